Context: an optimization exercise on an open-source flow, tuned for small area. The choices shown serve that exercise and are no tape-out recipe. Where RTL was checked, it was by simulation tests only, not by an equivalence proof against the original. Runs are listed by start time; runs that overlapped did not see each other's results, and the first one shown may already differ from the original design. Some runs may be left out. An edit can pass the tests and still lose a function that they never use. Only the layout flow was run in run 10; the RTL was not checked for function there. No driver is modelled on the clock port, so clocking that relies on it looks cheaper here than on a real chip.

<file path="flow/config.mk">
export PLATFORM = sky130hd
export DESIGN_NAME = chip8
export DESIGN_NICKNAME = chip8
export VERILOG_FILES = /design/flow/design.v
export SDC_FILE = /design/flow/constraint.sdc
export NUM_CORES = 4
export LEC_CHECK = 0
export CAP_MARGIN = 20
export CORE_MARGIN = 2
export CORE_UTILIZATION = 30
export SLEW_MARGIN = 20
</file>
<file path="flow/constraint.sdc">
create_clock -name core_clock -period 10.0 [get_ports {clk}]
set_input_delay 2.0000 -clock core_clock [delete_from_list [all_inputs] [get_ports {clk}]]
set_output_delay 2.0000 -clock core_clock [all_outputs]
set_load 0.01 [all_outputs]
</file>
<file path="flow/design.v">
module Display (
    input clk,
    input rst,
    output uart_tx,
    input [63:0] screen_row,  
    output [4:0] row_sel,
    input set,
    output busy
);
    localparam DELAY_FRAMES = 15;
    localparam TX_STATE_IDLE = 0;
    localparam TX_STATE_START_BIT = 1;
    localparam TX_STATE_WRITE = 2;
    localparam TX_STATE_STOP_BIT = 3;
    localparam START_BYTE = 8'hAA;
    localparam END_BYTE = 8'h55;
    localparam ESCAPE_BYTE = 8'hEC;
    localparam PH_START = 0;
    localparam PH_DATA = 1;
    localparam PH_END = 2;
    reg [3:0] txState;
    reg txPinRegister;
    reg [24:0] txCounter;
    reg [7:0] data_out;
    reg [8:0] byteCounter;
    reg [2:0] txBitNumber;
    reg escaped;
    reg [1:0] phase;
    assign row_sel = byteCounter[7:3];
    wire [7:0] tempData = screen_row[byteCounter[2:0] * 8 +: 8];
    assign uart_tx = txPinRegister;
    assign busy = set | (txState != TX_STATE_IDLE);
    always @(posedge clk) begin
        if (rst) begin
            txState <= TX_STATE_IDLE;
            txPinRegister <= 1;
            txCounter <= 0;
            data_out <= 0;
            byteCounter <= 0;
            txBitNumber <= 0;
            escaped <= 0;
            phase <= PH_START;
        end else begin
        case (txState)
            TX_STATE_IDLE: begin
                txPinRegister <= 1;
                if (set) begin
                    txState <= TX_STATE_START_BIT;
                    byteCounter <= 0;
                    escaped <= 0;
                    phase <= PH_START;
                    data_out <= START_BYTE;
                    txCounter <= 0;
                end
            end
            TX_STATE_START_BIT: begin
                txPinRegister <= 0;
                if (txCounter >= DELAY_FRAMES) begin
                    txState <= TX_STATE_WRITE;
                    txBitNumber <= 0;
                    txCounter <= 0;
                end else begin
                    txCounter <= txCounter + 1;
                end
            end
            TX_STATE_WRITE: begin
                txPinRegister <= data_out[txBitNumber];
                if (txCounter >= DELAY_FRAMES) begin
                    if (txBitNumber == 3'b111) begin
                        txState <= TX_STATE_STOP_BIT;
                    end else begin
                        txBitNumber <= txBitNumber + 1;
                    end
                    txCounter <= 0;
                end else begin
                    txCounter <= txCounter + 1;
                end
            end
            TX_STATE_STOP_BIT: begin
                txPinRegister <= 1;
                if (txCounter >= DELAY_FRAMES) begin
                    txCounter <= 0;
                    if (phase == PH_END) begin
                        txState <= TX_STATE_IDLE;
                    end else if (byteCounter == 256) begin
                        data_out <= END_BYTE;
                        phase <= PH_END;
                        txState <= TX_STATE_START_BIT;
                    end else begin
                        phase <= PH_DATA;
                        if (escaped) begin
                            data_out <= tempData;
                            escaped <= 0;
                            byteCounter <= byteCounter + 1;
                        end else begin
                            case (tempData)
                                START_BYTE, END_BYTE, ESCAPE_BYTE: begin
                                    escaped <= 1;
                                    data_out <= ESCAPE_BYTE;
                                end
                                default: begin
                                    data_out <= tempData;
                                    byteCounter <= byteCounter + 1;
                                end
                            endcase
                        end
                        txState <= TX_STATE_START_BIT;
                    end
                end else begin
                    txCounter <= txCounter + 1;
                end
            end
            default: txState <= TX_STATE_IDLE;
        endcase
        end
    end
endmodule
module chip8 (
    input clk,
    input rst,
    output [11:0] mem_addr,
    input [7:0] mem_rdata,
    output uart_tx
);
    reg [2047:0] screen;   
    reg display_set;
    wire display_busy;
    wire [4:0] display_row;
    Display display (
        .clk(clk),
        .rst(rst),
        .uart_tx(uart_tx),
        .screen_row(cur),
        .row_sel(display_row),
        .set(display_set),
        .busy(display_busy)
    );
    localparam S_FETCH0 = 0;
    localparam S_FETCH1 = 1;
    localparam S_FETCH2 = 2;
    localparam S_EXEC = 3;
    localparam S_DRAW0 = 4;
    localparam S_DRAW1 = 5;
    localparam S_SHOW = 6;
    localparam S_WAIT = 7;
    reg [2:0] state;
    reg [11:0] PC;
    reg [7:0] V [0:15];
    reg [11:0] I;
    reg [11:0] addr;
    reg [7:0] hi;
    reg [3:0] N;
    reg [3:0] r;
    reg [5:0] x;
    reg [4:0] y;
    assign mem_addr = addr;
    wire [3:0] instr = hi[7:4];
    wire [3:0] X = hi[3:0];
    wire [3:0] Y = mem_rdata[7:4];
    wire [7:0] NN = mem_rdata;
    wire [11:0] NNN = {hi[3:0], mem_rdata};
    wire [7:0] b = mem_rdata;
    wire [7:0] b_rev = {b[0], b[1], b[2], b[3], b[4], b[5], b[6], b[7]};
    wire [63:0] mask = {56'd0, b_rev} << x;
    wire [5:0] row = y + r;
    wire [4:0] rsel = (state == S_WAIT) ? display_row : row[4:0];
    wire [63:0] cur = screen[rsel * 64 +: 64];
    wire collide = (row < 32) && ((cur & mask) != 0);
    integer k;
    always @(posedge clk) begin
        if (rst) begin
            state <= S_FETCH0;
            PC <= 12'h200;
            I <= 0;
            addr <= 0;
            hi <= 0;
            N <= 0;
            r <= 0;
            x <= 0;
            y <= 0;
            screen <= 0;
            display_set <= 0;
            for (k = 0; k < 16; k = k + 1) V[k] <= 0;
        end else begin
            display_set <= 0;
            case (state)
                S_FETCH0: begin
                    addr <= PC;
                    state <= S_FETCH1;
                end
                S_FETCH1: begin
                    addr <= PC + 1;
                    state <= S_FETCH2;
                end
                S_FETCH2: begin
                    hi <= mem_rdata;
                    state <= S_EXEC;
                end
                S_EXEC: begin
                    PC <= PC + 2;
                    state <= S_FETCH0;
                    case (instr)
                        'h0: begin
                            if (NN[3:0] == 0) screen <= 0;
                            state <= S_SHOW;
                        end
                        'h1: PC <= NNN;
                        'h6: V[X] <= NN;
                        'h7: V[X] <= V[X] + NN;
                        'hA: I <= NNN;
                        'hD: begin
                            x <= V[X][5:0];
                            y <= V[Y][4:0];
                            V[15] <= 0;
                            N <= NN[3:0];
                            r <= 0;
                            addr <= I;
                            state <= (NN[3:0] == 0) ? S_SHOW : S_DRAW0;
                        end
                        default: ;
                    endcase
                end
                S_DRAW0: begin
                    state <= S_DRAW1;
                end
                S_DRAW1: begin
                    if (row < 32) screen[row[4:0] * 64 +: 64] <= cur ^ mask;
                    if (collide) V[15] <= 1;
                    addr <= addr + 1;
                    r <= r + 1;
                    state <= (r + 1 == N) ? S_SHOW : S_DRAW0;
                end
                S_SHOW: begin
                    display_set <= 1;
                    state <= S_WAIT;
                end
                S_WAIT: begin
                    if (!display_busy) state <= S_FETCH0;
                end
            endcase
        end
    end
endmodule
</file>
<file path="flow/run.sh">
#!/bin/bash
# synth_recipe.tcl (not shown) runs the flow's synth.tcl, then flattens the netlist and writes it again
# the make line also repeats each setting of config.mk as NAME=value (left out here)
make -C /OpenROAD-flow-scripts/flow DESIGN_CONFIG=/design/flow/config.mk WORK_HOME=/design/flow/orfs CLKGATE_MAP_FILE= SYNTH_SCRIPT=/design/flow/synth_recipe.tcl finish
</file>
==> run summary, run 1 <==
Logic synthesis:
- The flip-flop cell with the highest count after synthesis is sky130_fd_sc_hd__dfxtp_1.
- The count of flip-flops with a built-in enable after synthesis is 96.
- For this run, the number of Yosys warnings is 2.
- A synthesized cell averages 8.418 um^2.
- The post-synth design cell area is 103500 um^2.
- The number of unique standard cell types used by synthesis is 110.
- In the synthesized netlist, the number of instances is 12300.
- When the netlist entered floorplanning its net count stood at 12400.
- The fraction of the yosys area taken by sequential cells is 44.74%.
- In this run, synthesis produced a sequential element count of 2266.
- The share of synthesized registers carrying an async set or reset is 0%.

Clock network:
- In this run the deepest clock path goes through 3 buffers.
- Counting every sink on the clock net gives 2266.
- The CTS root buffer is sky130_fd_sc_hd__clkbuf_16.
- The number of clock buffers added by TritonCTS is 239.
- The clock latency on the worst-skew pair is 970 ps.
- The hold-fix buffer count after cts is 0.
- The number of gates resized after CTS is 0.
- The CTS tree is built.
- The H-tree was split into 4 levels.
- Clock-pin slew was measured on the worst setup and hold paths at 60 ps.
- The total setup buffers inserted after CTS is 0.

Worst hold path:
- The classification of the worst-slack hold path is flop to flop.
- The number of cells traversed by the worst hold path is 2.

Global routing:
- The pin count of the biggest net entering global routing is 236.
- The number of antenna violations at the first check in global routing is 16.
- The number of global-route vias before repair was 90740.
- For this run, the total global-route usage over all layers was measured as 26.14%.
- The final global-route overflow total is 0.
- The global-route wire length before repair is 677900 um.

Placement:
- The placed instances occupy a cell area of 106600 um^2.
- Routability-driven placement finished with a final weighted congestion of 0.9940.
- The placed wire-length estimate is 258800 um.
- The quantity of I/O buffers inserted on ports is 22.

Setup path:
- The required time at the endpoint of the critical path is 10640 ps.
- The critical setup path kind is flop to flop.
- The depth of the most critical reg-to-reg path is 15.
- The critical path contains buffers and inverters numbering 3 combined.
- Walking the worst path, the cells encountered are and3_4 > buf_4 > o21ai_4 > buf_12 > buf_12 > nor2_1 > a32oi_1 > a311oi_1 > o21ai_0 > ha_1 > nor4_1 > nand4_1 > nor4_1 > nor3_1 > nand3b_1.
- STA puts the critical path data arrival time at 8790 ps.
- The endpoint type of the worst setup path is a flop.
- The register-to-register setup slack is 1840 ps.
- The cell family contributing the most delay on the critical path is simple AND/OR/NAND/NOR gates.
- The largest individual stage delay along the critical path comes from the cell sky130_fd_sc_hd__buf_4.
- The total stage count of the critical path is 15.
- In this run the worst path has a maximum fanout of 66.
- The kind of launch point of the worst setup path is a flop.
- The largest incremental delay on the critical path is 840 ps.

Detailed routing:
- Wire segments on met3 add up to 63070 um in the final route.
- The number of design-rule violations left by the first detailed-router iteration is 16720.
- After detailed routing, the wire length on met1 is 182000 um.
- The mean routed wirelength per cell is 29.59 um.
- The final layout contains routed wiring with a total length of 479000 um.
- The detailed-route via count is 100400.
- Once detail routing completed, the nets flagged for antenna violations numbered 0.
- For this run, the detailed router's first-pass iteration total came to 10.
- Using the TritonRoute via totals, the vias-per-cell ratio works out to 6.203.
- The top layer reached by signal wires is met5.
- The amount of wire on met2 after detailed routing is 199100 um.
- After detailed routing, the number of remaining DRC violations is 0.

Floorplan:
- The boundary pin count is 23.
- Once the floorplan was initialized, standard cells occupied 30.16% of the core.
- The floorplan step defined a die boundary enclosing 349800 um^2.
- The row count is 215.
- The core area is 343300 um^2.
- The floorplan die height is 591.5 um.
- The die is 591.5 um wide.

Timing:
- The worst hold margin is 443.6 ps.
- The total negative slack for setup checks is 0 ps.
- The worst path needs 8157 ps of the cycle, external delays included.
- Setup repair after global routing left no endpoint under its margin.
- After layout, the worst path uses 81.57% of the clock period.
- The number of hold-slack violations in the final timing report was 0.
- The worst pin sits at a relative slew slack of 9.036%.
- The number of pins with negative max-slew slack in the final report was 0.
- Derived from the worst setup path, the maximum achievable clock frequency is 0.1226 GHz.
- The final setup violation count is 0.
- Across the routed clock network, the largest skew measured is 102.5 ps.
- For the pin with the worst max-slew slack, the measured transition is 1364 ps.

Flow run:
- The max-cap check violation count is 0.

Cells and area:
- After routing the design area is 114800 um^2.
- The post-route netlist has 7.900% of its cells at a drive strength greater than 1.
- Measured on the finished design, the core utilization comes to 33.45%.
- Compared with the post-synthesis result, the final layout area differs by 10.90%.
- The final layout contains 11530 nets.

Status:
- The flow ran to the end and the layout has no timing, DRC or antenna violations.
## path summary, 6_finish.rpt
kind | endpoint | from
max | V[15][4] | state[2]
min | display.txCounter[18] | display.txCounter[18]
max reg2reg | V[15][4] | state[2]
min reg2reg | display.txCounter[18] | display.txCounter[18]
## routing by layer
| metal | vias up | global-route usage [%] |
|---|---|---|
| met2 | 7417 | 38.17 |
| met4 | 18 | 16.48 |
| met3 | 1741 | 7.330 |
| met5 | - | 0 |
| li1 | 42350 | - |
| met1 | 48900 | 33.86 |
## cell families (layout without fill, tap and decap cells)
logic type               Yosys count  after routing  synth area share (%)
buffers and inverters           1443            763                 5.930
multiplexers                     484            484                 5.895
XOR/XNOR                          30             30                0.2683
flip-flops                      2266           2266                 44.74
other                              0             11                     0
AND/OR/NAND/NOR                 4817           4817                 19.48
adder cells (fa/ha/maj)           91             91                 1.114
AO/OA/AOI/OAI                   3169           3169                 22.58
## layout by cell type (no fill, tap or decap), drive strengths merged, types with 153 or more instances in the layout
| master | instances |
|---|---|
| nor2 | 2401 |
| nand3 | 514 |
| clkbuf | 361 |
| nand2 | 1366 |
| a211oi | 153 |
| mux2i | 354 |
| a21oi | 256 |
| a22oi | 2123 |
| buf | 261 |
| dfxtp | 2170 |
## cell type report
class | instances | area (um^2)
multi-input cells | 8591 | 51870
repair buffers | 281 | 2641
clock buffers | 361 | 7043
clock inverters | 71 | 1030
flip-flops and latches | 2266 | 46330
fillers | 35680 | 228400
well taps | 4557 | 5702
diodes | 11 | 27.53
inverters | 50 | 187.7
## synthesized netlist by cell type (113+ instances only)
cell type / number / area (um^2)
sky130_fd_sc_hd__a22oi_1: 2121 / 15920
sky130_fd_sc_hd__buf_2: 236 / 1181
sky130_fd_sc_hd__a21oi_1: 252 / 1261
sky130_fd_sc_hd__clkbuf_1: 1032 / 3874
sky130_fd_sc_hd__nor2_1: 2399 / 9005
sky130_fd_sc_hd__and2_1: 113 / 706.9
sky130_fd_sc_hd__mux2i_1: 353 / 3533
sky130_fd_sc_hd__and3_1: 135 / 844.6
sky130_fd_sc_hd__a31oi_1: 123 / 769.5
sky130_fd_sc_hd__dfxtp_1: 2170 / 43440
sky130_fd_sc_hd__nand3_1: 510 / 2552
sky130_fd_sc_hd__a211oi_1: 151 / 1134
sky130_fd_sc_hd__nand2_1: 1366 / 5127
## registers in the layout (all words and copies together) (netlist names), 2 cells and up, named ones only
register,count
state,3
display.byteCounter,9
N,4
V,96
display.phase,2
display.txState,2
x,6
PC,12
y,5
display.data_out,8
screen,2048
r,4
hi,8
I,12
display.txBitNumber,3
display.txCounter,25
addr,12
## worst min-delay path: stages, from the launching register on
cell	delay, ps
sky130_fd_sc_hd__dfxtp_1	320
sky130_fd_sc_hd__inv_1	50
sky130_fd_sc_hd__nor2_1	30
## through the flow
| stage | cells | setup slack (ps) |
|---|---|---|
| 2_1_floorplan | 12300 | 5099 |
| 4_1_cts | 16180 | 2435 |
| 6_report | 16190 | 1843 |
| 5_1_grt | 16180 | 2118 |
| 3_5_place_dp | 15740 | 2461 |
| 3_3_place_gp | 15740 | 2477 |
Power of run 1 is not shown: the default activity estimate is doubtful for this run.
==> inputs of run 2 (changes only) <==
==> flow/design.v (replaced) <==
module Display (
    input clk,
    input rst,
    output uart_tx,
    input head,           
    input [3:0] t16,      
    input [7:0] knext,    
    input set,
    output busy
);
    localparam F_IDLE = 3'd0;
    localparam F_AA = 3'd1;     
    localparam F_BW = 3'd2;     
    localparam F_CAP = 3'd3;    
    localparam F_RDY = 3'd4;    
    localparam F_55 = 3'd5;     
    localparam F_END = 3'd6;    
    localparam C_D = 2'd0;      
    localparam C_AA = 2'd1;
    localparam C_55 = 2'd2;
    localparam C_EC = 2'd3;
    reg [2:0] fs;
    reg [7:0] d;
    reg [7:0] sendk;
    reg escd;
    reg [3:0] bc;     
    reg [1:0] csrc;
    reg tx;
    assign uart_tx = tx;
    assign busy = (fs != F_IDLE);
    wire edge16 = (t16 == 4'd15);
    wire slot_end = (t16[2:0] == 3'd7);
    wire ready = edge16 && ((bc == 4'd0) || (bc == 4'd10));
    wire [2:0] bi = bc[2:0] - 3'd1;    
    wire [7:0] ec = 8'hEC;
    wire cbit = (csrc == C_D) ? d[0] :
                (csrc == C_AA) ? bi[0] :
                (csrc == C_55) ? !bi[0] : ec[bi];
    wire special = (d == 8'hAA) || (d == 8'h55) || (d == 8'hEC);
    wire cap = (fs == F_CAP);
    wire shift = cap || (edge16 && (csrc == C_D) && (bc >= 4'd1) && (bc <= 4'd8));
    wire go = ready && ((fs == F_AA) || (fs == F_RDY) || (fs == F_55));
    always @(posedge clk) begin
        if (shift) d <= {head, d[7:1]};
    end
    always @(posedge clk) begin
        if (rst) begin
            fs <= F_IDLE;
            sendk <= 0;
            escd <= 0;
            bc <= 0;
            csrc <= C_D;
            tx <= 1;
        end else begin
            if (go) begin
                tx <= 0;
                bc <= 1;
            end else if (edge16 && bc != 0) begin
                if (bc == 4'd10) begin
                    bc <= 0;
                end else begin
                    tx <= (bc == 4'd9) ? 1'b1 : cbit;
                    bc <= bc + 1;
                end
            end
            case (fs)
                F_IDLE: if (set) fs <= F_AA;
                F_AA: if (go) begin
                    csrc <= C_AA;
                    fs <= F_BW;
                end
                F_BW: if (slot_end && knext == sendk) fs <= F_CAP;
                F_CAP: if (slot_end) fs <= F_RDY;
                F_RDY: if (go) begin
                    if (special && !escd) begin
                        csrc <= C_EC;
                        escd <= 1;
                    end else begin
                        csrc <= C_D;
                        escd <= 0;
                        sendk <= sendk + 1;
                        fs <= (sendk == 8'd255) ? F_55 : F_BW;
                    end
                end
                F_55: if (go) begin
                    csrc <= C_55;
                    fs <= F_END;
                end
                F_END: if (edge16 && bc == 4'd10) fs <= F_IDLE;
                default: fs <= F_IDLE;
            endcase
        end
    end
endmodule
module chip8 (
    input clk,
    input rst,
    output [11:0] mem_addr,
    input [7:0] mem_rdata,
    output uart_tx
);
    localparam S_F0 = 4'd0;      
    localparam S_F1 = 4'd1;      
    localparam S_EX = 4'd2;      
    localparam S_VW = 4'd3;      
    localparam S_VOP = 4'd4;     
    localparam S_DXW = 4'd5;     
    localparam S_DXL = 4'd6;     
    localparam S_DYW = 4'd7;     
    localparam S_DYL = 4'd8;     
    localparam S_RW = 4'd9;      
    localparam S_ROT = 4'd10;    
    localparam S_VFW = 4'd11;    
    localparam S_VFL = 4'd12;    
    localparam S_SHOW = 4'd13;   
    localparam S_WAIT = 4'd14;   
    reg [3:0] state;
    reg [11:0] PC;
    reg [11:0] I;
    reg [7:0] hi;
    reg [3:0] N;
    reg [5:0] x;
    reg [4:0] y;
    reg coll;
    reg carry;
    reg vclr;
    reg [3:0] t16;
    reg [7:0] kreg;
    wire [2:0] j = t16[2:0];
    wire [7:0] knext = kreg + 8'd61;
    wire slot_end = (j == 3'd7);
    reg [2047:0] scr;
    reg [127:0] vr;
    wire shead = scr[0];
    wire vhead = vr[0];
    wire [3:0] op = hi[7:4];
    wire [3:0] X = hi[3:0];
    wire [3:0] Y = mem_rdata[7:4];
    wire [5:0] dr = {1'b0, kreg[7:3]} - {1'b0, y};
    wire [6:0] dc = {1'b0, kreg[2:0], j} - {1'b0, x};
    wire inrow = !dr[5] && (dr[4:0] < {1'b0, N});
    wire incol = !dc[6] && (dc[5:3] == 3'd0);
    wire [7:0] kn1 = slot_end ? knext : kreg;
    wire [3:0] ra = kn1[6:3] - y[3:0];
    wire rot = (state == S_RW) || (state == S_ROT);
    assign mem_addr = rot ? (I + {8'd0, ra}) : PC;
    wire [2:0] bsel = (state == S_ROT) ? ~dc[2:0] : j;
    wire rbit = mem_rdata[bsel];
    wire draw = (state == S_ROT) && op[3];
    wire sbit = draw && inrow && incol && rbit;
    wire clear = (state == S_ROT) && !op[3];
    wire snew = !clear && (shead ^ sbit);
    wire vop = (state == S_VOP);
    wire cin = carry && (j != 3'd0);
    wire vsum = op[0] ? (vhead ^ rbit ^ cin) : rbit;   
    wire vnew = vclr ? 1'b0 :
                vop ? vsum :
                (state == S_VFL) ? (coll && (j == 3'd0)) :
                vhead;
    wire [3:0] want = (state == S_DYW) ? Y : (state == S_VFW) ? 4'hF : X;
    wire hit = slot_end && (knext[3:0] == want);
    wire hit0 = slot_end && (knext == 8'd0);
    wire display_busy;
    Display display (
        .clk(clk),
        .rst(rst),
        .uart_tx(uart_tx),
        .head(shead),
        .t16(t16),
        .knext(knext),
        .set(state == S_SHOW),
        .busy(display_busy)
    );
    always @(posedge clk) begin
        scr <= {snew, scr[2047:1]};
        vr <= {vnew, vr[127:1]};
    end
    always @(posedge clk) begin
        if (rst) begin
            t16 <= 0;
            kreg <= 0;
            state <= S_ROT;
            vclr <= 1;
            hi <= 0;
            PC <= 12'h200;
            I <= 0;
            N <= 0;
            x <= 0;
            y <= 0;
            coll <= 0;
            carry <= 0;
        end else begin
            t16 <= t16 + 1;
            if (slot_end) kreg <= knext;
            if (draw && inrow && incol && rbit && shead) coll <= 1;
            carry <= (vhead & rbit) | (vhead & cin) | (rbit & cin);
            case (state)
                S_F0: begin
                    PC <= PC + 1;
                    state <= S_F1;
                end
                S_F1: begin
                    hi <= mem_rdata;
                    state <= S_EX;
                end
                S_EX: begin
                    state <= S_F0;
                    case (op)
                        4'h0: begin
                            PC <= PC + 1;
                            state <= (mem_rdata[3:0] == 0) ? S_RW : S_SHOW;
                        end
                        4'h1: PC <= {X, mem_rdata};
                        4'h6, 4'h7: state <= S_VW;
                        4'hA: begin
                            I <= {X, mem_rdata};
                            PC <= PC + 1;
                        end
                        4'hD: begin
                            N <= mem_rdata[3:0];
                            coll <= 0;
                            state <= S_DXW;
                        end
                        default: PC <= PC + 1;
                    endcase
                end
                S_VW: if (hit) state <= S_VOP;
                S_VOP: if (slot_end) begin
                    PC <= PC + 1;
                    state <= S_F0;
                end
                S_DXW: if (hit) state <= S_DXL;
                S_DXL: begin
                    if (j < 6) x <= {vhead, x[5:1]};
                    if (slot_end) state <= S_DYW;
                end
                S_DYW: if (hit) state <= S_DYL;
                S_DYL: begin
                    if (j < 5) y <= {vhead, y[4:1]};
                    if (slot_end) begin
                        PC <= PC + 1;
                        state <= S_RW;
                    end
                end
                S_RW: if (hit0) state <= S_ROT;
                S_ROT: if (hit0) begin
                    vclr <= 0;
                    state <= vclr ? S_F0 : op[3] ? S_VFW : S_SHOW;
                end
                S_VFW: if (hit) state <= S_VFL;
                S_VFL: if (slot_end) state <= S_SHOW;
                S_SHOW: state <= S_WAIT;
                S_WAIT: if (!display_busy) state <= S_F0;
                default: state <= S_F0;
            endcase
        end
    end
endmodule
--- a/flow/config.mk
+++ b/flow/config.mk
@@ -7,5 +7,5 @@
 export LEC_CHECK = 0
 export CAP_MARGIN = 20
 export CORE_MARGIN = 2
-export CORE_UTILIZATION = 30
+export CORE_UTILIZATION = 65
 export SLEW_MARGIN = 20
==> run 2 against run 1 <==
  * Worst setup slack better by 750 ps
  * Critical endpoint is now mem_addr[11]
  * Worst hold slack worse by 150 ps
  * Global-route usage down 5.5 points
  * Count of clock-buffer cells in the layout down 93
  * Largest cell class is now flip-flops and latches
  * Cell count down 74%
  * Critical path depth up 2
  * Die area down 78%
  * Core utilization up 42 points
  * Final area down 50%
  * Still clean
==> run summary, run 2 <==
Status:
- The run finished with no timing, DRC or antenna violations.

Logic synthesis:
- The leading area contributor after synthesis is sky130_fd_sc_hd__dfxtp_1.
- After synthesis, the cell types taking the most area are sky130_fd_sc_hd__dfxtp_1 91%, sky130_fd_sc_hd__ha_1 0.83%, sky130_fd_sc_hd__a21oi_1 0.79%.
- The number of unique standard cell types used by synthesis is 66 (-40%).
- The commonest cells after synthesis are 2261 x sky130_fd_sc_hd__dfxtp_1, 100 x sky130_fd_sc_hd__nor2_1, 78 x sky130_fd_sc_hd__a21oi_1, 78 x sky130_fd_sc_hd__nand2_1, 38 x sky130_fd_sc_hd__inv_1.
- The flop and latch count out of synthesis is 2269 (+0.13%).
- The flip-flop cell with the highest count after synthesis is sky130_fd_sc_hd__dfxtp_1.
- The post-synth design cell area is 49560 um^2 (-52%).
- The fraction of the yosys area taken by sequential cells was 91.82% (+47 points).
- The area share of the largest cell type after synthesis is 91.34% (+49 points).
- The share of synthesized registers carrying an async set or reset is 0% (unchanged).
- The most numerous cell in the Yosys netlist is sky130_fd_sc_hd__dfxtp_1.
- The post-synthesis cell count is 2929 (-76%).
- The mean area per synthesized cell is 16.92 um^2 (+100%).
- The number of warnings reported in the yosys synthesis log is 2 (unchanged).
- The count of flip-flops with a built-in enable after synthesis is 8 (-92%).
- The synthesized netlist net count is 2977 (-76%).

Floorplan:
- The row count is 101 (-53%).
- The floorplan die height is 280.1 um (-53%).
- The initial standard-cell utilization of the core is 65.47% (+35 points).
- The overall die width came to 280.1 um (-53%).
- The core area is 75700 um^2 (-78%).
- The boundary pin count is 23 (unchanged).
- The floorplan die area is 78470 um^2 (-78%).

Timing:
- The top achievable clock speed is 0.1349 GHz (+10%).
- The clock skew after layout is 48.42 ps (-54.07 ps).
- The number of hold-slack violations in the final timing report was 0 (unchanged).
- Setup repair after global routing left no endpoint under its margin.
- The actual slew at the worst max-slew pin was 1039 ps (-325.9 ps).
- The clock period minus final worst setup slack is 7411 ps (-746.0 ps).
- The total negative slack for setup checks is 0 ps (unchanged).
- The portion of the clock cycle consumed by the worst path in the final layout is 74.11% (-7.5 points).
- The number of pins with negative max-slew slack in the final report is 0 (unchanged).
- The worst max-slew margin expressed relative to the limit is 30.77% (+22 points).
- The final setup violation count is 0 (unchanged).

Worst hold path:
- The worst hold path terminates at vr[108].
- The worst hold path belongs to the class flop to flop.
- The number of cells traversed by the worst hold path is 0 (-2).
- The worst min-delay path startpoint is vr[109].

Global routing:
- The pin count of the biggest net entering global routing is 88 (-63%).
- The number of antenna violations at the first check in global routing is 3 (-13).
- The global-route usage over all layers is 20.69% (-5.5 points).
- The number of global-route vias before repair is 21640 (-76%).
- The final global-route overflow total is 0 (unchanged).
- The global-route wire length before repair is 125000 um (-82%).

Cells and area:
- The number of flip-flops in the largest register is 2048 (unchanged).
- The most common cell after layout, fill and taps aside is sky130_fd_sc_hd__dfxtp_1.
- In the layout the commonest cells are 2261 x sky130_fd_sc_hd__dfxtp_1, 188 x sky130_fd_sc_hd__clkbuf_16, 100 x sky130_fd_sc_hd__nor2_1.
- The layout overhead on the synthesized area is 15.99%.
- The largest registers in the layout are scr (2048), vr (128).
- The summed area of non-filler cells in the final layout came to 57480 um^2 (-50%).
- The register containing the most flip-flops in the final layout is scr.
- The net count of the finished layout came to 3147 (-73%).
- The share of cells above drive strength 1 is 10.11% (+2.2 points).
- The number of antenna repair diodes came to 0 (-11).

Setup path:
- The beginning of the worst register-to-register path is state[1].
- The depth of the most critical reg-to-reg path is 11 (-4).
- The endpoint type of the worst setup path is an output port.
- The critical path arrival was 5410 ps (-3380 ps).
- The largest driver fanout on the critical path came to 14 (-79%).
- The required time at the endpoint of the critical path is 8000 ps (-2640 ps).
- The critical setup path kind is flop to output port.
- The kind of launch point of the worst setup path is a flop.
- The register-to-register setup slack came to 6010 ps (+4170 ps).
- The worst register-to-register path ends at vr[127].

Clock network:
- The sink count of the clock tree came to 2269 (+0.13%).
- TritonCTS built the clock tree.
- The number of gates resized after CTS came to 0 (unchanged).
- The clock latency on the worst-skew pair is 750 ps (-220 ps).
- The H-tree level count came to 4 (unchanged).
- The hold-fix buffer count after cts is 0 (unchanged).
- The clock edge transition at the registers on the reported setup and hold paths came to 60 ps (about the same).
- The number of buffers inserted during clock tree synthesis is 187 (-22%).
- The worst-case clock buffer depth is 3 (unchanged).
- The CTS root buffer is sky130_fd_sc_hd__clkbuf_16.
- The total setup buffers inserted after CTS is 0 (unchanged).

Detailed routing:
- The total DRC errors in the routed layout is 0 (unchanged).
- The number of detailed-route iterations in the first pass is 5 (-5).
- The via count normalized by instance count is 4.639 (-25%).
- The detailed-route via count is 19640 (-80%).
- The mean routed wirelength per cell is 18.33 um (-38%).
- The final wirelength was 77600 um (-84%).
- The number of nets with antenna violations after routing is 0 (unchanged).
- The number of design-rule violations left by the first detailed-router iteration is 1103 (-93%).

Placement:
- The quantity of I/O buffers inserted on ports is 22 (unchanged).
- The placed wire-length estimate came to 31250 um (-88%).
- The instance area after placement is 50830 um^2 (-52%).
- The final weighted congestion in routability-driven placement came to 0.7954 (-20%).

Flow run:
- The max-cap check violation count is 0 (unchanged).
[run 2: cell count changes after synthesis, sizes merged, moves of 347 or more]
cell    previous run  this run
nor2            2401       100
nand3            514        20
nand2           1366        78
a22oi           2123         1
clkbuf          1032        28
buf              361        14
[run 2: final cells by class]
cell class	instances	area, um^2
sequential	2269	45500
tap	978	1224
multi-input combinational	580	3755
timing repair buffer	23	222.7
fill	3857	18210
clock inverter	77	1191
clock buffer	268	5445
inverter	38	142.6
[run 2: critical path, cell delays in order (launching register included)]
cell and delay (ps):
sky130_fd_sc_hd__dfxtp_1 430, sky130_fd_sc_hd__ha_1 250, sky130_fd_sc_hd__ha_1 600, sky130_fd_sc_hd__nand2_1 130, sky130_fd_sc_hd__xor2_1 300, sky130_fd_sc_hd__inv_1 80
sky130_fd_sc_hd__ha_1 280, sky130_fd_sc_hd__a21o_1 150, sky130_fd_sc_hd__a21oi_1 160, sky130_fd_sc_hd__xnor2_1 100, sky130_fd_sc_hd__xnor2_1 300, sky130_fd_sc_hd__ha_1 330
sky130_fd_sc_hd__nor2b_1 140, sky130_fd_sc_hd__o21ai_0 440, sky130_fd_sc_hd__nor2_1 130, sky130_fd_sc_hd__xnor2_1 150, sky130_fd_sc_hd__a21oi_1 140, sky130_fd_sc_hd__clkdlybuf4s50_1 550
[run 2: layer usage]
metal  share of wire [%]  track usage [%]
met1                  46            28.01
met2                  48            33.88
met3                 3.5            3.897
met4                 2.0            6.883
met5                   0                0
[run 2: through the flow]
step	setup slack, ps	utilization [%]	instances	hold WS (ps)
after global routing	2129	75.94	4233	298.9
after floorplan	4461	-	2929	309.6
after detailed placement	3266	67.15	3888	312.1
final	2589	75.94	4233	289.4
after global placement	3327	67.15	3888	310.1
after CTS	2420	75.92	4233	290.6
[run 2: kinds of logic after synthesis]
family                   count (synthesis)  synth area share [%]
XOR/XNOR                                54                0.9973
buffers and inverters                   80                0.6413
AO/OA/AOI/OAI                          174                 2.171
AND/OR/NAND/NOR                        284                 2.671
adder cells (fa/ha/maj)                 38                 1.035
flip-flops                            2269                 91.82
multiplexers                            30                0.6640
[run 2: how the worst max path moves through the flow]
stage	start	to	slack, ps	cells past startpoint
final	t16[1]	mem_addr[11]	2590	17
after floorplan	t16[1]	mem_addr[11]	4460	17
after global placement	kreg[0]	mem_addr[11]	3330	17
after detailed placement	t16[0]	mem_addr[11]	3270	17
after CTS	t16[1]	mem_addr[7]	2420	17
after global routing	kreg[0]	mem_addr[7]	2130	17
Power of run 2 is not shown: the default activity estimate is doubtful for this run.
==> inputs of run 3 (changes only) <==
--- a/flow/config.mk
+++ b/flow/config.mk
@@ -8,4 +8,5 @@
 export CAP_MARGIN = 20
 export CORE_MARGIN = 2
 export CORE_UTILIZATION = 65
+export CTS_BUF_LIST = sky130_fd_sc_hd__clkbuf_4
 export SLEW_MARGIN = 20
==> run 3 against run 2 <==
  * Synthesized area is the same
  * Clock skew up 62 ps
  * Count of clock-buffer cells in the layout grew 465
  * Maximum frequency decreased by 4.6%
  * Routed wire length fell by 18%
  * Highest routed layer unchanged
  * Core utilization is 0.82 points lower
  * Worst setup slack got worse by 360 ps
  * Register-to-register slack improved by 30 ps
  * Final area decreased by 1.1%
  * Worst hold slack worse by 67 ps
  * Synthesized cell count unchanged
==> run summary, run 3 <==
Detailed routing:
- The final wirelength is 63260 um (-18%).
- The routed length on met1 is 32400 um (-9.3%).
- After detailed routing, no signal wire sits above met4.
- The detailed-routed wire length on met3 is 2366 um (-13%).
- The number of nets with antenna violations after routing came to 0 (unchanged).
- The number of design-rule violations left by the first detailed-router iteration is 858 (-22%).
- The total DRC errors in the routed layout is 0 (unchanged).
- The amount of wire on met2 after detailed routing came to 27000 um (-28%).
- The detailed-route via count is 20770 (+5.8%).
- The via count normalized by instance count is 4.399 (-5.2%).
- The number of detailed-route iterations in the first pass is 5 (unchanged).
- The mean routed wirelength per cell is 13.40 um (-27%).

Logic synthesis:
- The area share of xor/xnor cells in the synthesized design is 0.9973% (unchanged).
- In the synthesized netlist the dominant register cell turns out to be sky130_fd_sc_hd__dfxtp_1.
- The number of warnings reported in the yosys synthesis log was 2 (unchanged).
- The arithmetic-cell share of the synthesized area counting full adders, half adders and majority gates came to 1.035% (unchanged).
- The most common cell in the synthesized netlist is sky130_fd_sc_hd__dfxtp_1.
- The post-synthesis cell count is 2929 (unchanged).
- The count of flip-flops with a built-in enable after synthesis is 8 (unchanged).
- The simple-gate area share of the yosys netlist was 2.671% (unchanged).
- The leading area contributor after synthesis is sky130_fd_sc_hd__dfxtp_1.
- The mean area per synthesized cell is 16.92 um^2 (unchanged).
- The area share of the largest cell type after synthesis is 91.34% (unchanged).
- The synthesized-area fraction occupied by ao, oa, aoi and oai cells is 2.171% (unchanged).
- The share of synthesized registers carrying an async set or reset is 0% (unchanged).
- The synthesized netlist net count is 2977 (unchanged).
- Sorting the synthesized cells by how often they occur yields 2261 x sky130_fd_sc_hd__dfxtp_1, 100 x sky130_fd_sc_hd__nor2_1, 78 x sky130_fd_sc_hd__a21oi_1, 78 x sky130_fd_sc_hd__nand2_1, 38 x sky130_fd_sc_hd__inv_1.
- The flop and latch count out of synthesis is 2269 (unchanged).
- Yosys attributes the largest share of cell area to sky130_fd_sc_hd__dfxtp_1 91%, sky130_fd_sc_hd__ha_1 0.83%, sky130_fd_sc_hd__a21oi_1 0.79%.
- The main combinational cell family by area after synthesis is simple AND/OR/NAND/NOR gates.
- The number of unique standard cell types used by synthesis was 66 (unchanged).
- The fraction of synthesized area in multiplexers is 0.6640% (unchanged).
- The post-synth design cell area came to 49560 um^2 (unchanged).
- The fraction of the yosys area taken by sequential cells came to 91.82% (unchanged).

Setup path:
- The critical path in this run is classified as flop to output port.
- The critical path arrival is 5770 ps (+360 ps).
- The endpoint type of the worst setup path is an output port.
- The depth of the most critical reg-to-reg path is 11 (unchanged).
- In this run the critical register-to-register path is launched from state[1].
- The startpoint of the worst setup timing path is t16[1].
- In this run the critical register-to-register path is captured at vr[127].
- The register-to-register setup slack was 6040 ps (+30 ps).
- The required time at the endpoint of the critical path is 8000 ps (about the same).
- The kind of launch point of the worst setup path is a flop.
- The largest driver fanout on the critical path is 14 (unchanged).

Cells and area:
- The total area of multi-input combinational cells was 3755 um^2 (unchanged).
- The layout overhead on the synthesized area is 14.74%.
- The largest registers in the layout are scr (2048), vr (128).
- The share of cells above drive strength 1 is 20.59% (+10 points).
- The fill cell total of the finished layout was 4459 (+16%).
- The number of flip-flops in the largest register was 2048 (unchanged).
- The number of standard cells in the layout, taps in and fillers out is 4721 (+12%).
- The net count of the finished layout is 3450 (+9.6%).
- In the layout the commonest cells are 2261 x sky130_fd_sc_hd__dfxtp_1, 733 x sky130_fd_sc_hd__clkbuf_4, 100 x sky130_fd_sc_hd__nor2_1.
- The library cell used most frequently in the layout, excluding fill and tap cells, is sky130_fd_sc_hd__dfxtp_1.
- The summed area of non-filler cells in the final layout is 56860 um^2 (-1.1%).
- The area taken by flip-flops and latches is 45500 um^2 (unchanged).
- More flip-flops sit in one register than any other, and that register is scr.

Floorplan:
- The initial standard-cell utilization of the core is 65.47% (unchanged).
- The floorplan die area is 78470 um^2 (unchanged).
- The overall die width is 280.1 um (unchanged).
- The core area came to 75700 um^2 (unchanged).
- The row count is 101 (unchanged).
- The floorplan die height was 280.1 um (unchanged).
- The boundary pin count came to 23 (unchanged).

Clock network:
- The clock edge transition at the registers on the reported setup and hold paths was 70 ps (about the same).
- The clock latency on the worst-skew pair is 1170 ps (+420 ps).
- The tree is rooted in a sky130_fd_sc_hd__clkbuf_4.
- The H-tree level count came to 5 (+1).
- The number of gates resized after CTS is 0 (unchanged).
- The worst-case clock buffer depth is 4 (+1).
- The total setup buffers inserted after CTS is 0 (unchanged).
- The hold-fix buffer count after cts is 0 (unchanged).
- The number of buffers inserted during clock tree synthesis is 490 (+160%).
- The CTS tree is built.
- The sink count of the clock tree is 2269 (unchanged).

Timing:
- The clock skew after layout was 110.3 ps (+61.92 ps).
- The top achievable clock speed came to 0.1288 GHz (-4.6%).
- The number of hold-slack violations in the final timing report is 0 (unchanged).
- The final setup violation count is 0 (unchanged).
- The portion of the clock cycle consumed by the worst path in the final layout is 77.66% (+3.6 points).
- The worst max-slew margin expressed relative to the limit was 26.02% (-4.7 points).
- The clock period minus final worst setup slack came to 7766 ps (+355.5 ps).
- The actual slew at the worst max-slew pin is 1098 ps (+59.61 ps).
- The number of pins with negative max-slew slack in the final report came to 0 (unchanged).
- The total negative slack for setup checks is 0 ps (unchanged).
- Setup repair after global routing left no endpoint under its margin.
- The slack of the critical path is 2234 ps (-355.5 ps).

Worst hold path:
- In this run the most critical hold path is launched from scr[1455].
- The tightest min-delay check is of the flop to flop type.
- The number of cells traversed by the worst hold path is 0 (unchanged).
- The path with the worst hold slack has its endpoint at scr[1454].

Global routing:
- The global-route wire length before repair was 107500 um (-14%).
- The number of global-route vias before repair is 22550 (+4.2%).
- The number of antenna violations at the first check in global routing came to 2 (-1).
- The final global-route overflow total is 0 (unchanged).
- The pin count of the biggest net entering global routing is 88 (unchanged).
- The global-route usage over all layers came to 16.86% (-3.8 points).

Placement:
- The worst slack at placement is 3266 ps (unchanged).
- The cell total after placement was 3888 (unchanged).
- The instance area after placement came to 50830 um^2 (unchanged).
- The final weighted congestion in routability-driven placement is 0.7954 (unchanged).
- The placed wire-length estimate was 31250 um (unchanged).
- The quantity of I/O buffers inserted on ports is 22 (unchanged).

Flow run:
- The max-cap check violation count was 0 (unchanged).

Status:
- The run finished with no timing, DRC or antenna violations.
[run 3: how the worst max path moves through the flow]
stage / to / slack [ps] / cells past startpoint
finish: mem_addr[11] / 2230 / 17
floorplan: mem_addr[11] / 4460 / 17
global placement: mem_addr[11] / 3330 / 17
CTS: mem_addr[7] / 2000 / 17
detailed placement: mem_addr[11] / 3270 / 17
global route: mem_addr[7] / 1690 / 17
[run 3: layer usage]
layer	track usage (%)	vias up
li1	-	10570
met2	23.20	369
met5	0	-
met3	4.930	124
met1	23.79	9703
met4	9.941	0
[run 3: area by class of cell]
class,instances,area share (%)
flip-flops and latches,2269,80.02
well taps,978,2.152
repair buffers,23,0.3917
diodes,3,0.01320
multi-input cells,580,6.603
clock inverters,97,0.8868
inverters,38,0.2508
clock buffers,733,9.677
[run 3: logic make-up (layout without fill, tap and decap cells)]
logic type / after synthesis / in the layout
and+or+nand+nor: 284 / 284
other: 0 / 3
muxes: 30 / 30
xor gates and xnor gates: 54 / 54
DFF: 2269 / 2269
buffers and inverters: 80 / 891
adders and majority gates: 38 / 38
AOI/OAI and AO/OA: 174 / 174
[run 3: critical path, stage by stage, from the launching register on]
cell and delay (ps):
sky130_fd_sc_hd__dfxtp_1 440, sky130_fd_sc_hd__ha_1 240, sky130_fd_sc_hd__ha_1 630, sky130_fd_sc_hd__nand2_1 130
sky130_fd_sc_hd__xor2_1 300, sky130_fd_sc_hd__inv_1 80, sky130_fd_sc_hd__ha_1 280, sky130_fd_sc_hd__a21o_1 150
sky130_fd_sc_hd__a21oi_1 170, sky130_fd_sc_hd__xnor2_1 100, sky130_fd_sc_hd__xnor2_1 280, sky130_fd_sc_hd__ha_1 330
sky130_fd_sc_hd__nor2b_1 140, sky130_fd_sc_hd__o21ai_0 440, sky130_fd_sc_hd__nor2_1 130, sky130_fd_sc_hd__xnor2_1 150
sky130_fd_sc_hd__a21oi_1 140, sky130_fd_sc_hd__clkdlybuf4s50_1 550
[run 3: metrics by stage]
| step | utilization (%) | hold WS [ps] |
|---|---|---|
| 5_1_grt | 75.12 | 216.1 |
| 6_report | 75.12 | 222.1 |
| 3_3_place_gp | 67.15 | 310.1 |
| 3_5_place_dp | 67.15 | 312.1 |
| 4_1_cts | 75.09 | 208.4 |
| 2_1_floorplan | - | 309.6 |
Power of run 3 is not shown: the default activity estimate is doubtful for this run.
==> inputs of run 4 (changes only) <==
--- a/flow/config.mk
+++ b/flow/config.mk
@@ -8,5 +8,5 @@
 export CAP_MARGIN = 20
 export CORE_MARGIN = 2
 export CORE_UTILIZATION = 65
-export CTS_BUF_LIST = sky130_fd_sc_hd__clkbuf_4
+export CTS_BUF_LIST = sky130_fd_sc_hd__clkbuf_8
 export SLEW_MARGIN = 20
==> run 4 against run 3 <==
  * Still clean
  * Count of clock-buffer cells in the layout fell by 326
  * First-iteration DRC count rose by 9.7%
  * Critical path depth did not move
  * Core utilization rose by 0.29 points
  * Worst setup slack improved by 210 ps
  * Flip-flop and latch count did not move
  * Final area rose by 0.38%
  * Routed wire length rose by 2.6%
  * Synthesized area did not move
  * Maximum frequency rose by 2.8%
  * Critical path type unchanged
  * Largest cell class unchanged
==> run summary, run 4 <==
Logic synthesis:
- sky130_fd_sc_hd__dfxtp_1 is the most common cell in the netlist.
- The leading area contributor after synthesis is sky130_fd_sc_hd__dfxtp_1.
- The number of unique standard cell types used by synthesis is 66 (unchanged).
- The area share of the largest cell type after synthesis is 91.34% (unchanged).
- Counting instances in the post-synthesis netlist gives the leading cell types as 2261 x sky130_fd_sc_hd__dfxtp_1, 100 x sky130_fd_sc_hd__nor2_1, 78 x sky130_fd_sc_hd__a21oi_1, 78 x sky130_fd_sc_hd__nand2_1, 38 x sky130_fd_sc_hd__inv_1.
- The flop and latch count out of synthesis is 2269 (unchanged).
- The fraction of the yosys area taken by sequential cells is 91.82% (unchanged).
- The number of warnings reported in the yosys synthesis log is 2 (unchanged).
- The post-synthesis cell count was 2929 (unchanged).
- The post-synth design cell area is 49560 um^2 (unchanged).
- Ranked by total cell area, the synthesized netlist is headed by sky130_fd_sc_hd__dfxtp_1 91%, sky130_fd_sc_hd__ha_1 0.83%, sky130_fd_sc_hd__a21oi_1 0.79%.
- The share of synthesized registers carrying an async set or reset is 0% (unchanged).
- The mean area per synthesized cell is 16.92 um^2 (unchanged).
- Among all flip-flop cells after synthesis, the most frequent one is sky130_fd_sc_hd__dfxtp_1.
- The count of flip-flops with a built-in enable after synthesis was 8 (unchanged).
- The synthesized netlist net count is 2977 (unchanged).

Status:
- The run finished with no timing, DRC or antenna violations.

Global routing:
- The global-route wire length before repair came to 108700 um (+1.1%).
- The final global-route overflow total is 0 (unchanged).
- The global-route usage over all layers is 17.23% (+0.37 points).
- The number of antenna violations at the first check in global routing is 1 (-1).
- The number of global-route vias before repair is 21410 (-5.0%).
- The pin count of the biggest net entering global routing is 88 (unchanged).

Floorplan:
- The row count was 101 (unchanged).
- The core area is 75700 um^2 (unchanged).
- The initial standard-cell utilization of the core is 65.47% (unchanged).
- The overall die width was 280.1 um (unchanged).
- The floorplan die area was 78470 um^2 (unchanged).
- The floorplan die height is 280.1 um (unchanged).
- The boundary pin count is 23 (unchanged).

Cells and area:
- The net count of the finished layout is 3281 (-4.9%).
- The register containing the most flip-flops in the final layout is scr.
- The most common cell after layout, fill and taps aside is sky130_fd_sc_hd__dfxtp_1.
- The layout overhead on the synthesized area is 15.18%.
- The fill cell total of the finished layout was 4133 (-7.3%).
- The area taken by flip-flops and latches came to 45500 um^2 (unchanged).
- In the final layout, the registers with the most flip-flops are scr (2048), vr (128).
- The total area of multi-input combinational cells is 3755 um^2 (unchanged).
- The number of flip-flops in the largest register is 2048 (unchanged).
- The share of cells above drive strength 1 is 13.66% (-6.9 points).
- In the layout the commonest cells are 2261 x sky130_fd_sc_hd__dfxtp_1, 407 x sky130_fd_sc_hd__clkbuf_8, 119 x sky130_fd_sc_hd__inv_1.
- The post-layout utilization of the core is 75.40% (+0.29 points).

Setup path:
- The kind of launch point of the worst setup path is a flop.
- The depth of the most critical reg-to-reg path is 11 (unchanged).
- The register-to-register setup slack is 6040 ps (about the same).
- The critical path goes through ha_1 > ha_1 > nand2_1 > xor2_1 > inv_1 > ha_1 > a21o_1 > a21oi_1 > xnor2_1 > xnor2_1 > ha_1 > nor2b_1 > o21ai_0 > nor2_1 > xnor2_1 > a21oi_1 > clkdlybuf4s50_1.
- The reg-to-reg endpoint is vr[127].
- The critical path arrival is 5550 ps (-220 ps).
- The startpoint identified for the worst register-to-register timing path is state[1].
- The largest incremental delay on the critical path is 630 ps (about the same).
- The required time at the endpoint of the critical path is 8000 ps (about the same).
- The slowest stage of the critical path belongs to the cell sky130_fd_sc_hd__ha_1.
- The endpoint type of the worst setup path is an output port.
- Among the stages of the critical path, the cell type that occurs most often is sky130_fd_sc_hd__ha_1.
- The largest driver fanout on the critical path is 14 (unchanged).
- The critical setup path kind is flop to output port.

Timing:
- The worst max-slew margin expressed relative to the limit is 29.83% (+3.8 points).
- The actual slew at the worst max-slew pin was 1051 ps (-46.64 ps).
- The clock skew after layout is 72.53 ps (-37.80 ps).
- Setup repair after global routing left no endpoint under its margin.
- The total negative slack for setup checks came to 0 ps (unchanged).
- The number of pins with negative max-slew slack in the final report came to 0 (unchanged).
- The final setup violation count is 0 (unchanged).
- The number of hold-slack violations in the final timing report came to 0 (unchanged).
- The top achievable clock speed came to 0.1324 GHz (+2.8%).
- The clock period minus final worst setup slack is 7555 ps (-211.4 ps).
- The portion of the clock cycle consumed by the worst path in the final layout is 75.55% (-2.1 points).

Clock network:
- The clock latency on the worst-skew pair was 930 ps (-240 ps).
- The hold-fix buffer count after cts is 0 (unchanged).
- The total setup buffers inserted after CTS is 0 (unchanged).
- The H-tree level count is 5 (unchanged).
- The number of buffers inserted during clock tree synthesis was 321 (-34%).
- CTS placed an instance of sky130_fd_sc_hd__clkbuf_8 at the clock tree root.
- The number of gates resized after CTS is 0 (unchanged).
- The sink count of the clock tree is 2269 (unchanged).
- The clock edge transition at the registers on the reported setup and hold paths is 60 ps (about the same).
- The CTS tree is built.
- The worst-case clock buffer depth is 4 (unchanged).

Flow run:
- The max-cap check violation count is 0 (unchanged).

Detailed routing:
- The number of nets with antenna violations after routing is 0 (unchanged).
- The mean routed wirelength per cell came to 14.68 um (+9.6%).
- The number of detailed-route iterations in the first pass came to 5 (unchanged).
- The final wirelength is 64910 um (+2.6%).
- The detailed-route via count is 19870 (-4.3%).
- The total DRC errors in the routed layout is 0 (unchanged).
- The number of design-rule violations left by the first detailed-router iteration came to 941 (+9.7%).
- The via count normalized by instance count is 4.494 (+2.1%).

Worst hold path:
- In this run the most critical hold path is launched from scr[1048].
- The number of cells traversed by the worst hold path was 0 (unchanged).
- The classification of the worst-slack hold path is flop to flop.
- The end of the worst hold path is scr[1047].

Placement:
- The quantity of I/O buffers inserted on ports is 22 (unchanged).
- The final weighted congestion in routability-driven placement came to 0.7954 (unchanged).
- The placed wire-length estimate is 31250 um (unchanged).
==> run 4: metal layers <==
layer	vias up	wire length [um]	global-route usage, %	part of all wire (%)
li1	9980	-	-	-
met1	9327	32630	24.50	50
met2	383	27720	24.56	43
met3	176	2480	4.263	3.8
met4	0	2082	9.159	3.2
met5	-	0	0	0
==> run 4: through the flow <==
step           area, um^2  hold slack, ps  instances  setup slack (ps)
3_3_place_gp        50830           310.1       3888              3327
4_1_cts             57060           266.5       4419              2282
2_1_floorplan       49560           309.6       2929              4461
6_report            57080           273.6       4421              2445
3_5_place_dp        50830           312.1       3888              3266
5_1_grt             57080           276.7       4421              1975
==> run 4: worst max path at each step <==
| stage | startpoint | end | depth (start not counted) |
|---|---|---|---|
| floorplan | t16[1] | mem_addr[11] | 17 |
| detailed placement | t16[0] | mem_addr[11] | 17 |
| CTS | t16[1] | mem_addr[7] | 17 |
| global placement | kreg[0] | mem_addr[11] | 17 |
| finish | t16[1] | mem_addr[7] | 17 |
| global route | kreg[0] | mem_addr[7] | 17 |
==> run 4: cells by family after synthesis <==
| group | Yosys count | synth area share, % |
|---|---|---|
| buffers and inverters | 80 | 0.6413 |
| muxes | 30 | 0.6640 |
| and+or+nand+nor | 284 | 2.671 |
| xor gates and xnor gates | 54 | 0.9973 |
| AOI/OAI and AO/OA | 174 | 2.171 |
| DFF | 2269 | 91.82 |
| adders and majority gates | 38 | 1.035 |
==> run 4: critical path, delay by kind of cell (launching register included) <==
family	cells	cell delay, ps
flip-flops	1	440
AND/OR/NAND/NOR	3	370
AO/OA/AOI/OAI	4	910
buffers and inverters	2	640
XOR/XNOR	4	840
adder cells (fa/ha/maj)	4	1480
==> run 4: final cells by class <==
type	count	share of cell area (%)
flip-flops and latches	2269	79.72
clock buffers	407	9.814
multi-input cells	580	6.578
well taps	978	2.144
clock inverters	124	1.094
repair buffers	23	0.3902
inverters	38	0.2499
diodes	2	0.008768
Power of run 4 is not shown: the default activity estimate is doubtful for this run.
==> inputs of run 5 (changes only) <==
--- a/flow/config.mk
+++ b/flow/config.mk
@@ -8,5 +8,7 @@
 export CAP_MARGIN = 20
 export CORE_MARGIN = 2
 export CORE_UTILIZATION = 65
-export CTS_BUF_LIST = sky130_fd_sc_hd__clkbuf_8
+export CTS_BUF_LIST = sky130_fd_sc_hd__clkbuf_16
+export CTS_CLUSTER_DIAMETER = 100
+export CTS_CLUSTER_SIZE = 32
 export SLEW_MARGIN = 20
==> run 5 against run 4 <==
  * Still clean on timing, DRC and antenna
  * Worst setup slack better by 150 ps
  * Clock skew down 54 ps
  * Core utilization shrank 5.3 points
  * Global-route usage decreased by 1.9 points
  * Count of clock-buffer cells in the layout is 325 lower
  * Critical path depth is the same
  * Non-clock buffer count stayed put
  * Via count down 8.9%
  * Critical path type unchanged
==> run summary, run 5 <==
Status:
- The run finished with no timing, DRC or antenna violations.

Setup path:
- The critical path arrival was 5400 ps (-150 ps).
- The required time at the endpoint of the critical path is 8000 ps (about the same).
- The reg-to-reg endpoint is vr[127].
- By startpoint and endpoint, the worst setup path is classified as flop to output port.
- The register-to-register setup slack is 6020 ps (-20 ps).
- The worst setup path is captured at an output port.
- The kind of launch point of the worst setup path is a flop.
- The depth of the most critical reg-to-reg path was 11 (unchanged).
- The beginning of the worst register-to-register path is state[1].
- The largest driver fanout on the critical path is 14 (unchanged).

Timing:
- The number of pins with negative max-slew slack in the final report is 0 (unchanged).
- The number of hold-slack violations in the final timing report is 0 (unchanged).
- The clock skew after layout was 18.56 ps (-53.97 ps).
- The final setup violation count is 0 (unchanged).
- The actual slew at the worst max-slew pin came to 1036 ps (-15.22 ps).
- The worst hold margin is 319.7 ps (+46.12 ps).
- The total negative slack for setup checks is 0 ps (unchanged).
- Setup repair after global routing left no endpoint under its margin.
- The portion of the clock cycle consumed by the worst path in the final layout was 74.03% (-1.5 points).
- The worst max-slew margin expressed relative to the limit is 30.91% (+1.1 points).
- The top achievable clock speed is 0.1351 GHz (+2.1%).
- The clock period minus final worst setup slack is 7403 ps (-152.0 ps).

Cells and area:
- The largest registers in the layout are scr (2048), vr (128).
- The number of antenna repair diodes is 0 (-2).
- The layout overhead on the synthesized area is 7.145%.
- Leaving out fill and tap cells, the most frequent cell in the layout is sky130_fd_sc_hd__dfxtp_1.
- The top cell types in the final layout, fill and taps aside, are 2261 x sky130_fd_sc_hd__dfxtp_1, 100 x sky130_fd_sc_hd__nor2_1, 82 x sky130_fd_sc_hd__clkbuf_16.
- The register containing the most flip-flops in the final layout is scr.
- The share of cells above drive strength 1 is 3.695% (-10 points).
- The number of flip-flops in the largest register is 2048 (unchanged).
- The post-layout utilization of the core is 70.15% (-5.3 points).
- The net count of the finished layout came to 3041 (-7.3%).

Clock network:
- The H-tree level count was 3 (-2).
- The root buffer cell chosen for the clock tree is sky130_fd_sc_hd__clkbuf_16.
- The sink count of the clock tree was 2269 (unchanged).
- The total setup buffers inserted after CTS is 0 (unchanged).
- TritonCTS built the clock tree.
- The clock latency on the worst-skew pair was 670 ps (-260 ps).
- The clock edge transition at the registers on the reported setup and hold paths is 120 ps (+60 ps).
- The hold-fix buffer count after cts came to 0 (unchanged).
- The worst-case clock buffer depth is 3 (-1).
- The number of gates resized after CTS is 0 (unchanged).
- The number of buffers inserted during clock tree synthesis is 81 (-75%).

Logic synthesis:
- The share of synthesized registers carrying an async set or reset is 0% (unchanged).
- The synthesized netlist net count is 2977 (unchanged).
- The mean area per synthesized cell was 16.92 um^2 (unchanged).
- The number of warnings reported in the yosys synthesis log came to 2 (unchanged).
- After synthesis, the cell types taking the most area are sky130_fd_sc_hd__dfxtp_1 91%, sky130_fd_sc_hd__ha_1 0.83%, sky130_fd_sc_hd__a21oi_1 0.79%.
- The biggest area contributor in the post-synthesis netlist is sky130_fd_sc_hd__dfxtp_1.
- The post-synthesis cell count is 2929 (unchanged).
- By instance count, the leading cell after synthesis is sky130_fd_sc_hd__dfxtp_1.
- The count of flip-flops with a built-in enable after synthesis is 8 (unchanged).
- Among all flip-flop cells after synthesis, the most frequent one is sky130_fd_sc_hd__dfxtp_1.
- The post-synth design cell area is 49560 um^2 (unchanged).
- Counting instances in the post-synthesis netlist gives the leading cell types as 2261 x sky130_fd_sc_hd__dfxtp_1, 100 x sky130_fd_sc_hd__nor2_1, 78 x sky130_fd_sc_hd__a21oi_1, 78 x sky130_fd_sc_hd__nand2_1, 38 x sky130_fd_sc_hd__inv_1.
- The area share of the largest cell type after synthesis was 91.34% (unchanged).
- The flop and latch count out of synthesis came to 2269 (unchanged).
- The number of unique standard cell types used by synthesis came to 66 (unchanged).
- The fraction of the yosys area taken by sequential cells was 91.82% (unchanged).

Floorplan:
- The core area was 75700 um^2 (unchanged).
- The floorplan die area is 78470 um^2 (unchanged).
- The floorplan die height is 280.1 um (unchanged).
- The boundary pin count is 23 (unchanged).
- The initial standard-cell utilization of the core came to 65.47% (unchanged).
- The overall die width is 280.1 um (unchanged).
- The row count is 101 (unchanged).

Global routing:
- The global-route usage over all layers is 15.36% (-1.9 points).
- The final global-route overflow total is 0 (unchanged).
- The global-route wire length before repair is 97460 um (-10%).
- The pin count of the biggest net entering global routing is 88 (unchanged).
- The number of antenna violations at the first check in global routing is 0 (-1).
- The number of global-route vias before repair is 18320 (-14%).

Worst hold path:
- The worst hold path begins at scr[1649].
- The worst hold path terminates at scr[1648].
- The number of cells traversed by the worst hold path is 0 (unchanged).
- The classification of the worst-slack hold path is flop to flop.

Placement:
- The final weighted congestion in routability-driven placement was 0.7954 (unchanged).
- The quantity of I/O buffers inserted on ports is 22 (unchanged).
- The placed wire-length estimate came to 31250 um (unchanged).

Detailed routing:
- The number of detailed-route iterations in the first pass was 5 (unchanged).
- The detailed-route via count was 18100 (-8.9%).
- The total DRC errors in the routed layout came to 0 (unchanged).
- The final wirelength is 59320 um (-8.6%).
- The via count normalized by instance count is 4.546 (+1.2%).
- The number of design-rule violations left by the first detailed-router iteration is 1053 (+12%).
- The number of nets with antenna violations after routing is 0 (unchanged).
- The mean routed wirelength per cell was 14.90 um (+1.5%).

Flow run:
- The max-cap check violation count is 0 (unchanged).
run 5: cell count changes in the layout (fill, tap and decap cells not counted), sizes merged:
cell / delta
inv: -82
clkinvlp: -5
clkinv: -25
clkbuf: -325
diode: -2
run 5: logic make-up (layout without fill, tap and decap cells):
kind of cell	Yosys count	in the layout	synth area share, %
flip-flops	2269	2269	91.82
AND/OR/NAND/NOR	284	284	2.671
XOR/XNOR	54	54	0.9973
AO/OA/AOI/OAI	174	174	2.171
adder cells (fa/ha/maj)	38	38	1.035
buffers and inverters	80	155	0.6413
multiplexers	30	30	0.6640
run 5: area by class of cell:
cell class | count | area, um^2
flip-flops and latches | 2269 | 45500
fillers | 4747 | 22600
multi-input cells | 580 | 3755
clock buffers | 82 | 2052
well taps | 978 | 1224
repair buffers | 23 | 222.7
clock inverters | 12 | 198.9
inverters | 38 | 142.6
run 5: layer usage:
| layer | track usage [%] | vias up | part of all wire (%) |
|---|---|---|---|
| met2 | 22.00 | 182 | 41 |
| li1 | - | 9313 | - |
| met1 | 23.91 | 8507 | 53 |
| met5 | 0 | - | 0 |
| met3 | 2.723 | 100 | 3.2 |
| met4 | 4.703 | 0 | 2.4 |
run 5: worst max path at each step:
stage / startpoint / end / slack, ps
2_1_floorplan: t16[1] / mem_addr[11] / 4460
3_3_place_gp: kreg[0] / mem_addr[11] / 3330
3_5_place_dp: t16[0] / mem_addr[11] / 3270
4_1_cts: t16[1] / mem_addr[7] / 2470
5_1_grt: kreg[0] / mem_addr[7] / 2160
6_report: t16[1] / mem_addr[7] / 2600
run 5: worst max-delay path, stage by stage, from the launching register on:
cell and delay [ps]:
sky130_fd_sc_hd__dfxtp_1 450, sky130_fd_sc_hd__ha_1 240, sky130_fd_sc_hd__ha_1 640, sky130_fd_sc_hd__nand2_1 130, sky130_fd_sc_hd__xor2_1 300, sky130_fd_sc_hd__inv_1 80
sky130_fd_sc_hd__ha_1 280, sky130_fd_sc_hd__a21o_1 150, sky130_fd_sc_hd__a21oi_1 160, sky130_fd_sc_hd__xnor2_1 100, sky130_fd_sc_hd__xnor2_1 300, sky130_fd_sc_hd__ha_1 330
sky130_fd_sc_hd__nor2b_1 140, sky130_fd_sc_hd__o21ai_0 440, sky130_fd_sc_hd__nor2_1 100, sky130_fd_sc_hd__xnor2_1 150, sky130_fd_sc_hd__a21oi_1 160, sky130_fd_sc_hd__clkdlybuf4s50_1 570
run 5: per-stage QoR:
| stage | setup WS, ps | std cells | area, um^2 |
|---|---|---|---|
| 2_1_floorplan | 4461 | 2929 | 49560 |
| 3_3_place_gp | 3327 | 3888 | 50830 |
| 3_5_place_dp | 3266 | 3888 | 50830 |
| 4_1_cts | 2470 | 3982 | 53080 |
| 5_1_grt | 2161 | 3982 | 53100 |
| 6_report | 2597 | 3982 | 53100 |
Power of run 5 is not shown: the default activity estimate is doubtful for this run.
==> inputs of run 6 (changes only) <==
--- a/flow/config.mk
+++ b/flow/config.mk
@@ -7,7 +7,7 @@
 export LEC_CHECK = 0
 export CAP_MARGIN = 20
 export CORE_MARGIN = 2
-export CORE_UTILIZATION = 65
+export CORE_UTILIZATION = 80
 export CTS_BUF_LIST = sky130_fd_sc_hd__clkbuf_16
 export CTS_CLUSTER_DIAMETER = 100
 export CTS_CLUSTER_SIZE = 32
==> run 6 against run 5 <==
  * The flow now stops in 4_1_cts
  * Synthesized area did not move
  * Synthesized cell count is the same
==> run summary, run 6 <==
Logic synthesis:
- By area the synthesized netlist is led by sky130_fd_sc_hd__dfxtp_1 91%, sky130_fd_sc_hd__ha_1 0.83%, sky130_fd_sc_hd__a21oi_1 0.79%.
- The commonest cells after synthesis are 2261 x sky130_fd_sc_hd__dfxtp_1, 100 x sky130_fd_sc_hd__nor2_1, 78 x sky130_fd_sc_hd__a21oi_1, 78 x sky130_fd_sc_hd__nand2_1, 38 x sky130_fd_sc_hd__inv_1.
- The synthesized netlist net count was 2977 (unchanged).
- In the synthesized netlist the dominant register cell turns out to be sky130_fd_sc_hd__dfxtp_1.
- The mean area per synthesized cell is 16.92 um^2 (unchanged).
- The area share of the largest cell type after synthesis came to 91.34% (unchanged).
- The number of warnings reported in the yosys synthesis log was 2 (unchanged).
- The count of flip-flops with a built-in enable after synthesis came to 8 (unchanged).
- The post-synth design cell area is 49560 um^2 (unchanged).
- By instance count, the leading cell after synthesis is sky130_fd_sc_hd__dfxtp_1.
- The fraction of the yosys area taken by sequential cells is 91.82% (unchanged).
- The flop and latch count out of synthesis was 2269 (unchanged).
- The biggest area contributor in the post-synthesis netlist is sky130_fd_sc_hd__dfxtp_1.
- The number of unique standard cell types used by synthesis came to 66 (unchanged).
- The share of synthesized registers carrying an async set or reset is 0% (unchanged).
- The post-synthesis cell count is 2929 (unchanged).

Clock network:
- The sink count of the clock tree came to 2269 (unchanged).
- The number of buffers inserted during clock tree synthesis came to 80 (-1.2%).
- The H-tree level count was 3 (unchanged).
- The number of gates resized after CTS is 0 (unchanged).
- The hold-fix buffer count after cts came to 0 (unchanged).
- The worst-case clock buffer depth is 3 (unchanged).
- The total setup buffers inserted after CTS is 0 (unchanged).
- The root buffer cell chosen for the clock tree is sky130_fd_sc_hd__clkbuf_16.

Status:
- The failing step is 4_1_cts.
- The flow did not finish.
- The tool reported: "[ERROR DPL-0033] detailed placement checks failed during check placement".

Floorplan:
- The initial standard-cell utilization of the core is 80.60% (+15 points).
- The overall die width came to 252.9 um (-9.7%).
- The boundary pin count was 23 (unchanged).
- The floorplan die height is 252.9 um (-9.7%).
- The row count is 91 (-9.9%).

Placement:
- The worst slack at placement is 2760 ps (-505.8 ps).
- The placed wire-length estimate is 53190 um (+70%).
- The quantity of I/O buffers inserted on ports was 22 (unchanged).
- The final weighted congestion in routability-driven placement is 0.8556 (+7.6%).
- The cell total after placement is 3700 (-4.8%).
==> run 6: cell counts after synthesis <==
Identical to the previous run, type by type.
==> run 6: worst max-delay path by stage <==
| stage | from | end | slack (ps) | cells after the start |
|---|---|---|---|---|
| global placement | t16[1] | mem_addr[11] | 3220 | 17 |
| detailed placement | t16[1] | mem_addr[9] | 2760 | 17 |
| floorplan | t16[1] | mem_addr[11] | 4460 | 17 |
==> run 6: per-stage QoR <==
step,area (um^2),hold slack [ps]
floorplan,49560,309.6
global placement,50600,311.3
detailed placement,50600,312.1
==> run 6: cell families after synthesis <==
kind of cell / after synthesis / synth area share, %
fa+ha+maj: 38 / 1.035
xor+xnor: 54 / 0.9973
flops: 2269 / 91.82
buf+inv: 80 / 0.6413
simple gates: 284 / 2.671
mux: 30 / 0.6640
compound gates: 174 / 2.171
==> inputs of run 7 (changes only) <==
--- a/flow/design.v
+++ b/flow/design.v
@@ -14,7 +14,6 @@
     localparam F_CAP = 3'd3;    
     localparam F_RDY = 3'd4;    
     localparam F_55 = 3'd5;     
-    localparam F_END = 3'd6;    
     localparam C_D = 2'd0;      
     localparam C_AA = 2'd1;
     localparam C_55 = 2'd2;
@@ -22,24 +21,20 @@
     reg [2:0] fs;
     reg [7:0] d;
     reg [7:0] sendk;
-    reg escd;
-    reg [3:0] bc;     
-    reg [1:0] csrc;
-    reg tx;
-    assign uart_tx = tx;
+    reg [3:0] bc;
+    reg [1:0] ch;     
+    wire [2:0] bi = bc[2:0];
+    wire [7:0] ec = 8'hEC;
+    wire cbit = (ch == C_D) ? d[0] :
+                (ch == C_AA) ? bi[0] :
+                (ch == C_55) ? !bi[0] : ec[bi];
+    assign uart_tx = bc[3] ? cbit : (bc != 4'd7);
     assign busy = (fs != F_IDLE);
     wire edge16 = (t16 == 4'd15);
     wire slot_end = (t16[2:0] == 3'd7);
-    wire ready = edge16 && ((bc == 4'd0) || (bc == 4'd10));
-    wire [2:0] bi = bc[2:0] - 3'd1;    
-    wire [7:0] ec = 8'hEC;
-    wire cbit = (csrc == C_D) ? d[0] :
-                (csrc == C_AA) ? bi[0] :
-                (csrc == C_55) ? !bi[0] : ec[bi];
     wire special = (d == 8'hAA) || (d == 8'h55) || (d == 8'hEC);
-    wire cap = (fs == F_CAP);
-    wire shift = cap || (edge16 && (csrc == C_D) && (bc >= 4'd1) && (bc <= 4'd8));
-    wire go = ready && ((fs == F_AA) || (fs == F_RDY) || (fs == F_55));
+    wire shift = (fs == F_CAP) || (edge16 && (ch == C_D) && bc[3]);
+    wire go = edge16 && (bc == 4'd0) && ((fs == F_AA) || (fs == F_RDY) || (fs == F_55));
     always @(posedge clk) begin
         if (shift) d <= {head, d[7:1]};
     end
@@ -47,46 +42,32 @@
         if (rst) begin
             fs <= F_IDLE;
             sendk <= 0;
-            escd <= 0;
             bc <= 0;
-            csrc <= C_D;
-            tx <= 1;
+            ch <= C_D;
         end else begin
-            if (go) begin
-                tx <= 0;
-                bc <= 1;
-            end else if (edge16 && bc != 0) begin
-                if (bc == 4'd10) begin
-                    bc <= 0;
-                end else begin
-                    tx <= (bc == 4'd9) ? 1'b1 : cbit;
-                    bc <= bc + 1;
-                end
-            end
+            if (go) bc <= 4'd7;
+            else if (edge16 && bc != 0) bc <= bc + 1;
             case (fs)
                 F_IDLE: if (set) fs <= F_AA;
                 F_AA: if (go) begin
-                    csrc <= C_AA;
+                    ch <= C_AA;
                     fs <= F_BW;
                 end
                 F_BW: if (slot_end && knext == sendk) fs <= F_CAP;
                 F_CAP: if (slot_end) fs <= F_RDY;
                 F_RDY: if (go) begin
-                    if (special && !escd) begin
-                        csrc <= C_EC;
-                        escd <= 1;
+                    if (special && ch != C_EC) begin
+                        ch <= C_EC;
                     end else begin
-                        csrc <= C_D;
-                        escd <= 0;
+                        ch <= C_D;
                         sendk <= sendk + 1;
                         fs <= (sendk == 8'd255) ? F_55 : F_BW;
                     end
                 end
                 F_55: if (go) begin
-                    csrc <= C_55;
-                    fs <= F_END;
-                end
-                F_END: if (edge16 && bc == 4'd10) fs <= F_IDLE;
+                    ch <= C_55;
+                    fs <= F_IDLE;
+                end
                 default: fs <= F_IDLE;
             endcase
         end
@@ -118,11 +99,9 @@
     reg [11:0] PC;
     reg [11:0] I;
     reg [7:0] hi;
-    reg [3:0] N;
     reg [5:0] x;
     reg [4:0] y;
-    reg coll;
-    reg carry;
+    reg cf;          
     reg vclr;
     reg [3:0] t16;
     reg [7:0] kreg;
@@ -138,7 +117,7 @@
     wire [3:0] Y = mem_rdata[7:4];
     wire [5:0] dr = {1'b0, kreg[7:3]} - {1'b0, y};
     wire [6:0] dc = {1'b0, kreg[2:0], j} - {1'b0, x};
-    wire inrow = !dr[5] && (dr[4:0] < {1'b0, N});
+    wire inrow = !dr[5] && (dr[4:0] < {1'b0, X});    
     wire incol = !dc[6] && (dc[5:3] == 3'd0);
     wire [7:0] kn1 = slot_end ? knext : kreg;
     wire [3:0] ra = kn1[6:3] - y[3:0];
@@ -146,16 +125,16 @@
     assign mem_addr = rot ? (I + {8'd0, ra}) : PC;
     wire [2:0] bsel = (state == S_ROT) ? ~dc[2:0] : j;
     wire rbit = mem_rdata[bsel];
-    wire draw = (state == S_ROT) && op[3];
+    wire draw = (state == S_ROT) && op[3] && !vclr;
     wire sbit = draw && inrow && incol && rbit;
-    wire clear = (state == S_ROT) && !op[3];
+    wire clear = (state == S_ROT) && (!op[3] || vclr);
     wire snew = !clear && (shead ^ sbit);
     wire vop = (state == S_VOP);
-    wire cin = carry && (j != 3'd0);
+    wire cin = cf && (j != 3'd0);
     wire vsum = op[0] ? (vhead ^ rbit ^ cin) : rbit;   
     wire vnew = vclr ? 1'b0 :
                 vop ? vsum :
-                (state == S_VFL) ? (coll && (j == 3'd0)) :
+                (state == S_VFL) ? (cf && (j == 3'd0)) :
                 vhead;
     wire [3:0] want = (state == S_DYW) ? Y : (state == S_VFW) ? 4'hF : X;
     wire hit = slot_end && (knext[3:0] == want);
@@ -176,24 +155,16 @@
         vr <= {vnew, vr[127:1]};
     end
     always @(posedge clk) begin
+        t16 <= t16 + 1;
+        if (slot_end) kreg <= knext;
         if (rst) begin
-            t16 <= 0;
-            kreg <= 0;
-            state <= S_ROT;
+            state <= S_RW;
             vclr <= 1;
-            hi <= 0;
             PC <= 12'h200;
             I <= 0;
-            N <= 0;
-            x <= 0;
-            y <= 0;
-            coll <= 0;
-            carry <= 0;
         end else begin
-            t16 <= t16 + 1;
-            if (slot_end) kreg <= knext;
-            if (draw && inrow && incol && rbit && shead) coll <= 1;
-            carry <= (vhead & rbit) | (vhead & cin) | (rbit & cin);
+            if (vop) cf <= (vhead & rbit) | (vhead & cin) | (rbit & cin);
+            if (sbit && shead) cf <= 1;
             case (state)
                 S_F0: begin
                     PC <= PC + 1;
@@ -216,11 +187,7 @@
                             I <= {X, mem_rdata};
                             PC <= PC + 1;
                         end
-                        4'hD: begin
-                            N <= mem_rdata[3:0];
-                            coll <= 0;
-                            state <= S_DXW;
-                        end
+                        4'hD: state <= S_DXW;
                         default: PC <= PC + 1;
                     endcase
                 end
@@ -239,6 +206,8 @@
                     if (j < 5) y <= {vhead, y[4:1]};
                     if (slot_end) begin
                         PC <= PC + 1;
+                        hi[3:0] <= mem_rdata[3:0];   
+                        cf <= 0;
                         state <= S_RW;
                     end
                 end
--- a/flow/config.mk
+++ b/flow/config.mk
@@ -7,7 +7,7 @@
 export LEC_CHECK = 0
 export CAP_MARGIN = 20
 export CORE_MARGIN = 2
-export CORE_UTILIZATION = 80
+export CORE_UTILIZATION = 65
 export CTS_BUF_LIST = sky130_fd_sc_hd__clkbuf_16
 export CTS_CLUSTER_DIAMETER = 100
 export CTS_CLUSTER_SIZE = 32
==> run 7 against run 6 <==
  * Now clean on timing, DRC and antenna
  * Synthesized cell count down 4.2%
  * Synthesized area shrank 0.75%
==> run summary, run 7 <==
Status:
- The flow ran to the end and the layout has no timing, DRC or antenna violations.

Logic synthesis:
- The post-synth design cell area was 49180 um^2 (-0.75%).
- The share of synthesized registers carrying an async set or reset is 0% (unchanged).
- The arithmetic-cell share of the synthesized area counting full adders, half adders and majority gates was 1.018% (-0.018 points).
- The post-synthesis cell count is 2807 (-4.2%).
- The simple-gate area share of the yosys netlist came to 2.221% (-0.45 points).
- The synthesized-area fraction occupied by ao, oa, aoi and oai cells is 1.987% (-0.18 points).
- The most numerous cell in the Yosys netlist is sky130_fd_sc_hd__dfxtp_1.
- The number of warnings reported in the yosys synthesis log is 2 (unchanged).
- The leading area contributor after synthesis is sky130_fd_sc_hd__dfxtp_1.
- The number of unique standard cell types used by synthesis is 72 (+9.1%).
- The flop and latch count out of synthesis is 2262 (-0.31%).
- The area share of xor/xnor cells in the synthesized design came to 0.8675% (-0.13 points).
- The fraction of synthesized area in multiplexers was 0.5291% (-0.13 points).
- The count of flip-flops with a built-in enable after synthesis came to 32 (+24).
- By area the synthesized netlist is led by sky130_fd_sc_hd__dfxtp_1 91%, sky130_fd_sc_hd__edfxtp_1 2.0%, sky130_fd_sc_hd__ha_1 0.81%.
- The area share of the largest cell type after synthesis came to 90.77% (-0.57 points).
- The mean area per synthesized cell is 17.52 um^2 (+3.6%).
- The synthesized netlist net count is 2854 (-4.1%).
- The fraction of the yosys area taken by sequential cells is 92.72% (+0.90 points).
- After synthesis, the largest family of logic cells by area is simple AND/OR/NAND/NOR gates.
- The commonest cells after synthesis are 2230 x sky130_fd_sc_hd__dfxtp_1, 70 x sky130_fd_sc_hd__nor2_1, 57 x sky130_fd_sc_hd__nand2_1.
- The flip-flop cell with the highest count after synthesis is sky130_fd_sc_hd__dfxtp_1.

Cells and area:
- The area taken by flip-flops and latches is 45600 um^2.
- The share of cells above drive strength 1 is 3.867%.
- In the final design database the tool counted 2932 nets.
- The largest registers in the layout are scr (2048), vr (128).
- The fill cell total of the finished layout is 4659.
- Summing all multi-input logic gate instances after layout gives 3257 um^2.
- The library cell used most frequently in the layout, excluding fill and tap cells, is sky130_fd_sc_hd__dfxtp_1.
- The number of flip-flops in the largest register is 2048.
- Relative to the synthesized area, the layout overhead comes to 7.044%.
- The register containing the most flip-flops in the final layout is scr.
- 0 antenna diodes ended up in the layout.
- The library cells used most frequently in the layout, excluding fill and tap cells, are 2230 x sky130_fd_sc_hd__dfxtp_1, 83 x sky130_fd_sc_hd__clkbuf_16, 70 x sky130_fd_sc_hd__nor2_1.

Timing:
- Setup repair after global routing left no endpoint under its margin.
- The final setup violation count is 0.
- Setup slack on the critical path of the routed design comes to 2194 ps.
- The clock skew after layout is 33.69 ps.
- The worst max-slew margin expressed relative to the limit is 31.09%.
- Dividing the final minimum period by the clock period gives 78.06%.
- Counting I/O delays and the setup requirement, the final critical path takes 7806 ps.
- On the final layout, the worst hold slack is 313.3 ps.
- The number of pins with negative max-slew slack in the final report is 0.
- The number of hold-slack violations in the final timing report is 0.
- At the pin with the least slew margin, the transition time is 1027 ps.
- Summed over all failing endpoints, the final setup total negative slack is 0 ps.
- The top achievable clock speed is 0.1281 GHz.

Clock network:
- The number of buffers inserted during clock tree synthesis is 80 (unchanged).
- The CTS tree is built.
- The total setup buffers inserted after CTS came to 0 (unchanged).
- The H-tree level count is 3 (unchanged).
- The worst-case clock buffer depth is 3 (unchanged).
- The hold-fix buffer count after cts is 0 (unchanged).
- CTS placed an instance of sky130_fd_sc_hd__clkbuf_16 at the clock tree root.
- The clock latency on the worst-skew pair is 680 ps.
- The number of gates resized after CTS is 0 (unchanged).
- The sink count of the clock tree came to 2262 (-0.31%).
- The clock edge transition at the registers on the reported setup and hold paths is 120 ps.

Detailed routing:
- The first routing iteration left 861 violations.
- The via count normalized by instance count is 4.535.
- The number of nets with antenna violations after routing is 0.
- The mean routed wirelength per cell is 14.65 um.
- For this run, design rule violations remaining after detail routing come to 0.
- After detailed routing, the total wire length is 56640 um.
- The detailed-route via count is 17530.
- The pre-antenna-repair detailed-routing pass consisted of 5 iterations.

Floorplan:
- The overall die width came to 279.1 um (+10%).
- The core region is 74700 um^2.
- The initial standard-cell utilization of the core is 65.84% (-15 points).
- The floorplan die height is 279.1 um (+10%).
- The boundary pin count is 23 (unchanged).
- The floorplan die area is 77880 um^2.
- The row count is 100 (+9.9%).

Setup path:
- The endpoint type of the worst setup path is an output port.
- At the worst endpoint, the required time is 8000 ps.
- Of all nets on the critical path, the largest fanout is 15.
- The setup path with the least slack is of type flop to output port.
- The critical path arrival is 5810 ps.
- The number of cells on the worst reg-to-reg path is 10.
- STA classifies the critical path startpoint as a flop.

Global routing:
- The global-route wire length before repair is 94030 um.
- The pin count of the biggest net entering global routing is 46.
- The number of antenna violations at the first check in global routing came to 1.
- The number of global-route vias before repair came to 17800.
- The global-route usage over all layers is 14.86%.
- After global routing the overflow that remains totals 0.

Worst hold path:
- The worst hold path passes through 0 cells.
- The worst hold path belongs to the class flop to flop.

Placement:
- The quantity of I/O buffers inserted on ports is 22 (unchanged).
- The worst slack at placement is 2915 ps (+155.3 ps).
- The final weighted congestion in routability-driven placement is 0.7908 (-7.6%).
- The placed wire-length estimate is 29470 um (-45%).

Flow run:
- The max-cap check violation count is 0.
==> run 7: cell count changes after synthesis, moves of 5 or more <==
cell                       delta
sky130_fd_sc_hd__buf_1        -5
sky130_fd_sc_hd__nand2_1     -21
sky130_fd_sc_hd__and3_1      +13
sky130_fd_sc_hd__a21oi_1     -41
sky130_fd_sc_hd__a22oi_1      +8
sky130_fd_sc_hd__nand3_1     -11
sky130_fd_sc_hd__clkbuf_1    -11
sky130_fd_sc_hd__nor3_1      -10
sky130_fd_sc_hd__mux2i_1      -8
sky130_fd_sc_hd__edfxtp_1    +24
sky130_fd_sc_hd__nor2_1      -30
sky130_fd_sc_hd__dfxtp_1     -31
==> run 7: area by class of cell <==
class	instances	share of cell area (%)
clock inverter	10	0.1996
clock buffer	83	3.945
timing repair buffer	24	0.4468
sequential	2262	86.62
inverter	42	0.2994
multi-input combinational	475	6.186
tap	969	2.303
==> run 7: worst paths after layout <==
check	from	endpoint	slack [ps]
worst max register to register	state[3]	cf	6460
worst min register to register	scr[50]	scr[49]	310
worst min-delay path	scr[50]	scr[49]	310
worst max-delay path	t16[1]	mem_addr[11]	2190
==> run 7: logic make-up (layout without fill, tap and decap cells) <==
kind of cell | after synthesis | after routing
muxes | 23 | 23
DFF | 2262 | 2262
and+or+nand+nor | 219 | 219
buffers and inverters | 70 | 159
AOI/OAI and AO/OA | 149 | 149
adders and majority gates | 37 | 37
xor gates and xnor gates | 47 | 47
==> run 7: layer usage <==
metal  track usage (%)  part of all wire (%)  vias up  wire (um)
met2             20.90                    40      207      22650
met4             4.177                   2.5        2       1390
met1             23.45                    54     8251      30580
met3             3.004                   3.5       96       2009
met5                 0                 0.014        -          8
li1                  -                     -     8970          -
==> run 7: critical path, cell delays in order (launching register included) <==
cell and delay, ps:
sky130_fd_sc_hd__dfxtp_1 440, sky130_fd_sc_hd__ha_1 210, sky130_fd_sc_hd__ha_1 610, sky130_fd_sc_hd__inv_1 300, sky130_fd_sc_hd__nor4_1 360, sky130_fd_sc_hd__xor2_1 280, sky130_fd_sc_hd__inv_1 100, sky130_fd_sc_hd__fa_1 510
sky130_fd_sc_hd__inv_1 70, sky130_fd_sc_hd__ha_1 260, sky130_fd_sc_hd__a21o_1 180, sky130_fd_sc_hd__a21oi_1 230, sky130_fd_sc_hd__nor2b_1 70, sky130_fd_sc_hd__o21ai_0 480, sky130_fd_sc_hd__nor2_1 160, sky130_fd_sc_hd__xnor2_1 170
sky130_fd_sc_hd__a21oi_1 160, sky130_fd_sc_hd__clkdlybuf4s50_1 550
==> run 7: per-stage QoR <==
| stage | area, um^2 | util [%] | cells |
|---|---|---|---|
| after detailed placement | 50470 | 67.56 | 3772 |
| after floorplan | 49180 | - | 2807 |
| after global routing | 52650 | 70.48 | 3865 |
| after global placement | 50470 | 67.56 | 3772 |
| after CTS | 52650 | 70.48 | 3865 |
| final | 52650 | 70.48 | 3865 |
Power of run 7 is not shown: the default activity estimate is doubtful for this run.
==> inputs of run 8 (changes only) <==
--- a/flow/config.mk
+++ b/flow/config.mk
@@ -9,6 +9,6 @@
 export CORE_MARGIN = 2
 export CORE_UTILIZATION = 65
 export CTS_BUF_LIST = sky130_fd_sc_hd__clkbuf_16
-export CTS_CLUSTER_DIAMETER = 100
-export CTS_CLUSTER_SIZE = 32
+export CTS_CLUSTER_DIAMETER = 70
+export CTS_CLUSTER_SIZE = 36
 export SLEW_MARGIN = 20
==> run 8 against run 7 <==
  * Still clean on timing, DRC and antenna
  * Register-to-register slack better by 30 ps
  * Via count down 0.83%
  * Sequential share of layout area down 0.13 points
  * Maximum frequency up 1.2%
  * Cell count unchanged
  * Synthesized area unchanged
  * Largest cell class unchanged
  * Highest routed layer unchanged
==> run summary, run 8 <==
Status:
- The run finished with no timing, DRC or antenna violations.

Detailed routing:
- The number of design-rule violations left by the first detailed-router iteration is 790 (-8.2%).
- The amount of wire on met2 after detailed routing is 22590 um (-0.24%).
- The via count normalized by instance count is 4.497 (-0.83%).
- The number of detailed-route iterations in the first pass came to 5 (unchanged).
- The routed length on met1 is 31110 um (+1.7%).
- The total DRC errors in the routed layout came to 0 (unchanged).
- The final wirelength is 57080 um (+0.78%).
- The number of nets with antenna violations after routing is 0 (unchanged).
- The mean routed wirelength per cell is 14.77 um (+0.78%).
- The detailed-route via count came to 17380 (-0.83%).
- The detailed-routed wire length on met3 came to 1853 um (-7.8%).
- In this run the top signal layer used is met5.

Logic synthesis:
- The share of synthesized registers carrying an async set or reset was 0% (unchanged).
- The flop and latch count out of synthesis came to 2262 (unchanged).
- The leading area contributor after synthesis is sky130_fd_sc_hd__dfxtp_1.
- In the post-synthesis netlist, the cell with the most instances is sky130_fd_sc_hd__dfxtp_1.
- The area share of the largest cell type after synthesis is 90.77% (unchanged).
- The synthesized netlist net count is 2854 (unchanged).
- After synthesis, the most frequently instantiated cells are 2230 x sky130_fd_sc_hd__dfxtp_1, 70 x sky130_fd_sc_hd__nor2_1, 57 x sky130_fd_sc_hd__nand2_1.
- For this run, the leading register cell type out of synthesis is sky130_fd_sc_hd__dfxtp_1.
- The mean area per synthesized cell is 17.52 um^2 (unchanged).
- The count of flip-flops with a built-in enable after synthesis is 32 (unchanged).
- The post-synth design cell area is 49180 um^2 (unchanged).
- The number of unique standard cell types used by synthesis is 72 (unchanged).
- The number of warnings reported in the yosys synthesis log is 2 (unchanged).
- The fraction of the yosys area taken by sequential cells is 92.72% (unchanged).
- Ranked by total cell area, the synthesized netlist is headed by sky130_fd_sc_hd__dfxtp_1 91%, sky130_fd_sc_hd__edfxtp_1 2.0%, sky130_fd_sc_hd__ha_1 0.81%.
- The post-synthesis cell count came to 2807 (unchanged).

Setup path:
- The total buffers and inverters traversed by the critical path was 4 (unchanged).
- Traced cell by cell, the critical path runs through ha_1 > ha_1 > inv_1 > nor4_1 > xor2_1 > inv_1 > fa_1 > inv_1 > ha_1 > a21o_1 > a21oi_1 > nor2b_1 > o21ai_0 > nor2_1 > xnor2_1 > a21oi_1 > clkdlybuf4s50_1.
- The cell with the largest stage delay on the worst path is sky130_fd_sc_hd__ha_1.
- STA classifies the critical path startpoint as a flop.
- In this run the critical register-to-register path is launched from state[3].
- The largest incremental delay on the critical path is 610 ps (about the same).
- The critical setup path kind is flop to output port.
- The reg-to-reg endpoint is cf.
- The register-to-register setup slack is 6490 ps (+30 ps).
- Broken down by cell family, the worst path's largest delay share belongs to adder cells.
- The depth of the most critical reg-to-reg path is 10 (unchanged).
- The largest driver fanout on the critical path came to 15 (unchanged).
- The critical path arrival is 5710 ps (-100 ps).
- The required time at the endpoint of the critical path is 8000 ps (about the same).
- STA classifies the critical path endpoint as an output port.

Clock network:
- The clock latency on the worst-skew pair is 660 ps (-20 ps).
- The number of buffers inserted during clock tree synthesis was 76 (-5.0%).
- The hold-fix buffer count after cts is 0 (unchanged).
- The number of gates resized after CTS was 0 (unchanged).
- The total setup buffers inserted after CTS is 0 (unchanged).
- The worst-case clock buffer depth came to 3 (unchanged).
- The CTS tree is built.
- The H-tree level count was 3 (unchanged).
- The sink count of the clock tree was 2262 (unchanged).
- The CTS root buffer is sky130_fd_sc_hd__clkbuf_16.
- The clock edge transition at the registers on the reported setup and hold paths was 120 ps (about the same).

Floorplan:
- The floorplan die height came to 279.1 um (unchanged).
- The overall die width is 279.1 um (unchanged).
- The floorplan die area came to 77880 um^2 (unchanged).
- The core area came to 74700 um^2 (unchanged).
- The row count is 100 (unchanged).
- The boundary pin count is 23 (unchanged).
- The initial standard-cell utilization of the core is 65.84% (unchanged).

Timing:
- The total negative slack for setup checks is 0 ps (unchanged).
- The clock skew after layout is 26.28 ps (-7.416 ps).
- The number of pins with negative max-slew slack in the final report is 0 (unchanged).
- The final setup violation count is 0 (unchanged).
- The clock period minus final worst setup slack came to 7713 ps (-93.79 ps).
- The top achievable clock speed is 0.1297 GHz (+1.2%).
- The number of hold-slack violations in the final timing report is 0 (unchanged).
- The worst max-slew margin expressed relative to the limit is 36.56% (+5.5 points).
- The portion of the clock cycle consumed by the worst path in the final layout is 77.13% (-0.94 points).
- The actual slew at the worst max-slew pin is 945.9 ps (-81.50 ps).
- Setup repair after global routing left no endpoint under its margin.

Cells and area:
- The net count of the finished layout was 2928 (-0.14%).
- The area taken by flip-flops and latches is 45600 um^2 (unchanged).
- In the final layout, the registers with the most flip-flops are scr (2048), vr (128).
- The fill cell total of the finished layout is 4672 (+0.28%).
- The layout overhead on the synthesized area is 7.202%.
- The number of flip-flops in the largest register is 2048 (unchanged).
- The total area of multi-input combinational cells came to 3257 um^2 (unchanged).
- The share of cells above drive strength 1 came to 4.040% (+0.17 points).
- Leaving out fill and tap cells, the most frequent cell in the layout is sky130_fd_sc_hd__dfxtp_1.
- The register with the most flip-flops in the final layout is scr.
- The number of antenna repair diodes is 0 (unchanged).
- Leaving out fill and tap cells, the most frequent cells in the layout are 2230 x sky130_fd_sc_hd__dfxtp_1, 80 x sky130_fd_sc_hd__clkbuf_16, 70 x sky130_fd_sc_hd__nor2_1.

Worst hold path:
- The worst hold path terminates at scr[2042].
- The classification of the worst-slack hold path is flop to flop.
- The worst hold path begins at scr[2043].
- The number of cells traversed by the worst hold path was 0 (unchanged).

Placement:
- The quantity of I/O buffers inserted on ports was 22 (unchanged).
- The final weighted congestion in routability-driven placement was 0.7908 (unchanged).
- The placed wire-length estimate came to 29470 um (unchanged).

Global routing:
- The final global-route overflow total was 0 (unchanged).
- The global-route usage over all layers is 14.94% (+0.079 points).
- The number of global-route vias before repair is 17740 (-0.38%).
- The pin count of the biggest net entering global routing came to 46 (unchanged).
- The number of antenna violations at the first check in global routing is 2 (+1).
- The global-route wire length before repair is 94270 um (+0.26%).

Flow run:
- The max-cap check violation count was 0 (unchanged).
run 8: cell families after synthesis:
| group | share of synthesized area (%) |
|---|---|
| flops | 92.72 |
| fa+ha+maj | 1.018 |
| mux | 0.5291 |
| buf+inv | 0.6563 |
| xor+xnor | 0.8675 |
| simple gates | 2.221 |
| compound gates | 1.987 |
run 8: layer usage:
metal | vias to the layer above | GRT usage [%]
met5 | - | 0
met4 | 2 | 4.467
met3 | 99 | 2.811
met2 | 198 | 20.89
met1 | 8112 | 23.73
li1 | 8969 | -
run 8: worst register-to-register path, stage by stage, from the launching register on:
cell and delay, ps:
sky130_fd_sc_hd__dfxtp_1 720, sky130_fd_sc_hd__inv_2 250, sky130_fd_sc_hd__nor3_2 480, sky130_fd_sc_hd__nor2_1 100, sky130_fd_sc_hd__a21oi_2 240, sky130_fd_sc_hd__mux4_2 530, sky130_fd_sc_hd__mux2i_1 360, sky130_fd_sc_hd__fa_1 250
sky130_fd_sc_hd__nor2_1 50, sky130_fd_sc_hd__a211oi_1 220, sky130_fd_sc_hd__a31oi_1 70
run 8: layout make-up:
cell class / instances / share of cell area (%)
clock buffers: 80 / 3.797
clock inverters: 13 / 0.4888
inverters: 42 / 0.2990
multi-input cells: 475 / 6.177
flip-flops and latches: 2262 / 86.49
well taps: 969 / 2.299
repair buffers: 24 / 0.4461
run 8: how the worst max path moves through the flow:
stage / start / cells past startpoint / slack (ps) / end
global placement: t16[1] / 17 / 2990 / mem_addr[11]
finish: t16[1] / 17 / 2290 / mem_addr[11]
floorplan: t16[1] / 17 / 4320 / mem_addr[11]
global route: t16[1] / 17 / 1870 / mem_addr[11]
CTS: t16[1] / 17 / 2190 / mem_addr[11]
detailed placement: t16[1] / 17 / 2920 / mem_addr[11]
run 8: through the flow:
stage | worst slack [ps] | utilization [%] | instance area, um^2 | std cells | hold WS (ps)
detailed placement | 2915 | 67.56 | 50470 | 3772 | 312.1
global placement | 2995 | 67.56 | 50470 | 3772 | 310.1
floorplan | 4319 | - | 49180 | 2807 | 309.6
global route | 1869 | 70.59 | 52730 | 3865 | 322.2
finish | 2287 | 70.59 | 52730 | 3865 | 311.8
CTS | 2192 | 70.59 | 52730 | 3865 | 314.8
Power of run 8 is not shown: the default activity estimate is doubtful for this run.
==> inputs of run 9 (changes only) <==
==> flow/flow/run.sh (new file) <==
#!/bin/bash
# Standard layout with two changes: port buffers use the smallest buffer cell,
# and clock tree synthesis builds larger leaf clusters of clkbuf_16 without
# dummy loads.
set -euo pipefail
export BUFFER_PORTS_ARGS="-buffer_cell sky130_fd_sc_hd__buf_1"
export CTS_ARGS="-sink_clustering_enable -repair_clock_nets -buf_list sky130_fd_sc_hd__clkbuf_16 -sink_clustering_size 32 -sink_clustering_max_diameter 100 -dont_use_dummy_load"
bash standard.sh > standard.log 2>&1
==> flow/standard.sh (new file) <==
#!/bin/bash
# synth_recipe.tcl (not shown) runs the flow's synth.tcl, then flattens the netlist and writes it again
# the make line also repeats each setting of config.mk as NAME=value (left out here)
make -C /OpenROAD-flow-scripts/flow DESIGN_CONFIG=/design/flow/config.mk WORK_HOME=/design/flow/orfs CLKGATE_MAP_FILE= SYNTH_SCRIPT=/design/flow/synth_recipe.tcl "${@:-finish}"
--- a/flow/config.mk
+++ b/flow/config.mk
@@ -8,7 +8,4 @@
 export CAP_MARGIN = 20
 export CORE_MARGIN = 2
 export CORE_UTILIZATION = 65
-export CTS_BUF_LIST = sky130_fd_sc_hd__clkbuf_16
-export CTS_CLUSTER_DIAMETER = 70
-export CTS_CLUSTER_SIZE = 36
 export SLEW_MARGIN = 20
removed: flow/run.sh
==> run 9 against run 8 <==
  * Worst hold slack got worse by 15 ps
  * Synthesized area unchanged
  * Routed wire length decreased by 1.2%
  * First-iteration DRC count increased by 18%
  * Count of clock-buffer cells in the layout unchanged
  * Cell count decreased by 0.34%
==> run summary, run 9 <==
Timing:
- The top achievable clock speed is 0.1345 GHz (+3.7%).
- The clock skew after layout is 46.94 ps (+20.67 ps).
- The number of pins with negative max-slew slack in the final report is 0 (unchanged).
- The number of hold-slack violations in the final timing report is 0 (unchanged).
- The total negative slack for setup checks is 0 ps (unchanged).
- The clock period minus final worst setup slack is 7436 ps (-276.9 ps).
- The final setup violation count came to 0 (unchanged).
- The portion of the clock cycle consumed by the worst path in the final layout was 74.36% (-2.8 points).
- Setup repair after global routing left no endpoint under its margin.
- The worst max-slew margin expressed relative to the limit is 32.79% (-3.8 points).
- The actual slew at the worst max-slew pin is 1002 ps (+56.27 ps).

Cells and area:
- Ranked by flip-flop count, first place goes to scr.
- The net count of the finished layout was 2932 (+0.14%).
- The number of antenna repair diodes is 0 (unchanged).
- The most common cell after layout, fill and taps aside is sky130_fd_sc_hd__dfxtp_1.
- Relative to the synthesized area, the layout overhead comes to 6.400%.
- The post-layout utilization of the core was 70.06% (-0.53 points).
- The share of cells above drive strength 1 is 3.642% (-0.40 points).
- The number of flip-flops in the largest register is 2048 (unchanged).
- In the layout the commonest cells are 2230 x sky130_fd_sc_hd__dfxtp_1, 80 x sky130_fd_sc_hd__clkbuf_16, 70 x sky130_fd_sc_hd__nor2_1.
- The largest registers in the layout are scr (2048), vr (128).

Global routing:
- The number of global-route vias before repair is 17870 (+0.73%).
- The final global-route overflow total came to 0 (unchanged).
- The global-route usage over all layers is 14.89% (-0.053 points).
- The pin count of the biggest net entering global routing came to 46 (unchanged).
- The number of antenna violations at the first check in global routing came to 0 (-2).
- The global-route wire length before repair was 94090 um (-0.20%).

Placement:
- The final weighted congestion in routability-driven placement is 0.8021 (+1.4%).
- The placed wire-length estimate is 29750 um (+0.95%).
- The quantity of I/O buffers inserted on ports is 22 (unchanged).

Logic synthesis:
- After synthesis, the most frequently instantiated cells are 2230 x sky130_fd_sc_hd__dfxtp_1, 70 x sky130_fd_sc_hd__nor2_1, 57 x sky130_fd_sc_hd__nand2_1.
- The area share of the largest cell type after synthesis is 90.77% (unchanged).
- The share of synthesized registers carrying an async set or reset is 0% (unchanged).
- The biggest area contributor in the post-synthesis netlist is sky130_fd_sc_hd__dfxtp_1.
- The flop and latch count out of synthesis is 2262 (unchanged).
- The mean area per synthesized cell came to 17.52 um^2 (unchanged).
- The most numerous cell in the Yosys netlist is sky130_fd_sc_hd__dfxtp_1.
- The number of unique standard cell types used by synthesis is 72 (unchanged).
- The synthesized netlist net count is 2854 (unchanged).
- By area the synthesized netlist is led by sky130_fd_sc_hd__dfxtp_1 91%, sky130_fd_sc_hd__edfxtp_1 2.0%, sky130_fd_sc_hd__ha_1 0.81%.
- The flip-flop cell with the highest count after synthesis is sky130_fd_sc_hd__dfxtp_1.
- The count of flip-flops with a built-in enable after synthesis is 32 (unchanged).
- The fraction of the yosys area taken by sequential cells is 92.72% (unchanged).
- The post-synth design cell area is 49180 um^2 (unchanged).
- The post-synthesis cell count is 2807 (unchanged).
- The number of warnings reported in the yosys synthesis log is 2 (unchanged).

Detailed routing:
- The total DRC errors in the routed layout came to 0 (unchanged).
- The number of detailed-route iterations in the first pass was 5 (unchanged).
- The detailed-route via count is 17340 (-0.24%).
- The number of design-rule violations left by the first detailed-router iteration is 931 (+18%).
- The number of nets with antenna violations after routing is 0 (unchanged).
- The via count normalized by instance count is 4.501 (about the same).
- The mean routed wirelength per cell is 14.63 um (-0.92%).
- The final wirelength is 56360 um (-1.2%).

Worst hold path:
- The worst hold path belongs to the class flop to flop.
- The startpoint identified for the worst hold timing path is scr[67].

Clock network:
- The worst-case clock buffer depth is 3 (unchanged).
- The hold-fix buffer count after cts came to 0 (unchanged).
- The root buffer cell chosen for the clock tree is sky130_fd_sc_hd__clkbuf_16.
- The number of gates resized after CTS came to 0 (unchanged).
- The total setup buffers inserted after CTS is 0 (unchanged).
- The clock latency on the worst-skew pair was 650 ps (about the same).
- The number of buffers inserted during clock tree synthesis was 80 (+5.3%).
- The H-tree level count is 3 (unchanged).
- The sink count of the clock tree came to 2262 (unchanged).
- TritonCTS built the clock tree.
- The clock edge transition at the registers on the reported setup and hold paths is 120 ps (about the same).

Setup path:
- The critical path arrival is 5440 ps (-270 ps).
- The beginning of the worst register-to-register path is state[3].
- The endpoint type of the worst setup path is an output port.
- The required time at the endpoint of the critical path is 8000 ps (about the same).
- The critical setup path kind is flop to output port.
- The largest incremental delay on the critical path came to 620 ps (about the same).
- STA classifies the critical path startpoint as a flop.
- The slowest stage of the critical path is the sky130_fd_sc_hd__ha_1 cell.
- The largest driver fanout on the critical path is 15 (unchanged).
- The signal on the critical path passes through ha_1 > ha_1 > inv_1 > nor4_1 > xor2_1 > inv_1 > fa_1 > inv_1 > ha_1 > a21o_1 > a21oi_1 > nor2b_1 > o21ai_0 > nor2_1 > xnor2_1 > a21oi_1 > buf_1.
- The startpoint of the worst setup timing path is t16[1].

Status:
- The flow ran to the end and the layout has no timing, DRC or antenna violations.

Floorplan:
- The boundary pin count is 23 (unchanged).
- The floorplan die height is 279.1 um (unchanged).
- The core area is 74700 um^2 (unchanged).
- The initial standard-cell utilization of the core was 65.84% (unchanged).
- The row count came to 100 (unchanged).
- The floorplan die area is 77880 um^2 (unchanged).
- The overall die width was 279.1 um (unchanged).

Flow run:
- The max-cap check violation count is 0 (unchanged).
## run 9: final cells by class
class	count	area (um^2)
Fill cell	4657	22370
Multi-Input combinational cell	475	3257
Clock buffer	80	2002
Tap cell	969	1212
Inverter	42	157.7
Sequential cell	2262	45600
Timing Repair Buffer	24	98.84
## run 9: per-layer routing
metal | wire, um | share of wire (%) | track usage (%) | vias to the layer above
met5 | 0 | 0 | 0 | -
met4 | 1532 | 2.7 | 4.563 | 0
met3 | 1764 | 3.1 | 2.795 | 104
met2 | 21820 | 39 | 20.68 | 178
met1 | 31250 | 55 | 23.73 | 8100
li1 | - | - | - | 8956
## run 9: critical path: cells and delay by family (launching register included)
kind | cells | cell delay, ps
and+or+nand+nor | 3 | 610
buffers and inverters | 4 | 650
adders and majority gates | 4 | 1610
AOI/OAI and AO/OA | 4 | 1050
DFF | 1 | 450
xor gates and xnor gates | 2 | 420
## run 9: worst paths after layout
kind | slack (ps) | depth (start not counted) | endpoint
min reg2reg | 300 | 0 | scr[66]
min | 300 | 0 | scr[66]
max | 2560 | 17 | mem_addr[9]
max reg2reg | 6310 | 10 | cf
## run 9: cells by family after synthesis
logic type / synth area share (%)
muxes: 0.5291
buffers and inverters: 0.6563
adders and majority gates: 1.018
and+or+nand+nor: 2.221
AOI/OAI and AO/OA: 1.987
DFF: 92.72
xor gates and xnor gates: 0.8675
## run 9: metrics by stage
| step | hold WS [ps] | instance area (um^2) | cells | setup slack, ps |
|---|---|---|---|---|
| 2_1_floorplan | 309.6 | 49180 | 2807 | 4319 |
| 3_3_place_gp | 311.9 | 50330 | 3772 | 3343 |
| 3_5_place_dp | 312.1 | 50330 | 3772 | 3206 |
| 4_1_cts | 300.6 | 52330 | 3852 | 2466 |
| 5_1_grt | 310.0 | 52330 | 3852 | 2143 |
| 6_report | 296.8 | 52330 | 3852 | 2564 |
Power of run 9 is not shown: the default activity estimate is doubtful for this run.
==> inputs of run 10 (changes only) <==
==> flow/design.v (replaced) <==
module Display (
    input clk,
    input rst,
    output uart_tx,
    input [3:0] t16,      
    input go,             
    input [1:0] gch,      
    input d0,             
    output ready,         
    output dshift,        
    output esc            
);
    localparam C_D = 2'd0;
    localparam C_AA = 2'd1;
    localparam C_55 = 2'd2;
    localparam C_EC = 2'd3;
    reg [3:0] bc;
    reg [1:0] ch;
    wire [2:0] bi = bc[2:0];
    wire [7:0] ec = 8'hEC;
    wire cbit = (ch == C_D) ? d0 :
                (ch == C_AA) ? bi[0] :
                (ch == C_55) ? !bi[0] : ec[bi];
    assign uart_tx = bc[3] ? cbit : (bc != 4'd7);
    wire edge16 = (t16 == 4'd15);
    assign ready = edge16 && (bc == 4'd0);
    assign dshift = edge16 && (ch == C_D) && bc[3];
    assign esc = (ch == C_EC);
    always @(posedge clk) begin
        if (rst) begin
            bc <= 0;
            ch <= C_D;
        end else if (go) begin
            bc <= 4'd7;
            ch <= gch;
        end else if (edge16 && bc != 0) begin
            bc <= bc + 1;
        end
    end
endmodule
module chip8 (
    input clk,
    input rst,
    output [11:0] mem_addr,
    input [7:0] mem_rdata,
    output uart_tx
);
    localparam S_F0 = 5'd0;      
    localparam S_F1 = 5'd1;      
    localparam S_EX = 5'd2;      
    localparam S_VW = 5'd3;      
    localparam S_VOP = 5'd4;     
    localparam S_DXW = 5'd5;     
    localparam S_DXL = 5'd6;     
    localparam S_DYW = 5'd7;     
    localparam S_DYL = 5'd8;     
    localparam S_RW = 5'd9;      
    localparam S_ROT = 5'd10;    
    localparam S_VFW = 5'd11;    
    localparam S_VFL = 5'd12;    
    localparam S_AA = 5'd13;     
    localparam S_BW = 5'd14;     
    localparam S_CAP = 5'd15;    
    localparam S_RDY = 5'd16;    
    localparam S_55 = 5'd17;     
    localparam C_D = 2'd0;
    localparam C_AA = 2'd1;
    localparam C_55 = 2'd2;
    localparam C_EC = 2'd3;
    reg [4:0] state;
    reg [11:0] PC;
    reg [11:0] I;
    reg [7:0] hi;
    reg [5:0] x;
    reg [4:0] y;
    reg cf;          
    reg vclr;
    reg [3:0] t16;
    reg [7:0] kreg;
    wire [2:0] j = t16[2:0];
    wire [7:0] knext = kreg + 8'd61;
    wire slot_end = (j == 3'd7);
    reg [2047:0] scr;
    reg [127:0] vr;
    wire shead = scr[0];
    wire vhead = vr[0];
    wire [3:0] op = hi[7:4];
    wire [3:0] X = hi[3:0];
    wire [3:0] Y = mem_rdata[7:4];
    wire [5:0] dr = {1'b0, kreg[7:3]} - {1'b0, y};
    wire [6:0] dc = {1'b0, kreg[2:0], j} - {1'b0, x};
    wire inrow = !dr[5] && (dr[4:0] < {1'b0, X});    
    wire incol = !dc[6] && (dc[5:3] == 3'd0);
    wire [7:0] kn1 = slot_end ? knext : kreg;
    wire [3:0] ra = kn1[6:3] - y[3:0];
    wire rot = (state == S_RW) || (state == S_ROT);
    assign mem_addr = rot ? (I + {8'd0, ra}) : PC;
    wire [2:0] bsel = (state == S_ROT) ? ~dc[2:0] : j;
    wire rbit = mem_rdata[bsel];
    wire draw = (state == S_ROT) && op[3] && !vclr;
    wire sbit = draw && inrow && incol && rbit;
    wire clear = (state == S_ROT) && (!op[3] || vclr);
    wire snew = !clear && (shead ^ sbit);
    wire vop = (state == S_VOP);
    wire cin = cf && (j != 3'd0);
    wire vsum = op[0] ? (vhead ^ rbit ^ cin) : rbit;   
    wire vnew = vclr ? 1'b0 :
                vop ? vsum :
                (state == S_VFL) ? (cf && (j == 3'd0)) :
                vhead;
    wire [3:0] want = (state == S_DYW) ? Y : (state == S_VFW) ? 4'hF : X;
    wire hit = slot_end && (knext[3:0] == want);
    wire hit0 = slot_end && (knext == 8'd0);
    wire [7:0] sendk = {y, x[2:0]};
    wire special = (hi == 8'hAA) || (hi == 8'h55) || (hi == 8'hEC);
    wire ready, dshift, esc;
    wire go = ready && ((state == S_AA) || (state == S_RDY) || (state == S_55));
    wire [1:0] gch = (state == S_AA) ? C_AA :
                     (state == S_55) ? C_55 :
                     (special && !esc) ? C_EC : C_D;
    Display display (
        .clk(clk),
        .rst(rst),
        .uart_tx(uart_tx),
        .t16(t16),
        .go(go),
        .gch(gch),
        .d0(hi[0]),
        .ready(ready),
        .dshift(dshift),
        .esc(esc)
    );
    always @(posedge clk) begin
        scr <= {snew, scr[2047:1]};
        vr <= {vnew, vr[127:1]};
    end
    always @(posedge clk) begin
        t16 <= t16 + 1;
        if (slot_end) kreg <= knext;
        if (state == S_CAP || dshift) hi <= {shead, hi[7:1]};
        if (rst) begin
            state <= S_RW;
            vclr <= 1;
            PC <= 12'h200;
            I <= 0;
        end else begin
            if (vop) cf <= (vhead & rbit) | (vhead & cin) | (rbit & cin);
            if (sbit && shead) cf <= 1;
            case (state)
                S_F0: begin
                    PC <= PC + 1;
                    state <= S_F1;
                end
                S_F1: begin
                    hi <= mem_rdata;
                    state <= S_EX;
                end
                S_EX: begin
                    state <= S_F0;
                    case (op)
                        4'h0: begin
                            PC <= PC + 1;
                            state <= (mem_rdata[3:0] == 0) ? S_RW : S_AA;
                        end
                        4'h1: PC <= {X, mem_rdata};
                        4'h6, 4'h7: state <= S_VW;
                        4'hA: begin
                            I <= {X, mem_rdata};
                            PC <= PC + 1;
                        end
                        4'hD: state <= S_DXW;
                        default: PC <= PC + 1;
                    endcase
                end
                S_VW: if (hit) state <= S_VOP;
                S_VOP: if (slot_end) begin
                    PC <= PC + 1;
                    state <= S_F0;
                end
                S_DXW: if (hit) state <= S_DXL;
                S_DXL: begin
                    if (j < 6) x <= {vhead, x[5:1]};
                    if (slot_end) state <= S_DYW;
                end
                S_DYW: if (hit) state <= S_DYL;
                S_DYL: begin
                    if (j < 5) y <= {vhead, y[4:1]};
                    if (slot_end) begin
                        PC <= PC + 1;
                        hi[3:0] <= mem_rdata[3:0];   
                        cf <= 0;
                        state <= S_RW;
                    end
                end
                S_RW: if (hit0) state <= S_ROT;
                S_ROT: if (hit0) begin
                    vclr <= 0;
                    state <= vclr ? S_F0 : op[3] ? S_VFW : S_AA;
                end
                S_VFW: if (hit) state <= S_VFL;
                S_VFL: if (slot_end) state <= S_AA;
                S_AA: begin
                    x[2:0] <= 0;
                    y <= 0;
                    if (go) state <= S_BW;
                end
                S_BW: if (slot_end && knext == sendk) state <= S_CAP;
                S_CAP: if (slot_end) state <= S_RDY;
                S_RDY: if (go && gch == C_D) begin
                    {y, x[2:0]} <= sendk + 1;
                    state <= (sendk == 8'd255) ? S_55 : S_BW;
                end
                S_55: if (go) state <= S_F0;
                default: state <= S_F0;
            endcase
        end
    end
endmodule
==> run 10 against run 9 <==
  * Still clean on timing, DRC and antenna
  * Maximum frequency is 2.0% higher
  * Synthesized area fell by 0.64%
  * Cell count up 0.57%
  * Worst setup slack better by 150 ps
  * Count of clock-buffer cells in the layout increased by 1
  * Via count is 1.4% higher
  * Sequential share of layout area decreased by 0.53 points
  * Routed wire length grew 3.3%
  * Clock skew grew 19 ps
  * Die area down 0.63%
  * First-iteration DRC count shrank 13%
  * Flip-flop and latch count shrank 18
  * Critical path type unchanged
  * Highest routed layer unchanged
==> run summary, run 10 <==
Logic synthesis:
- The fraction of the yosys area taken by sequential cells is 92.26% (-0.46 points).
- The synthesized netlist net count was 2879 (+0.88%).
- The post-synth design cell area is 48870 um^2 (-0.64%).
- The area share of the largest cell type after synthesis came to 91.27% (+0.51 points).
- The synthesized design spends more area on one cell type than any other, namely sky130_fd_sc_hd__dfxtp_1.
- The count of flip-flops with a built-in enable after synthesis is 16 (-50%).
- The number of unique standard cell types used by synthesis is 71 (-1.4%).
- The post-synthesis cell count was 2832 (+0.89%).
- The commonest cells after synthesis are 2228 x sky130_fd_sc_hd__dfxtp_1, 78 x sky130_fd_sc_hd__nand2_1, 59 x sky130_fd_sc_hd__nor2_1.
- Yosys instantiated no cell more often than sky130_fd_sc_hd__dfxtp_1.
- By area the synthesized netlist is led by sky130_fd_sc_hd__dfxtp_1 91%, sky130_fd_sc_hd__edfxtp_1 0.98%, sky130_fd_sc_hd__ha_1 0.82%.
- The share of synthesized registers carrying an async set or reset was 0% (unchanged).
- The flip-flop cell with the highest count after synthesis is sky130_fd_sc_hd__dfxtp_1.
- The number of warnings reported in the yosys synthesis log is 2 (unchanged).
- The mean area per synthesized cell was 17.26 um^2 (-1.5%).
- The flop and latch count out of synthesis is 2244 (-0.80%).

Clock network:
- The number of gates resized after CTS was 0 (unchanged).
- The hold-fix buffer count after cts is 0 (unchanged).
- The tree is rooted in a sky130_fd_sc_hd__clkbuf_16.
- The H-tree level count came to 3 (unchanged).
- The total setup buffers inserted after CTS is 0 (unchanged).
- The clock edge transition at the registers on the reported setup and hold paths came to 100 ps (-20 ps).
- The sink count of the clock tree is 2244 (-0.80%).
- The clock latency on the worst-skew pair came to 630 ps (-20 ps).
- The number of buffers inserted during clock tree synthesis is 81 (+1.3%).
- The worst-case clock buffer depth came to 3 (unchanged).
- TritonCTS built the clock tree.

Detailed routing:
- The mean routed wirelength per cell is 15.03 um (+2.7%).
- The number of detailed-route iterations in the first pass is 5 (unchanged).
- The number of design-rule violations left by the first detailed-router iteration came to 809 (-13%).
- The number of nets with antenna violations after routing is 0 (unchanged).
- The detailed-route via count came to 17570 (+1.4%).
- The via count normalized by instance count was 4.536 (+0.78%).
- The final wirelength was 58230 um (+3.3%).
- The total DRC errors in the routed layout was 0 (unchanged).

Setup path:
- STA classifies the critical path startpoint as a flop.
- The endpoint type of the worst setup path is an output port.
- The required time at the endpoint of the critical path is 8000 ps (about the same).
- The critical path arrival is 5290 ps (-150 ps).
- The largest driver fanout on the critical path is 15 (unchanged).
- The critical setup path kind is flop to output port.

Cells and area:
- Leaving out fill and tap cells, the most frequent cells in the layout are 2228 x sky130_fd_sc_hd__dfxtp_1, 81 x sky130_fd_sc_hd__clkbuf_16, 78 x sky130_fd_sc_hd__nand2_1.
- The net count of the finished layout is 2954 (+0.75%).
- The largest registers in the layout are scr (2048), vr (128).
- The fill cell total of the finished layout is 4666 (+0.19%).
- The most common cell after layout, fill and taps aside is sky130_fd_sc_hd__dfxtp_1.
- The number of flip-flops in the largest register is 2048 (unchanged).
- The number of antenna repair diodes is 0 (unchanged).
- Relative to the synthesized area, the layout overhead comes to 6.519%.
- More flip-flops sit in one register than any other, and that register is scr.
- The share of cells above drive strength 1 was 3.511% (-0.13 points).

Placement:
- The placed wire-length estimate is 30440 um (+2.3%).
- The final weighted congestion in routability-driven placement is 0.8102 (+1.0%).
- The quantity of I/O buffers inserted on ports is 22 (unchanged).

Global routing:
- The pin count of the biggest net entering global routing is 33 (-28%).
- The number of global-route vias before repair came to 17850 (-0.11%).
- The number of antenna violations at the first check in global routing was 0 (unchanged).
- The final global-route overflow total is 0 (unchanged).
- The global-route wire length before repair is 96290 um (+2.3%).
- The global-route usage over all layers is 15.46% (+0.57 points).

Floorplan:
- The overall die width came to 278.2 um (-0.32%).
- The core area came to 74450 um^2 (-0.33%).
- The floorplan die height is 278.2 um (-0.32%).
- The boundary pin count is 23 (unchanged).
- The floorplan die area is 77390 um^2 (-0.63%).
- The initial standard-cell utilization of the core is 65.64% (-0.20 points).
- The row count is 100 (unchanged).

Timing:
- The actual slew at the worst max-slew pin is 907.3 ps (-94.89 ps).
- The clock skew after layout is 66.32 ps (+19.37 ps).
- The worst max-slew margin expressed relative to the limit came to 39.05% (+6.3 points).
- The number of pins with negative max-slew slack in the final report is 0 (unchanged).
- Setup repair after global routing left no endpoint under its margin.
- The total negative slack for setup checks came to 0 ps (unchanged).
- The portion of the clock cycle consumed by the worst path in the final layout is 72.87% (-1.5 points).
- The clock period minus final worst setup slack is 7287 ps (-149.1 ps).
- The number of hold-slack violations in the final timing report is 0 (unchanged).
- The final setup violation count is 0 (unchanged).
- The top achievable clock speed is 0.1372 GHz (+2.0%).

Status:
- The flow ran to the end and the layout has no timing, DRC or antenna violations.

Flow run:
- The max-cap check violation count is 0 (unchanged).

Worst hold path:
- The worst hold path belongs to the class flop to flop.
==> run 10: changes by cell type after synthesis, moves of 5 or more <==
cell and delta:
sky130_fd_sc_hd__nor2_1 -11, sky130_fd_sc_hd__a211oi_1 -8, sky130_fd_sc_hd__o21ai_0 +22, sky130_fd_sc_hd__mux2i_1 +18
sky130_fd_sc_hd__o31ai_1 +6, sky130_fd_sc_hd__nand3_1 +10, sky130_fd_sc_hd__edfxtp_1 -16, sky130_fd_sc_hd__and3_1 -7
sky130_fd_sc_hd__nor3_1 +6, sky130_fd_sc_hd__a21o_1 +7, sky130_fd_sc_hd__nand2b_1 -5, sky130_fd_sc_hd__o22ai_1 -6
sky130_fd_sc_hd__nand2_1 +21
==> run 10: worst paths after layout <==
check / cells past startpoint / endpoint / slack (ps) / start
worst max-delay path: 16 / mem_addr[11] / 2710 / t16[1]
worst min-delay path: 0 / scr[423] / 300 / scr[424]
worst min register to register: 0 / scr[423] / 300 / scr[424]
worst max register to register: 10 / vr[127] / 6060 / state[1]
==> run 10: area by class of cell <==
cell class              instances  area [um^2]  area share, %
flip-flops and latches       2244        45080          86.61
multi-input cells             513         3467          6.661
clock buffers                  81         2027          3.894
well taps                     969         1212          2.329
inverters                      42        157.7         0.3029
repair buffers                 25        105.1         0.2019
==> run 10: logic make-up after synthesis <==
family | Yosys count | share of synthesized area (%)
flip-flops | 2244 | 92.26
XOR/XNOR | 47 | 0.8731
multiplexers | 39 | 0.8091
AO/OA/AOI/OAI | 161 | 2.158
buffers and inverters | 75 | 0.6708
adder cells (fa/ha/maj) | 37 | 1.024
AND/OR/NAND/NOR | 229 | 2.207
==> run 10: worst max-delay path, cell delays in order (launching register included) <==
cell and delay [ps]:
sky130_fd_sc_hd__dfxtp_1 470, sky130_fd_sc_hd__ha_1 240, sky130_fd_sc_hd__ha_1 640, sky130_fd_sc_hd__and2_1 240
sky130_fd_sc_hd__xor2_1 260, sky130_fd_sc_hd__inv_1 100, sky130_fd_sc_hd__fa_1 510, sky130_fd_sc_hd__inv_1 70
sky130_fd_sc_hd__ha_1 280, sky130_fd_sc_hd__a21o_1 150, sky130_fd_sc_hd__a21oi_1 220, sky130_fd_sc_hd__nor2b_1 70
sky130_fd_sc_hd__o21ai_0 470, sky130_fd_sc_hd__nor2_1 170, sky130_fd_sc_hd__xnor2_1 170, sky130_fd_sc_hd__o21ai_0 410
sky130_fd_sc_hd__buf_1 210
==> run 10: stage by stage <==
step | instances | utilization [%] | setup slack (ps) | hold WS [ps] | area, um^2
5_1_grt | 3874 | 69.92 | 2265 | 303.6 | 52050
3_3_place_gp | 3792 | 67.19 | 3455 | 311.3 | 50020
4_1_cts | 3874 | 69.92 | 2622 | 299.9 | 52050
2_1_floorplan | 2832 | - | 4403 | 309.6 | 48870
3_5_place_dp | 3793 | 67.20 | 3336 | 312.1 | 50030
6_report | 3874 | 69.92 | 2713 | 301.2 | 52050
==> run 10: routing by layer <==
metal	up-vias	part of all wire, %	GRT usage [%]
li1	9026	-	-
met1	8228	54	24.38
met2	211	40	21.86
met3	108	3.3	2.796
met4	0	2.7	4.699
met5	-	0	0
Power of run 10 is not shown: the default activity estimate is doubtful for this run.
==> inputs of run 11 (changes only) <==
--- a/flow/design.v
+++ b/flow/design.v
@@ -63,6 +63,8 @@
     localparam S_CAP = 5'd15;    
     localparam S_RDY = 5'd16;    
     localparam S_55 = 5'd17;     
+    localparam S_ZW = 5'd18;     
+    localparam S_ZROT = 5'd19;   
     localparam C_D = 2'd0;
     localparam C_AA = 2'd1;
     localparam C_55 = 2'd2;
@@ -74,7 +76,6 @@
     reg [5:0] x;
     reg [4:0] y;
     reg cf;          
-    reg vclr;
     reg [3:0] t16;
     reg [7:0] kreg;
     wire [2:0] j = t16[2:0];
@@ -94,17 +95,18 @@
     wire [7:0] kn1 = slot_end ? knext : kreg;
     wire [3:0] ra = kn1[6:3] - y[3:0];
     wire rot = (state == S_RW) || (state == S_ROT);
+    wire zero = (state == S_ZW) || (state == S_ZROT);
     assign mem_addr = rot ? (I + {8'd0, ra}) : PC;
     wire [2:0] bsel = (state == S_ROT) ? ~dc[2:0] : j;
     wire rbit = mem_rdata[bsel];
-    wire draw = (state == S_ROT) && op[3] && !vclr;
+    wire draw = (state == S_ROT) && op[3];
     wire sbit = draw && inrow && incol && rbit;
-    wire clear = (state == S_ROT) && (!op[3] || vclr);
+    wire clear = ((state == S_ROT) && !op[3]) || (state == S_ZROT);
     wire snew = !clear && (shead ^ sbit);
     wire vop = (state == S_VOP);
     wire cin = cf && (j != 3'd0);
     wire vsum = op[0] ? (vhead ^ rbit ^ cin) : rbit;   
-    wire vnew = vclr ? 1'b0 :
+    wire vnew = zero ? 1'b0 :
                 vop ? vsum :
                 (state == S_VFL) ? (cf && (j == 3'd0)) :
                 vhead;
@@ -139,8 +141,7 @@
         if (slot_end) kreg <= knext;
         if (state == S_CAP || dshift) hi <= {shead, hi[7:1]};
         if (rst) begin
-            state <= S_RW;
-            vclr <= 1;
+            state <= S_ZW;
             PC <= 12'h200;
             I <= 0;
         end else begin
@@ -193,10 +194,9 @@
                     end
                 end
                 S_RW: if (hit0) state <= S_ROT;
-                S_ROT: if (hit0) begin
-                    vclr <= 0;
-                    state <= vclr ? S_F0 : op[3] ? S_VFW : S_AA;
-                end
+                S_ROT: if (hit0) state <= op[3] ? S_VFW : S_AA;
+                S_ZW: if (hit0) state <= S_ZROT;
+                S_ZROT: if (hit0) state <= S_F0;
                 S_VFW: if (hit) state <= S_VFL;
                 S_VFL: if (slot_end) state <= S_AA;
                 S_AA: begin
==> run 11 against run 10 <==
  * Global-route usage increased by 0.32 points
  * Synthesized cell count about the same
  * Non-clock buffer count increased by 2
  * Synthesized area decreased by 0.17%
  * Clock skew increased by 17 ps
  * Maximum frequency increased by 4.9%
  * Worst setup slack improved by 340 ps
  * Register-to-register slack improved by 240 ps
  * Worst hold slack got worse by 20 ps
  * Critical path depth unchanged
  * Sequential share of layout area about the same
  * Routed wire length increased by 1.7%
==> run summary, run 11 <==
Timing:
- The top achievable clock speed came to 0.1439 GHz (+4.9%).
- The worst max-slew margin expressed relative to the limit was 35.69% (-3.4 points).
- Setup repair after global routing left no endpoint under its margin.
- The actual slew at the worst max-slew pin is 963.3 ps (+56.07 ps).
- The number of pins with negative max-slew slack in the final report is 0 (unchanged).
- The number of hold-slack violations in the final timing report is 0 (unchanged).
- The clock skew after layout is 83.77 ps (+17.45 ps).
- The portion of the clock cycle consumed by the worst path in the final layout is 69.47% (-3.4 points).
- The total negative slack for setup checks is 0 ps (unchanged).
- The clock period minus final worst setup slack is 6947 ps (-339.4 ps).
- The final setup violation count is 0 (unchanged).

Floorplan:
- The overall die width is 278.0 um (about the same).
- The core area is 74320 um^2 (-0.17%).
- The floorplan die area is 77260 um^2 (-0.17%).
- The initial standard-cell utilization of the core came to 65.64% (about the same).
- The row count came to 100 (unchanged).
- The floorplan die height is 278.0 um (about the same).
- The boundary pin count is 23 (unchanged).

Detailed routing:
- The final wirelength is 59230 um (+1.7%).
- The number of detailed-route iterations in the first pass was 5 (unchanged).
- The total DRC errors in the routed layout is 0 (unchanged).
- The number of design-rule violations left by the first detailed-router iteration is 1123 (+39%).
- The via count normalized by instance count was 4.605 (+1.5%).
- The mean routed wirelength per cell is 15.29 um (+1.7%).
- The detailed-route via count is 17840 (+1.5%).
- The number of nets with antenna violations after routing is 0 (unchanged).

Logic synthesis:
- The synthesized netlist net count came to 2877 (-0.069%).
- The most numerous cell in the Yosys netlist is sky130_fd_sc_hd__dfxtp_1.
- The leading area contributor after synthesis is sky130_fd_sc_hd__dfxtp_1.
- The fraction of the yosys area taken by sequential cells came to 92.37% (+0.11 points).
- The mean area per synthesized cell is 17.23 um^2 (-0.13%).
- The count of flip-flops with a built-in enable after synthesis was 16 (unchanged).
- The number of unique standard cell types used by synthesis was 75 (+5.6%).
- The area share of the largest cell type after synthesis is 91.39% (+0.11 points).
- The share of synthesized registers carrying an async set or reset is 0% (unchanged).
- The post-synth design cell area is 48790 um^2 (-0.17%).
- Ranked by total cell area, the synthesized netlist is headed by sky130_fd_sc_hd__dfxtp_1 91%, sky130_fd_sc_hd__edfxtp_1 0.98%, sky130_fd_sc_hd__ha_1 0.80%.
- Among all flip-flop cells after synthesis, the most frequent one is sky130_fd_sc_hd__dfxtp_1.
- After synthesis, the most frequently instantiated cells are 2227 x sky130_fd_sc_hd__dfxtp_1, 73 x sky130_fd_sc_hd__nor2_1, 64 x sky130_fd_sc_hd__a21oi_1.
- The flop and latch count out of synthesis is 2243 (-0.045%).
- The post-synthesis cell count came to 2831 (-0.035%).
- The number of warnings reported in the yosys synthesis log is 2 (unchanged).

Cells and area:
- In the layout the commonest cells are 2227 x sky130_fd_sc_hd__dfxtp_1, 81 x sky130_fd_sc_hd__clkbuf_16, 73 x sky130_fd_sc_hd__nor2_1.
- The total area of multi-input combinational cells was 3447 um^2 (-0.58%).
- The number of antenna repair diodes is 0 (unchanged).
- The layout overhead on the synthesized area is 6.630%.
- The share of cells above drive strength 1 came to 3.477% (-0.034 points).
- Leaving out fill and tap cells, the most frequent cell in the layout is sky130_fd_sc_hd__dfxtp_1.
- The area taken by flip-flops and latches is 45060 um^2 (about the same).
- The fill cell total of the finished layout is 4697 (+0.66%).
- The largest registers in the layout are scr (2048), vr (128).
- The register containing the most flip-flops in the final layout is scr.
- The net count of the finished layout was 2953 (-0.034%).
- The number of flip-flops in the largest register is 2048 (unchanged).

Global routing:
- The number of antenna violations at the first check in global routing is 2 (+2).
- The pin count of the biggest net entering global routing was 41 (+24%).
- The global-route usage over all layers is 15.78% (+0.32 points).
- The global-route wire length before repair is 98310 um (+2.1%).
- The final global-route overflow total is 0 (unchanged).
- The number of global-route vias before repair is 18040 (+1.1%).

Clock network:
- TritonCTS built the clock tree.
- The sink count of the clock tree came to 2243 (-0.045%).
- The total setup buffers inserted after CTS was 0 (unchanged).
- The hold-fix buffer count after cts is 0 (unchanged).
- The clock edge transition at the registers on the reported setup and hold paths was 120 ps (+20 ps).
- The number of gates resized after CTS is 0 (unchanged).
- The worst-case clock buffer depth is 3 (unchanged).
- The H-tree level count came to 3 (unchanged).
- The clock latency on the worst-skew pair is 650 ps (+20 ps).
- The CTS root buffer is sky130_fd_sc_hd__clkbuf_16.
- The number of buffers inserted during clock tree synthesis is 81 (unchanged).

Placement:
- The final weighted congestion in routability-driven placement is 0.8419 (+3.9%).
- The placed wire-length estimate is 30920 um (+1.6%).
- The quantity of I/O buffers inserted on ports is 22 (unchanged).

Setup path:
- The required time at the endpoint of the critical path was 8000 ps (about the same).
- The kind of launch point of the worst setup path is a flop.
- The critical setup path kind is flop to output port.
- The endpoint type of the worst setup path is an output port.
- The largest driver fanout on the critical path is 13 (-2).
- The critical path arrival is 4950 ps (-340 ps).

Status:
- The run finished with no timing, DRC or antenna violations.

Worst hold path:
- The classification of the worst-slack hold path is flop to flop.

Flow run:
- The max-cap check violation count is 0 (unchanged).
[run 11: cell count changes in the layout (fill, tap and decap cells not counted), moves of 4 or more]
cell | before | now
sky130_fd_sc_hd__nor2_1 | 59 | 73
sky130_fd_sc_hd__and3_1 | 11 | 15
sky130_fd_sc_hd__nor4_1 | 3 | 9
sky130_fd_sc_hd__o31ai_1 | 8 | 0
sky130_fd_sc_hd__mux2i_1 | 35 | 17
sky130_fd_sc_hd__a21oi_1 | 37 | 64
sky130_fd_sc_hd__or3_1 | 1 | 5
sky130_fd_sc_hd__nand3_1 | 19 | 14
sky130_fd_sc_hd__nor3b_1 | 2 | 8
sky130_fd_sc_hd__nand2_1 | 78 | 51
sky130_fd_sc_hd__o21ai_0 | 52 | 36
sky130_fd_sc_hd__nor3_1 | 13 | 8
sky130_fd_sc_hd__a22oi_1 | 11 | 5
[run 11: routing by layer]
layer | GRT usage (%) | vias up | routed length (um)
li1 | - | 9058 | -
met2 | 22.04 | 276 | 23760
met3 | 2.989 | 112 | 2309
met5 | 0 | - | 0
met1 | 24.85 | 8395 | 31380
met4 | 5.295 | 0 | 1776
[run 11: per-stage QoR]
step	util [%]	hold WS [ps]	worst slack (ps)	instance area, um^2	std cells
after CTS	69.98	285.5	2977	52010	3874
after detailed placement	67.26	312.1	3711	49990	3793
after floorplan	-	309.6	4426	48790	2831
after global placement	67.26	310.3	3927	49990	3793
after global routing	69.99	278.2	2558	52020	3874
final	69.99	281.5	3053	52020	3874
[run 11: final cells by class]
type	instances	share of cell area (%)
timing repair buffer	27	0.2309
inverter	40	0.2886
clock buffer	81	3.896
multi-input combinational	514	6.626
tap	969	2.331
sequential	2243	86.63
[run 11: cells by family (layout without fill, tap and decap cells)]
family / Yosys count / after routing / share of synthesized area, %
and+or+nand+nor: 234 / 234 / 2.416
AOI/OAI and AO/OA: 175 / 175 / 2.293
xor gates and xnor gates: 47 / 47 / 0.8720
DFF: 2243 / 2243 / 92.37
buffers and inverters: 74 / 148 / 0.5873
muxes: 21 / 21 / 0.4411
adders and majority gates: 37 / 37 / 1.021
[run 11: final timing paths]
path / start / to / slack (ps) / depth (start not counted)
max: t16[1] / mem_addr[9] / 3050 / 16
min: scr[1831] / scr[1830] / 280 / 0
max reg2reg: state[1] / vr[127] / 6300 / 10
min reg2reg: scr[1831] / scr[1830] / 280 / 0
[run 11: critical path, cell delays in order, from the launching register on]
cell                      delay (ps)
sky130_fd_sc_hd__dfxtp_1         480
sky130_fd_sc_hd__ha_1            240
sky130_fd_sc_hd__ha_1            560
sky130_fd_sc_hd__nand2_1         160
sky130_fd_sc_hd__xnor2_1         270
sky130_fd_sc_hd__ha_1            240
sky130_fd_sc_hd__fa_1            430
sky130_fd_sc_hd__inv_1           120
sky130_fd_sc_hd__ha_1            240
sky130_fd_sc_hd__a21o_1          180
sky130_fd_sc_hd__a21oi_1         220
sky130_fd_sc_hd__nor2b_1          70
sky130_fd_sc_hd__o21ai_0         450
sky130_fd_sc_hd__nor2_1          130
sky130_fd_sc_hd__xnor2_1         170
sky130_fd_sc_hd__a21oi_1         170
sky130_fd_sc_hd__buf_1           160
Power of run 11 is not shown: the default activity estimate is doubtful for this run.
==> inputs of run 12 (changes only) <==
==> flow/flow/run.sh (replaced) <==
#!/bin/bash
# Standard layout with two changes: port buffers use the smallest buffer cell,
# and clock tree synthesis builds larger leaf clusters of clkbuf_16 without
# dummy loads.
set -euo pipefail
export BUFFER_PORTS_ARGS="-buffer_cell sky130_fd_sc_hd__buf_1"
export CTS_ARGS="-sink_clustering_enable -repair_clock_nets -buf_list sky130_fd_sc_hd__clkbuf_16 -sink_clustering_size 36 -sink_clustering_max_diameter 50 -dont_use_dummy_load"
bash standard.sh > standard.log 2>&1
--- a/flow/config.mk
+++ b/flow/config.mk
@@ -8,4 +8,5 @@
 export CAP_MARGIN = 20
 export CORE_MARGIN = 2
 export CORE_UTILIZATION = 65
+export PLACE_DENSITY = 0.75
 export SLEW_MARGIN = 20
==> run 12 against run 11 <==
  * Count of clock-buffer cells in the layout rose by 37
  * Critical path depth unchanged
  * Final area increased by 1.8%
  * Routed wire length increased by 21%
  * Core utilization is 1.2 points higher
  * Flip-flop and latch count did not move
  * Register-to-register slack hardly changed
  * Synthesized cell count stayed put
  * Worst setup slack improved by 13 ps
  * Worst hold slack got worse by 19 ps
  * Non-clock buffer count grew 1
==> run summary, run 12 <==
Status:
- The run finished with no timing, DRC or antenna violations.

Placement:
- The quantity of I/O buffers inserted on ports is 22 (unchanged).
- The final weighted congestion in routability-driven placement was 0.8212 (-2.5%).
- The placed wire-length estimate is 32410 um (+4.8%).

Setup path:
- The total stage count of the critical path is 16 (unchanged).
- The register-to-register setup slack is 6310 ps (about the same).
- On the critical path the largest part of the delay comes from adder cells.
- The required time at the endpoint of the critical path was 8000 ps (about the same).
- The largest incremental delay on the critical path came to 560 ps (about the same).
- The largest driver fanout on the critical path is 13 (unchanged).
- The critical path arrival is 4930 ps (-20 ps).
- Walking the worst path, the cells encountered are ha_1 > ha_1 > and2_1 > xor2_1 > inv_1 > fa_1 > inv_1 > ha_1 > a21o_1 > a21oi_1 > nor2b_1 > o21ai_0 > nor2_1 > xnor2_1 > a21oi_1 > buf_1.
- The total buffers and inverters traversed by the critical path is 3 (+1).
- The cell with the largest stage delay on the worst path is sky130_fd_sc_hd__ha_1.
- By startpoint and endpoint, the worst setup path is classified as flop to output port.
- The endpoint type of the worst setup path is an output port.
- The cell repeated most along the worst path is sky130_fd_sc_hd__ha_1.
- The depth of the most critical reg-to-reg path was 10 (unchanged).
- The worst setup path is launched from a flop.

Logic synthesis:
- The number of unique standard cell types used by synthesis is 75 (unchanged).
- In the post-synthesis netlist, the biggest area contributors are sky130_fd_sc_hd__dfxtp_1 91%, sky130_fd_sc_hd__edfxtp_1 0.98%, sky130_fd_sc_hd__ha_1 0.80%.
- The largest total area in the synthesized netlist belongs to sky130_fd_sc_hd__dfxtp_1.
- The synthesized-area fraction occupied by ao, oa, aoi and oai cells came to 2.293% (unchanged).
- The flip-flop cell with the highest count after synthesis is sky130_fd_sc_hd__dfxtp_1.
- The synthesized netlist net count came to 2877 (unchanged).
- The share of synthesized registers carrying an async set or reset is 0% (unchanged).
- The fraction of the yosys area taken by sequential cells came to 92.37% (unchanged).
- The post-synth design cell area is 48790 um^2 (unchanged).
- The main combinational cell family by area after synthesis is simple AND/OR/NAND/NOR gates.
- The number of warnings reported in the yosys synthesis log was 2 (unchanged).
- The area share of xor/xnor cells in the synthesized design is 0.8720% (unchanged).
- After synthesis, the most frequently instantiated cells are 2227 x sky130_fd_sc_hd__dfxtp_1, 73 x sky130_fd_sc_hd__nor2_1, 64 x sky130_fd_sc_hd__a21oi_1.
- The post-synthesis cell count is 2831 (unchanged).
- The arithmetic-cell share of the synthesized area counting full adders, half adders and majority gates is 1.021% (unchanged).
- The mean area per synthesized cell is 17.23 um^2 (unchanged).
- The fraction of synthesized area in multiplexers is 0.4411% (unchanged).
- The most numerous cell in the Yosys netlist is sky130_fd_sc_hd__dfxtp_1.
- The count of flip-flops with a built-in enable after synthesis is 16 (unchanged).
- The area share of the largest cell type after synthesis was 91.39% (unchanged).
- The simple-gate area share of the yosys netlist is 2.416% (unchanged).
- The flop and latch count out of synthesis is 2243 (unchanged).

Clock network:
- The sink count of the clock tree came to 2243 (unchanged).
- The number of gates resized after CTS was 0 (unchanged).
- The worst-case clock buffer depth is 3 (unchanged).
- The total setup buffers inserted after CTS is 0 (unchanged).
- The clock edge transition at the registers on the reported setup and hold paths was 70 ps (-50 ps).
- The cell sitting at the root of the clock tree is a sky130_fd_sc_hd__clkbuf_16.
- The hold-fix buffer count after cts was 0 (unchanged).
- The number of buffers inserted during clock tree synthesis was 118 (+46%).
- The H-tree level count is 3 (unchanged).
- The CTS tree is built.
- The clock latency on the worst-skew pair came to 680 ps (+30 ps).

Timing:
- The clock period minus final worst setup slack is 6934 ps (-13.41 ps).
- The number of hold-slack violations in the final timing report came to 0 (unchanged).
- The top achievable clock speed is 0.1442 GHz (+0.19%).
- The clock skew after layout came to 88.27 ps (+4.505 ps).
- The worst max-slew margin expressed relative to the limit was 32.37% (-3.3 points).
- The total negative slack for setup checks was 0 ps (unchanged).
- The number of pins with negative max-slew slack in the final report is 0 (unchanged).
- The portion of the clock cycle consumed by the worst path in the final layout is 69.34% (-0.13 points).
- The final setup violation count is 0 (unchanged).
- Setup repair after global routing left no endpoint under its margin.
- The actual slew at the worst max-slew pin is 1005 ps (+41.81 ps).

Global routing:
- The number of global-route vias before repair is 20250 (+12%).
- The pin count of the biggest net entering global routing is 41 (unchanged).
- The number of antenna violations at the first check in global routing was 1 (-1).
- The final global-route overflow total was 0 (unchanged).
- The global-route usage over all layers was 19.50% (+3.7 points).
- The global-route wire length before repair is 117800 um (+20%).

Detailed routing:
- The via count normalized by instance count is 4.710 (+2.3%).
- The detailed-route via count is 18420 (+3.3%).
- The number of nets with antenna violations after routing is 0 (unchanged).
- The mean routed wirelength per cell came to 18.39 um (+20%).
- The final wirelength is 71960 um (+21%).
- The number of detailed-route iterations in the first pass was 5 (unchanged).
- The number of design-rule violations left by the first detailed-router iteration is 1059 (-5.7%).
- The total DRC errors in the routed layout is 0 (unchanged).

Worst hold path:
- The number of cells traversed by the worst hold path came to 0 (unchanged).
- The classification of the worst-slack hold path is flop to flop.

Flow run:
- The max-cap check violation count was 0 (unchanged).

Cells and area:
- The net count of the finished layout was 2991 (+1.3%).
- The fill cell total of the finished layout was 4260 (-9.3%).
- The largest registers in the layout are scr (2048), vr (128).
- The number of antenna repair diodes was 0 (unchanged).
- The library cells used most frequently in the layout, excluding fill and tap cells, are 2227 x sky130_fd_sc_hd__dfxtp_1, 118 x sky130_fd_sc_hd__clkbuf_16, 73 x sky130_fd_sc_hd__nor2_1.
- Leaving out fill and tap cells, the most frequent cell in the layout is sky130_fd_sc_hd__dfxtp_1.
- The number of flip-flops in the largest register is 2048 (unchanged).
- The share of cells above drive strength 1 is 4.689% (+1.2 points).
- Counting flops per register, the top entry is scr.
- The post-layout utilization of the core is 71.24% (+1.2 points).
- Compared with the post-synthesis result, the final layout area differs by 8.530%.

Floorplan:
- The boundary pin count was 23 (unchanged).
- The initial standard-cell utilization of the core is 65.64% (unchanged).
- The floorplan die height is 278.0 um (unchanged).
- The floorplan die area is 77260 um^2 (unchanged).
- The row count is 100 (unchanged).
- The overall die width is 278.0 um (unchanged).
- The core area is 74320 um^2 (unchanged).
## run 12: cell counts after synthesis
Identical to the previous run, type by type.
## run 12: stage by stage
stage	cell area (um^2)	instances	hold WS (ps)	setup slack [ps]
floorplan	48790	2831	309.6	4426
global placement	49990	3794	311.7	3739
detailed placement	49990	3794	312.1	3689
CTS	52950	3912	258.5	2976
global route	52950	3912	253.2	2657
finish	52950	3912	262.0	3066
## run 12: per-layer routing
layer / GRT usage (%) / up-vias / wire (um)
li1: - / 9146 / -
met1: 27.20 / 8894 / 33620
met2: 32.26 / 268 / 34680
met3: 3.257 / 116 / 2223
met4: 4.809 / 0 / 1436
met5: 0 / - / 0
## run 12: kinds of logic (layout without fill, tap and decap cells)
family                     count (synthesis)  in the layout
adders and majority gates                 37             37
DFF                                     2243           2243
and+or+nand+nor                          234            234
AOI/OAI and AO/OA                        175            175
buffers and inverters                     74            186
xor gates and xnor gates                  47             47
muxes                                     21             21
## run 12: layout make-up
type,count,area (um^2),share of cell area (%)
clock buffer,118,2953,5.577
inverter,40,150.1,0.2836
multi-input combinational,514,3441,6.499
sequential,2243,45060,85.11
tap,969,1212,2.290
timing repair buffer,28,127.6,0.2410
## run 12: final timing paths
check	start	endpoint
setup / recovery	t16[1]	mem_addr[9]
hold / removal	scr[7]	scr[6]
setup reg to reg	state[1]	vr[127]
hold reg to reg	scr[7]	scr[6]
Power of run 12 is not shown: the default activity estimate is doubtful for this run.
==> inputs of run 13 (changes only) <==
==> flow/flow/run.sh (replaced) <==
#!/bin/bash
# Standard layout with two changes: port buffers use the smallest buffer cell,
# and clock tree synthesis builds larger leaf clusters of clkbuf_16 without
# dummy loads.
set -euo pipefail
export BUFFER_PORTS_ARGS="-buffer_cell sky130_fd_sc_hd__buf_1"
export CTS_ARGS="-sink_clustering_enable -repair_clock_nets -buf_list sky130_fd_sc_hd__clkbuf_16 -sink_clustering_size 34 -sink_clustering_max_diameter 80 -dont_use_dummy_load"
bash standard.sh > standard.log 2>&1
--- a/flow/config.mk
+++ b/flow/config.mk
@@ -8,5 +8,4 @@
 export CAP_MARGIN = 20
 export CORE_MARGIN = 2
 export CORE_UTILIZATION = 65
-export PLACE_DENSITY = 0.75
 export SLEW_MARGIN = 20
==> run 13 against run 12 <==
  * Routed wire length decreased by 19%
  * Synthesized area unchanged
  * Synthesized cell count unchanged
  * Die area unchanged
  * Sequential share of layout area increased by 1.7 points
  * Largest cell class unchanged
  * Critical path depth unchanged
  * Clock skew decreased by 2.5 ps
  * Count of clock-buffer cells in the layout decreased by 41
  * Global-route usage decreased by 4.1 points
==> run summary, run 13 <==
Clock network:
- The total setup buffers inserted after CTS came to 0 (unchanged).
- The H-tree level count is 3 (unchanged).
- The number of buffers inserted during clock tree synthesis was 77 (-35%).
- The CTS root buffer is sky130_fd_sc_hd__clkbuf_16.
- The worst-case clock buffer depth is 3 (unchanged).
- The clock edge transition at the registers on the reported setup and hold paths is 110 ps (+40 ps).
- The number of gates resized after CTS is 0 (unchanged).
- The sink count of the clock tree is 2243 (unchanged).
- TritonCTS built the clock tree.
- The hold-fix buffer count after cts came to 0 (unchanged).
- The clock latency on the worst-skew pair was 650 ps (-30 ps).

Floorplan:
- The overall die width is 278.0 um (unchanged).
- The core area is 74320 um^2 (unchanged).
- The row count came to 100 (unchanged).
- The floorplan die area is 77260 um^2 (unchanged).
- The boundary pin count is 23 (unchanged).
- The floorplan die height is 278.0 um (unchanged).
- The initial standard-cell utilization of the core is 65.64% (unchanged).

Setup path:
- By startpoint and endpoint, the worst setup path is classified as flop to output port.
- The critical path arrival is 4930 ps (about the same).
- The endpoint type of the worst setup path is an output port.
- The required time at the endpoint of the critical path is 8000 ps (about the same).
- The worst setup path is launched from a flop.
- The largest driver fanout on the critical path is 13 (unchanged).

Cells and area:
- The top cell types in the final layout, fill and taps aside, are 2227 x sky130_fd_sc_hd__dfxtp_1, 77 x sky130_fd_sc_hd__clkbuf_16, 73 x sky130_fd_sc_hd__nor2_1.
- From synthesis to final layout, the design area changed by 6.412%.
- The number of antenna repair diodes is 0 (unchanged).
- The most common cell after layout, fill and taps aside is sky130_fd_sc_hd__dfxtp_1.
- The share of cells above drive strength 1 is 3.309% (-1.4 points).
- The number of flip-flops in the largest register is 2048 (unchanged).
- The total area of multi-input combinational cells is 3441 um^2 (unchanged).
- The net count of the finished layout is 2949 (-1.4%).
- In the final layout, the registers with the most flip-flops are scr (2048), vr (128).
- The area taken by flip-flops and latches was 45060 um^2 (unchanged).
- scr holds more flip-flops than any other register.
- The fill cell total of the finished layout was 4722 (+11%).
- The post-layout utilization of the core is 69.85% (-1.4 points).

Logic synthesis:
- In the post-synthesis netlist, the cell with the most instances is sky130_fd_sc_hd__dfxtp_1.
- Sorting the synthesized cells by how often they occur yields 2227 x sky130_fd_sc_hd__dfxtp_1, 73 x sky130_fd_sc_hd__nor2_1, 64 x sky130_fd_sc_hd__a21oi_1.
- The post-synth design cell area came to 48790 um^2 (unchanged).
- The number of unique standard cell types used by synthesis is 75 (unchanged).
- The leading area contributor after synthesis is sky130_fd_sc_hd__dfxtp_1.
- The flop and latch count out of synthesis is 2243 (unchanged).
- The area share of the largest cell type after synthesis is 91.39% (unchanged).
- By area the synthesized netlist is led by sky130_fd_sc_hd__dfxtp_1 91%, sky130_fd_sc_hd__edfxtp_1 0.98%, sky130_fd_sc_hd__ha_1 0.80%.
- The share of synthesized registers carrying an async set or reset was 0% (unchanged).
- For this run, the leading register cell type out of synthesis is sky130_fd_sc_hd__dfxtp_1.
- The fraction of the yosys area taken by sequential cells came to 92.37% (unchanged).
- The synthesized netlist net count was 2877 (unchanged).
- The count of flip-flops with a built-in enable after synthesis is 16 (unchanged).
- The mean area per synthesized cell is 17.23 um^2 (unchanged).
- The number of warnings reported in the yosys synthesis log is 2 (unchanged).
- The post-synthesis cell count was 2831 (unchanged).

Timing:
- The number of hold-slack violations in the final timing report is 0 (unchanged).
- The clock skew after layout is 85.78 ps (-2.488 ps).
- The worst max-slew margin expressed relative to the limit is 19.07% (-13 points).
- Setup repair after global routing left no endpoint under its margin.
- The number of pins with negative max-slew slack in the final report came to 0 (unchanged).
- The portion of the clock cycle consumed by the worst path in the final layout is 69.25% (-0.085 points).
- The total negative slack for setup checks came to 0 ps (unchanged).
- The actual slew at the worst max-slew pin is 1203 ps (+197.7 ps).
- The clock period minus final worst setup slack was 6925 ps (-8.460 ps).
- The final setup violation count is 0 (unchanged).
- The top achievable clock speed is 0.1444 GHz (+0.12%).

Global routing:
- The global-route usage over all layers is 15.43% (-4.1 points).
- The final global-route overflow total is 0 (unchanged).
- The global-route wire length before repair came to 96500 um (-18%).
- The number of antenna violations at the first check in global routing is 0 (-1).
- The pin count of the biggest net entering global routing is 41 (unchanged).
- The number of global-route vias before repair is 17870 (-12%).

Detailed routing:
- The via count normalized by instance count was 4.589 (-2.6%).
- The number of nets with antenna violations after routing is 0 (unchanged).
- The number of detailed-route iterations in the first pass was 5 (unchanged).
- The final wirelength is 58240 um (-19%).
- The detailed-route via count is 17760 (-3.6%).
- The mean routed wirelength per cell came to 15.05 um (-18%).
- The total DRC errors in the routed layout is 0 (unchanged).
- The number of design-rule violations left by the first detailed-router iteration is 977 (-7.7%).

Flow run:
- The max-cap check violation count came to 0 (unchanged).

Placement:
- The final weighted congestion in routability-driven placement is 0.8419 (+2.5%).
- The placed wire-length estimate is 30920 um (-4.6%).
- The quantity of I/O buffers inserted on ports was 22 (unchanged).

Worst hold path:
- The classification of the worst-slack hold path is flop to flop.

Status:
- The flow ran to the end and the layout has no timing, DRC or antenna violations.
[run 13: stage by stage]
step	instances	cell area [um^2]	hold slack, ps	worst slack (ps)
3_5_place_dp	3793	49990	312.1	3711
6_report	3870	51910	281.6	3075
2_1_floorplan	2831	48790	309.6	4426
3_3_place_gp	3793	49990	310.3	3927
5_1_grt	3870	51910	282.5	2592
4_1_cts	3870	51910	278.0	2996
[run 13: area by class of cell]
cell class | instances | area share, %
Sequential cell | 2243 | 86.80
Clock buffer | 77 | 3.712
Inverter | 40 | 0.2892
Multi-Input combinational cell | 514 | 6.628
Tap cell | 969 | 2.335
Timing Repair Buffer | 27 | 0.2314
[run 13: final timing paths]
| path | from | to | slack (ps) | cells after the start |
|---|---|---|---|---|
| max | t16[1] | mem_addr[9] | 3070 | 16 |
| min | scr[1591] | scr[1590] | 280 | 0 |
| max reg2reg | state[1] | state[2] | 6230 | 6 |
| min reg2reg | scr[1591] | scr[1590] | 280 | 0 |
[run 13: layer usage]
layer,wire length (um),global-route usage (%)
met1,31190,24.29
met2,23200,21.69
met3,1903,2.384
met4,1941,5.780
met5,0,0
[run 13: worst max-delay path: stages, from the launching register on]
cell	delay, ps
sky130_fd_sc_hd__dfxtp_1	480
sky130_fd_sc_hd__ha_1	240
sky130_fd_sc_hd__ha_1	560
sky130_fd_sc_hd__nand2_1	160
sky130_fd_sc_hd__xnor2_1	270
sky130_fd_sc_hd__ha_1	240
sky130_fd_sc_hd__fa_1	430
sky130_fd_sc_hd__inv_1	120
sky130_fd_sc_hd__ha_1	240
sky130_fd_sc_hd__a21o_1	180
sky130_fd_sc_hd__a21oi_1	220
sky130_fd_sc_hd__nor2b_1	70
sky130_fd_sc_hd__o21ai_0	450
sky130_fd_sc_hd__nor2_1	130
sky130_fd_sc_hd__xnor2_1	180
sky130_fd_sc_hd__a21oi_1	170
sky130_fd_sc_hd__buf_1	160
[run 13: cell families after synthesis]
kind of cell / Yosys count / share of synthesized area [%]
flops: 2243 / 92.37
simple gates: 234 / 2.416
compound gates: 175 / 2.293
buf+inv: 74 / 0.5873
xor+xnor: 47 / 0.8720
fa+ha+maj: 37 / 1.021
mux: 21 / 0.4411
Power of run 13 is not shown: the default activity estimate is doubtful for this run.
==> inputs of run 14 (changes only) <==
==> flow/flow/run.sh (replaced) <==
#!/bin/bash
# Standard layout with two changes: port buffers use the smallest buffer cell,
# and clock tree synthesis builds larger leaf clusters of clkbuf_16 without
# dummy loads.
set -euo pipefail
export BUFFER_PORTS_ARGS="-buffer_cell sky130_fd_sc_hd__buf_1"
export CTS_ARGS="-sink_clustering_enable -repair_clock_nets -buf_list sky130_fd_sc_hd__clkbuf_16 -sink_clustering_size 36 -sink_clustering_max_diameter 80 -dont_use_dummy_load"
bash standard.sh > standard.log 2>&1
==> run 14 against run 13 <==
  * Routed wire length rose by 0.42%
  * Cell count barely moved
  * Synthesized area did not move
  * Clock skew rose by 12 ps
  * Synthesized cell count did not move
  * Global-route usage barely moved
  * Still clean on timing, DRC and antenna
  * Non-clock buffer count did not move
==> run summary, run 14 <==
Status:
- The run finished with no timing, DRC or antenna violations.

Logic synthesis:
- The arithmetic-cell share of the synthesized area counting full adders, half adders and majority gates is 1.021% (unchanged).
- The number of warnings reported in the yosys synthesis log is 2 (unchanged).
- By count the netlist is led by 2227 x sky130_fd_sc_hd__dfxtp_1, 73 x sky130_fd_sc_hd__nor2_1, 64 x sky130_fd_sc_hd__a21oi_1.
- The leading area contributor after synthesis is sky130_fd_sc_hd__dfxtp_1.
- Yosys attributes the largest share of cell area to sky130_fd_sc_hd__dfxtp_1 91%, sky130_fd_sc_hd__edfxtp_1 0.98%, sky130_fd_sc_hd__ha_1 0.80%.
- The most used flip-flop cell after synthesis is sky130_fd_sc_hd__dfxtp_1.
- The fraction of synthesized area in multiplexers is 0.4411% (unchanged).
- The synthesized-area fraction occupied by ao, oa, aoi and oai cells is 2.293% (unchanged).
- The fraction of the yosys area taken by sequential cells came to 92.37% (unchanged).
- The count of flip-flops with a built-in enable after synthesis is 16 (unchanged).
- The post-synthesis cell count is 2831 (unchanged).
- The number of unique standard cell types used by synthesis is 75 (unchanged).
- The area share of the largest cell type after synthesis is 91.39% (unchanged).
- The simple-gate area share of the yosys netlist is 2.416% (unchanged).
- The flop and latch count out of synthesis is 2243 (unchanged).
- The post-synth design cell area is 48790 um^2 (unchanged).
- The mean area per synthesized cell is 17.23 um^2 (unchanged).
- The synthesized netlist net count is 2877 (unchanged).
- The share of synthesized registers carrying an async set or reset is 0% (unchanged).
- The area share of xor/xnor cells in the synthesized design came to 0.8720% (unchanged).
- After synthesis, the largest family of logic cells by area is simple AND/OR/NAND/NOR gates.
- In the post-synthesis netlist, the cell with the most instances is sky130_fd_sc_hd__dfxtp_1.

Detailed routing:
- The number of design-rule violations left by the first detailed-router iteration is 960 (-1.7%).
- The number of nets with antenna violations after routing was 0 (unchanged).
- The mean routed wirelength per cell is 15.12 um (+0.50%).
- The detailed-route via count is 17660 (-0.56%).
- The total DRC errors in the routed layout came to 0 (unchanged).
- The via count normalized by instance count came to 4.567 (-0.49%).
- The final wirelength is 58480 um (+0.42%).
- The number of detailed-route iterations in the first pass is 5 (unchanged).

Global routing:
- The met3 track demand over resource is 2.443% (+0.059 points).
- The met2 routing resource usage after global routing is 21.63% (-0.058 points).
- The final global-route overflow total is 0 (unchanged).
- The number of antenna violations at the first check in global routing was 0 (unchanged).
- The pin count of the biggest net entering global routing was 41 (unchanged).
- The global-route wire length before repair is 96490 um (about the same).
- The global-route usage over all layers is 15.45% (+0.019 points).
- The number of global-route vias before repair is 17900 (+0.17%).
- The layer carrying the most global-route usage is met1.
- The met1 layer usage reported by global route is 24.29% (about the same).

Setup path:
- STA classifies the critical path endpoint as an output port.
- The critical path goes through ha_1 > ha_1 > nand2_1 > xnor2_1 > ha_1 > fa_1 > inv_1 > ha_1 > a21o_1 > a21oi_1 > nor2b_1 > o21ai_0 > nor2_1 > xnor2_1 > a21oi_1 > buf_1.
- The critical path arrival came to 4880 ps (-50 ps).
- The largest incremental delay on the critical path is 570 ps (about the same).
- The slowest stage of the critical path is the sky130_fd_sc_hd__ha_1 cell.
- The cell repeated most along the worst path is sky130_fd_sc_hd__ha_1.
- Broken down by cell family, the worst path's largest delay share belongs to adder cells.
- The largest driver fanout on the critical path came to 13 (unchanged).
- The register-to-register setup slack is 6310 ps (+80 ps).
- The total buffers and inverters traversed by the critical path was 2 (unchanged).
- The critical path is of the flop to output port type.
- STA classifies the critical path startpoint as a flop.
- The required time at the endpoint of the critical path is 8000 ps (about the same).

Clock network:
- The total setup buffers inserted after CTS is 0 (unchanged).
- The hold-fix buffer count after cts is 0 (unchanged).
- The H-tree level count came to 3 (unchanged).
- The number of buffers inserted during clock tree synthesis is 74 (-3.9%).
- The worst-case clock buffer depth is 3 (unchanged).
- The clock edge transition at the registers on the reported setup and hold paths is 110 ps (about the same).
- The clock latency on the worst-skew pair is 650 ps (about the same).
- The CTS root buffer is sky130_fd_sc_hd__clkbuf_16.
- TritonCTS built the clock tree.
- The number of gates resized after CTS is 0 (unchanged).
- The sink count of the clock tree is 2243 (unchanged).

Timing:
- The worst hold margin came to 266.5 ps (-15.10 ps).
- The worst max-slew margin expressed relative to the limit came to 35.93% (+17 points).
- The top achievable clock speed came to 0.1453 GHz (+0.63%).
- The number of pins with negative max-slew slack in the final report is 0 (unchanged).
- The actual slew at the worst max-slew pin came to 959.8 ps (-243.1 ps).
- The final setup violation count is 0 (unchanged).
- The portion of the clock cycle consumed by the worst path in the final layout is 68.82% (-0.44 points).
- Setup repair after global routing left no endpoint under its margin.
- The clock skew after layout is 98.07 ps (+12.29 ps).
- The total negative slack for setup checks is 0 ps (unchanged).
- The clock period minus final worst setup slack is 6882 ps (-43.58 ps).
- The number of hold-slack violations in the final timing report is 0 (unchanged).

Cells and area:
- The number of standard cells in the layout, taps in and fillers out is 3867 (-0.078%).
- Leaving out fill and tap cells, the most frequent cell in the layout is sky130_fd_sc_hd__dfxtp_1.
- The number of antenna repair diodes came to 0 (unchanged).
- The top cell types in the final layout, fill and taps aside, are 2227 x sky130_fd_sc_hd__dfxtp_1, 74 x sky130_fd_sc_hd__clkbuf_16, 73 x sky130_fd_sc_hd__nor2_1.
- The summed area of non-filler cells in the final layout is 51840 um^2 (-0.13%).
- The net count of the finished layout is 2946 (-0.10%).
- The number of flip-flops in the largest register is 2048 (unchanged).
- scr holds more flip-flops than any other register.
- The share of cells above drive strength 1 came to 3.244% (-0.066 points).
- The layout overhead on the synthesized area is 6.271%.
- In the final layout, the registers with the most flip-flops are scr (2048), vr (128).

Floorplan:
- The boundary pin count is 23 (unchanged).
- The overall die width is 278.0 um (unchanged).
- The floorplan die height is 278.0 um (unchanged).
- The initial standard-cell utilization of the core is 65.64% (unchanged).
- The core area was 74320 um^2 (unchanged).
- The row count was 100 (unchanged).
- The floorplan die area is 77260 um^2 (unchanged).

Placement:
- The placed wire-length estimate is 30920 um (unchanged).
- The cell total after placement is 3793 (unchanged).
- The instance area after placement came to 49990 um^2 (unchanged).
- The final weighted congestion in routability-driven placement is 0.8419 (unchanged).
- The quantity of I/O buffers inserted on ports is 22 (unchanged).

Flow run:
- The max-cap check violation count is 0 (unchanged).

Worst hold path:
- The classification of the worst-slack hold path is flop to flop.
-- run 14: path summary, 6_finish.rpt --
| kind | depth (start not counted) | end | start |
|---|---|---|---|
| hold reg to reg | 0 | scr[1581] | scr[1582] |
| setup reg to reg | 10 | vr[127] | state[1] |
| setup / recovery | 16 | mem_addr[9] | t16[1] |
| hold / removal | 0 | scr[1581] | scr[1582] |
-- run 14: logic make-up after synthesis --
| logic type | Yosys count |
|---|---|
| AO/OA/AOI/OAI | 175 |
| XOR/XNOR | 47 |
| adder cells (fa/ha/maj) | 37 |
| buffers and inverters | 74 |
| flip-flops | 2243 |
| multiplexers | 21 |
| AND/OR/NAND/NOR | 234 |
-- run 14: final cells by class --
class                      instances  area, um^2
timing repair buffer              27       120.1
inverter                          40       150.1
sequential                      2243       45060
multi-input combinational        514        3447
clock buffer                      74        1852
tap                              969        1212
fill                            4740       22480
-- run 14: per-stage QoR --
stage               util (%)  worst slack, ps
finish                 69.76             3118
global route           69.76             2657
CTS                    69.75             3052
detailed placement     67.26             3711
global placement       67.26             3927
floorplan                  -             4426
-- run 14: routing by layer --
layer  part of all wire, %  wire (um)
met5                     0          0
met4                   3.5       2023
met3                   3.1       1825
met2                    40      23160
met1                    54      31470
Power of run 14 is not shown: the default activity estimate is doubtful for this run.
==> inputs of run 15 (changes only) <==
==> flow/flow/run.sh (replaced) <==
#!/bin/bash
# Standard layout with two changes: port buffers use the smallest buffer cell,
# and clock tree synthesis builds larger leaf clusters of clkbuf_16 without
# dummy loads.
set -euo pipefail
export BUFFER_PORTS_ARGS="-buffer_cell sky130_fd_sc_hd__buf_1"
export CTS_ARGS="-sink_clustering_enable -repair_clock_nets -buf_list {sky130_fd_sc_hd__clkbuf_8 sky130_fd_sc_hd__clkbuf_16} -root_buf sky130_fd_sc_hd__clkbuf_16 -tree_buf sky130_fd_sc_hd__clkbuf_8 -sink_clustering_buffer sky130_fd_sc_hd__clkbuf_16 -sink_clustering_size 36 -sink_clustering_max_diameter 80 -dont_use_dummy_load"
bash standard.sh > standard.log 2>&1
==> run 15 against run 14 <==
  * Die area unchanged
  * Final area unchanged
  * Non-clock buffer count unchanged
  * Synthesized area unchanged
  * Worst setup slack unchanged
  * Routed wire length unchanged
  * Core utilization unchanged
  * Sequential share of layout area unchanged
  * Worst hold slack unchanged
  * Via count unchanged
  * Clock skew unchanged
  * Critical endpoint unchanged
  * Largest cell class unchanged
==> run summary, run 15 <==
Status:
- The flow ran to the end and the layout has no timing, DRC or antenna violations.

Floorplan:
- The boundary pin count came to 23 (unchanged).
- The row count came to 100 (unchanged).
- The floorplan die height is 278.0 um (unchanged).
- The floorplan die area is 77260 um^2 (unchanged).
- The core area is 74320 um^2 (unchanged).
- The overall die width is 278.0 um (unchanged).
- The initial standard-cell utilization of the core is 65.64% (unchanged).

Global routing:
- The number of global-route vias before repair is 17900 (unchanged).
- The global-route usage over all layers is 15.45% (unchanged).
- The final global-route overflow total came to 0 (unchanged).
- The number of antenna violations at the first check in global routing was 0 (unchanged).
- The global-route wire length before repair is 96490 um (unchanged).
- The pin count of the biggest net entering global routing is 41 (unchanged).

Logic synthesis:
- The post-synth design cell area is 48790 um^2 (unchanged).
- The count of flip-flops with a built-in enable after synthesis is 16 (unchanged).
- The synthesized-area fraction occupied by ao, oa, aoi and oai cells is 2.293% (unchanged).
- The simple-gate area share of the yosys netlist is 2.416% (unchanged).
- The number of unique standard cell types used by synthesis is 75 (unchanged).
- The area share of the largest cell type after synthesis is 91.39% (unchanged).
- After synthesis, the largest family of logic cells by area is simple AND/OR/NAND/NOR gates.
- The flip-flop cell with the highest count after synthesis is sky130_fd_sc_hd__dfxtp_1.
- The area share of xor/xnor cells in the synthesized design is 0.8720% (unchanged).
- The flop and latch count out of synthesis was 2243 (unchanged).
- The fraction of the yosys area taken by sequential cells came to 92.37% (unchanged).
- Yosys instantiated no cell more often than sky130_fd_sc_hd__dfxtp_1.
- The post-synthesis cell count is 2831 (unchanged).
- The fraction of synthesized area in multiplexers came to 0.4411% (unchanged).
- Summed over all instances, the cell type with the most area after synthesis is sky130_fd_sc_hd__dfxtp_1.
- By area the synthesized netlist is led by sky130_fd_sc_hd__dfxtp_1 91%, sky130_fd_sc_hd__edfxtp_1 0.98%, sky130_fd_sc_hd__ha_1 0.80%.
- The arithmetic-cell share of the synthesized area counting full adders, half adders and majority gates was 1.021% (unchanged).
- The mean area per synthesized cell is 17.23 um^2 (unchanged).
- The share of synthesized registers carrying an async set or reset is 0% (unchanged).
- Sorting the synthesized cells by how often they occur yields 2227 x sky130_fd_sc_hd__dfxtp_1, 73 x sky130_fd_sc_hd__nor2_1, 64 x sky130_fd_sc_hd__a21oi_1.
- The synthesized netlist net count is 2877 (unchanged).
- The number of warnings reported in the yosys synthesis log came to 2 (unchanged).

Clock network:
- The hold-fix buffer count after cts is 0 (unchanged).
- The clock edge transition at the registers on the reported setup and hold paths is 110 ps (about the same).
- The worst-case clock buffer depth is 3 (unchanged).
- The clock latency on the worst-skew pair is 650 ps (about the same).
- The number of gates resized after CTS is 0 (unchanged).
- The H-tree level count came to 3 (unchanged).
- The sink count of the clock tree is 2243 (unchanged).
- The number of buffers inserted during clock tree synthesis was 74 (unchanged).
- The root buffer cell chosen for the clock tree is sky130_fd_sc_hd__clkbuf_16.
- The total setup buffers inserted after CTS came to 0 (unchanged).
- The CTS tree is built.

Setup path:
- The largest driver fanout on the critical path is 13 (unchanged).
- The cell with the largest stage delay on the worst path is sky130_fd_sc_hd__ha_1.
- The required time at the endpoint of the critical path is 8000 ps (about the same).
- The total buffers and inverters traversed by the critical path is 2 (unchanged).
- The kind of cell with the highest combined delay along the critical path is adder cells.
- The cell repeated most along the worst path is sky130_fd_sc_hd__ha_1.
- The critical setup path kind is flop to output port.
- Walking the worst path, the cells encountered are ha_1 > ha_1 > nand2_1 > xnor2_1 > ha_1 > fa_1 > inv_1 > ha_1 > a21o_1 > a21oi_1 > nor2b_1 > o21ai_0 > nor2_1 > xnor2_1 > a21oi_1 > buf_1.
- The endpoint type of the worst setup path is an output port.
- The depth of the most critical reg-to-reg path came to 10 (unchanged).
- The register-to-register setup slack is 6310 ps (about the same).
- The beginning of the worst register-to-register path is state[1].
- The largest incremental delay on the critical path was 570 ps (about the same).
- STA classifies the critical path startpoint as a flop.
- The endpoint identified for the worst register-to-register timing path is vr[127].
- The critical path starts at t16[1].
- The critical path arrival is 4880 ps (about the same).

Timing:
- The portion of the clock cycle consumed by the worst path in the final layout is 68.82% (unchanged).
- Setup repair after global routing left no endpoint under its margin.
- The actual slew at the worst max-slew pin is 959.8 ps (unchanged).
- The top achievable clock speed was 0.1453 GHz (unchanged).
- The worst max-slew margin expressed relative to the limit is 35.93% (unchanged).
- The total negative slack for setup checks came to 0 ps (unchanged).
- The clock period minus final worst setup slack is 6882 ps (unchanged).
- The number of pins with negative max-slew slack in the final report is 0 (unchanged).
- The number of hold-slack violations in the final timing report was 0 (unchanged).
- The final setup violation count is 0 (unchanged).
- The clock skew after layout came to 98.07 ps (unchanged).

Flow run:
- The max-cap check violation count came to 0 (unchanged).

Worst hold path:
- The classification of the worst-slack hold path is flop to flop.
- The end of the worst hold path is scr[1581].
- The number of cells traversed by the worst hold path is 0 (unchanged).
- The worst hold path begins at scr[1582].

Detailed routing:
- The via count normalized by instance count is 4.567 (unchanged).
- The amount of wire on met2 after detailed routing is 23160 um (unchanged).
- The detailed-route via count came to 17660 (unchanged).
- The detailed-routed wire length on met3 is 1825 um (unchanged).
- Routed signal wires occupy layers up through met4.
- The routed length on met1 is 31470 um (unchanged).
- The total DRC errors in the routed layout was 0 (unchanged).
- The mean routed wirelength per cell is 15.12 um (unchanged).
- The final wirelength was 58480 um (unchanged).
- The number of design-rule violations left by the first detailed-router iteration is 960 (unchanged).
- The number of detailed-route iterations in the first pass came to 5 (unchanged).
- The number of nets with antenna violations after routing is 0 (unchanged).

Cells and area:
- The share of cells above drive strength 1 is 3.244% (unchanged).
- The layout overhead on the synthesized area is 6.271% (unchanged).
- The register containing the most flip-flops in the final layout is scr.
- In the final layout, the registers with the most flip-flops are scr (2048), vr (128).
- The net count of the finished layout came to 2946 (unchanged).
- The most common cell after layout, fill and taps aside is sky130_fd_sc_hd__dfxtp_1.
- The number of antenna repair diodes is 0 (unchanged).
- The number of flip-flops in the largest register is 2048 (unchanged).
- The fill cell total of the finished layout came to 4740 (unchanged).
- In the layout the commonest cells are 2227 x sky130_fd_sc_hd__dfxtp_1, 74 x sky130_fd_sc_hd__clkbuf_16, 73 x sky130_fd_sc_hd__nor2_1.
- The total area of multi-input combinational cells was 3447 um^2 (unchanged).
- The area taken by flip-flops and latches came to 45060 um^2 (unchanged).

Placement:
- The final weighted congestion in routability-driven placement is 0.8419 (unchanged).
- The quantity of I/O buffers inserted on ports was 22 (unchanged).
- The placed wire-length estimate is 30920 um (unchanged).
run 15: cell counts in the layout (fill, tap and decap cells not counted):
No cell type changed its count.
run 15: worst max-delay path by stage:
stage | endpoint | slack (ps) | cells after the start
after floorplan | mem_addr[11] | 4430 | 16
after global placement | mem_addr[11] | 3930 | 16
after detailed placement | mem_addr[9] | 3710 | 16
after CTS | mem_addr[9] | 3050 | 16
after global routing | mem_addr[11] | 2660 | 16
final | mem_addr[9] | 3120 | 16
run 15: metrics by stage:
stage          util (%)  std cells  setup slack (ps)  hold WS [ps]  instance area, um^2
4_1_cts           69.75       3867              3052         273.0                51840
6_report          69.76       3867              3118         266.5                51840
2_1_floorplan         -       2831              4426         309.6                48790
5_1_grt           69.76       3867              2657         269.8                51840
3_5_place_dp      67.26       3793              3711         312.1                49990
3_3_place_gp      67.26       3793              3927         310.3                49990
run 15: routing by layer:
layer / GRT usage [%] / up-vias
met5: 0 / -
met4: 5.960 / 0
met3: 2.443 / 114
met2: 21.63 / 236
met1: 24.29 / 8265
li1: - / 9044
run 15: layout make-up:
class | instances | area share (%)
inverters | 40 | 0.2896
flip-flops and latches | 2243 | 86.92
repair buffers | 27 | 0.2317
multi-input cells | 514 | 6.649
clock buffers | 74 | 3.572
well taps | 969 | 2.339
run 15: cells by family (layout without fill, tap and decap cells):
group | Yosys count | after routing
XOR/XNOR | 47 | 47
adder cells (fa/ha/maj) | 37 | 37
AO/OA/AOI/OAI | 175 | 175
multiplexers | 21 | 21
buffers and inverters | 74 | 141
AND/OR/NAND/NOR | 234 | 234
flip-flops | 2243 | 2243
Power of run 15 is not shown: the default activity estimate is doubtful for this run.
==> inputs of run 16 (changes only) <==
==> flow/flow/run.sh (replaced) <==
#!/bin/bash
# Standard layout with two changes: port buffers use the smallest buffer cell,
# and clock tree synthesis builds larger leaf clusters of clkbuf_16 without
# dummy loads.
set -euo pipefail
export BUFFER_PORTS_ARGS="-buffer_cell sky130_fd_sc_hd__buf_1"
export CTS_ARGS="-sink_clustering_enable -repair_clock_nets -buf_list sky130_fd_sc_hd__clkbuf_16 -sink_clustering_size 38 -sink_clustering_max_diameter 60 -dont_use_dummy_load"
bash standard.sh > standard.log 2>&1
==> run 16 against run 15 <==
  * Still clean
  * Clock skew decreased by 7.1 ps
  * Synthesized cell count unchanged
  * Worst hold slack got worse by 22 ps
  * Count of clock-buffer cells in the layout increased by 12
  * Synthesized area unchanged
  * Via count increased by 0.22%
  * Global-route usage about the same
  * First-iteration DRC count increased by 2.1%
  * Core utilization increased by 0.40 points
  * Die area unchanged
  * Cell count increased by 0.31%
  * Sequential share of layout area decreased by 0.49 points
  * Critical endpoint unchanged
  * Highest routed layer unchanged
==> run summary, run 16 <==
Status:
- The flow ran to the end and the layout has no timing, DRC or antenna violations.

Setup path:
- The endpoint type of the worst setup path is an output port.
- The most critical setup path has its startpoint at t16[1].
- The required time at the endpoint of the critical path came to 8000 ps (about the same).
- The largest driver fanout on the critical path is 13 (unchanged).
- The critical setup path kind is flop to output port.
- The register-to-register setup slack is 6390 ps (+80 ps).
- STA classifies the critical path startpoint as a flop.
- The critical path arrival came to 4880 ps (about the same).
- In this run the critical register-to-register path is launched from state[1].

Logic synthesis:
- The number of unique standard cell types used by synthesis came to 75 (unchanged).
- After synthesis, the most frequently instantiated cells are 2227 x sky130_fd_sc_hd__dfxtp_1, 73 x sky130_fd_sc_hd__nor2_1, 64 x sky130_fd_sc_hd__a21oi_1.
- The largest total area in the synthesized netlist belongs to sky130_fd_sc_hd__dfxtp_1.
- The mean area per synthesized cell is 17.23 um^2 (unchanged).
- The post-synthesis cell count is 2831 (unchanged).
- The number of warnings reported in the yosys synthesis log came to 2 (unchanged).
- The count of flip-flops with a built-in enable after synthesis is 16 (unchanged).
- The area share of xor/xnor cells in the synthesized design came to 0.8720% (unchanged).
- By area the synthesized netlist is led by sky130_fd_sc_hd__dfxtp_1 91%, sky130_fd_sc_hd__edfxtp_1 0.98%, sky130_fd_sc_hd__ha_1 0.80%.
- The synthesized netlist net count came to 2877 (unchanged).
- The most numerous cell in the Yosys netlist is sky130_fd_sc_hd__dfxtp_1.
- The synthesized-area fraction occupied by ao, oa, aoi and oai cells was 2.293% (unchanged).
- The simple-gate area share of the yosys netlist is 2.416% (unchanged).
- The flop and latch count out of synthesis is 2243 (unchanged).
- The post-synth design cell area is 48790 um^2 (unchanged).
- The arithmetic-cell share of the synthesized area counting full adders, half adders and majority gates is 1.021% (unchanged).
- The fraction of the yosys area taken by sequential cells is 92.37% (unchanged).
- For this run, the leading register cell type out of synthesis is sky130_fd_sc_hd__dfxtp_1.
- The area share of the largest cell type after synthesis was 91.39% (unchanged).
- The fraction of synthesized area in multiplexers came to 0.4411% (unchanged).
- The share of synthesized registers carrying an async set or reset came to 0% (unchanged).
- By area, the combinational part of the netlist is dominated by simple AND/OR/NAND/NOR gates.

Clock network:
- The clock latency on the worst-skew pair is 670 ps (+20 ps).
- The H-tree level count is 3 (unchanged).
- The sink count of the clock tree came to 2243 (unchanged).
- The total setup buffers inserted after CTS is 0 (unchanged).
- The number of buffers inserted during clock tree synthesis is 86 (+16%).
- The clock edge transition at the registers on the reported setup and hold paths is 120 ps (about the same).
- The CTS tree is built.
- The hold-fix buffer count after cts was 0 (unchanged).
- The CTS root buffer is sky130_fd_sc_hd__clkbuf_16.
- The number of gates resized after CTS was 0 (unchanged).
- The worst-case clock buffer depth came to 3 (unchanged).

Cells and area:
- The net count of the finished layout is 2958 (+0.41%).
- The largest registers in the layout are scr (2048), vr (128).
- The share of cells above drive strength 1 is 3.608% (+0.36 points).
- The most common cell after layout, fill and taps aside is sky130_fd_sc_hd__dfxtp_1.
- The number of flip-flops in the largest register is 2048 (unchanged).
- The summed area of non-filler cells in the final layout was 52140 um^2 (+0.57%).
- Relative to the synthesized area, the layout overhead comes to 6.873%.
- The top cell types in the final layout, fill and taps aside, are 2227 x sky130_fd_sc_hd__dfxtp_1, 86 x sky130_fd_sc_hd__clkbuf_16, 73 x sky130_fd_sc_hd__nor2_1.
- Ranked by flip-flop count, first place goes to scr.
- The number of antenna repair diodes is 0 (unchanged).

Timing:
- The actual slew at the worst max-slew pin is 1128 ps (+168.1 ps).
- The clock period minus final worst setup slack is 6877 ps (-4.790 ps).
- The final setup violation count came to 0 (unchanged).
- Setup repair after global routing left no endpoint under its margin.
- The top achievable clock speed came to 0.1454 GHz (about the same).
- The slack of the critical path is 3123 ps (+4.790 ps).
- The worst hold margin is 244.3 ps (-22.23 ps).
- The total negative slack for setup checks is 0 ps (unchanged).
- The number of pins with negative max-slew slack in the final report is 0 (unchanged).
- The worst max-slew margin expressed relative to the limit is 24.11% (-12 points).
- The portion of the clock cycle consumed by the worst path in the final layout came to 68.77% (about the same).
- The clock skew after layout is 90.97 ps (-7.105 ps).
- The number of hold-slack violations in the final timing report came to 0 (unchanged).

Detailed routing:
- The detailed-route via count is 17700 (+0.22%).
- The total DRC errors in the routed layout came to 0 (unchanged).
- The number of nets with antenna violations after routing is 0 (unchanged).
- The final wirelength was 58260 um (-0.38%).
- The number of detailed-route iterations in the first pass is 5 (unchanged).
- The via count normalized by instance count is 4.562 (about the same).
- The number of design-rule violations left by the first detailed-router iteration is 980 (+2.1%).
- The mean routed wirelength per cell is 15.02 um (-0.69%).

Flow run:
- The max-cap check violation count is 0 (unchanged).

Global routing:
- The number of antenna violations at the first check in global routing is 0 (unchanged).
- The layer carrying the most global-route usage is met1.
- The pin count of the biggest net entering global routing is 41 (unchanged).
- The global-route wire length before repair was 96280 um (-0.22%).
- The met2 routing resource usage after global routing is 21.56% (-0.064 points).
- The global-route usage over all layers is 15.44% (about the same).
- The met3 track demand over resource is 2.804% (+0.36 points).
- The number of global-route vias before repair is 17910 (+0.034%).
- The met1 layer usage reported by global route is 24.37% (+0.080 points).
- The final global-route overflow total is 0 (unchanged).

Floorplan:
- The floorplan die height was 278.0 um (unchanged).
- The row count is 100 (unchanged).
- The core area is 74320 um^2 (unchanged).
- The floorplan die area is 77260 um^2 (unchanged).
- The boundary pin count is 23 (unchanged).
- The overall die width is 278.0 um (unchanged).
- The initial standard-cell utilization of the core was 65.64% (unchanged).

Placement:
- The instance area after placement came to 49990 um^2 (unchanged).
- The quantity of I/O buffers inserted on ports was 22 (unchanged).
- The final weighted congestion in routability-driven placement is 0.8419 (unchanged).
- The placed wire-length estimate is 30920 um (unchanged).
- The worst slack at placement is 3711 ps (unchanged).

Worst hold path:
- The worst min-delay path startpoint is scr[1579].
- The min-delay analysis places its worst path in the category flop to flop.
run 16: cell counts after synthesis:
No cell type changed its count.
run 16: cells by family (layout without fill, tap and decap cells):
| group | count (synthesis) | after routing |
|---|---|---|
| flip-flops | 2243 | 2243 |
| AND/OR/NAND/NOR | 234 | 234 |
| AO/OA/AOI/OAI | 175 | 175 |
| buffers and inverters | 74 | 153 |
| XOR/XNOR | 47 | 47 |
| adder cells (fa/ha/maj) | 37 | 37 |
| multiplexers | 21 | 21 |
run 16: routing by layer:
metal	wire [um]	vias up
li1	-	9082
met1	31460	8248
met2	23020	256
met3	1988	111
met4	1787	0
met5	0	-
run 16: critical path, cell delays in order (launching register included):
cell and delay (ps):
sky130_fd_sc_hd__dfxtp_1 460, sky130_fd_sc_hd__ha_1 240, sky130_fd_sc_hd__ha_1 550, sky130_fd_sc_hd__nand2_1 150, sky130_fd_sc_hd__xnor2_1 270, sky130_fd_sc_hd__ha_1 240
sky130_fd_sc_hd__fa_1 430, sky130_fd_sc_hd__inv_1 120, sky130_fd_sc_hd__ha_1 240, sky130_fd_sc_hd__a21o_1 180, sky130_fd_sc_hd__a21oi_1 220, sky130_fd_sc_hd__nor2b_1 70
sky130_fd_sc_hd__o21ai_0 460, sky130_fd_sc_hd__nor2_1 140, sky130_fd_sc_hd__xnor2_1 180, sky130_fd_sc_hd__a21oi_1 170, sky130_fd_sc_hd__buf_1 160
run 16: final cells by class:
cell class / instances / area (um^2)
Clock buffer: 86 / 2152
Fill cell: 4711 / 22180
Inverter: 40 / 150.1
Multi-Input combinational cell: 514 / 3441
Sequential cell: 2243 / 45060
Tap cell: 969 / 1212
Timing Repair Buffer: 27 / 120.1
run 16: worst paths after layout:
kind | end | cells after the start
max | mem_addr[9] | 16
min | scr[1578] | 0
max reg2reg | vr[127] | 10
min reg2reg | scr[1578] | 0
run 16: through the flow:
stage | instances | utilization (%)
final | 3879 | 70.15
after global routing | 3879 | 70.15
after CTS | 3879 | 70.15
after detailed placement | 3793 | 67.26
after global placement | 3793 | 67.26
after floorplan | 2831 | -
Power of run 16 is not shown: the default activity estimate is doubtful for this run.
==> inputs of run 17 (changes only) <==
==> flow/flow/run.sh (replaced) <==
#!/bin/bash
# Standard layout with two changes: port buffers use the smallest buffer cell,
# and clock tree synthesis builds larger leaf clusters (up to 36 sinks within
# 80 um) of clkbuf_16 without
# dummy loads.
set -euo pipefail
export BUFFER_PORTS_ARGS="-buffer_cell sky130_fd_sc_hd__buf_1"
export CTS_ARGS="-sink_clustering_enable -repair_clock_nets -buf_list sky130_fd_sc_hd__clkbuf_16 -sink_clustering_size 36 -sink_clustering_max_diameter 80 -dont_use_dummy_load"
bash standard.sh > standard.log 2>&1
==> run 17 against run 16 <==
  * Still clean
  * Via count fell by 0.21%
  * Worst setup slack got worse by 4.8 ps
  * Maximum frequency barely moved
  * Final area fell by 0.56%
  * Critical path depth did not move
  * Largest cell class unchanged
==> run summary, run 17 <==
Detailed routing:
- The via count normalized by instance count came to 4.567 (about the same).
- The number of nets with antenna violations after routing is 0 (unchanged).
- The number of detailed-route iterations in the first pass is 5 (unchanged).
- The final wirelength is 58480 um (+0.38%).
- The mean routed wirelength per cell is 15.12 um (+0.69%).
- The number of design-rule violations left by the first detailed-router iteration is 960 (-2.0%).
- The total DRC errors in the routed layout is 0 (unchanged).
- The detailed-route via count is 17660 (-0.21%).

Setup path:
- The critical path goes through ha_1 > ha_1 > nand2_1 > xnor2_1 > ha_1 > fa_1 > inv_1 > ha_1 > a21o_1 > a21oi_1 > nor2b_1 > o21ai_0 > nor2_1 > xnor2_1 > a21oi_1 > buf_1.
- The kind of launch point of the worst setup path is a flop.
- The depth of the most critical reg-to-reg path was 10 (unchanged).
- The largest individual stage delay along the critical path comes from the cell sky130_fd_sc_hd__ha_1.
- The worst setup path is of the flop to output port kind.
- The largest incremental delay on the critical path is 570 ps (+20 ps).
- The worst setup path is captured at an output port.
- The largest driver fanout on the critical path is 13 (unchanged).
- Among the stages of the critical path, the cell type that occurs most often is sky130_fd_sc_hd__ha_1.
- The register-to-register setup slack is 6310 ps (-80 ps).
- The required time at the endpoint of the critical path is 8000 ps (about the same).
- The reg-to-reg endpoint is vr[127].
- The critical path arrival is 4880 ps (about the same).
- The startpoint of the worst setup timing path is t16[1].
- The beginning of the worst register-to-register path is state[1].

Global routing:
- The number of antenna violations at the first check in global routing came to 0 (unchanged).
- The global-route wire length before repair came to 96490 um (+0.22%).
- The final global-route overflow total came to 0 (unchanged).
- The number of global-route vias before repair is 17900 (-0.034%).
- The global-route usage over all layers is 15.45% (about the same).
- The pin count of the biggest net entering global routing was 41 (unchanged).

Timing:
- The actual slew at the worst max-slew pin is 959.8 ps (-168.1 ps).
- The clock period minus final worst setup slack was 6882 ps (+4.790 ps).
- The final setup violation count is 0 (unchanged).
- The total negative slack for setup checks is 0 ps (unchanged).
- Setup repair after global routing left no endpoint under its margin.
- The worst max-slew margin expressed relative to the limit was 35.93% (+12 points).
- The clock skew after layout is 98.07 ps (+7.105 ps).
- The number of pins with negative max-slew slack in the final report came to 0 (unchanged).
- The top achievable clock speed is 0.1453 GHz (about the same).
- The portion of the clock cycle consumed by the worst path in the final layout is 68.82% (about the same).
- The number of hold-slack violations in the final timing report is 0 (unchanged).

Floorplan:
- The overall die width is 278.0 um (unchanged).
- The row count is 100 (unchanged).
- The core area came to 74320 um^2 (unchanged).
- The floorplan die area is 77260 um^2 (unchanged).
- The boundary pin count is 23 (unchanged).
- The initial standard-cell utilization of the core was 65.64% (unchanged).
- The floorplan die height is 278.0 um (unchanged).

Clock network:
- The total setup buffers inserted after CTS is 0 (unchanged).
- The clock edge transition at the registers on the reported setup and hold paths is 110 ps (about the same).
- The tree is rooted in a sky130_fd_sc_hd__clkbuf_16.
- The number of buffers inserted during clock tree synthesis is 74 (-14%).
- The worst-case clock buffer depth is 3 (unchanged).
- The hold-fix buffer count after cts came to 0 (unchanged).
- The CTS tree is built.
- The sink count of the clock tree came to 2243 (unchanged).
- The H-tree level count is 3 (unchanged).
- The number of gates resized after CTS is 0 (unchanged).
- The clock latency on the worst-skew pair is 650 ps (-20 ps).

Worst hold path:
- The number of cells traversed by the worst hold path is 0 (unchanged).
- For hold timing, the worst endpoint is scr[1581].
- The classification of the worst-slack hold path is flop to flop.
- The worst min-delay path startpoint is scr[1582].

Placement:
- The instance area after placement is 49990 um^2 (unchanged).
- The quantity of I/O buffers inserted on ports is 22 (unchanged).
- The placed wire-length estimate is 30920 um (unchanged).
- The final weighted congestion in routability-driven placement is 0.8419 (unchanged).

Logic synthesis:
- The flop and latch count out of synthesis is 2243 (unchanged).
- The area share of the largest cell type after synthesis is 91.39% (unchanged).
- The leading area contributor after synthesis is sky130_fd_sc_hd__dfxtp_1.
- The flip-flop cell with the highest count after synthesis is sky130_fd_sc_hd__dfxtp_1.
- Counting instances in the post-synthesis netlist gives the leading cell types as 2227 x sky130_fd_sc_hd__dfxtp_1, 73 x sky130_fd_sc_hd__nor2_1, 64 x sky130_fd_sc_hd__a21oi_1.
- The count of flip-flops with a built-in enable after synthesis was 16 (unchanged).
- The synthesized netlist net count came to 2877 (unchanged).
- The number of warnings reported in the yosys synthesis log came to 2 (unchanged).
- The share of synthesized registers carrying an async set or reset was 0% (unchanged).
- The fraction of the yosys area taken by sequential cells was 92.37% (unchanged).
- By area the synthesized netlist is led by sky130_fd_sc_hd__dfxtp_1 91%, sky130_fd_sc_hd__edfxtp_1 0.98%, sky130_fd_sc_hd__ha_1 0.80%.
- The post-synth design cell area came to 48790 um^2 (unchanged).
- The post-synthesis cell count was 2831 (unchanged).
- The number of unique standard cell types used by synthesis is 75 (unchanged).
- The mean area per synthesized cell is 17.23 um^2 (unchanged).
- In the post-synthesis netlist, the cell with the most instances is sky130_fd_sc_hd__dfxtp_1.

Flow run:
- The max-cap check violation count came to 0 (unchanged).

Cells and area:
- The largest registers in the layout are scr (2048), vr (128).
- The share of cells above drive strength 1 is 3.244% (-0.36 points).
- The summed area of non-filler cells in the final layout is 51840 um^2 (-0.56%).
- The net count of the finished layout is 2946 (-0.41%).
- The number of antenna repair diodes is 0 (unchanged).
- Leaving out fill and tap cells, the most frequent cells in the layout are 2227 x sky130_fd_sc_hd__dfxtp_1, 74 x sky130_fd_sc_hd__clkbuf_16, 73 x sky130_fd_sc_hd__nor2_1.
- The most common cell after layout, fill and taps aside is sky130_fd_sc_hd__dfxtp_1.
- The post-layout utilization of the core is 69.76% (-0.40 points).
- The layout overhead on the synthesized area is 6.271%.
- The number of flip-flops in the largest register was 2048 (unchanged).
- The register containing the most flip-flops in the final layout is scr.

Status:
- The run finished with no timing, DRC or antenna violations.
## run 17: cell counts after synthesis
Identical to the previous run, type by type.
## run 17: how the worst max path moves through the flow
stage	slack (ps)	end	depth (start not counted)
2_1_floorplan	4430	mem_addr[11]	16
3_3_place_gp	3930	mem_addr[11]	16
3_5_place_dp	3710	mem_addr[9]	16
4_1_cts	3050	mem_addr[9]	16
5_1_grt	2660	mem_addr[11]	16
6_report	3120	mem_addr[9]	16
## run 17: layer usage
metal / global-route usage (%) / wire length [um]
met1: 24.29 / 31470
met3: 2.443 / 1825
met4: 5.960 / 2023
met5: 0 / 0
met2: 21.63 / 23160
## run 17: cell type report
class	count	area, um^2
Tap cell	969	1212
Fill cell	4740	22480
Sequential cell	2243	45060
Timing Repair Buffer	27	120.1
Clock buffer	74	1852
Multi-Input combinational cell	514	3447
Inverter	40	150.1
## run 17: worst max-delay path: cells and delay by family, from the launching register on
family | cells | cell delay [ps]
adders and majority gates | 5 | 1720
AOI/OAI and AO/OA | 4 | 1020
DFF | 1 | 470
buffers and inverters | 2 | 280
and+or+nand+nor | 3 | 360
xor gates and xnor gates | 2 | 440
## run 17: logic make-up after synthesis
family,count (synthesis),synth area share (%)
flip-flops,2243,92.37
AND/OR/NAND/NOR,234,2.416
AO/OA/AOI/OAI,175,2.293
buffers and inverters,74,0.5873
XOR/XNOR,47,0.8720
adder cells (fa/ha/maj),37,1.021
multiplexers,21,0.4411
## run 17: metrics by stage
stage                     hold slack [ps]  std cells  setup slack (ps)
after floorplan                     309.6       2831              4426
after global placement              310.3       3793              3927
after detailed placement            312.1       3793              3711
after CTS                           273.0       3867              3052
after global routing                269.8       3867              2657
final                               266.5       3867              3118
Power of run 17 is not shown: the default activity estimate is doubtful for this run.
==> inputs of run 18 (changes only) <==
--- a/flow/design.v
+++ b/flow/design.v
@@ -82,7 +82,11 @@
     wire [7:0] knext = kreg + 8'd61;
     wire slot_end = (j == 3'd7);
     reg [2047:0] scr;
-    reg [127:0] vr;
+    reg [95:0] vr;
+    reg [3:0] vi;
+    reg [2:0] vj;
+    wire [3:0] vinext = vi + 4'd1;
+    wire vend = (vj == 3'd5);
     wire shead = scr[0];
     wire vhead = vr[0];
     wire [3:0] op = hi[7:4];
@@ -97,21 +101,21 @@
     wire rot = (state == S_RW) || (state == S_ROT);
     wire zero = (state == S_ZW) || (state == S_ZROT);
     assign mem_addr = rot ? (I + {8'd0, ra}) : PC;
-    wire [2:0] bsel = (state == S_ROT) ? ~dc[2:0] : j;
+    wire [2:0] bsel = (state == S_ROT) ? ~dc[2:0] : vj;
     wire rbit = mem_rdata[bsel];
     wire draw = (state == S_ROT) && op[3];
     wire sbit = draw && inrow && incol && rbit;
     wire clear = ((state == S_ROT) && !op[3]) || (state == S_ZROT);
     wire snew = !clear && (shead ^ sbit);
     wire vop = (state == S_VOP);
-    wire cin = cf && (j != 3'd0);
+    wire cin = cf && (vj != 3'd0);
     wire vsum = op[0] ? (vhead ^ rbit ^ cin) : rbit;   
     wire vnew = zero ? 1'b0 :
                 vop ? vsum :
-                (state == S_VFL) ? (cf && (j == 3'd0)) :
+                (state == S_VFL) ? (cf && (vj == 3'd0)) :
                 vhead;
     wire [3:0] want = (state == S_DYW) ? Y : (state == S_VFW) ? 4'hF : X;
-    wire hit = slot_end && (knext[3:0] == want);
+    wire hit = vend && (vinext == want);
     wire hit0 = slot_end && (knext == 8'd0);
     wire [7:0] sendk = {y, x[2:0]};
     wire special = (hi == 8'hAA) || (hi == 8'h55) || (hi == 8'hEC);
@@ -134,10 +138,12 @@
     );
     always @(posedge clk) begin
         scr <= {snew, scr[2047:1]};
-        vr <= {vnew, vr[127:1]};
+        vr <= {vnew, vr[95:1]};
     end
     always @(posedge clk) begin
         t16 <= t16 + 1;
+        vj <= vend ? 3'd0 : vj + 3'd1;
+        if (vend) vi <= vinext;
         if (slot_end) kreg <= knext;
         if (state == S_CAP || dshift) hi <= {shead, hi[7:1]};
         if (rst) begin
@@ -174,19 +180,19 @@
                     endcase
                 end
                 S_VW: if (hit) state <= S_VOP;
-                S_VOP: if (slot_end) begin
+                S_VOP: if (vend) begin
                     PC <= PC + 1;
                     state <= S_F0;
                 end
                 S_DXW: if (hit) state <= S_DXL;
                 S_DXL: begin
-                    if (j < 6) x <= {vhead, x[5:1]};
-                    if (slot_end) state <= S_DYW;
+                    x <= {vhead, x[5:1]};
+                    if (vend) state <= S_DYW;
                 end
                 S_DYW: if (hit) state <= S_DYL;
                 S_DYL: begin
-                    if (j < 5) y <= {vhead, y[4:1]};
-                    if (slot_end) begin
+                    if (vj < 5) y <= {vhead, y[4:1]};
+                    if (vend) begin
                         PC <= PC + 1;
                         hi[3:0] <= mem_rdata[3:0];   
                         cf <= 0;
@@ -198,7 +204,7 @@
                 S_ZW: if (hit0) state <= S_ZROT;
                 S_ZROT: if (hit0) state <= S_F0;
                 S_VFW: if (hit) state <= S_VFL;
-                S_VFL: if (slot_end) state <= S_AA;
+                S_VFL: if (vend) state <= S_AA;
                 S_AA: begin
                     x[2:0] <= 0;
                     y <= 0;
==> flow/flow/run.sh (replaced) <==
#!/bin/bash
# Standard layout with two changes: port buffers use the smallest buffer cell,
# and clock tree synthesis builds larger leaf clusters (up to 36 sinks within
# 80 um) of clkbuf_16, without dummy loads.
set -euo pipefail
export BUFFER_PORTS_ARGS="-buffer_cell sky130_fd_sc_hd__buf_1"
export CTS_ARGS="-sink_clustering_enable -repair_clock_nets -buf_list sky130_fd_sc_hd__clkbuf_16 -sink_clustering_size 30 -sink_clustering_max_diameter 80 -dont_use_dummy_load"
bash standard.sh > standard.log 2>&1
==> run 18 against run 17 <==
  * Clock skew decreased by 9.3 ps
  * Critical path depth unchanged
  * Global-route usage increased by 3.4 points
  * Non-clock buffer count decreased by 2
  * Synthesized area decreased by 0.80%
  * Cell count increased by 0.13%
  * Final area decreased by 0.17%
  * Worst setup slack got worse by 5.9 ps
  * Flip-flop and latch count decreased by 25
  * Register-to-register slack improved by 80 ps
==> run summary, run 18 <==
Setup path:
- The signal on the critical path passes through ha_1 > nor3_1 > nand2_1 > xnor2_1 > inv_1 > fa_1 > inv_1 > ha_1 > a21o_1 > a21oi_1 > nor2b_1 > o21ai_0 > nor2_1 > xnor2_1 > o21ai_0 > buf_1.
- The critical setup path kind is flop to output port.
- The largest driver fanout on the critical path is 9 (-4).
- The cell with the largest stage delay on the worst path is sky130_fd_sc_hd__edfxtp_1.
- The largest incremental delay on the critical path is 540 ps (-30 ps).
- The critical path arrival is 4890 ps (about the same).
- The total buffers and inverters traversed by the critical path is 3 (+1).
- STA classifies the critical path startpoint as a flop.
- The required time at the endpoint of the critical path was 8000 ps (about the same).
- Broken down by cell family, the worst path's largest delay share belongs to adder cells.
- STA classifies the critical path endpoint as an output port.

Logic synthesis:
- The post-synthesis cell count is 2822 (-0.32%).
- The number of warnings reported in the yosys synthesis log was 2 (unchanged).
- The count of flip-flops with a built-in enable after synthesis came to 20 (+4).
- Of all cell types, the one taking the most synthesized area is sky130_fd_sc_hd__dfxtp_1.
- The synthesized netlist net count was 2872 (-0.17%).
- The share of synthesized registers carrying an async set or reset is 0% (unchanged).
- The flop and latch count out of synthesis was 2218 (-1.1%).
- By count the netlist is led by 2198 x sky130_fd_sc_hd__dfxtp_1, 71 x sky130_fd_sc_hd__nand2_1, 65 x sky130_fd_sc_hd__nor2_1.
- The post-synth design cell area is 48400 um^2 (-0.80%).
- The mean area per synthesized cell was 17.15 um^2 (-0.48%).
- For this run, the leading register cell type out of synthesis is sky130_fd_sc_hd__dfxtp_1.
- The area share of the largest cell type after synthesis is 90.92% (-0.47 points).
- In the post-synthesis netlist, the cell with the most instances is sky130_fd_sc_hd__dfxtp_1.
- By area the synthesized netlist is led by sky130_fd_sc_hd__dfxtp_1 91%, sky130_fd_sc_hd__edfxtp_1 1.2%, sky130_fd_sc_hd__ha_1 0.90%.
- The fraction of the yosys area taken by sequential cells was 92.16% (-0.21 points).
- The number of unique standard cell types used by synthesis is 69 (-8.0%).

Global routing:
- The met2 routing resource usage after global routing came to 30.03% (+8.4 points).
- The met3 track demand over resource is 2.928% (+0.48 points).
- The global-route usage over all layers was 18.81% (+3.4 points).
- The number of global-route vias before repair came to 19600 (+9.5%).
- After global routing, the most crowded layer is met2.
- The met1 layer usage reported by global route is 27.11% (+2.8 points).
- The global-route wire length before repair came to 112900 um (+17%).
- The pin count of the biggest net entering global routing is 39 (-4.9%).
- The final global-route overflow total is 0 (unchanged).
- The number of antenna violations at the first check in global routing is 0 (unchanged).

Clock network:
- The H-tree level count is 3 (unchanged).
- In this run the clock root is driven by a sky130_fd_sc_hd__clkbuf_16.
- The hold-fix buffer count after cts was 0 (unchanged).
- The clock edge transition at the registers on the reported setup and hold paths was 100 ps (about the same).
- The total setup buffers inserted after CTS is 0 (unchanged).
- The sink count of the clock tree is 2218 (-1.1%).
- The worst-case clock buffer depth came to 3 (unchanged).
- The CTS tree is built.
- The clock latency on the worst-skew pair came to 670 ps (+20 ps).
- The number of buffers inserted during clock tree synthesis is 86 (+16%).
- The number of gates resized after CTS is 0 (unchanged).

Detailed routing:
- The via count normalized by instance count is 4.649 (+1.8%).
- The detailed-route via count is 18000 (+1.9%).
- The number of detailed-route iterations in the first pass is 5 (unchanged).
- The mean routed wirelength per cell is 17.92 um (+18%).
- The number of design-rule violations left by the first detailed-router iteration is 1027 (+7.0%).
- The final wirelength was 69390 um (+19%).
- The total DRC errors in the routed layout is 0 (unchanged).
- The number of nets with antenna violations after routing came to 0 (unchanged).

Cells and area:
- The library cells used most frequently in the layout, excluding fill and tap cells, are 2198 x sky130_fd_sc_hd__dfxtp_1, 86 x sky130_fd_sc_hd__clkbuf_16, 71 x sky130_fd_sc_hd__nand2_1.
- The register with the most flip-flops in the final layout is scr.
- The layout overhead on the synthesized area is 6.936%.
- The summed area of non-filler cells in the final layout was 51750 um^2 (-0.17%).
- The share of cells above drive strength 1 is 3.376% (+0.13 points).
- The net count of the finished layout is 2955 (+0.31%).
- The number of antenna repair diodes is 0 (unchanged).
- The largest registers in the layout are scr (2048), vr (96).
- The number of flip-flops in the largest register is 2048 (unchanged).
- The fill cell total of the finished layout was 4359 (-8.0%).
- Leaving out fill and tap cells, the most frequent cell in the layout is sky130_fd_sc_hd__dfxtp_1.

Timing:
- The top achievable clock speed is 0.1452 GHz (about the same).
- The total negative slack for setup checks is 0 ps (unchanged).
- The final setup violation count is 0 (unchanged).
- The actual slew at the worst max-slew pin was 1001 ps (+41.63 ps).
- The worst max-slew margin expressed relative to the limit was 32.83% (-3.1 points).
- The clock period minus final worst setup slack is 6888 ps (+5.950 ps).
- The number of hold-slack violations in the final timing report is 0 (unchanged).
- Setup repair after global routing left no endpoint under its margin.
- The number of pins with negative max-slew slack in the final report was 0 (unchanged).
- The clock skew after layout is 88.74 ps (-9.330 ps).
- The worst hold margin is 286.0 ps (+19.51 ps).
- The portion of the clock cycle consumed by the worst path in the final layout is 68.88% (about the same).

Floorplan:
- The initial standard-cell utilization of the core is 65.34% (-0.30 points).
- The overall die width is 276.9 um (-0.39%).
- The core area is 74070 um^2 (-0.34%).
- The floorplan die height is 276.9 um (-0.39%).
- The row count was 100 (unchanged).
- The floorplan die area was 76660 um^2 (-0.78%).
- The boundary pin count is 23 (unchanged).

Placement:
- The placed wire-length estimate was 33490 um (+8.3%).
- The quantity of I/O buffers inserted on ports came to 22 (unchanged).
- The final weighted congestion in routability-driven placement was 0.7885 (-6.3%).
- The instance area after placement came to 49600 um^2 (-0.77%).

Flow run:
- The max-cap check violation count was 0 (unchanged).

Status:
- The run finished with no timing, DRC or antenna violations.

Worst hold path:
- The min-delay analysis places its worst path in the category flop to flop.
[run 18: path summary, 6_finish.rpt]
check                  to      from  cells past startpoint  slack (ps)
max          mem_addr[11]   kreg[0]                     16        3110
min               scr[45]   scr[46]                      0         290
max reg2reg            cf  state[4]                     10        6390
min reg2reg       scr[45]   scr[46]                      0         290
[run 18: kinds of logic after synthesis]
kind of cell	count (synthesis)	synth area share, %
simple gates	241	2.420
fa+ha+maj	41	1.132
xor+xnor	48	0.8687
buf+inv	75	0.5817
mux	28	0.5998
compound gates	171	2.239
flops	2218	92.16
[run 18: stage by stage]
| step | setup slack [ps] | instances | utilization, % |
|---|---|---|---|
| global placement | 3941 | 3786 | 66.97 |
| CTS | 3030 | 3872 | 69.87 |
| detailed placement | 3740 | 3786 | 66.97 |
| global route | 2552 | 3872 | 69.87 |
| finish | 3112 | 3872 | 69.87 |
| floorplan | 4479 | 2822 | - |
[run 18: per-layer routing]
layer  share of wire, %  wire (um)
met4                2.0       1395
met5                  0          0
met3                3.1       2142
met2                 46      32120
met1                 49      33730
[run 18: layout make-up]
class	count	area, um^2	share of cell area [%]
sequential	2218	44600	86.18
clock buffer	86	2152	4.158
multi-input combinational	529	3513	6.789
tap	969	1212	2.343
timing repair buffer	25	105.1	0.2031
inverter	45	168.9	0.3264
Power of run 18 is not shown: the default activity estimate is doubtful for this run.
==> inputs of run 19 (changes only) <==
==> flow/flow/run.sh (replaced) <==
#!/bin/bash
# Standard layout with two changes: port buffers use the smallest buffer cell,
# and clock tree synthesis builds larger leaf clusters (up to 36 sinks within
# 80 um) of clkbuf_16, without dummy loads.
set -euo pipefail
export BUFFER_PORTS_ARGS="-buffer_cell sky130_fd_sc_hd__buf_1"
export CTS_ARGS="-sink_clustering_enable -repair_clock_nets -buf_list sky130_fd_sc_hd__clkbuf_16 -sink_clustering_size 36 -sink_clustering_max_diameter 80 -dont_use_dummy_load"
export POST_CTS_TCL="$(pwd)/flow/post_cts.tcl"
bash standard.sh > standard.log 2>&1
==> flow/flow/post_cts.tcl (new file) <==
# Clock tree clean-up after CTS. A clock leaf buffer sometimes gets a
# flip-flop far from the rest of its cluster, and that one long wire slows the
# clock edge at every flip-flop on the net. Move each such flip-flop to the
# nearest leaf buffer that has room instead, then report the worst estimated clock-pin slew.
set far_limit 70000 ;# dbu (70 um)
set max_fanout 36
set block [ord::get_db_block]

proc ctr {inst} {
  set b [$inst getBBox]
  return [list [expr {([$b xMin] + [$b xMax]) / 2}] [expr {([$b yMin] + [$b yMax]) / 2}]]
}

# leaf buffers: clkbuf_16 whose output drives flip-flops
set leaves {}
foreach inst [$block getInsts] {
  if {[[$inst getMaster] getName] ne "sky130_fd_sc_hd__clkbuf_16"} { continue }
  set net [[$inst findITerm X] getNet]
  if {$net eq "NULL"} { continue }
  set ff 0
  foreach it [$net getITerms] {
    if {[string match "*df*" [[[$it getInst] getMaster] getName]]} { incr ff }
  }
  if {$ff > 0} { lappend leaves $inst }
}

set moved 0
foreach inst $leaves {
  lassign [ctr $inst] bx by
  set net [[$inst findITerm X] getNet]
  foreach it [$net getITerms] {
    if {[$it getIoType] ne "INPUT"} { continue }
    set ff [$it getInst]
    if {![string match "*df*" [[$ff getMaster] getName]]} { continue }
    lassign [ctr $ff] fx fy
    set d [expr {abs($fx - $bx) + abs($fy - $by)}]
    if {$d <= $far_limit} { continue }
    set best ""; set bestd $d
    foreach other $leaves {
      if {[llength [[[$other findITerm X] getNet] getITerms]] > $max_fanout} { continue }
      lassign [ctr $other] ox oy
      set od [expr {abs($fx - $ox) + abs($fy - $oy)}]
      if {$od < $bestd} { set best $other; set bestd $od }
    }
    if {$best eq ""} { continue }
    $it disconnect
    $it connect [[$best findITerm X] getNet]
    puts "moved [$ff getName] from [$inst getName] ($d dbu) to [$best getName] ($bestd dbu)"
    incr moved
  }
}
puts "moved $moved far clock sinks"

estimate_parasitics -placement
set worst 0
foreach inst $leaves {
  set net [get_nets -of_objects [get_pins -of_objects [get_cells [$inst getName]] -filter "direction == output"]]
  foreach p [get_pins -of_objects $net -filter "direction == input"] {
    foreach a {slew_max_rise slew_max_fall} {
      set s [get_property $p $a]
      if {$s > $worst} { set worst $s }
    }
  }
}
puts "worst estimated clock leaf slew: $worst"
==> run 19 against run 18 <==
  * Still clean
  * Core utilization is 0.37 points lower
  * Flip-flop and latch count stayed put
  * Sequential share of layout area is 0.46 points higher
  * First-iteration DRC count is 7.2% lower
  * Maximum frequency hardly changed
  * Die area stayed put
  * Global-route usage is 0.23 points lower
  * Register-to-register slack worse by 20 ps
  * Final area is 0.53% lower
  * Largest cell class unchanged
==> run summary, run 19 <==
Logic synthesis:
- The number of unique standard cell types used by synthesis came to 69 (unchanged).
- Of all cell types, the one taking the most synthesized area is sky130_fd_sc_hd__dfxtp_1.
- The flip-flop cell with the highest count after synthesis is sky130_fd_sc_hd__dfxtp_1.
- After synthesis, the most frequently instantiated cells are 2198 x sky130_fd_sc_hd__dfxtp_1, 71 x sky130_fd_sc_hd__nand2_1, 65 x sky130_fd_sc_hd__nor2_1.
- The count of flip-flops with a built-in enable after synthesis is 20 (unchanged).
- The post-synthesis cell count is 2822 (unchanged).
- The synthesized netlist net count is 2872 (unchanged).
- In the post-synthesis netlist, the biggest area contributors are sky130_fd_sc_hd__dfxtp_1 91%, sky130_fd_sc_hd__edfxtp_1 1.2%, sky130_fd_sc_hd__ha_1 0.90%.
- The mean area per synthesized cell came to 17.15 um^2 (unchanged).
- The area share of the largest cell type after synthesis came to 90.92% (unchanged).
- The flop and latch count out of synthesis is 2218 (unchanged).
- The number of warnings reported in the yosys synthesis log was 2 (unchanged).
- The fraction of the yosys area taken by sequential cells is 92.16% (unchanged).
- The post-synth design cell area is 48400 um^2 (unchanged).
- The share of synthesized registers carrying an async set or reset is 0% (unchanged).
- The most numerous cell in the Yosys netlist is sky130_fd_sc_hd__dfxtp_1.

Clock network:
- The clock latency on the worst-skew pair is 650 ps (-20 ps).
- The sink count of the clock tree is 2218 (unchanged).
- TritonCTS built the clock tree.
- The clock edge transition at the registers on the reported setup and hold paths is 130 ps (+30 ps).

Placement:
- The worst slack at placement is 3740 ps (unchanged).
- The final weighted congestion in routability-driven placement is 0.7885 (unchanged).
- The placed wire-length estimate was 33490 um (unchanged).
- The quantity of I/O buffers inserted on ports is 22 (unchanged).

Timing:
- The top achievable clock speed was 0.1450 GHz (about the same).
- The total negative slack for setup checks is 0 ps (unchanged).
- The actual slew at the worst max-slew pin is 1002 ps (+0.2120 ps).
- The portion of the clock cycle consumed by the worst path in the final layout came to 68.94% (about the same).
- The number of pins with negative max-slew slack in the final report was 0 (unchanged).
- The worst hold margin is 237.4 ps (-48.59 ps).
- The clock skew after layout is 85.17 ps (-3.576 ps).
- The number of hold-slack violations in the final timing report was 0 (unchanged).
- The worst max-slew margin expressed relative to the limit is 32.87% (+0.035 points).
- Setup repair after global routing left no endpoint under its margin.
- The final setup violation count is 0 (unchanged).
- The clock period minus final worst setup slack is 6894 ps (+6.590 ps).
- The slack of the critical path is 3106 ps (-6.590 ps).

Setup path:
- The largest driver fanout on the critical path is 9 (unchanged).
- The largest individual stage delay along the critical path comes from the cell sky130_fd_sc_hd__edfxtp_1.
- The depth of the most critical reg-to-reg path was 10 (unchanged).
- The critical setup path kind is flop to output port.
- The kind of launch point of the worst setup path is a flop.
- Traced cell by cell, the critical path runs through ha_1 > nor3_1 > nand2_1 > xnor2_1 > inv_1 > fa_1 > inv_1 > ha_1 > a21o_1 > a21oi_1 > nor2b_1 > o21ai_0 > nor2_1 > xnor2_1 > o21ai_0 > buf_1.
- The endpoint type of the worst setup path is an output port.
- The critical path arrival came to 4890 ps (about the same).
- The required time at the endpoint of the critical path is 8000 ps (about the same).
- The largest incremental delay on the critical path was 540 ps (about the same).

Global routing:
- The global-route wire length before repair is 111700 um (-1.1%).
- The pin count of the biggest net entering global routing came to 39 (unchanged).
- The global-route usage over all layers came to 18.58% (-0.23 points).
- The number of global-route vias before repair is 19340 (-1.4%).
- The final global-route overflow total is 0 (unchanged).
- The number of antenna violations at the first check in global routing is 2 (+2).

Detailed routing:
- The mean routed wirelength per cell is 17.89 um (-0.14%).
- The final wirelength is 69090 um (-0.43%).
- The via count normalized by instance count came to 4.639 (-0.22%).
- The detailed-route via count is 17910 (-0.51%).
- The number of nets with antenna violations after routing came to 0 (unchanged).
- The number of detailed-route iterations in the first pass was 5 (unchanged).
- The total DRC errors in the routed layout is 0 (unchanged).
- The number of design-rule violations left by the first detailed-router iteration is 953 (-7.2%).

Worst hold path:
- The number of cells traversed by the worst hold path is 0 (unchanged).
- The min-delay analysis places its worst path in the category flop to flop.

Cells and area:
- The fill cell total of the finished layout is 4432 (+1.7%).
- The layout overhead on the synthesized area is 6.368%.
- The library cell used most frequently in the layout, excluding fill and tap cells, is sky130_fd_sc_hd__dfxtp_1.
- The number of antenna repair diodes is 0 (unchanged).
- The number of flip-flops in the largest register is 2048 (unchanged).
- The largest registers in the layout are scr (2048), vr (96).
- The library cells used most frequently in the layout, excluding fill and tap cells, are 2198 x sky130_fd_sc_hd__dfxtp_1, 75 x sky130_fd_sc_hd__clkbuf_16, 71 x sky130_fd_sc_hd__nand2_1.
- The net count of the finished layout was 2944 (-0.37%).
- The register containing the most flip-flops in the final layout is scr.
- The share of cells above drive strength 1 was 3.008% (-0.37 points).

Floorplan:
- The floorplan die area is 76660 um^2 (unchanged).
- The boundary pin count is 23 (unchanged).
- The core area is 74070 um^2 (unchanged).
- The floorplan die height came to 276.9 um (unchanged).
- The initial standard-cell utilization of the core is 65.34% (unchanged).
- The row count is 100 (unchanged).
- The overall die width was 276.9 um (unchanged).

Status:
- The flow ran to the end and the layout has no timing, DRC or antenna violations.

Flow run:
- The max-cap check violation count was 0 (unchanged).
run 19: routing by layer:
layer  wire length [um]  GRT usage [%]  vias to the layer above
li1                   -              -                     9014
met2              31500          29.69                      235
met4               1385          4.599                        0
met1              33860          26.78                     8560
met3               2352          3.172                      101
met5                  0              0                        -
run 19: per-stage QoR:
step           utilization (%)  cells  cell area [um^2]
2_1_floorplan                -   2822             48400
3_3_place_gp             66.97   3786             49600
6_report                 69.50   3861             51480
3_5_place_dp             66.97   3786             49600
5_1_grt                  69.50   3861             51480
run 19: logic make-up after synthesis:
family	after synthesis	share of synthesized area, %
simple gates	241	2.420
buf+inv	75	0.5817
xor+xnor	48	0.8687
fa+ha+maj	41	1.132
flops	2218	92.16
mux	28	0.5998
compound gates	171	2.239
run 19: final timing paths:
path	from	endpoint	slack (ps)
hold reg to reg	scr[1014]	scr[1013]	240
hold / removal	scr[1014]	scr[1013]	240
setup reg to reg	state[4]	cf	6370
setup / recovery	kreg[0]	mem_addr[11]	3110
run 19: worst max-delay path: cells and delay by family (launching register included):
kind                       cells  cell delay [ps]
and+or+nand+nor                4              710
AOI/OAI and AO/OA              4             1080
DFF                            1              540
xor gates and xnor gates       2              450
adders and majority gates      3             1140
buffers and inverters          3              380
run 19: cell type report:
| cell class | count | area, um^2 | area share, % |
|---|---|---|---|
| Clock buffer | 75 | 1877 | 3.646 |
| Timing Repair Buffer | 25 | 105.1 | 0.2042 |
| Multi-Input combinational cell | 529 | 3513 | 6.825 |
| Tap cell | 969 | 1212 | 2.355 |
| Inverter | 45 | 168.9 | 0.3281 |
| Sequential cell | 2218 | 44600 | 86.64 |
Power of run 19 is not shown: the default activity estimate is doubtful for this run.
==> inputs of run 20 (changes only) <==
==> flow/flow/run.sh (replaced) <==
#!/bin/bash
# Standard layout with three changes: port buffers use the smallest buffer
# cell; clock tree synthesis builds larger leaf clusters (up to 36 sinks within
# 80 um) of clkbuf_16, without dummy loads; and after it, post_cts.tcl moves any
# flip-flop that ended up far from its leaf buffer to a nearer one.
set -euo pipefail
export BUFFER_PORTS_ARGS="-buffer_cell sky130_fd_sc_hd__buf_1"
export CTS_ARGS="-sink_clustering_enable -repair_clock_nets -buf_list sky130_fd_sc_hd__clkbuf_16 -sink_clustering_size 36 -sink_clustering_max_diameter 80 -dont_use_dummy_load"
export POST_CTS_TCL="$(pwd)/flow/post_cts.tcl"
bash standard.sh > standard.log 2>&1
==> run 20 against run 19 <==
  * Worst hold slack is the same
  * Register-to-register slack is essentially flat
  * Global-route usage is the same
  * Sequential share of layout area is the same
  * Non-clock buffer count is the same
  * Flip-flop and latch count is the same
  * Critical path depth is the same
  * Via count is the same
  * Count of clock-buffer cells in the layout is the same
  * Synthesized area is the same
==> run summary, run 20 <==
Status:
- The run finished with no timing, DRC or antenna violations.

Setup path:
- The total stage count of the critical path is 16 (unchanged).
- The critical path goes through ha_1 > nor3_1 > nand2_1 > xnor2_1 > inv_1 > fa_1 > inv_1 > ha_1 > a21o_1 > a21oi_1 > nor2b_1 > o21ai_0 > nor2_1 > xnor2_1 > o21ai_0 > buf_1.
- The largest driver fanout on the critical path is 9 (unchanged).
- The register-to-register setup slack is 6370 ps (about the same).
- The required time at the endpoint of the critical path is 8000 ps (about the same).
- The critical path arrival is 4890 ps (about the same).
- STA classifies the critical path endpoint as an output port.
- The critical path in this run is classified as flop to output port.
- The largest incremental delay on the critical path came to 540 ps (about the same).
- Grouping stages by cell kind, the critical path spends the most delay in adder cells.
- The endpoint identified for the worst register-to-register timing path is cf.
- The depth of the most critical reg-to-reg path came to 10 (unchanged).
- The kind of launch point of the worst setup path is a flop.
- In this run the critical register-to-register path is launched from state[4].
- For this design, the slowest cell found on the critical path is sky130_fd_sc_hd__edfxtp_1.
- The total buffers and inverters traversed by the critical path is 3 (unchanged).

Timing:
- The number of hold-slack violations in the final timing report is 0 (unchanged).
- The top achievable clock speed came to 0.1450 GHz (unchanged).
- The final setup violation count is 0 (unchanged).
- The worst hold margin was 237.4 ps (unchanged).
- The actual slew at the worst max-slew pin is 1002 ps (unchanged).
- The clock period minus final worst setup slack was 6894 ps (unchanged).
- The number of pins with negative max-slew slack in the final report is 0 (unchanged).
- The worst max-slew margin expressed relative to the limit is 32.87% (unchanged).
- The clock skew after layout is 85.17 ps (unchanged).
- The portion of the clock cycle consumed by the worst path in the final layout is 68.94% (unchanged).
- The total negative slack for setup checks is 0 ps (unchanged).
- Setup repair after global routing left no endpoint under its margin.

Logic synthesis:
- The count of flip-flops with a built-in enable after synthesis came to 20 (unchanged).
- The main combinational cell family by area after synthesis is simple AND/OR/NAND/NOR gates.
- In the synthesized netlist the dominant register cell turns out to be sky130_fd_sc_hd__dfxtp_1.
- The mean area per synthesized cell came to 17.15 um^2 (unchanged).
- The post-synth design cell area was 48400 um^2 (unchanged).
- The leading area contributor after synthesis is sky130_fd_sc_hd__dfxtp_1.
- The fraction of the yosys area taken by sequential cells is 92.16% (unchanged).
- The fraction of synthesized area in multiplexers is 0.5998% (unchanged).
- By area the synthesized netlist is led by sky130_fd_sc_hd__dfxtp_1 91%, sky130_fd_sc_hd__edfxtp_1 1.2%, sky130_fd_sc_hd__ha_1 0.90%.
- The area share of xor/xnor cells in the synthesized design is 0.8686% (unchanged).
- The number of warnings reported in the yosys synthesis log is 2 (unchanged).
- The simple-gate area share of the yosys netlist was 2.420% (unchanged).
- The share of synthesized registers carrying an async set or reset came to 0% (unchanged).
- The area share of the largest cell type after synthesis is 90.92% (unchanged).
- The most numerous cell in the Yosys netlist is sky130_fd_sc_hd__dfxtp_1.
- The synthesized-area fraction occupied by ao, oa, aoi and oai cells came to 2.239% (unchanged).
- The commonest cells after synthesis are 2198 x sky130_fd_sc_hd__dfxtp_1, 71 x sky130_fd_sc_hd__nand2_1, 65 x sky130_fd_sc_hd__nor2_1.
- The post-synthesis cell count is 2822 (unchanged).
- The arithmetic-cell share of the synthesized area counting full adders, half adders and majority gates is 1.132% (unchanged).
- The flop and latch count out of synthesis came to 2218 (unchanged).
- The synthesized netlist net count is 2872 (unchanged).
- The number of unique standard cell types used by synthesis is 69 (unchanged).

Detailed routing:
- The total DRC errors in the routed layout was 0 (unchanged).
- The number of nets with antenna violations after routing is 0 (unchanged).
- The final wirelength is 69090 um (unchanged).
- The detailed-routed wire length on met3 is 2352 um (unchanged).
- The routed length on met1 is 33860 um (unchanged).
- The number of detailed-route iterations in the first pass is 5 (unchanged).
- The detailed-route via count is 17910 (unchanged).
- The mean routed wirelength per cell was 17.89 um (unchanged).
- The number of design-rule violations left by the first detailed-router iteration is 953 (unchanged).
- The via count normalized by instance count is 4.639 (unchanged).
- In this run the top signal layer used is met4.
- The amount of wire on met2 after detailed routing is 31500 um (unchanged).

Global routing:
- The global-route usage over all layers is 18.58% (unchanged).
- The pin count of the biggest net entering global routing was 39 (unchanged).
- The final global-route overflow total is 0 (unchanged).
- The number of global-route vias before repair is 19340 (unchanged).
- The number of antenna violations at the first check in global routing is 2 (unchanged).
- The global-route wire length before repair is 111700 um (unchanged).

Worst hold path:
- The end of the worst hold path is scr[1013].
- The classification of the worst-slack hold path is flop to flop.
- The number of cells traversed by the worst hold path is 0 (unchanged).
- The worst hold path begins at scr[1014].

Placement:
- The quantity of I/O buffers inserted on ports is 22 (unchanged).
- The cell total after placement was 3786 (unchanged).
- The final weighted congestion in routability-driven placement is 0.7885 (unchanged).
- The placed wire-length estimate is 33490 um (unchanged).

Cells and area:
- The share of cells above drive strength 1 is 3.008% (unchanged).
- The number of antenna repair diodes was 0 (unchanged).
- The number of standard cells in the layout, taps in and fillers out is 3861 (unchanged).
- In the layout the commonest cells are 2198 x sky130_fd_sc_hd__dfxtp_1, 75 x sky130_fd_sc_hd__clkbuf_16, 71 x sky130_fd_sc_hd__nand2_1.
- The number of flip-flops in the largest register is 2048 (unchanged).
- The layout overhead on the synthesized area came to 6.368% (unchanged).
- The most common cell after layout, fill and taps aside is sky130_fd_sc_hd__dfxtp_1.
- The register containing the most flip-flops in the final layout is scr.
- The net count of the finished layout is 2944 (unchanged).
- The largest registers in the layout are scr (2048), vr (96).

Floorplan:
- The core area is 74070 um^2 (unchanged).
- The boundary pin count is 23 (unchanged).
- The floorplan die area is 76660 um^2 (unchanged).
- The row count is 100 (unchanged).
- The initial standard-cell utilization of the core is 65.34% (unchanged).
- The overall die width is 276.9 um (unchanged).
- The floorplan die height is 276.9 um (unchanged).

Flow run:
- The max-cap check violation count was 0 (unchanged).

Clock network:
- The clock latency on the worst-skew pair is 650 ps (about the same).
- The sink count of the clock tree came to 2218 (unchanged).
- TritonCTS built the clock tree.
- The clock edge transition at the registers on the reported setup and hold paths came to 130 ps (about the same).
run 20: metrics by stage:
step | setup WS [ps] | utilization [%] | cell area, um^2
5_1_grt | 2558 | 69.50 | 51480
6_report | 3106 | 69.50 | 51480
3_5_place_dp | 3740 | 66.97 | 49600
3_3_place_gp | 3941 | 66.97 | 49600
2_1_floorplan | 4479 | - | 48400
run 20: worst max-delay path by stage:
stage                 start           end  slack, ps
finish              kreg[0]  mem_addr[11]       3110
detailed placement  kreg[0]  mem_addr[11]       3740
floorplan           kreg[0]  mem_addr[11]       4480
global route        kreg[0]  mem_addr[11]       2560
global placement    kreg[0]  mem_addr[11]       3940
run 20: cell families after synthesis:
family                   after synthesis
AO/OA/AOI/OAI                        171
XOR/XNOR                              48
adder cells (fa/ha/maj)               41
buffers and inverters                 75
flip-flops                          2218
multiplexers                          28
AND/OR/NAND/NOR                      241
run 20: area by class of cell:
type                    instances  area (um^2)
fillers                      4432        22590
repair buffers                 25        105.1
flip-flops and latches       2218        44600
inverters                      45        168.9
well taps                     969         1212
clock buffers                  75         1877
multi-input cells             529         3513
run 20: per-layer routing:
layer | up-vias | track usage, %
li1 | 9014 | -
met1 | 8560 | 26.78
met2 | 235 | 29.69
met3 | 101 | 3.172
met4 | 0 | 4.599
met5 | - | 0
Power of run 20 is not shown: the default activity estimate is doubtful for this run.
==> inputs of run 21 (changes only) <==
--- a/flow/flow/run.sh
+++ b/flow/flow/run.sh
@@ -5,6 +5,6 @@
 # flip-flop that ended up far from its leaf buffer to a nearer one.
 set -euo pipefail
 export BUFFER_PORTS_ARGS="-buffer_cell sky130_fd_sc_hd__buf_1"
-export CTS_ARGS="-sink_clustering_enable -repair_clock_nets -buf_list sky130_fd_sc_hd__clkbuf_16 -sink_clustering_size 36 -sink_clustering_max_diameter 80 -dont_use_dummy_load"
+export CTS_ARGS="-sink_clustering_enable -repair_clock_nets -buf_list sky130_fd_sc_hd__clkbuf_16 -sink_clustering_size 34 -sink_clustering_max_diameter 80 -dont_use_dummy_load"
 export POST_CTS_TCL="$(pwd)/flow/post_cts.tcl"
 bash standard.sh > standard.log 2>&1
==> run 21 against run 20 <==
  * Synthesized cell count stayed put
  * Critical endpoint unchanged
  * Die area unchanged
  * First-iteration DRC count up 0.52%
==> run summary, run 21 <==
Logic synthesis:
- The flip-flop cell with the highest count after synthesis is sky130_fd_sc_hd__dfxtp_1.
- The number of warnings reported in the yosys synthesis log is 2 (unchanged).
- The share of synthesized registers carrying an async set or reset is 0% (unchanged).
- By area the synthesized netlist is led by sky130_fd_sc_hd__dfxtp_1 91%, sky130_fd_sc_hd__edfxtp_1 1.2%, sky130_fd_sc_hd__ha_1 0.90%.
- The mean area per synthesized cell is 17.15 um^2 (unchanged).
- After synthesis, the most frequently instantiated cells are 2198 x sky130_fd_sc_hd__dfxtp_1, 71 x sky130_fd_sc_hd__nand2_1, 65 x sky130_fd_sc_hd__nor2_1.
- The post-synth design cell area is 48400 um^2 (unchanged).
- The number of unique standard cell types used by synthesis is 69 (unchanged).
- The area share of the largest cell type after synthesis came to 90.92% (unchanged).
- sky130_fd_sc_hd__dfxtp_1 is the most common cell in the netlist.
- The post-synthesis cell count is 2822 (unchanged).
- The synthesized netlist net count is 2872 (unchanged).
- Of all cell types, the one taking the most synthesized area is sky130_fd_sc_hd__dfxtp_1.
- The count of flip-flops with a built-in enable after synthesis was 20 (unchanged).
- The fraction of the yosys area taken by sequential cells came to 92.16% (unchanged).
- The flop and latch count out of synthesis was 2218 (unchanged).

Cells and area:
- In the layout the commonest cells are 2198 x sky130_fd_sc_hd__dfxtp_1, 78 x sky130_fd_sc_hd__clkbuf_16, 71 x sky130_fd_sc_hd__nand2_1.
- The area taken by flip-flops and latches is 44600 um^2 (unchanged).
- The share of cells above drive strength 1 is 3.109% (+0.10 points).
- The number of flip-flops in the largest register is 2048 (unchanged).
- The number of antenna repair diodes came to 0 (unchanged).
- The total area of multi-input combinational cells is 3513 um^2 (unchanged).
- The area growth from synthesis to layout is 6.522%.
- The register containing the most flip-flops in the final layout is scr.
- The fill cell total of the finished layout came to 4412 (-0.45%).
- The net count of the finished layout is 2947 (+0.10%).
- The library cell used most frequently in the layout, excluding fill and tap cells, is sky130_fd_sc_hd__dfxtp_1.
- In the final layout, the registers with the most flip-flops are scr (2048), vr (96).

Global routing:
- The final global-route overflow total was 0 (unchanged).
- The number of global-route vias before repair was 19370 (+0.19%).
- The global-route wire length before repair came to 112000 um (+0.22%).
- The pin count of the biggest net entering global routing is 39 (unchanged).
- The global-route usage over all layers came to 18.68% (+0.097 points).
- The number of antenna violations at the first check in global routing is 2 (unchanged).

Timing:
- Setup repair after global routing left no endpoint under its margin.
- The number of pins with negative max-slew slack in the final report is 0 (unchanged).
- The actual slew at the worst max-slew pin is 996.5 ps (-5.129 ps).
- The portion of the clock cycle consumed by the worst path in the final layout came to 68.86% (-0.085 points).
- The clock period minus final worst setup slack was 6886 ps (-8.480 ps).
- The final setup violation count is 0 (unchanged).
- The clock skew after layout is 94.66 ps (+9.492 ps).
- The number of hold-slack violations in the final timing report is 0 (unchanged).
- The total negative slack for setup checks is 0 ps (unchanged).
- The worst max-slew margin expressed relative to the limit is 33.21% (+0.34 points).
- The top achievable clock speed is 0.1452 GHz (+0.12%).

Flow run:
- The max-cap check violation count was 0 (unchanged).

Setup path:
- The cell with the largest stage delay on the worst path is sky130_fd_sc_hd__edfxtp_1.
- The critical path arrival is 4890 ps (about the same).
- STA classifies the critical path startpoint as a flop.
- The worst setup path is of the flop to output port kind.
- STA classifies the critical path endpoint as an output port.
- The largest driver fanout on the critical path is 9 (unchanged).
- The largest incremental delay on the critical path is 540 ps (about the same).
- The required time at the endpoint of the critical path is 8000 ps (about the same).
- Traced cell by cell, the critical path runs through ha_1 > nor3_1 > nand2_1 > xnor2_1 > inv_1 > fa_1 > inv_1 > ha_1 > a21o_1 > a21oi_1 > nor2b_1 > o21ai_0 > nor2_1 > xnor2_1 > o21ai_0 > buf_1.

Clock network:
- The clock latency on the worst-skew pair is 640 ps (about the same).
- TritonCTS built the clock tree.
- The sink count of the clock tree came to 2218 (unchanged).
- The clock edge transition at the registers on the reported setup and hold paths is 110 ps (-20 ps).

Detailed routing:
- The via count normalized by instance count was 4.646 (+0.17%).
- The amount of wire on met2 after detailed routing is 32000 um (+1.6%).
- The number of design-rule violations left by the first detailed-router iteration is 958 (+0.52%).
- The detailed-route via count was 17950 (+0.25%).
- The number of nets with antenna violations after routing was 0 (unchanged).
- The number of detailed-route iterations in the first pass is 5 (unchanged).
- The top layer reached by signal wires is met5.
- The routed length on met1 was 33580 um (-0.81%).
- The detailed-routed wire length on met3 is 2479 um (+5.4%).
- The mean routed wirelength per cell came to 17.97 um (+0.40%).
- The final wirelength is 69420 um (+0.48%).
- The total DRC errors in the routed layout is 0 (unchanged).

Floorplan:
- The boundary pin count is 23 (unchanged).
- The floorplan die area came to 76660 um^2 (unchanged).
- The core area is 74070 um^2 (unchanged).
- The overall die width is 276.9 um (unchanged).
- The initial standard-cell utilization of the core is 65.34% (unchanged).
- The floorplan die height is 276.9 um (unchanged).
- The row count is 100 (unchanged).

Placement:
- The quantity of I/O buffers inserted on ports is 22 (unchanged).
- The final weighted congestion in routability-driven placement is 0.7885 (unchanged).
- The placed wire-length estimate is 33490 um (unchanged).

Status:
- The flow ran to the end and the layout has no timing, DRC or antenna violations.

Worst hold path:
- The path class of the tightest hold or removal check is flop to flop.
-- run 21: cell counts after synthesis --
Identical to the previous run, type by type.
-- run 21: layout make-up --
class | instances | area share, %
Multi-Input combinational cell | 529 | 6.815
Timing Repair Buffer | 25 | 0.2039
Sequential cell | 2218 | 86.52
Inverter | 45 | 0.3276
Clock buffer | 78 | 3.786
Tap cell | 969 | 2.352
-- run 21: worst paths after layout --
| path | from | end | cells after the start | slack (ps) |
|---|---|---|---|---|
| min | scr[44] | scr[43] | 0 | 280 |
| min reg2reg | scr[44] | scr[43] | 0 | 280 |
| max | kreg[0] | mem_addr[11] | 16 | 3110 |
| max reg2reg | state[4] | cf | 10 | 6400 |
-- run 21: logic make-up after synthesis --
kind of cell	Yosys count	share of synthesized area (%)
simple gates	241	2.420
mux	28	0.5998
xor+xnor	48	0.8687
flops	2218	92.16
compound gates	171	2.239
fa+ha+maj	41	1.132
buf+inv	75	0.5817
-- run 21: metrics by stage --
| stage | area, um^2 | hold slack [ps] | utilization, % | setup WS, ps | std cells |
|---|---|---|---|---|---|
| global route | 51550 | 291.2 | 69.60 | 2553 | 3864 |
| detailed placement | 49600 | 312.1 | 66.97 | 3740 | 3786 |
| floorplan | 48400 | 309.6 | - | 4479 | 2822 |
| global placement | 49600 | 310.0 | 66.97 | 3941 | 3786 |
| finish | 51550 | 279.8 | 69.60 | 3114 | 3864 |
-- run 21: worst max-delay path, delay by kind of cell, from the launching register on --
kind                     cells  cell delay (ps)
XOR/XNOR                     2              450
AO/OA/AOI/OAI                4             1060
adder cells (fa/ha/maj)      3             1140
buffers and inverters        3              380
flip-flops                   1              540
AND/OR/NAND/NOR              4              700
-- run 21: metal layers --
metal  vias to the layer above  global-route usage, %
met5                         -                      0
met3                       100                  3.223
li1                       9023                      -
met2                       221                  29.96
met4                         2                  4.710
met1                      8608                  26.78
Power of run 21 is not shown: the default activity estimate is doubtful for this run.
==> inputs of run 22 (changes only) <==
--- a/flow/flow/run.sh
+++ b/flow/flow/run.sh
@@ -5,6 +5,6 @@
 # flip-flop that ended up far from its leaf buffer to a nearer one.
 set -euo pipefail
 export BUFFER_PORTS_ARGS="-buffer_cell sky130_fd_sc_hd__buf_1"
-export CTS_ARGS="-sink_clustering_enable -repair_clock_nets -buf_list sky130_fd_sc_hd__clkbuf_16 -sink_clustering_size 34 -sink_clustering_max_diameter 80 -dont_use_dummy_load"
+export CTS_ARGS="-sink_clustering_enable -repair_clock_nets -buf_list sky130_fd_sc_hd__clkbuf_16 -sink_clustering_size 35 -sink_clustering_max_diameter 80 -dont_use_dummy_load"
 export POST_CTS_TCL="$(pwd)/flow/post_cts.tcl"
 bash standard.sh > standard.log 2>&1
==> run 22 against run 21 <==
  * Still clean
  * Via count up 0.17%
  * Clock skew down 2.4 ps
  * Worst setup slack better by 13 ps
  * Core utilization about the same
  * Count of clock-buffer cells in the layout down 1
  * Register-to-register slack worse by 50 ps
  * Die area unchanged
  * Cell count about the same
  * Maximum frequency up 0.19%
  * Final area about the same
  * Synthesized area unchanged
  * Global-route usage about the same
  * Critical path type unchanged
  * Highest routed layer is now met4
==> run summary, run 22 <==
Status:
- The flow ran to the end and the layout has no timing, DRC or antenna violations.

Logic synthesis:
- In the post-synthesis netlist, the biggest area contributors are sky130_fd_sc_hd__dfxtp_1 91%, sky130_fd_sc_hd__edfxtp_1 1.2%, sky130_fd_sc_hd__ha_1 0.90%.
- The leading area contributor after synthesis is sky130_fd_sc_hd__dfxtp_1.
- The commonest cells after synthesis are 2198 x sky130_fd_sc_hd__dfxtp_1, 71 x sky130_fd_sc_hd__nand2_1, 65 x sky130_fd_sc_hd__nor2_1.
- The mean area per synthesized cell was 17.15 um^2 (unchanged).
- The flop and latch count out of synthesis is 2218 (unchanged).
- The post-synth design cell area was 48400 um^2 (unchanged).
- The post-synthesis cell count is 2822 (unchanged).
- The synthesized netlist net count is 2872 (unchanged).
- The fraction of the yosys area taken by sequential cells was 92.16% (unchanged).
- In the post-synthesis netlist, the cell with the most instances is sky130_fd_sc_hd__dfxtp_1.
- The share of synthesized registers carrying an async set or reset is 0% (unchanged).
- The flip-flop cell with the highest count after synthesis is sky130_fd_sc_hd__dfxtp_1.
- The number of unique standard cell types used by synthesis came to 69 (unchanged).
- The number of warnings reported in the yosys synthesis log is 2 (unchanged).
- The count of flip-flops with a built-in enable after synthesis is 20 (unchanged).
- The area share of the largest cell type after synthesis was 90.92% (unchanged).

Cells and area:
- The layout overhead on the synthesized area was 6.471% (about the same).
- The library cell used most frequently in the layout, excluding fill and tap cells, is sky130_fd_sc_hd__dfxtp_1.
- In the layout the commonest cells are 2198 x sky130_fd_sc_hd__dfxtp_1, 77 x sky130_fd_sc_hd__clkbuf_16, 71 x sky130_fd_sc_hd__nand2_1.
- The share of cells above drive strength 1 came to 3.075% (-0.033 points).
- The fill cell total of the finished layout came to 4446 (+0.77%).
- The number of flip-flops in the largest register was 2048 (unchanged).
- The largest registers in the layout are scr (2048), vr (96).
- The register containing the most flip-flops in the final layout is scr.
- The number of antenna repair diodes came to 0 (unchanged).
- The net count of the finished layout is 2946 (-0.034%).

Floorplan:
- The floorplan die height is 276.9 um (unchanged).
- The boundary pin count is 23 (unchanged).
- The overall die width is 276.9 um (unchanged).
- The initial standard-cell utilization of the core was 65.34% (unchanged).
- The floorplan die area was 76660 um^2 (unchanged).
- The core area was 74070 um^2 (unchanged).
- The row count was 100 (unchanged).

Detailed routing:
- The number of nets with antenna violations after routing is 0 (unchanged).
- The via count normalized by instance count was 4.656 (+0.20%).
- The number of design-rule violations left by the first detailed-router iteration came to 946 (-1.3%).
- The detailed-route via count is 17990 (+0.17%).
- The final wirelength was 69440 um (about the same).
- The number of detailed-route iterations in the first pass is 6 (+1).
- The total DRC errors in the routed layout came to 0 (unchanged).
- The mean routed wirelength per cell is 17.98 um (about the same).

Clock network:
- TritonCTS built the clock tree.
- The sink count of the clock tree came to 2218 (unchanged).
- The clock latency on the worst-skew pair is 640 ps (about the same).
- The clock edge transition at the registers on the reported setup and hold paths is 110 ps (about the same).

Setup path:
- The required time at the endpoint of the critical path is 8000 ps (about the same).
- The largest driver fanout on the critical path is 9 (unchanged).
- The endpoint type of the worst setup path is an output port.
- STA classifies the critical path startpoint as a flop.
- The critical setup path kind is flop to output port.
- The critical path arrival came to 4870 ps (-20 ps).

Flow run:
- The max-cap check violation count is 0 (unchanged).

Placement:
- The final weighted congestion in routability-driven placement is 0.7885 (unchanged).
- The quantity of I/O buffers inserted on ports is 22 (unchanged).
- The placed wire-length estimate is 33490 um (unchanged).

Worst hold path:
- The classification of the worst-slack hold path is flop to flop.

Timing:
- The actual slew at the worst max-slew pin was 1010 ps (+13.76 ps).
- Setup repair after global routing left no endpoint under its margin.
- The final setup violation count was 0 (unchanged).
- The top achievable clock speed was 0.1455 GHz (+0.19%).
- The clock period minus final worst setup slack came to 6873 ps (-12.80 ps).
- The total negative slack for setup checks is 0 ps (unchanged).
- The worst max-slew margin expressed relative to the limit is 32.29% (-0.92 points).
- The clock skew after layout is 92.31 ps (-2.352 ps).
- The number of pins with negative max-slew slack in the final report is 0 (unchanged).
- The portion of the clock cycle consumed by the worst path in the final layout is 68.73% (-0.13 points).
- The number of hold-slack violations in the final timing report came to 0 (unchanged).

Global routing:
- The number of antenna violations at the first check in global routing was 0 (-2).
- The final global-route overflow total is 0 (unchanged).
- The number of global-route vias before repair is 19320 (-0.25%).
- The global-route wire length before repair is 112000 um (about the same).
- The global-route usage over all layers is 18.68% (about the same).
- The pin count of the biggest net entering global routing is 39 (unchanged).
## run 22: cell counts after synthesis
No cell type changed its count.
## run 22: worst max-delay path: stages, from the launching register on
cell	delay, ps
sky130_fd_sc_hd__edfxtp_1	540
sky130_fd_sc_hd__ha_1	320
sky130_fd_sc_hd__nor3_1	380
sky130_fd_sc_hd__nand2_1	120
sky130_fd_sc_hd__xnor2_1	300
sky130_fd_sc_hd__inv_1	110
sky130_fd_sc_hd__fa_1	530
sky130_fd_sc_hd__inv_1	80
sky130_fd_sc_hd__ha_1	280
sky130_fd_sc_hd__a21o_1	180
sky130_fd_sc_hd__a21oi_1	240
sky130_fd_sc_hd__nor2b_1	70
sky130_fd_sc_hd__o21ai_0	440
sky130_fd_sc_hd__nor2_1	120
sky130_fd_sc_hd__xnor2_1	150
sky130_fd_sc_hd__o21ai_0	200
sky130_fd_sc_hd__buf_1	190
## run 22: area by class of cell
type / instances / area [um^2] / area share (%)
Tap cell: 969 / 1212 / 2.353
Clock buffer: 77 / 1927 / 3.739
Inverter: 45 / 168.9 / 0.3278
Sequential cell: 2218 / 44600 / 86.56
Multi-Input combinational cell: 529 / 3513 / 6.818
Timing Repair Buffer: 25 / 105.1 / 0.2040
## run 22: path summary, 6_finish.rpt
check,depth (start not counted),slack (ps),start,to
worst min-delay path,0,260,scr[1162],scr[1161]
worst min register to register,0,260,scr[1162],scr[1161]
worst max-delay path,16,3130,kreg[0],mem_addr[11]
worst max register to register,10,6350,state[4],cf
## run 22: cell families (layout without fill, tap and decap cells)
| logic type | Yosys count | after routing | synth area share, % |
|---|---|---|---|
| adders and majority gates | 41 | 41 | 1.132 |
| muxes | 28 | 28 | 0.5998 |
| xor gates and xnor gates | 48 | 48 | 0.8687 |
| buffers and inverters | 75 | 147 | 0.5817 |
| and+or+nand+nor | 241 | 241 | 2.420 |
| AOI/OAI and AO/OA | 171 | 171 | 2.239 |
| DFF | 2218 | 2218 | 92.16 |
## run 22: layer usage
| layer | wire, um | share of wire (%) | up-vias | GRT usage, % |
|---|---|---|---|---|
| met3 | 2202 | 3.2 | 113 | 2.809 |
| met2 | 32060 | 46 | 238 | 29.83 |
| met5 | 0 | 0 | - | 0 |
| met1 | 33560 | 48 | 8616 | 26.89 |
| li1 | - | - | 9018 | - |
| met4 | 1611 | 2.3 | 0 | 5.407 |
## run 22: metrics by stage
step | hold WS, ps | std cells | util, % | worst slack, ps | cell area [um^2]
after floorplan | 309.6 | 2822 | - | 4479 | 48400
after global placement | 310.0 | 3786 | 66.97 | 3941 | 49600
after detailed placement | 312.1 | 3786 | 66.97 | 3740 | 49600
after global routing | 255.0 | 3863 | 69.57 | 2573 | 51530
final | 256.9 | 3863 | 69.57 | 3127 | 51530
Power of run 22 is not shown: the default activity estimate is doubtful for this run.

## separate check: timing with driven ports
In the flow no input, the clock included, has a driving cell. The finished layouts below were timed again as built, in two steps.
Step 1: set_driving_cell puts a clkbuf_16 on clk and a buf_2 on each other input, an assumption about the parent block.
Step 2 adds t to the input delays and takes it off the output delays; t is the mean of the earliest and latest rising clock arrival at the registers after step 1. Input paths then give back, and output paths get back, about the clock's delay inside the block.
Slacks: ideal / step 1 / step 2; pairs: ideal / step 1.
run | t (ns) | setup WS [ns] | hold slack, ns | worst setup path after step 2 | clock arrival spread, ns
run 1 | 1.028 | 1.843 / 1.843 / 1.843 | 0.444 / 0.444 / 0.444 | register to register | 0.105 / 0.105
run 2 | 0.819 | 2.589 / 2.520 / 3.339 | 0.289 / 0.289 / 0.289 | register to output | 0.092 / 0.092
run 3 | 1.161 | 2.234 / 2.174 / 3.335 | 0.222 / 0.222 / 0.222 | register to output | 0.205 / 0.205
run 4 | 0.924 | 2.445 / 2.384 / 3.309 | 0.274 / 0.274 / 0.274 | register to output | 0.133 / 0.133
run 5 | 0.720 | 2.597 / 2.536 / 3.256 | 0.320 / 0.320 / 0.320 | register to output | 0.026 / 0.026
run 7 | 0.718 | 2.194 / 2.131 / 2.848 | 0.313 / 0.313 / 0.313 | register to output | 0.043 / 0.043
run 8 | 0.710 | 2.287 / 2.225 / 2.935 | 0.312 / 0.312 / 0.312 | register to output | 0.030 / 0.031
run 9 | 0.699 | 2.564 / 2.499 / 3.198 | 0.297 / 0.297 / 0.297 | register to output | 0.068 / 0.068
run 10 | 0.675 | 2.713 / 2.652 / 3.327 | 0.301 / 0.301 / 0.301 | register to output | 0.102 / 0.102
run 11 | 0.685 | 3.053 / 2.988 / 3.673 | 0.281 / 0.281 / 0.281 | register to output | 0.107 / 0.107
run 12 | 0.718 | 3.066 / 3.001 / 3.719 | 0.262 / 0.262 / 0.262 | register to output | 0.129 / 0.129
run 13 | 0.682 | 3.075 / 3.011 / 3.693 | 0.282 / 0.282 / 0.282 | register to output | 0.101 / 0.101
run 14 | 0.673 | 3.118 / 3.054 / 3.728 | 0.266 / 0.266 / 0.266 | register to output | 0.106 / 0.107
run 15 | 0.673 | 3.118 / 3.054 / 3.728 | 0.266 / 0.266 / 0.266 | register to output | 0.106 / 0.107
run 16 | 0.689 | 3.123 / 3.059 / 3.748 | 0.244 / 0.244 / 0.244 | register to output | 0.107 / 0.106
run 17 | 0.673 | 3.118 / 3.054 / 3.728 | 0.266 / 0.266 / 0.266 | register to output | 0.106 / 0.107
run 18 | 0.690 | 3.112 / 3.046 / 3.736 | 0.286 / 0.286 / 0.286 | register to output | 0.096 / 0.096
run 19 | 0.682 | 3.106 / 3.038 / 3.720 | 0.237 / 0.237 / 0.237 | register to output | 0.123 / 0.123
run 20 | 0.682 | 3.106 / 3.038 / 3.720 | 0.237 / 0.237 / 0.237 | register to output | 0.123 / 0.123
run 21 | 0.674 | 3.114 / 3.045 / 3.720 | 0.280 / 0.280 / 0.280 | register to output | 0.117 / 0.117
run 22 | 0.679 | 3.127 / 3.061 / 3.740 | 0.257 / 0.257 / 0.257 | register to output | 0.124 / 0.124
After both steps every run listed still meets setup and hold.
